Context: an optimization exercise on an open-source flow, tuned for small area and a short achievable clock period. The choices shown serve that exercise and are no tape-out recipe. At most, simulation tests tie the RTL to the original design; equivalence was not proved. Order is by start time. A run may have started before the one above it ended, and the first run may already hold edits. Not every run is shown, and edits may drop behaviour that the tests do not exercise. Function not checked in runs 2 to 4, 16, 18, 24 and 26: the RTL went through the layout flow alone. Power figures rest on the tool's default switching activity, not on a simulated workload.

### design/flow/config.mk
export PLATFORM = sky130hd
export DESIGN_NAME = mult_top
export DESIGN_NICKNAME = mult_top
export VERILOG_FILES = /design/flow/design.v
export SDC_FILE = /design/flow/constraint.sdc
export NUM_CORES = 4
export LEC_CHECK = 0
export CAP_MARGIN = 20
export CORE_MARGIN = 2
export CORE_UTILIZATION = 40
export SLEW_MARGIN = 20
### design/flow/constraint.sdc
create_clock -name core_clock -period 7.0 [get_ports {clk}]
set_input_delay 1.4000 -clock core_clock [delete_from_list [all_inputs] [get_ports {clk}]]
set_output_delay 1.4000 -clock core_clock [all_outputs]
set_load 0.01 [all_outputs]
### design/flow/design.v
module ELM_Mitchw6(
    input [15:0] x,
    input [15:0] y,
    output [31:0] p
    );
    wire [1:0] sign_factor;
    wire [16:0] PP_2;
    wire [14:0] PP_1;
    wire [27:0] PP_0;
    PP_2_gen High(
        .x1(x[15:13]),
        .y(y),
        .sign_factor(sign_factor[1]),
        .PP(PP_2)
        );
    PP_1_gen Middle(
        .x(x[13:0]),
        .y1(y[15:13]),
        .sign_factor(sign_factor[0]),
        .PP(PP_1)
        );
    PP_0_gen Low(
        .x0(x[13:0]),
        .y0(y[13:0]),
        .PP(PP_0)
        );
    PP_add Final(
        .sign_factor(sign_factor),
        .PP_2(PP_2),
        .PP_1(PP_1),
        .PP_0(PP_0),
        .p(p)
        );
endmodule
module PP_2_gen(
    input [2:0] x1,
    input [15:0] y,
    output sign_factor,
    output [16:0] PP
    );
    wire one, two, sign;
    code encode_block(
        .one(one),
        .two(two),
        .sign(sign),
        .y2(x1[2]),
        .y1(x1[1]),
        .y0(x1[0])
        );
    wire [16:0] tmp1_pp; 
    assign tmp1_pp = {y[15],y};  
    wire [17:0] out1;
    assign out1[0] = sign;
    genvar i;
    generate
        for ( i = 0; i < 17; i = i+1 )
            begin : pp_rad4_first 
            product pp_pr(tmp1_pp[i],out1[i],one,two,sign,PP[i],out1[i+1]);
            end
    endgenerate
    sgn_gen sign_gen(one,two,sign,sign_factor);
endmodule
module PP_1_gen(
    input [13:0] x,
    input [2:0] y1,
    output sign_factor,
    output [14:0] PP
    );
    wire one, two, sign;
    code encode_block(
        .one(one),
        .two(two),
        .sign(sign),
        .y2(y1[2]),
        .y1(y1[1]),
        .y0(y1[0])
        );
    wire [14:0] tmp1_pp; 
    assign tmp1_pp = {x[13],x};  
    wire [15:0] out1;
    assign out1[0] = sign;
    genvar i;
    generate
        for ( i = 0; i < 15; i = i+1 )
            begin : pp_rad4_first 
            product pp_pr(tmp1_pp[i],out1[i],one,two,sign,PP[i],out1[i+1]);
            end
    endgenerate
    sgn_gen sign_gen(one,two,sign,sign_factor);
endmodule   
module code(one,two,sign,y2,y1,y0);  
	input y2,y1,y0;                     
	output one,two,sign;                
	wire [1:0]k;                        
	xor x1(one,y0,y1);                  
	xor x2(k[1],y2,y1);                 
	not n1(k[0],one);                   
	and a1(two,k[0],k[1]);              
	assign sign=y2;                     
endmodule       
module product(x1,x0,one,two,sign,p,i);
	input x1,x0,sign,one,two;
	output p,i;
	wire [1:0] k;
	xor xo1(i,x1,sign);
	and a1(k[1],i,one);
	and a0(k[0],x0,two);
	or o1(p,k[1],k[0]);
endmodule
module sgn_gen(one,two,sign,sign_factor);
    input sign,one,two;
    output sign_factor;
    wire k;
    or o1(k,one,two);
    and a1(sign_factor,sign,k);
endmodule
module PP_0_gen(
    input signed [13:0] x0,
    input signed [13:0] y0,
    output signed [27:0] PP
    );
    wire [13:0] x0_abs;
    assign x0_abs = x0 ^ {14{x0[13]}};
    wire [13:0] k_x0;
    wire zero_x0;
    wire [13:0] x0_abs2;
	assign x0_abs2 = x0_abs;
    LOD14 lod_x0(
        .data_i(x0_abs),
        .zero_o(zero_x0),
        .data_o(k_x0));
    wire [3:0] k_x0_enc;
    PriorityEncoder_14v2 PE_x0(
        .data_i(k_x0),
        .code_o(k_x0_enc));
    wire [4:0] x_shift;
    LBarrel Lshift_x0(
        .data_i(x0_abs2),
        .shift_i(k_x0),
        .data_o(x_shift));
    wire [13:0] y0_abs;
    assign y0_abs = y0 ^ {14{y0[13]}};
    wire [13:0] k_y0;
    wire zero_y0;
    LOD14 lod_y0(
        .data_i(y0_abs),
        .zero_o(zero_y0),
        .data_o(k_y0));
	wire [13:0] y0_abs2;
	assign y0_abs2 = y0_abs;  
    wire [3:0] k_y0_enc;
    PriorityEncoder_14v2 PE_y0(
        .data_i(k_y0),
        .code_o(k_y0_enc));
    wire [4:0] y_shift;
    LBarrel Lshift_y0(
        .data_i(y0_abs2),
        .shift_i(k_y0),
        .data_o(y_shift));
    wire [9:0] x_log;
    wire [9:0] y_log;
    wire [9:0] p_log;
    assign x_log = {1'b0,k_x0_enc,x_shift};
    assign y_log = {1'b0,k_y0_enc,y_shift};
    assign p_log = x_log + y_log;
    wire [21:0] p_l1b;
    wire [5:0] l1_input;
    assign l1_input = {1'b1,p_log[4:0]};
    L1Barrel L1shift_plog(
        .data_i(l1_input),
        .shift_i(p_log[8:5]),
        .data_o(p_l1b));
    wire [10:0] p_low;
    wire not_k_l5 = ~p_log[9];
    assign p_low = p_l1b[15:5] & {11{not_k_l5}};
    wire [5:0] p_med;
    assign p_med = p_log[9] ? p_l1b[5:0] : p_l1b[21:16];
    wire [10:0] p_high;
    assign p_high = p_l1b[16:6] & {11{p_log[9]}};
    wire [27:0] PP_abs;
    assign PP_abs = {p_high,p_med,p_low};
    wire p_sign;
    wire [27:0] PP_temp;
    assign p_sign = x0[13] ^ y0[13];
    assign PP_temp = PP_abs ^ {28{p_sign}};
    wire notZeroA, notZeroB, notZeroD;
    assign notZeroA = ~zero_x0 | x0[13] | x0[0];
    assign notZeroB = ~zero_y0 | y0[13] | y0[0];
    assign notZeroD = notZeroA & notZeroB;
    assign PP = notZeroD? PP_temp : 28'b0;
endmodule
module LOD14(
    input [13:0] data_i,
    output zero_o,
    output [13:0] data_o
    );
	 wire [13:0] z;
	 wire [3:0] zdet;
	 wire [3:0] select;
	 assign zdet[3] = |(data_i[13:12]);
	 assign zdet[2] = |(data_i[11:8]);
	 assign zdet[1] = |(data_i[7:4]);
	 assign zdet[0] = |(data_i[3:0]);
	 assign zero_o = ~( zdet[0]  | zdet[1] );
	 LOD4 lod4_1 (
		.data_i(data_i[3:0]), 
		.data_o(z[3:0])
	 );
	  LOD4 lod4_2 (
            .data_i(data_i[7:4]), 
            .data_o(z[7:4])
         );
      LOD4 lod4_3 (
           .data_i(data_i[11:8]), 
           .data_o(z[11:8])
        );
	 LOD2 lod2_4 (
                .data_i(data_i[13:12]), 
                .data_o(z[13:12])
             );
	 	LOD4 lod4_5 (
                .data_i(zdet), 
                .data_o(select)
             );
	Muxes2in1Array2 Inst_MUX214_3 (
         .data_i(z[13:12]), 
         .select_i(select[3]), 
         .data_o(data_o[13:12])
     );
	Muxes2in1Array4 Inst_MUX214_2 (
        .data_i(z[11:8]), 
        .select_i(select[2]), 
        .data_o(data_o[11:8])
    );
	 Muxes2in1Array4 Inst_MUX214_1 (
        .data_i(z[7:4]), 
        .select_i(select[1]), 
        .data_o(data_o[7:4])
    );
	 Muxes2in1Array4 Inst_MUX214_0 (
		.data_i(z[3:0]), 
		.select_i(select[0]), 
		.data_o(data_o[3:0])
    );
endmodule
module LOD4(
    input [3:0] data_i,
    output [3:0] data_o
    );
	 wire mux0;
	 wire mux1;
	 wire mux2;
	 assign mux2 = (data_i[3]==1) ? 1'b0 : 1'b1;
	 assign mux1 = (data_i[2]==1) ? 1'b0 : mux2;
	 assign mux0 = (data_i[1]==1) ? 1'b0 : mux1;
	 assign data_o[3] = data_i[3];
	 assign data_o[2] =(mux2 & data_i[2]);
	 assign data_o[1] =(mux1 & data_i[1]);
	 assign data_o[0] =(mux0 & data_i[0]);
endmodule
module LOD2(
    input [1:0] data_i,
    output [1:0] data_o
    );
	 assign data_o[1] = data_i[1];
	 assign data_o[0] =(~data_i[1] & data_i[0]);
endmodule
module Muxes2in1Array4(
    input [3:0] data_i,
    input select_i,
    output [3:0] data_o
    );
	assign data_o[3] = select_i ? data_i[3] : 1'b0;
	assign data_o[2] = select_i ? data_i[2] : 1'b0;
	assign data_o[1] = select_i ? data_i[1] : 1'b0;
	assign data_o[0] = select_i ? data_i[0] : 1'b0;
endmodule
module Muxes2in1Array2(
    input [1:0] data_i,
    input select_i,
    output [1:0] data_o
    );
	assign data_o[1] = select_i ? data_i[1] : 1'b0;
	assign data_o[0] = select_i ? data_i[0] : 1'b0;
endmodule
module PriorityEncoder_14v2(
    input [13:0] data_i,
    output [3:0] code_o
    );
	wire tmp10, tmp20,tmp30,tmp40;
	assign tmp10 = ~(~(data_i[1] | data_i[3]) & ~data_i[5]);
	assign tmp20 = ~(~(data_i[7] | data_i[9]) & ~data_i[11]);
	assign code_o[0] = tmp10 | tmp20;
	assign tmp30 = ~(~(data_i[2] | data_i[3]) & ~data_i[6]);
	assign tmp40 = ~(~(data_i[7] | data_i[10]) & ~data_i[11]);
	assign code_o[1] = tmp30 | tmp40;
	wire [1:0] tmp50, tmp60;
	wire tmp70, tmp80;
	assign tmp50 = ~ (data_i[5:4] | data_i[7:6]);
	assign tmp70 = ~&(tmp50);
	assign code_o[2] = tmp70 | data_i[12];
	assign tmp60 = ~ (data_i[9:8] | data_i[11:10]);
	assign tmp80 = ~&(tmp60);
	assign code_o[3] = tmp80 | data_i[12];
endmodule
module LBarrel(
    input [13:0] data_i,
    input [13:0] shift_i,
    output [4:0] data_o);
	wire [11:0] tmp1_l;  
	wire [5:0] tmp2_l;	 
	wire [2:0] tmp3_l;	 
	assign tmp1_l = ~(data_i[11:0] & shift_i[12:1]);
	assign tmp2_l = ~(tmp1_l[11:6] & tmp1_l[5:0]);	
    assign tmp3_l = ~(tmp2_l[5:3] | tmp2_l[2:0]);
	assign data_o[4] = 	~&tmp3_l;
	wire [11:0] tmp1_r;
	wire [5:0] tmp2_r;
	wire [2:0] tmp3_r;
	assign tmp1_r[11] = 1'b1;
	assign tmp1_r[10:0] = ~(data_i[10:0] & shift_i[12:2]);
	assign tmp2_r = ~(tmp1_r[11:6] & tmp1_r[5:0]);	
    assign tmp3_r = ~(tmp2_r[5:3] | tmp2_r[2:0]);
	assign data_o[3] = 	~&tmp3_r;
	wire [11:0] tmp1_u;
	wire [5:0] tmp2_u;
	wire [2:0] tmp3_u;
	assign tmp1_u[11] = 1'b1;
	assign tmp1_u[10] = 1'b1;
	assign tmp1_u[9:0] = ~(data_i[9:0] & shift_i[12:3]);
	assign tmp2_u = ~(tmp1_u[11:6] & tmp1_u[5:0]);	
    assign tmp3_u = ~(tmp2_u[5:3] | tmp2_u[2:0]);
	assign data_o[2] = 	~&tmp3_u;
	wire [11:0] tmp1_d;
	wire [5:0] tmp2_d;
	wire [2:0] tmp3_d;
    assign tmp1_d[11] = 1'b1;
	assign tmp1_d[10] = 1'b1;
	assign tmp1_d[9] = 1'b1;
	assign tmp1_d[8:0] = ~(data_i[8:0] & shift_i[12:4]);
	assign tmp2_d = ~(tmp1_d[11:6] & tmp1_d[5:0]);	
    assign tmp3_d = ~(tmp2_d[5:3] | tmp2_d[2:0]);
	assign data_o[1] = 	~&tmp3_d;
	wire [11:0] tmp1_m;
	wire [5:0] tmp2_m;
	wire [2:0] tmp3_m;
    assign tmp1_m[11] = 1'b1;
	assign tmp1_m[10] = 1'b1;
	assign tmp1_m[9] = 1'b1;
	assign tmp1_m[8] = 1'b1;
	assign tmp1_m[7:0] = ~(data_i[7:0] & shift_i[12:5]);
	assign tmp2_m = ~(tmp1_m[11:6] & tmp1_m[5:0]);	
    assign tmp3_m = ~(tmp2_m[5:3] | tmp2_m[2:0]);
	assign data_o[0] = 	~&tmp3_m;
endmodule
module L1Barrel(
    input [5:0] data_i,
    input [3:0] shift_i,
    output reg [21:0] data_o);
    always @*
        case (shift_i)
           4'b0000: data_o = data_i;
           4'b0001: data_o = data_i << 1;
           4'b0010: data_o = data_i << 2;
           4'b0011: data_o = data_i << 3;
           4'b0100: data_o = data_i << 4;
           4'b0101: data_o = data_i << 5;
           4'b0110: data_o = data_i << 6;
           4'b0111: data_o = data_i << 7;
           4'b1000: data_o = data_i << 8;
           4'b1001: data_o = data_i << 9;
           4'b1010: data_o = data_i << 10;
           4'b1011: data_o = data_i << 11;
           4'b1100: data_o = data_i << 12;
           4'b1101: data_o = data_i << 13;
           4'b1110: data_o = data_i << 14;
           default: data_o = data_i << 15;
        endcase
endmodule
module PP_add(
    input [1:0] sign_factor,
    input [16:0] PP_2,
    input [14:0] PP_1,
    input [27:0] PP_0,
    output [31:0] p
    );
    wire [2:0] E_MSB;
    assign E_MSB[0] = ~ PP_0[27];
    assign E_MSB[1] = ~ PP_1[14];
    assign E_MSB[2] = ~ PP_2[16];
    wire [15:0] sum00_FA;
    wire [15:0] carry00_FA;
    wire [15:0] tmp001_FA;
    wire [15:0] tmp002_FA;
    wire [15:0] tmp003_FA;
    assign tmp001_FA = {E_MSB[0],PP_0[27],PP_0[27:14]};
    assign tmp002_FA = {E_MSB[1],PP_1};
    assign tmp003_FA = {PP_2[15:0]};
    genvar i001;
    generate
        for (i001 = 0; i001 < 16; i001 = i001 + 1)
            begin : pp_fad00
            FAd pp_fad(tmp001_FA[i001],tmp002_FA[i001], tmp003_FA[i001], carry00_FA[i001],sum00_FA[i001]);
            end
    endgenerate
    wire sum00_HA, carry00_HA;
    assign carry00_HA = PP_2[16];  
    assign sum00_HA = E_MSB[2];  
    wire [31:0] tmp1_add;
    wire [31:0] tmp2_add;
    assign tmp1_add = {E_MSB[2],sum00_HA,sum00_FA,PP_0[13:0]};
    assign tmp2_add = {carry00_HA,carry00_FA,sign_factor[1],{14{sign_factor[0]}}};
    assign p = tmp1_add + tmp2_add;
endmodule
module FAd(a,b,c,cy,sm);
	input a,b,c;
	output cy,sm;
	wire x,y,z;
	xor x1(x,a,b);
	xor x2(sm,x,c);
	and a1(y,a,b);
	and a2(z,x,c);
	or o1(cy,y,z);
endmodule 
module mult_top(
    input clk,
    input  [15:0] x,
    input  [15:0] y,
    output reg [31:0] p_out
    );
    wire [31:0] P_vec;
    reg [15:0] X_vec;
    reg [15:0] Y_vec;
    ELM_Mitchw6 mult(X_vec,Y_vec,P_vec); 
    always @(posedge clk) 
    begin
        p_out <= P_vec;
        X_vec <= x;
        Y_vec <= y;
    end
endmodule 
### design/flow/run.sh
#!/bin/bash
# synth_recipe.tcl (not shown) runs the flow's synth.tcl, then flattens the netlist and writes it again
# the make line also repeats each setting of config.mk as NAME=value (left out here)
make -C /OpenROAD-flow-scripts/flow DESIGN_CONFIG=/design/flow/config.mk WORK_HOME=/design/flow/orfs CLKGATE_MAP_FILE= SYNTH_SCRIPT=/design/flow/synth_recipe.tcl finish
==> results of run 1 <==
## routing by layer
| metal | vias up | part of all wire (%) |
|---|---|---|
| li1 | 4490 | - |
| met5 | - | 0 |
| met3 | 55 | 5.1 |
| met4 | 0 | 3.2 |
| met1 | 4260 | 45 |
| met2 | 320 | 46 |
## cell usage in the layout (no fill, tap or decap), types with 7 or more instances in the layout
cell and count:
buf_4 132, nor2_1 128, nand2_1 76, a21oi_1 76
clkdlybuf4s50_1 64, dfxtp_1 58, inv_1 58, xnor2_1 57
o21ai_0 56, a211oi_1 37, ha_1 37, nand3_1 29
nor3_1 29, mux2i_1 21, fa_1 17, nor2b_1 15
o22ai_1 15, a21o_1 15, o221ai_1 14, o21ai_1 13
a21oi_2 12, a31oi_1 12, o21a_1 12, nand2b_1 11
xor2_1 11, a221oi_1 9, o211ai_1 9, clkbuf_16 9
nand4_1 8, a21boi_0 8, o31ai_1 8, nor4_2 8
o2111ai_1 7, nor4_1 7, and2_1 7
## state kept, by name (all words and copies together), names as in the netlist
signal / flops
Y_vec: 16
p_out: 32
X_vec: 16
## through the flow
step | instance area, sq um | power, uW | cells | util, % | hold slack, ns
3_3_place_gp | 9840 | 2730 | 1517 | 48.5 | 1.07
2_1_floorplan | 8290 | 1990 | 1151 | - | 0.900
3_5_place_dp | 9840 | 2730 | 1518 | 48.5 | 1.09
6_report | 10800 | 3500 | 1546 | 53.1 | 1.10
5_1_grt | 10800 | 3780 | 1546 | 53.1 | 1.14
4_1_cts | 10200 | 3270 | 1534 | 50.1 | 1.10
## layout make-up
class / count / area (sq um)
multi-input cells: 933 / 6870
repair buffers: 202 / 1730
clock buffers: 12 / 236
flip-flops and latches: 64 / 1290
inverters: 61 / 229
clock inverters: 4 / 77.6
well taps: 270 / 338
fillers: 1977 / 9530
## power by group through the flow
stage | clock, uW | sequential [uW] | combinational (uW)
after detailed placement | 0 | 521 | 2210
after global placement | 0 | 522 | 2210
after floorplan | 0 | 554 | 1430
after global routing | 540 | 523 | 2720
final | 512 | 515 | 2480
after CTS | 523 | 513 | 2230
## kinds of logic (layout without fill, tap and decap cells)
kind of cell | after synthesis | in the layout | share of synthesized area [%]
AOI/OAI and AO/OA | 394 | 394 | 32.9
xor gates and xnor gates | 70 | 70 | 7.40
adders and majority gates | 58 | 58 | 10.4
buffers and inverters | 154 | 279 | 7.52
DFF | 64 | 64 | 15.5
muxes | 32 | 32 | 3.93
and+or+nand+nor | 379 | 379 | 22.5
## worst reg2reg max path: cells and delay by family (launching register included)
kind | cells | cell delay, ns
and+or+nand+nor | 11 | 2.04
buffers and inverters | 5 | 0.72
adders and majority gates | 3 | 0.56
AOI/OAI and AO/OA | 13 | 2.89
DFF | 1 | 0.37
## worst paths after layout
| check | endpoint | cells after the start |
|---|---|---|
| hold / removal | p_out[0] | 3 |
| setup / recovery | p_out[31] | 32 |
| setup reg to reg | p_out[31] | 32 |
| hold reg to reg | p_out[0] | 3 |
## timing repair
item                       in CTS  in global routing
gates resized for setup         3                119
pin swaps                       0                 31
setup endpoints to repair       5                 22
buffers inserted                0                 12
==> run summary, run 1 <==
std cell rows=52; Yosys reg bits=64; Final Cycle Share=between 90% and 100%; Cell Pwr Density=approximately 330 nW/um^2; Clock power frac=between 10% and 20%; Worst VDD drop=about 0.00014 V; post-synthesis sequential area ratio=~15%; Logic pwr share=70.7%; grt peak-use layer=met2; Vias=around 9000; Sw Share=44.5%; met3 Use GR=slightly below 4%; Layout area overhead=30.0%; Leakage=approximately 0.0042 uW; GPL Wtd Cong=0.937; CTS max path bufs=2; CP max-delay cell=or3b_2; TNS Setup=0 ns; area leader, netlist=dfxtp_1; Clock Latency Late Sink=0.36 ns; CTS sink cnt=64; Synth Cell Area=approximately 8300 sq um; core area=20300 sq um; met2 Track Usage GR=between 30% and 40%; drt first pass iters=5; CP max stage delay=approximately 0.46 ns; cell mode on critical path=buf_4; Net Count, Synth=about 1200; largest net degree at the start of global routing=34; synthesized netlist cell count=approximately 1200; RR Startpoint=X_vec[13]; critical-path maximum fanout=6; top_reg_cell synth=dfxtp_1; CTS hold repair buffers=0; 1st-iter DRT viols=680; Synth area leaders=dfxtp_1, xnor2_1, ha_1; Setup-failing EPs final=0; final hold vios=0; GRT Total Usage=between 20% and 30%; Via density=between 5 and 6; Max H-tree Level=3; Final WS setup=roughly 0.33 ns; CTS tree=yes; final wirelength=26400 um; first-pass GRT wire length=~42000 um; Yosys cell types=just under 90; Warnings, synthesis=2; vias in the first global route=just over 8000; Net Switching=approximately 1600 uW; Slew headroom=approximately 33%; global-route met1 utilization=between 30% and 40%; DIE HEIGHT=148 um; Post-synth EDFFs=0; layout cells sized above 1=between 20% and 30%; Hold Crit Start=Y_vec[14]; Critical Path RT=between 7 and 8 ns; Chip Width=~150 um; Max Transition Viols Final=0; Setup Skew=~0.017 ns; CTS root buf=clkbuf_16; Initial Utilization=40.8%; CP Capture Type=register; # diodes=0; DP HPWL=slightly below 20000 um; I/O Pins=65; startpoint class of the critical path=register; initial antenna violation count=0; Layout Nets=roughly 1400; Critical path buffers and inverters=5; WL per Instance=17.1 um; global route total overflow=0; Int Power=1940 uW; max cap viols=0; top cells by instance count after synthesis=nor2_1, a21oi_1, nand2_1, clkbuf_1, o21ai_0; IO Port Bufs=between 60 and 70; worst slew pin tran=between 0.9 and 1 ns; Async SR Flop Fraction=0%; max frequency=roughly 0.15 GHz; Reg clk slew, reported paths=0.06 ns; DR DRC count=0; Critical path origin=X_vec[13]; Die ar.=21900 sq um; CP delay by family, top=compound AO/OA/AOI/OAI gates; top-count cell post-synth=nor2_1; Final ANT Viol Nets=0; pre-CTS setup slack=-0.0719 ns; R2R setup slack=~0.33 ns; Mean Syn Cell Area=between 7 and 8 sq um; Arrival @ worst endpoint=around 6.9 ns; sequential share of power=roughly 15%; HP Class=reg2reg; Tmin final=approximately 6.7 ns; top-area cell type share of the netlist area=roughly 15%; status=complete, no violations; Crit Path Class=reg2reg; Num CTS Buffers=9
==> run 2, diff against run 1 <==
==> design/flow/design.v (replaced) <==
module ELM_Mitchw6(
    input [15:0] x,
    input [15:0] y,
    output [31:0] p
    );
    wire xone = x[14] ^ x[13];
    wire xtwo = ~xone & (x[15] ^ x[14]);
    wire xneg = x[15] & (xone | xtwo);
    wire [16:0] ys = {y[15], y};
    wire [16:0] pp2 = (({17{xone}} & ys) | ({17{xtwo}} & {ys[15:0], 1'b0})) ^ {17{xneg}};
    wire yone = y[14] ^ y[13];
    wire ytwo = ~yone & (y[15] ^ y[14]);
    wire yneg = y[15] & (yone | ytwo);
    wire [14:0] xs = {x[13], x[13:0]};
    wire [14:0] pp1 = (({15{yone}} & xs) | ({15{ytwo}} & {xs[13:0], 1'b0})) ^ {15{yneg}};
    wire [12:0] ax = x[12:0] ^ {13{x[13]}};
    wire [12:0] ay = y[12:0] ^ {13{y[13]}};
    function [3:0] lod;
        input [12:0] a;
        integer i;
        begin
            lod = 4'd0;
            for (i = 0; i < 13; i = i + 1)
                if (a[i]) lod = i;
        end
    endfunction
    wire [3:0] kx = lod(ax);
    wire [3:0] ky = lod(ay);
    wire [17:0] sx = {ax, 5'b0} >> kx;
    wire [17:0] sy = {ay, 5'b0} >> ky;
    wire [9:0] pl = {1'b0, kx, sx[4:0]} + {1'b0, ky, sy[4:0]};
    wire [36:0] ab = {31'b0, 1'b1, pl[4:0]} << pl[9:5];
    wire [27:0] pa = ab[32:5];
    wire s = x[13] ^ y[13];
    wire nz = (x[13] | (|x[7:0])) & (y[13] | (|y[7:0]));
    wire [27:0] pp0 = {28{nz}} & (pa ^ {28{s}});
    assign p = {{1{pp2[16]}}, pp2, 14'b0} + {{3{pp1[14]}}, pp1, 14'b0}
             + {{4{pp0[27]}}, pp0} + {17'b0, xneg, {14{yneg}}};
endmodule
module mult_top(
    input clk,
    input  [15:0] x,
    input  [15:0] y,
    output reg [31:0] p_out
    );
    wire [31:0] P_vec;
    reg [15:0] X_vec;
    reg [15:0] Y_vec;
    ELM_Mitchw6 mult(X_vec,Y_vec,P_vec); 
    always @(posedge clk) 
    begin
        p_out <= P_vec;
        X_vec <= x;
        Y_vec <= y;
    end
endmodule 
==> run summary, run 2 <==
Final ANT Viol Nets=0; top_reg_cell synth=dfxtp_1; WL per Instance=16.9 um; dpl cells=between 1000 and 1500; critical-path maximum fanout=4; Yosys cell types=81; Reg-to-Reg End=p_out[30]; Clock Latency Late Sink=0.36 ns; post-synthesis sequential area ratio=about 17%; DR DRC count=0; IO Port Bufs=64; top-count cell post-synth=a21oi_1; Worst setup endpoint=p_out[30]; Logic pwr share=77.5%; HP Class=reg2reg; RR Startpoint=Y_vec[1]; hold slack=~1.3 ns; cell mode on critical path=a21o_1; sequential share of power=about an eighth; CTS max path bufs=2; Num CTS Buffers=9; 1st-iter DRT viols=between 500 and 600; Layout Nets=around 1400; most frequent cells in the layout=buf_4, nor2_1, xnor2_1; first-pass GRT wire length=roughly 38000 um; SO Faults=setup timing; CP max-delay cell=a2111o_1; area occupied by multi-input gates=around 7000 sq um; Yosys reg bits=64; DIE HEIGHT=143 um; largest net degree at the start of global routing=25; startpoint class of the critical path=register; CTS sink cnt=64; Arrival @ worst endpoint=roughly 7.7 ns; Mean Syn Cell Area=between 8 and 9 sq um; unrepaired setup endpoints after global routing=yes; Non-Filler Instances=about 1500; top-area cell type share of the netlist area=16.7%; Tmin final=7.47 ns; Worst VDD drop=0.000361 V; vias in the first global route=roughly 7600; Slew headroom=just under 30%; worst slew pin tran=~1.0 ns; Setup Skew=around 0.0080 ns; Int Power=2530 uW; Leakage=0.00525 uW; Max H-tree Level=3; Via density=about 5.5; Hold Crit Start=Y_vec[15]; Core Util, Final=between 60% and 70%; Synth area leaders=dfxtp_1, ha_1, xnor2_1; DR top layer=met4; max frequency=~0.13 GHz; Regs by FF count=p_out x32, X_vec x16, Y_vec x16; Cell Area, Placed=slightly above 10000 sq um; global route total overflow=0; layout cells sized above 1=38.6%; Net Switching=~1800 uW; wire length on met3=1160 um; Vias=~8200; GRT Total Usage=about a quarter; Final Cycle Share=107%; DP HPWL=around 17000 um; drt first pass iters=5; std cell rows=50; Cell Pwr Density=366 nW/um^2; largest reg by FF count=p_out; Setup-failing EPs final=18; initial antenna violation count=0; Reg area=approximately 1300 sq um; Chip Width=about 140 um; fin area=about 12000 sq um; max cap viols=0; final hold vios=0; Die ar.=20300 sq um; Synth Cell Area=between 7000 and 8000 sq um; DR WL met2=about 12000 um; Net Count, Synth=1092; synthesized netlist cell count=~960; FILL cells=approximately 1500; Warnings, synthesis=2; Initial Utilization=between 40% and 50%; Max Transition Viols Final=0; Sw Share=a little over two fifths; Clock power frac=between 10% and 20%; max reg flops=32; CTS tree=yes; top cells by instance count after synthesis=a21oi_1, ha_1, nor2_1, xnor2_1, dfxtp_1; worst r2r path cells=35; CP Capture Type=register; status=finished with violations; R2R setup slack=-0.47 ns; CP max stage delay=between 0.5 and 0.6 ns; CTS root buf=clkbuf_16; Crit Path Class=reg2reg; Reg clk slew, reported paths=approximately 0.06 ns; area leader, netlist=dfxtp_1; met1 wire length=11400 um; Post-synth EDFFs=0; GPL Wtd Cong=a little over 0.9; Layout area overhead=54.7%; core area=between 15000 and 20000 sq um; Critical path origin=Y_vec[1]; final wirelength=between 20000 and 30000 um; I/O Pins=65; commonest non-fill, non-tap cell in the layout=buf_4; Critical Path RT=between 7 and 8 ns; Final WS setup=-0.471 ns; Async SR Flop Fraction=0%; # diodes=0
==> run 2: critical path, delay by kind of cell, from the launching register on <==
kind / cells / cell delay [ns]
multiplexers: 4 / 0.84
AND/OR/NAND/NOR: 5 / 0.79
XOR/XNOR: 1 / 0.11
flip-flops: 1 / 0.39
buffers and inverters: 4 / 0.44
AO/OA/AOI/OAI: 16 / 3.18
adder cells (fa/ha/maj): 5 / 1.61
==> run 2: through the flow <==
| step | total power (uW) | setup WS (ns) | TNS [ns] |
|---|---|---|---|
| floorplan | 2110 | -0.102 | -0.120 |
| global placement | 3210 | -0.671 | -7.90 |
| detailed placement | 3210 | -0.769 | -9.09 |
| CTS | 3920 | -0.286 | -2.45 |
| global route | 4680 | -0.929 | -11.17 |
| finish | 4350 | -0.471 | -4.59 |
==> run 2: what timing repair did <==
item,CTS,global route
gates resized for setup,76,124
buffers inserted,28,28
hold buffers,0,0
endpoints found under the setup margin,21,23
pin swaps,64,78
==> run 2: kinds of logic after synthesis <==
family | count (synthesis) | synth area share, %
muxes | 72 | 9.97
buffers and inverters | 117 | 6.25
and+or+nand+nor | 244 | 15.2
adders and majority gates | 101 | 18.4
xor gates and xnor gates | 79 | 9.01
AOI/OAI and AO/OA | 281 | 24.5
DFF | 64 | 16.7
==> run 2: worst min path at each step <==
stage	endpoint	slack, ns	depth (start not counted)
after floorplan	p_out[15]	1.06	5
after global placement	p_out[31]	1.25	5
after detailed placement	p_out[31]	1.28	5
after CTS	p_out[31]	1.28	5
after global routing	p_out[31]	1.37	5
final	p_out[31]	1.26	5
==> run 2: cell type report <==
| type | count | area share [%] |
|---|---|---|
| multi-input combinational | 777 | 59.1 |
| timing repair buffer | 336 | 23.3 |
| sequential | 64 | 10.9 |
| tap | 234 | 2.46 |
| clock buffer | 10 | 2.01 |
| inverter | 57 | 1.80 |
| clock inverter | 6 | 0.421 |
==> run 2: per-layer routing <==
metal	GRT usage [%]	vias to the layer above
li1	-	4055
met1	32.7	3888
met2	37.0	236
met3	3.26	51
met4	8.34	0
met5	0	-
==> run 2: power groups by stage <==
stage / Combinational, uW / Sequential, uW / Clock (uW)
6_report: 3370 / 526 / 452
4_1_cts: 2920 / 527 / 467
3_3_place_gp: 2680 / 531 / 0
5_1_grt: 3660 / 535 / 479
3_5_place_dp: 2680 / 531 / 0
2_1_floorplan: 1540 / 570 / 0
==> run 3, diff against run 2 <==
==> design/flow/design.v (replaced) <==
module ELM_log(
    input  [12:0] a,
    output [3:0]  k,
    output [4:0]  f
    );
    wire [12:0] above;    
    wire [12:0] lead;     
    assign above[12] = 1'b0;
    genvar i, j;
    generate
        for (i = 11; i >= 0; i = i - 1) begin : g_above
            assign above[i] = |a[12:i+1];
        end
        for (i = 0; i < 13; i = i + 1) begin : g_lead
            assign lead[i] = a[i] & ~above[i];
        end
    endgenerate
    assign k[0] = lead[1] | lead[3] | lead[5] | lead[7] | lead[9] | lead[11];
    assign k[1] = lead[2] | lead[3] | lead[6] | lead[7] | lead[10] | lead[11];
    assign k[2] = lead[4] | lead[5] | lead[6] | lead[7] | lead[12];
    assign k[3] = lead[8] | lead[9] | lead[10] | lead[11] | lead[12];
    generate
        for (j = 0; j < 5; j = j + 1) begin : g_f
            wire [12:0] t;
            for (i = 0; i < 13; i = i + 1) begin : g_t
                if (i - 1 - j >= 0) begin : g_on
                    assign t[i] = lead[i] & a[i-1-j];
                end else begin : g_off
                    assign t[i] = 1'b0;
                end
            end
            assign f[4-j] = |t;
        end
    endgenerate
endmodule
module ELM_add #(parameter W = 18) (
    input  [W-1:0] a,
    input  [W-1:0] b,
    input          ci,
    output [W-1:0] s
    );
    wire [W-1:0] p0 = a ^ b;
    wire [W-1:0] g0 = a & b;
    wire [W-1:0] g [0:5];
    wire [W-1:0] p [0:5];
    assign g[0] = {g0[W-1:1], g0[0] | (p0[0] & ci)};
    assign p[0] = p0;
    genvar l, i;
    generate
        for (l = 0; l < 5; l = l + 1) begin : g_lvl
            for (i = 0; i < W; i = i + 1) begin : g_bit
                if (i >= (1 << l)) begin : g_op
                    assign g[l+1][i] = g[l][i] | (p[l][i] & g[l][i-(1<<l)]);
                    assign p[l+1][i] = p[l][i] & p[l][i-(1<<l)];
                end else begin : g_pass
                    assign g[l+1][i] = g[l][i];
                    assign p[l+1][i] = p[l][i];
                end
            end
        end
    endgenerate
    assign s = p0 ^ {g[5][W-2:0], ci};
endmodule
module ELM_front(
    input  [15:0] x,
    input  [15:0] y,
    output [17:0] h,       
    output        yneg,    
    output [4:0]  ksum,    
    output [4:0]  fx,
    output [4:0]  fy,
    output        sn       
    );
    wire xone = x[14] ^ x[13];
    wire xtwo = ~xone & (x[15] ^ x[14]);
    wire xneg = x[15] & (xone | xtwo);
    wire [17:0] ys = {y[15], y[15], y};
    wire [17:0] pp2 = (({18{xone}} & ys) | ({18{xtwo}} & {ys[16:0], 1'b0})) ^ {18{xneg}};
    wire yone = y[14] ^ y[13];
    wire ytwo = ~yone & (y[15] ^ y[14]);
    assign yneg = y[15] & (yone | ytwo);
    wire [17:0] xs = {{4{x[13]}}, x[13:0]};
    wire [17:0] pp1 = (({18{yone}} & xs) | ({18{ytwo}} & {xs[16:0], 1'b0})) ^ {18{yneg}};
    ELM_add #(18) add_h(.a(pp2), .b(pp1), .ci(xneg), .s(h));
    wire [12:0] ax = x[12:0] ^ {13{x[13]}};
    wire [12:0] ay = y[12:0] ^ {13{y[13]}};
    wire [3:0] kx, ky;
    ELM_log log_x(.a(ax), .k(kx), .f(fx));
    ELM_log log_y(.a(ay), .k(ky), .f(fy));
    wire nz = (x[13] | (|x[7:0])) & (y[13] | (|y[7:0]));
    wire [4:0] kk = kx + ky;
    assign ksum = kk | {5{~nz}};
    assign sn = nz & (x[13] ^ y[13]);
endmodule
module ELM_back(
    input  [17:0] h,
    input         yneg,
    input  [4:0]  ksum,
    input  [4:0]  fx,
    input  [4:0]  fy,
    input         sn,
    output [31:0] p
    );
    wire [5:0] m = fx + fy;
    wire [6:0] w = m[5] ? {1'b1, m[4:0], 1'b0} : {1'b0, 1'b1, m[4:0]};
    wire [24:0] oh;
    genvar i, j;
    generate
        for (i = 0; i < 25; i = i + 1) begin : g_oh
            assign oh[i] = (ksum == i);
        end
    endgenerate
    wire [27:0] a;
    generate
        for (j = 0; j < 28; j = j + 1) begin : g_a
            wire [6:0] t;
            for (i = 0; i < 7; i = i + 1) begin : g_t
                if (j + 5 - i >= 0 && j + 5 - i <= 24) begin : g_on
                    assign t[i] = w[i] & oh[j+5-i];
                end else begin : g_off
                    assign t[i] = 1'b0;
                end
            end
            assign a[j] = |t;
        end
    endgenerate
    wire [27:0] pp0 = a ^ {28{sn}};
    assign p[13:0] = pp0[13:0] - yneg;
    wire c14 = yneg & (|pp0[13:0]);
    ELM_add #(18) add_p(.a(h), .b({{4{sn}}, pp0[27:14]}), .ci(c14), .s(p[31:14]));
endmodule
module ELM_Mitchw6(
    input [15:0] x,
    input [15:0] y,
    output [31:0] p
    );
    wire [17:0] h;
    wire yneg, sn;
    wire [4:0] ksum, fx, fy;
    ELM_front front(.x(x), .y(y), .h(h), .yneg(yneg), .ksum(ksum), .fx(fx), .fy(fy), .sn(sn));
    ELM_back back(.h(h), .yneg(yneg), .ksum(ksum), .fx(fx), .fy(fy), .sn(sn), .p(p));
endmodule
module mult_top(
    input clk,
    input  [15:0] x,
    input  [15:0] y,
    output reg [31:0] p_out
    );
    wire [17:0] h_d;
    wire yneg_d, sn_d;
    wire [4:0] ksum_d, fx_d, fy_d;
    ELM_front front(.x(x), .y(y), .h(h_d), .yneg(yneg_d), .ksum(ksum_d),
                    .fx(fx_d), .fy(fy_d), .sn(sn_d));
    reg [17:0] h_q;
    reg yneg_q, sn_q;
    reg [4:0] ksum_q, fx_q, fy_q;
    wire [31:0] P_vec;
    ELM_back back(.h(h_q), .yneg(yneg_q), .ksum(ksum_q), .fx(fx_q), .fy(fy_q),
                  .sn(sn_q), .p(P_vec));
    always @(posedge clk)
    begin
        h_q <= h_d;
        yneg_q <= yneg_d;
        ksum_q <= ksum_d;
        fx_q <= fx_d;
        fy_q <= fy_d;
        sn_q <= sn_d;
        p_out <= P_vec;
    end
endmodule
--- a/design/flow/config.mk
+++ b/design/flow/config.mk
@@ -6,6 +6,8 @@
 export NUM_CORES = 4
 export LEC_CHECK = 0
+export ABC_AREA = 1
 export CAP_MARGIN = 20
 export CORE_MARGIN = 2
 export CORE_UTILIZATION = 40
+export SETUP_SLACK_MARGIN = 0
 export SLEW_MARGIN = 20
==> run summary, run 3 <==
status=complete, no violations; Post-synth EDFFs=0; Vias=7557; R2R setup slack=roughly 1.4 ns; Tmin final=approximately 5.6 ns; # diodes=0; CP max-delay cell=nor2_4; worst r2r path cells=25; Leakage=~0.0041 uW; Yosys reg bits=67; Synth Cell Area=approximately 7400 sq um; post-synthesis sequential area ratio=roughly 18%; Layout Nets=approximately 1300; largest net degree at the start of global routing=27; Regs by FF count=p_out x32, h_q x18; Hold Crit Start=h_q[0]; Max H-tree Level=3; cell mode on critical path=nand2_1; Reg-to-Reg End=p_out[28]; vias in the first global route=6920; first-pass GRT wire length=33400 um; hold depth=1; post-CTS setup repair buffer count=0; unrepaired setup endpoints after global routing=no; Reg area=1340 sq um; startpoint class of the critical path=register; Cell Pwr Density=roughly 340 nW/um^2; Critical path origin=fy_q[4]; Critical Path RT=~7.3 ns; synthesized netlist cell count=1136; critical-path maximum fanout=24; top_reg_cell synth=dfxtp_1; Warnings, synthesis=2; CTS sink cnt=between 60 and 70; GPL Wtd Cong=~0.96; Setup Skew=approximately 0.006 ns; Num CTS Buffers=9; CTS root buf=clkbuf_16; area leader, netlist=dfxtp_1; Overall Power=between 2000 and 3000 uW; final hold vios=0; DIE HEIGHT=approximately 140 um; core area=approximately 18000 sq um; Die ar.=19500 sq um; Crit Path Class=reg2reg; largest reg by FF count=p_out; Reg clk slew, reported paths=0.06 ns; Net Count, Synth=1217; Via density=roughly 5.3; FILL cells=roughly 1900; layout cells sized above 1=6.30%; CP Capture Type=register; TNS Setup=0 ns; drt first pass iters=6; Yosys cell types=between 50 and 60; max reg flops=32; Initial Utilization=about two fifths; Synth area leaders=dfxtp_1, nand2_1, xor2_1; IO Port Bufs=64; max frequency=0.178 GHz; worst slew pin tran=~0.92 ns; CP max stage delay=~0.52 ns; top cells by instance count after synthesis=nand2_1, inv_1, nor2_1, o22ai_1, nand3_1; Clock Latency Late Sink=roughly 0.34 ns; CTS max path bufs=2; 1st-iter DRT viols=702; Layout area overhead=14.2%; most frequent cells in the layout=nand2_1, inv_1, nor2_1; Final ANT Viol Nets=0; GRT Total Usage=between 20% and 30%; std cell rows=49; Slew headroom=between 30% and 40%; I/O Pins=65; Async SR Flop Fraction=0%; DP HPWL=16200 um; Setup-failing EPs final=0; dpl cells=roughly 1400; DR DRC count=0; final wirelength=approximately 20000 um; Worst VDD drop=~0.00025 V; global route total overflow=0; CTS hold repair buffers=0; commonest non-fill, non-tap cell in the layout=nand2_1; WL per Instance=roughly 14 um; HP Class=reg2reg; top-count cell post-synth=nand2_1; max cap viols=0; area occupied by multi-input gates=~5200 sq um; CTS tree=yes; Chip Width=roughly 140 um; top-area cell type share of the netlist area=between 10% and 20%; Worst setup endpoint=p_out[28]; Post-CTS Resized=0; Max Transition Viols Final=0; RR Startpoint=fy_q[4]; Arrival @ worst endpoint=between 5 and 6 ns; Mean Syn Cell Area=between 6 and 7 sq um; Non-Filler Instances=1420; Final Cycle Share=80.0%; initial antenna violation count=0; hold slack=between 0.5 and 0.6 ns
-- run 3: changes by cell type after synthesis, sizes merged, moves of 19 or more --
cell,delta
a21oi,-19
clkbuf,-28
ha,-38
inv,+110
mux2i,-59
nand2,+193
nand3,+67
nor2,+49
nor3,-19
o22ai,+44
xnor2,-39
xor2,+65
-- run 3: worst min path at each step --
stage                     end  slack [ns]
finish              p_out[14]        0.51
global route        p_out[14]        0.53
CTS                 p_out[14]        0.51
detailed placement  p_out[14]        0.50
global placement    p_out[14]        0.48
floorplan           p_out[14]        0.47
-- run 3: final cells by class --
type	instances	share of cell area, %
Clock buffer	10	2.72
Clock inverter	6	0.773
Inverter	166	7.40
Multi-Input combinational cell	876	62.0
Sequential cell	67	15.9
Tap cell	229	3.40
Timing Repair Buffer	66	7.79
-- run 3: stage by stage --
| step | setup WS, ns | area (sq um) | util (%) |
|---|---|---|---|
| after global placement | 1.41 | 8120 | 45.1 |
| after CTS | 1.44 | 8420 | 46.7 |
| after floorplan | 2.41 | 7370 | - |
| after global routing | 0.819 | 8420 | 46.7 |
| after detailed placement | 1.30 | 8120 | 45.1 |
| final | 1.40 | 8420 | 46.7 |
-- run 3: per-layer routing --
metal  routed length [um]  GRT usage (%)  share of wire [%]
met5                    0              0                  0
met4                  406           6.11                2.0
met3                 1080           2.58                5.4
met2                 8880           31.9                 44
met1                 9790           29.1                 49
-- run 3: where the power goes --
group          internal, uW  total, uW  switching (uW)
registers               546        599            52.9
logic                   694       1820            1120
clock network           276        451             175
-- run 3: cell families after synthesis --
family | count (synthesis) | synth area share, %
DFF | 67 | 18.2
adders and majority gates | 48 | 8.65
buffers and inverters | 193 | 11.1
xor gates and xnor gates | 105 | 12.5
and+or+nand+nor | 497 | 31.0
AOI/OAI and AO/OA | 226 | 18.6
-- run 3: worst max-delay path: cells and delay by family, from the launching register on --
kind	cells	cell delay, ns
xor+xnor	1	0.16
compound gates	7	1.60
flops	1	0.30
fa+ha+maj	3	1.31
simple gates	14	2.15
==> run 4, diff against run 3 <==
--- a/design/flow/config.mk
+++ b/design/flow/config.mk
@@ -10,4 +10,4 @@
 export CORE_MARGIN = 2
 export CORE_UTILIZATION = 40
-export SETUP_SLACK_MARGIN = 0
+export SETUP_SLACK_MARGIN = 3.5
 export SLEW_MARGIN = 20
==> run summary, run 4 <==
Final ANT Viol Nets=0; Warnings, synthesis=2; Reg clk slew, reported paths=0.06 ns; Cell Pwr Density=352 nW/um^2; Layout Nets=approximately 1400; HP Class=reg2reg; CTS hold repair buffers=0; CTS max path bufs=2; I/O Pins=65; top-count cell post-synth=nand2_1; Mean Syn Cell Area=6.49 sq um; worst slew pin tran=between 0.9 and 1 ns; post-synthesis sequential area ratio=a little under a fifth; area leader, netlist=dfxtp_1; Crit Path Class=reg2reg; largest net degree at the start of global routing=27; CP max stage delay=0.38 ns; final wirelength=~24000 um; CTS root buf=clkbuf_16; Async SR Flop Fraction=0%; Reg-to-Reg End=p_out[9]; Overall Power=between 3000 and 4000 uW; largest reg by FF count=p_out; Die ar.=19500 sq um; drt first pass iters=6; unrepaired setup endpoints after global routing=yes; std cell rows=49; max frequency=approximately 0.23 GHz; DIE HEIGHT=140 um; Setup-failing EPs final=0; DR WL met2=around 12000 um; Setup Skew=between 0.008 and 0.009 ns; GRT Total Usage=22.9%; hold depth=1; layout cells sized above 1=a little under a third; Arrival @ worst endpoint=4.53 ns; Post-synth EDFFs=0; Critical Path RT=approximately 7.2 ns; 1st-iter DRT viols=slightly below 800; Max Transition Viols Final=0; Layout area overhead=49.1%; top cells by instance count after synthesis=nand2_1, inv_1, nor2_1, o22ai_1, nand3_1; DP HPWL=around 16000 um; worst r2r path cells=31; Chip Width=around 140 um; CP max-delay cell=fa_2; Regs by FF count=p_out x32, h_q x18; Max H-tree Level=3; Via density=5.46; WL per Instance=around 16 um; TNS Setup=0 ns; status=complete, no violations; Worst VDD drop=~0.00025 V; GPL Wtd Cong=about 0.96; DR top layer=met4; critical-path maximum fanout=7; Tmin final=approximately 4.3 ns; Yosys cell types=a little over 50; Vias=8580; Critical path origin=fx_q[0]; wire length on met3=1340 um; initial antenna violation count=0; core area=approximately 18000 sq um; top-area cell type share of the netlist area=18.2%; CTS sink cnt=67; IO Port Bufs=between 60 and 70; max reg flops=32; Initial Utilization=about two fifths; Synth Cell Area=~7400 sq um; most frequent cells in the layout=nand2_1, inv_1, buf_4; met1 wire length=between 10000 and 15000 um; Worst setup endpoint=p_out[9]; Net Count, Synth=between 1000 and 1500; R2R setup slack=about 2.7 ns; commonest non-fill, non-tap cell in the layout=nand2_1; CTS tree=yes; Clock Latency Late Sink=~0.35 ns; RR Startpoint=fx_q[0]; cell mode on critical path=buf_4; vias in the first global route=~8000; Synth area leaders=dfxtp_1, nand2_1, xor2_1; Final Cycle Share=between 60% and 70%; top_reg_cell synth=dfxtp_1; first-pass GRT wire length=about 37000 um; max cap viols=0; synthesized netlist cell count=roughly 1100; DR DRC count=0; startpoint class of the critical path=register; Yosys reg bits=67; FILL cells=roughly 1600; Leakage=0.00529 uW; final hold vios=0; Core Util, Final=~61%; CP Capture Type=register; Slew headroom=about a third; Num CTS Buffers=9; # diodes=0; global route total overflow=0
run 4: changes by cell type in the layout (fill, tap and decap cells not counted), sizes merged, moves of 2 or more:
cell	change
clkbuf	+2
buf	+152
clkdlybuf4s50	-32
clkdlybuf4s15	+3
dlygate4sd2	+15
dlymetal6s2s	+7
run 4: per-layer routing:
metal | track usage (%) | up-vias
met1 | 29.8 | 3956
met4 | 8.89 | 0
met5 | 0 | -
met2 | 38.5 | 379
li1 | - | 4184
met3 | 2.86 | 61
run 4: stage by stage:
step	setup slack (ns)	hold slack (ns)	cell area (sq um)	cells
after floorplan	3.00	0.493	7710	1136
after global placement	1.80	0.541	8400	1404
after detailed placement	1.71	0.560	8400	1404
after CTS	2.73	0.575	9900	1512
after global routing	2.47	0.606	11000	1571
final	2.71	0.569	11000	1571
run 4: worst min-delay path by stage:
| stage | to | start |
|---|---|---|
| 2_1_floorplan | p_out[0] | yneg_q |
| 3_3_place_gp | p_out[14] | h_q[0] |
| 3_5_place_dp | p_out[14] | h_q[0] |
| 4_1_cts | p_out[14] | h_q[0] |
| 5_1_grt | p_out[14] | h_q[0] |
| 6_report | p_out[14] | h_q[0] |
run 4: layout make-up:
class,count,area [sq um],share of cell area [%]
Clock buffer,9,225,2.05
Timing Repair Buffer,214,1970,17.9
Inverter,166,649,5.91
Clock inverter,7,98.8,0.899
Tap cell,229,287,2.61
Timing Repair inverter,1,6.26,0.0569
Multi-Input combinational cell,878,6410,58.3
Sequential cell,67,1350,12.2
run 4: logic make-up after synthesis:
family	synth area share (%)
AOI/OAI and AO/OA	18.6
adders and majority gates	8.65
buffers and inverters	11.1
and+or+nand+nor	31.0
DFF	18.2
xor gates and xnor gates	12.5
run 4: report_power, final:
part	total (uW)	switching (uW)	leakage (uW)	internal (uW)
logic	2770	1490	0.00457	1280
registers	610	62.4	0.000565	548
clock network	497	183	0.000156	314
run 4: repair_timing:
| item | in CTS | in global routing |
|---|---|---|
| pin swaps | 82 | 99 |
| setup buffers | 88 | 59 |
| endpoints found under the setup margin | 53 | 31 |
| gates cloned | 4 | 0 |
| resized for setup | 137 | 177 |
run 4: critical path, delay by kind of cell, from the launching register on:
family	cells	cell delay, ns
adders and majority gates	2	0.54
DFF	1	0.32
buffers and inverters	19	2.42
and+or+nand+nor	10	0.91
==> run 5, diff against run 4 <==
--- a/design/flow/design.v
+++ b/design/flow/design.v
@@ -68,6 +68,5 @@
     output        yneg,    
     output [4:0]  ksum,    
-    output [4:0]  fx,
-    output [4:0]  fy,
+    output [5:0]  m,       
     output        sn       
     );
@@ -86,4 +85,5 @@
     wire [12:0] ay = y[12:0] ^ {13{y[13]}};
     wire [3:0] kx, ky;
+    wire [4:0] fx, fy;
     ELM_log log_x(.a(ax), .k(kx), .f(fx));
     ELM_log log_y(.a(ay), .k(ky), .f(fy));
@@ -92,4 +92,5 @@
     assign ksum = kk | {5{~nz}};
     assign sn = nz & (x[13] ^ y[13]);
+    assign m = fx + fy;
 endmodule
 module ELM_back(
@@ -97,10 +98,8 @@
     input         yneg,
     input  [4:0]  ksum,
-    input  [4:0]  fx,
-    input  [4:0]  fy,
+    input  [5:0]  m,
     input         sn,
     output [31:0] p
     );
-    wire [5:0] m = fx + fy;
     wire [6:0] w = m[5] ? {1'b1, m[4:0], 1'b0} : {1'b0, 1'b1, m[4:0]};
     wire [24:0] oh;
@@ -137,7 +136,8 @@
     wire [17:0] h;
     wire yneg, sn;
-    wire [4:0] ksum, fx, fy;
-    ELM_front front(.x(x), .y(y), .h(h), .yneg(yneg), .ksum(ksum), .fx(fx), .fy(fy), .sn(sn));
-    ELM_back back(.h(h), .yneg(yneg), .ksum(ksum), .fx(fx), .fy(fy), .sn(sn), .p(p));
+    wire [4:0] ksum;
+    wire [5:0] m;
+    ELM_front front(.x(x), .y(y), .h(h), .yneg(yneg), .ksum(ksum), .m(m), .sn(sn));
+    ELM_back back(.h(h), .yneg(yneg), .ksum(ksum), .m(m), .sn(sn), .p(p));
 endmodule
 module mult_top(
@@ -149,12 +149,14 @@
     wire [17:0] h_d;
     wire yneg_d, sn_d;
-    wire [4:0] ksum_d, fx_d, fy_d;
+    wire [4:0] ksum_d;
+    wire [5:0] m_d;
     ELM_front front(.x(x), .y(y), .h(h_d), .yneg(yneg_d), .ksum(ksum_d),
-                    .fx(fx_d), .fy(fy_d), .sn(sn_d));
+                    .m(m_d), .sn(sn_d));
     reg [17:0] h_q;
     reg yneg_q, sn_q;
-    reg [4:0] ksum_q, fx_q, fy_q;
+    reg [4:0] ksum_q;
+    reg [5:0] m_q;
     wire [31:0] P_vec;
-    ELM_back back(.h(h_q), .yneg(yneg_q), .ksum(ksum_q), .fx(fx_q), .fy(fy_q),
+    ELM_back back(.h(h_q), .yneg(yneg_q), .ksum(ksum_q), .m(m_q),
                   .sn(sn_q), .p(P_vec));
     always @(posedge clk)
@@ -163,6 +165,5 @@
         yneg_q <= yneg_d;
         ksum_q <= ksum_d;
-        fx_q <= fx_d;
-        fy_q <= fy_d;
+        m_q <= m_d;
         sn_q <= sn_d;
         p_out <= P_vec;
--- a/design/flow/config.mk
+++ b/design/flow/config.mk
@@ -10,4 +10,3 @@
 export CORE_MARGIN = 2
 export CORE_UTILIZATION = 40
-export SETUP_SLACK_MARGIN = 3.5
 export SLEW_MARGIN = 20
==> run summary, run 5 <==
status=complete, no violations; Slew headroom=between 30 and 40%; Leakage=0.00403 uW; Hold Crit Start=h_q[17]; std cell rows=slightly below 50; Setup-failing EPs final=0; CTS sink cnt=63; top cells by instance count after synthesis=nand2_1, inv_1, nor2_1, nand3_1, xor2_1; GRT Total Usage=about a fifth; Setup Skew=around 0.0066 ns; Vias=~7500; vias in the first global route=about 6800; Reg clk slew, reported paths=0.06 ns; top_reg_cell synth=dfxtp_1; Critical Path RT=just over 7 ns; Layout area overhead=14.6%; Yosys reg bits=between 60 and 70; CTS root buf=clkbuf_16; HP Class=reg2reg; Layout Nets=roughly 1300; largest reg by FF count=p_out; Crit Path Class=in2reg; TNS Setup=0 ns; 1st-iter DRT viols=690; fin area=roughly 8400 sq um; synthesized netlist cell count=roughly 1100; worst slew pin tran=0.981 ns; max cap viols=0; DR DRC count=0; Max Transition Viols Final=0; Max H-tree Level=3; max frequency=~0.21 GHz; Clock Latency Late Sink=roughly 0.34 ns; DP HPWL=15400 um; Die ar.=between 15000 and 20000 sq um; Async SR Flop Fraction=0%; Final ANT Viol Nets=0; I/O Pins=65; Final Cycle Share=~67%; CP Capture Type=register; global route total overflow=0; largest net degree at the start of global routing=29; unrepaired setup endpoints after global routing=no; CTS hold repair buffers=0; top-count cell post-synth=nand2_1; initial antenna violation count=0; drt first pass iters=5; Cell Area, Placed=approximately 8000 sq um; Mean Syn Cell Area=approximately 6.5 sq um; RR Startpoint=m_q[5]; Post-synth EDFFs=0; Chip Width=140 um; Regs by FF count=p_out x32, h_q x18, m_q x6; DIE HEIGHT=approximately 140 um; post-CTS setup repair buffer count=0; final hold vios=0; worst r2r path cells=21; CTS max path bufs=2; post-synthesis sequential area ratio=roughly 17%; Post-CTS Resized=0; Reg-to-Reg End=p_out[30]; most frequent cells in the layout=nand2_1, inv_1, nor2_1; Net Count, Synth=1221; Warnings, synthesis=2; startpoint class of the critical path=input port; IO Port Bufs=64; Tmin final=around 4.7 ns; Num CTS Buffers=9; Initial Utilization=roughly two fifths; area leader, netlist=dfxtp_1; Arrival @ worst endpoint=4.91 ns; first-pass GRT wire length=about 33000 um; # diodes=0; Cell Pwr Density=342 nW/um^2; Synth area leaders=dfxtp_1, nand2_1, xor2_1; top-area cell type share of the netlist area=approximately 17%; R2R setup slack=approximately 2.4 ns; Yosys cell types=52; Via density=5.31; Synth Cell Area=approximately 7400 sq um; hold depth=2; Worst VDD drop=between 0.0003 and 0.0004 V; max reg flops=32; critical-path maximum fanout=20; core area=approximately 18000 sq um; CTS tree=yes; hold-critical path endpoint=p_out[31]; WL per Instance=approximately 14 um; GPL Wtd Cong=slightly above 0.9; final wirelength=19600 um; layout cells sized above 1=between 7 and 8%; commonest non-fill, non-tap cell in the layout=nand2_1
==> run 5: area by class of cell <==
| type | count | area [sq um] |
|---|---|---|
| inverters | 141 | 537 |
| repair buffers | 68 | 671 |
| well taps | 229 | 287 |
| multi-input cells | 902 | 5330 |
| flip-flops and latches | 63 | 1260 |
| clock inverters | 7 | 120 |
| fillers | 1932 | 9600 |
| clock buffers | 9 | 225 |
==> run 5: routing by layer <==
layer	vias up	track usage, %	part of all wire (%)
li1	3892	-	-
met1	3352	28.4	48
met2	264	31.8	44
met3	30	2.51	5.9
met4	0	6.47	1.7
met5	-	0	0
==> run 5: worst max path at each step <==
stage	start	to	slack [ns]	cells past startpoint
final	y[13]	m_q[4]	2.31	16
after global routing	y[13]	m_q[5]	1.93	17
after CTS	y[13]	h_q[14]	2.29	16
after detailed placement	y[13]	h_q[14]	1.92	16
after global placement	y[13]	h_q[14]	2.03	16
after floorplan	y[13]	h_q[14]	3.13	15
==> run 5: cell families after synthesis <==
kind of cell | share of synthesized area (%)
buffers and inverters | 10.4
AOI/OAI and AO/OA | 16.6
adders and majority gates | 8.68
and+or+nand+nor | 33.6
xor gates and xnor gates | 13.6
DFF | 17.2
==> run 5: report_power, final <==
group	total [uW]	internal (uW)	switching [uW]
clock network	510	348	162
logic	1760	670	1090
registers	613	530	82.5
==> run 5: critical path: stages <==
cell and delay (ns):
clkdlybuf4s50_1 0.92, xnor2_1 0.55, nand2_1 0.11, nor2_2 0.16
nand3_2 0.14, nor2_2 0.19, inv_1 0.07, nor2_2 0.20
nand2_1 0.08, o2111ai_1 0.12, ha_1 0.20, inv_1 0.06
fa_1 0.39, nor2_1 0.12, a211oi_1 0.06, xor2_1 0.14
==> run 5: stage by stage <==
stage | setup slack (ns) | hold WS, ns | util (%) | instances | power [uW]
after floorplan | 3.13 | 0.472 | - | 1140 | 1920
after detailed placement | 1.92 | 0.550 | 44.8 | 1403 | 2370
after global placement | 2.03 | 0.544 | 44.8 | 1403 | 2360
after CTS | 2.29 | 0.559 | 46.8 | 1419 | 2890
final | 2.31 | 0.554 | 46.8 | 1419 | 2880
after global routing | 1.93 | 0.612 | 46.8 | 1419 | 3150
==> run 6, diff against run 5 <==
==> design/flow/flow/run.sh (new file) <==
#!/bin/bash
# Standard layout, with the port buffers made from the smallest buffer cell.
cp standard.sh standard_copy.sh.txt
export BUFFER_PORTS_ARGS="-buffer_cell sky130_fd_sc_hd__buf_1"
bash standard.sh > standard.log 2>&1
==> design/flow/standard.sh (new file) <==
#!/bin/bash
# synth_recipe.tcl (not shown) runs the flow's synth.tcl, then flattens the netlist and writes it again
# the make line also repeats each setting of config.mk as NAME=value (left out here)
make -C /OpenROAD-flow-scripts/flow DESIGN_CONFIG=/design/flow/config.mk WORK_HOME=/design/flow/orfs CLKGATE_MAP_FILE= SYNTH_SCRIPT=/design/flow/synth_recipe.tcl "${@:-finish}"
removed: design/flow/run.sh
==> run summary, run 6 <==
status=complete, no violations; Async SR Flop Fraction=0%; CTS tree=yes; CTS hold repair buffers=0; sequential share of power=~22%; startpoint class of the critical path=register; Clock power frac=a little under a fifth; unrepaired setup endpoints after global routing=no; Layout area overhead=9.17%; GRT Total Usage=19.7%; TNS Setup=0 ns; Chip Width=around 140 um; Crit Path Class=reg2reg; Worst VDD drop=0.000240 V; core area=between 15000 and 20000 sq um; max cap viols=0; worst r2r path cells=21; Die ar.=about 20000 sq um; initial antenna violation count=0; Final Cycle Share=between 60 and 70%; drt first pass iters=5; Clock Latency Late Sink=approximately 0.34 ns; DR DRC count=0; CP Capture Type=register; Slew headroom=between 30% and 40%; Setup Skew=0.00464 ns; hold depth=2; CTS sink cnt=63; synthesized netlist cell count=about 1100; area leader, netlist=dfxtp_1; top-count cell post-synth=nand2_1; top cells by instance count after synthesis=nand2_1, inv_1, nor2_1, nand3_1, xor2_1; commonest non-fill, non-tap cell in the layout=nand2_1; 1st-iter DRT viols=880; Post-synth EDFFs=0; HP Class=reg2reg; Yosys cell types=52; Non-Filler Instances=1419; post-CTS setup repair buffer count=0; Synth Cell Area=7350 sq um; Int Power=about 1400 uW; Setup-failing EPs final=0; most frequent cells in the layout=nand2_1, inv_1, nor2_1; Yosys reg bits=63; CTS root buf=clkbuf_16; final wirelength=a little under 20000 um; layout cells sized above 1=between 7 and 8%; Hold Crit Start=h_q[17]; Sw Share=47.6%; post-synthesis sequential area ratio=17.2%; Synth area leaders=dfxtp_1, nand2_1, xor2_1; Logic pwr share=59.7%; dpl cells=approximately 1400; max frequency=0.219 GHz; critical-path maximum fanout=18; largest net degree at the start of global routing=29; std cell rows=49; Tmin final=4.57 ns; Warnings, synthesis=2; Reg-to-Reg End=p_out[30]; Mean Syn Cell Area=around 6.5 sq um; hold-critical path endpoint=p_out[31]; Cell Pwr Density=345 nW/um^2; Core Util, Final=between 40% and 50%; Leakage=between 0.003 and 0.004 uW; largest reg by FF count=p_out; top_reg_cell synth=dfxtp_1; Arrival @ worst endpoint=approximately 4.8 ns; first-pass GRT wire length=approximately 32000 um; DIE HEIGHT=140 um; DP HPWL=~15000 um; max reg flops=32; RR Startpoint=m_q[5]; Post-CTS Resized=0; # diodes=0; Critical Path RT=7.26 ns; vias in the first global route=6777; GPL Wtd Cong=roughly 0.91; Max H-tree Level=3; global route total overflow=0; top-area cell type share of the netlist area=between 10% and 20%; Net Count, Synth=roughly 1200; Initial Utilization=approximately 41%; I/O Pins=65; Regs by FF count=p_out x32, h_q x18, m_q x6; IO Port Bufs=64; Final ANT Viol Nets=0; final hold vios=0; WL per Instance=around 14 um; Reg clk slew, reported paths=approximately 0.050 ns; R2R setup slack=between 2 and 2.5 ns; FILL cells=1962; Net Switching=between 1000 and 1500 uW; Num CTS Buffers=9; CTS max path bufs=2; Layout Nets=1266; worst slew pin tran=0.910 ns; Max Transition Viols Final=0; Vias=~7500; Via density=~5.3
run 6: cell counts after synthesis:
Identical to the previous run, type by type.
run 6: layout make-up:
class	count	area, sq um	area share [%]
inverters	141	537	6.69
well taps	229	287	3.57
clock inverters	7	121	1.51
clock buffers	9	225	2.81
flip-flops and latches	63	1260	15.7
repair buffers	68	270	3.37
multi-input cells	902	5330	66.3
run 6: worst max-delay path by stage:
stage	end	startpoint	slack [ns]
after CTS	p_out[30]	m_q[5]	2.46
after floorplan	h_q[14]	y[13]	3.13
after global routing	p_out[28]	m_q[5]	2.03
final	p_out[30]	m_q[5]	2.43
after detailed placement	h_q[14]	y[13]	2.29
after global placement	h_q[14]	y[13]	2.38
run 6: metal layers:
metal | up-vias | share of wire (%) | global-route usage [%]
li1 | 3892 | - | -
met1 | 3281 | 49 | 28.1
met2 | 296 | 43 | 30.5
met3 | 43 | 6.5 | 3.13
met4 | 0 | 2.4 | 6.26
met5 | - | 0 | 0
run 6: power by group through the flow:
| stage | sequential, uW | combinational [uW] | clock (uW) |
|---|---|---|---|
| detailed placement | 618 | 1630 | 0 |
| global placement | 616 | 1640 | 0 |
| global route | 628 | 1870 | 533 |
| floorplan | 629 | 1290 | 0 |
| finish | 610 | 1650 | 506 |
| CTS | 612 | 1650 | 517 |
run 6: worst max-delay path: stages, from the launching register on:
cell,delay (ns)
dfxtp_1,0.86
inv_6,0.21
nand2_2,0.11
nand2_2,0.24
inv_1,0.34
o21ai_1,0.12
nor2_1,0.13
nand3_1,0.09
nand2_1,0.19
nand3_1,0.10
nor2_1,0.10
a21boi_1,0.10
fa_1,0.44
fa_1,0.44
nand2_1,0.08
nand2_1,0.05
o21ai_0,0.15
inv_1,0.10
nand3_1,0.08
o2111ai_1,0.19
a21oi_1,0.21
xor2_1,0.15
run 6: stage by stage:
stage	power (uW)	setup slack [ns]	hold WS, ns	instance area [sq um]
2_1_floorplan	1920	3.13	0.472	7350
3_3_place_gp	2260	2.38	0.541	7680
3_5_place_dp	2250	2.29	0.546	7680
4_1_cts	2770	2.46	0.555	8030
5_1_grt	3030	2.03	0.584	8030
6_report	2770	2.43	0.551	8030
run 6: cell families (layout without fill, tap and decap cells):
kind of cell    count (synthesis)  count (layout)  share of synthesized area [%]
xor+xnor                      111             111                           13.6
buf+inv                       175             225                           10.4
fa+ha+maj                      48              48                           8.68
simple gates                  539             539                           33.6
flops                          63              63                           17.2
compound gates                204             204                           16.6
==> run 7, diff against run 6 <==
==> design/flow/flow/run.sh (replaced) <==
#!/bin/bash
# Standard layout, with two changes passed to the ORFS make run:
#  - no full/half adder cell extraction in synthesis (ABC maps the adders),
#  - port buffers made from the smallest buffer cell.
export ADDER_MAP_FILE=
export BUFFER_PORTS_ARGS="-buffer_cell sky130_fd_sc_hd__buf_1"
bash standard.sh > standard.log 2>&1
==> run summary, run 7 <==
status=complete, no violations; met1 wire length=between 10000 and 15000 um; Clock Latency Late Sink=between 0.3 and 0.4 ns; worst slew pin tran=approximately 1.0 ns; I/O Pins=65; DP HPWL=approximately 16000 um; Slew headroom=32.7%; CP max stage delay=slightly below 0.6 ns; TNS Setup=0 ns; unrepaired setup endpoints after global routing=no; CP delay by family, top=simple AND/OR/NAND/NOR gates; hold-critical path endpoint=p_out[14]; Setup-failing EPs final=0; CTS root buf=clkbuf_16; Num CTS Buffers=9; first-pass GRT wire length=between 30000 and 40000 um; IO Port Bufs=64; CP max-delay cell=nand2_1; top-area cell type share of the netlist area=18.0%; startpoint class of the critical path=input port; Vias=a little over 8000; GRT Total Usage=between 20% and 30%; Post-CTS Resized=0; Worst VDD drop=roughly 0.00014 V; most frequent cells in the layout=nand2_1, nor2_1, inv_1; Final Cycle Share=approximately 57%; 1st-iter DRT viols=between 900 and 1000; GPL Wtd Cong=approximately 0.93; Crit Path Class=in2reg; FILL cells=about 2000; Chip Width=between 100 and 150 um; layout cells sized above 1=~7.8%; CTS hold repair buffers=0; wire length on met3=between 1000 and 1500 um; core area=between 15000 and 20000 sq um; cell mode on critical path=nand2_1; area leader, netlist=nand2_1; Reg clk slew, reported paths=about 0.060 ns; max reg flops=32; CTS sink cnt=63; Hold Crit Start=yneg_q; Via density=between 5 and 6; R2R setup slack=a little over 3 ns; top_reg_cell synth=dfxtp_1; CP Capture Type=register; Layout Nets=~1400; Yosys reg bits=between 60 and 70; DR DRC count=0; hold depth=2; critical-path maximum fanout=17; vias in the first global route=between 7000 and 8000; commonest non-fill, non-tap cell in the layout=nand2_1; DIE HEIGHT=~140 um; Synth Cell Area=~7500 sq um; Leakage=between 0.004 and 0.005 uW; Tmin final=4.02 ns; Setup Skew=between 0.006 and 0.007 ns; largest net degree at the start of global routing=37; Synth area leaders=nand2_1, dfxtp_1, xor2_1; area occupied by multi-input gates=between 5000 and 6000 sq um; Arrival @ worst endpoint=4.25 ns; RR Startpoint=m_q[5]; HP Class=reg2reg; synthesized netlist cell count=between 1000 and 1500; Post-synth EDFFs=0; Critical path buffers and inverters=1; Final WS setup=just under 3 ns; Cell Pwr Density=338 nW/um^2; top-count cell post-synth=nand2_1; dpl cells=approximately 1600; Reg-to-Reg End=p_out[30]; post-CTS setup repair buffer count=0; top cells by instance count after synthesis=nand2_1, nor2_1, inv_1, nand3_1, xor2_1; WL per Instance=between 10 and 15 um; Die ar.=a little under 20000 sq um; Critical Path RT=7.23 ns; Max H-tree Level=3; worst r2r path cells=23; Mean Syn Cell Area=5.77 sq um; pre-CTS setup slack=2.16 ns; max frequency=0.249 GHz; Async SR Flop Fraction=0%; Yosys cell types=51; DR WL met2=~9100 um; final hold vios=0; max cap viols=0; Max Transition Viols Final=0; Net Count, Synth=1326; Regs by FF count=p_out x32, h_q x18, m_q x6; Final ANT Viol Nets=0; CTS tree=yes; drt first pass iters=5; DR top layer=met4; # diodes=0; Initial Utilization=between 40% and 50%; largest reg by FF count=p_out; global route total overflow=0; Non-Filler Instances=between 1500 and 2000; Warnings, synthesis=2; final wirelength=approximately 21000 um; post-synthesis sequential area ratio=between 10% and 20%; Layout area overhead=8.40%; initial antenna violation count=0; std cell rows=49; Cell Chain, Critical Path=clkbuf_2, nand2_1, nand2_1, xor2_1, o21ai_0, nand3_1, o21ai_1, nand2_1, nand3_1, nand3_1, nand2_1, a21o_1, nand2_1, nand3_1, nand2_1; CTS max path bufs=2; Reg area=1260 sq um
==> run 7: how the worst max path moves through the flow <==
stage | startpoint | endpoint | depth (start not counted)
2_1_floorplan | y[13] | h_q[11] | 20
3_3_place_gp | y[13] | h_q[16] | 15
3_5_place_dp | y[13] | h_q[16] | 15
4_1_cts | y[13] | h_q[16] | 15
5_1_grt | y[13] | h_q[17] | 15
6_report | y[13] | h_q[16] | 15
==> run 7: worst reg2reg max path, cell delays in order (launching register included) <==
cell and delay, ns:
dfxtp_1 0.85, nand2_1 0.56, inv_1 0.58, nor3_1 0.12, nor2_1 0.16, nand2_1 0.07, nand2_1 0.05, nand2_1 0.14
nor2_2 0.18, nand2_1 0.07, nor2_1 0.10, nand2_1 0.10, nand3_2 0.07, nand2_2 0.10, nand2_2 0.08, nand2_2 0.06
nand2_2 0.06, nand2_2 0.07, nand2_1 0.09, nand2_2 0.08, nand2_1 0.10, nand2_1 0.05, nand2_1 0.05, nand2_1 0.05
==> run 7: cell type report <==
cell class	instances	share of cell area [%]
multi-input cells	1038	66.6
flip-flops and latches	63	15.6
inverters	157	7.35
well taps	229	3.54
repair buffers	66	3.17
clock buffers	9	2.79
clock inverters	7	0.990
==> run 7: logic make-up (layout without fill, tap and decap cells) <==
| logic type | Yosys count | in the layout | share of synthesized area (%) |
|---|---|---|---|
| buffers and inverters | 192 | 239 | 10.9 |
| AND/OR/NAND/NOR | 759 | 759 | 44.6 |
| AO/OA/AOI/OAI | 172 | 172 | 14.3 |
| XOR/XNOR | 107 | 107 | 13.3 |
| flip-flops | 63 | 63 | 16.9 |
==> run 7: power by group <==
group          internal (uW)  total (uW)  leakage [uW]  switching [uW]
Sequential               516         598      0.000531            82.1
Clock                    280         455      0.000148             175
Combinational            529        1680       0.00342            1150
Total                   1330        2730       0.00410            1410
==> run 7: layer usage <==
metal | GRT usage [%] | up-vias
li1 | - | 4264
met1 | 30.2 | 3550
met2 | 32.5 | 337
met3 | 2.74 | 26
met4 | 5.26 | 0
met5 | 0 | -
==> run 7: per-stage QoR <==
stage / util [%] / hold WS, ns / power [uW] / area, sq um
6_report: 44.6 / 0.561 / 2730 / 8090
5_1_grt: 44.6 / 0.595 / 2980 / 8090
4_1_cts: 44.6 / 0.557 / 2730 / 8090
3_5_place_dp: 42.9 / 0.549 / 2270 / 7780
3_3_place_gp: 42.9 / 0.548 / 2260 / 7780
2_1_floorplan: - / 0.483 / 1910 / 7460
==> run 8, diff against run 7 <==
--- a/design/flow/config.mk
+++ b/design/flow/config.mk
@@ -10,3 +10,4 @@
 export CORE_MARGIN = 2
 export CORE_UTILIZATION = 40
+export SETUP_SLACK_MARGIN = 3.8
 export SLEW_MARGIN = 20
==> run summary, run 8 <==
drt first pass iters=6; Arrival @ worst endpoint=between 3 and 4 ns; largest reg by FF count=p_out; Vias=about 8600; Final ANT Viol Nets=0; worst r2r path cells=14; first-pass GRT wire length=around 36000 um; unrepaired setup endpoints after global routing=yes; Num CTS Buffers=9; status=complete, no violations; layout cells sized above 1=approximately 24%; Via density=~5.3; Async SR Flop Fraction=0%; Final Cycle Share=46.7%; Initial Utilization=between 40% and 50%; Yosys reg bits=63; final wirelength=23200 um; Synth Cell Area=7460 sq um; Yosys cell types=slightly above 50; compound-cell area share of the yosys netlist=14.3%; Post-Synth XOR/XNOR Area=between 10% and 20%; 1st-iter DRT viols=about 760; final hold vios=0; Max Transition Viols Final=0; Max H-tree Level=3; post-synthesis sequential area ratio=between 10% and 20%; Die ar.=a little under 20000 sq um; Chip Width=between 100 and 150 um; I/O Pins=65; critical-path maximum fanout=8; synthesized netlist cell count=~1300; CTS sink cnt=63; vias in the first global route=approximately 7500; Net Count, Synth=roughly 1300; largest family of logic cells by synthesized area=simple AND/OR/NAND/NOR gates; Mean Syn Cell Area=5.77 sq um; Synth area leaders=nand2_1, dfxtp_1, xor2_1; Worst VDD drop=approximately 0.00016 V; CTS hold repair buffers=0; Setup Skew=between 0.006 and 0.007 ns; CTS max path bufs=2; fin area=a little under 10000 sq um; Layout Nets=between 1000 and 1500; top_reg_cell synth=dfxtp_1; Tmin final=3.27 ns; WL per Instance=14.3 um; top-count cell post-synth=nand2_1; # diodes=0; DP HPWL=16300 um; Core Util, Final=~54%; Clock Latency Late Sink=about 0.34 ns; max frequency=~0.31 GHz; IO Port Bufs=64; Crit Path Class=in2reg; most frequent cells in the layout=nand2_1, nor2_1, inv_1; Layout area overhead=31.3%; core area=between 15000 and 20000 sq um; max reg flops=32; GRT Total Usage=between 20% and 30%; CTS root buf=clkbuf_16; commonest non-fill, non-tap cell in the layout=nand2_1; HP Class=reg2reg; Post-synth EDFFs=0; std cell rows=between 40 and 50; Cell Pwr Density=around 300 nW/um^2; Reg clk slew, reported paths=0.06 ns; TNS Setup=0 ns; CTS tree=yes; largest net degree at the start of global routing=37; Warnings, synthesis=2; global route total overflow=0; Regs by FF count=p_out x32, h_q x18, m_q x6; pre-CTS setup slack=2.62 ns; startpoint class of the critical path=input port; hold depth=2; CP Capture Type=register; area leader, netlist=nand2_1; worst slew pin tran=0.603 ns; max cap viols=0; adder-cell area share of the yosys netlist=0%; Cell Area, Placed=around 8100 sq um; Setup-failing EPs final=0; mux cell area share after synthesis=0%; Slew headroom=about three fifths; Final WS setup=approximately 3.7 ns; post-synthesis simple-gate area fraction=44.6%; initial antenna violation count=0; DR DRC count=0; top cells by instance count after synthesis=nand2_1, nor2_1, inv_1, nand3_1, xor2_1; Leakage=approximately 0.0047 uW; Critical Path RT=~7.2 ns; GPL Wtd Cong=0.950; top-area cell type share of the netlist area=between 15 and 20%; DIE HEIGHT=around 140 um
-- run 8: per-stage QoR --
step | hold slack, ns | cells | total power, uW
after floorplan | 0.483 | 1293 | 1940
after global placement | 0.552 | 1553 | 2290
after detailed placement | 0.555 | 1553 | 2300
after CTS | 0.564 | 1585 | 2810
after global routing | 0.614 | 1622 | 3270
final | 0.570 | 1622 | 3010
-- run 8: logic make-up (layout without fill, tap and decap cells) --
group | Yosys count | after routing
AND/OR/NAND/NOR | 759 | 761
XOR/XNOR | 107 | 107
flip-flops | 63 | 63
AO/OA/AOI/OAI | 172 | 172
buffers and inverters | 192 | 290
-- run 8: power breakdown --
part	internal, uW	total (uW)	switching [uW]
Clock	280	453	173
Combinational	683	1960	1280
Sequential	519	596	77.2
-- run 8: critical path, stage by stage --
cell       delay [ns]
clkbuf_16        0.18
clkinv_8         0.07
nand2_8          0.08
nand2_4          0.10
nand2_8          0.09
buf_12           0.16
o22ai_4          0.11
xor2_2           0.17
or2_4            0.17
nand2_2          0.09
inv_2            0.07
nand2_1          0.07
nor2_1           0.20
nand3_2          0.11
nand2_2          0.09
a21o_1           0.14
nand2_1          0.07
nand3_2          0.07
nand2_1          0.06
-- run 8: worst paths after layout --
kind                from   endpoint  slack, ns
setup reg to reg  m_q[5]  p_out[31]       4.01
hold / removal    yneg_q  p_out[14]       0.57
hold reg to reg   yneg_q  p_out[14]       0.57
setup / recovery   y[13]    h_q[17]       3.73
-- run 8: metal layers --
metal / up-vias / wire length, um / track usage, %
met3: 54 / 1430 / 2.39
met2: 352 / 10800 / 35.6
met5: - / 0 / 0
li1: 4384 / - / -
met4: 0 / 487 / 7.68
met1: 3838 / 10500 / 30.4
-- run 8: cell type report --
type	instances	area (sq um)
flip-flops and latches	63	1270
multi-input cells	1040	6500
well taps	229	287
inverters	157	638
clock inverters	7	80.1
fillers	1774	8350
clock buffers	9	225
repair buffers	117	793
-- run 8: repair_timing --
action | 4_1_cts | 5_1_grt
buffers inserted | 12 | 36
endpoints found under the hold margin | 0 | 0
pin swaps | 12 | 51
resized for setup | 61 | 155
setup endpoints to repair | 53 | 34
gates cloned | 4 | 1
==> run 9, diff against run 8 <==
--- a/design/flow/config.mk
+++ b/design/flow/config.mk
@@ -10,4 +10,4 @@
 export CORE_MARGIN = 2
 export CORE_UTILIZATION = 40
-export SETUP_SLACK_MARGIN = 3.8
+export SETUP_SLACK_MARGIN = 3.0
 export SLEW_MARGIN = 20
==> run summary, run 9 <==
Synth area leaders=nand2_1, dfxtp_1, xor2_1; Initial Utilization=41.1%; CTS hold repair buffers=0; status=complete, no violations; Hold Crit Start=yneg_q; CTS max path bufs=2; layout cells sized above 1=under 10%; CTS sink cnt=63; Tmin final=around 3.7 ns; commonest non-fill, non-tap cell in the layout=nand2_1; Net Count, Synth=approximately 1300; # diodes=0; Leakage=~0.0041 uW; Yosys cell types=51; DP HPWL=roughly 16000 um; Critical Path RT=~7.2 ns; Reg clk slew, reported paths=around 0.060 ns; Via density=a little over 5; Clock Latency Late Sink=0.33 ns; unrepaired setup endpoints after global routing=no; Worst VDD drop=0.000141 V; startpoint class of the critical path=input port; IO Port Bufs=64; Regs by FF count=p_out x32, h_q x18, m_q x6; global-route met1 utilization=a little under a third; Chip Width=roughly 140 um; FILL cells=1976; max frequency=around 0.27 GHz; CTS tree=yes; CTS root buf=clkbuf_16; Arrival @ worst endpoint=approximately 3.9 ns; TNS Setup=0 ns; Yosys reg bits=63; Slew headroom=between 30% and 40%; final wirelength=21000 um; Max H-tree Level=3; Synth Cell Area=about 7500 sq um; Setup-failing EPs final=0; max cap viols=0; top cells by instance count after synthesis=nand2_1, nor2_1, inv_1, nand3_1, xor2_1; DIE HEIGHT=about 140 um; Post-synth EDFFs=0; Vias=around 8200; DR DRC count=0; area leader, netlist=nand2_1; global route total overflow=0; top-count cell post-synth=nand2_1; post-synthesis sequential area ratio=16.9%; drt first pass iters=6; synthesized netlist cell count=~1300; 1st-iter DRT viols=a little over 900; most frequent cells in the layout=nand2_1, nor2_1, inv_1; Critical path origin=x[13]; std cell rows=49; vias in the first global route=~7200; Cell Pwr Density=337 nW/um^2; met2 Track Usage GR=between 30% and 40%; Mean Syn Cell Area=around 5.8 sq um; grt peak-use layer=met2; Layout Nets=1368; Warnings, synthesis=2; met3 Use GR=under 10%; HP Class=reg2reg; GPL Wtd Cong=between 0.9 and 1; worst slew pin tran=1.01 ns; Overall Power=~2700 uW; Async SR Flop Fraction=0%; initial antenna violation count=0; Setup Skew=roughly 0.0069 ns; Max Transition Viols Final=0; RR Startpoint=m_q[5]; largest net degree at the start of global routing=37; I/O Pins=65; WL per Instance=13.4 um; first-pass GRT wire length=approximately 35000 um; core area=around 18000 sq um; Final Cycle Share=a little over half; largest reg by FF count=p_out; top-area cell type share of the netlist area=18.0%; Crit Path Class=in2reg; top_reg_cell synth=dfxtp_1; Layout area overhead=9.16%; critical-path maximum fanout=20; max reg flops=32; final hold vios=0; GRT Total Usage=20.8%; Final ANT Viol Nets=0; Die ar.=around 20000 sq um; CP Capture Type=register; post-CTS setup repair buffer count=0; Num CTS Buffers=9
[run 9: cell counts after synthesis]
No cell type changed its count.
[run 9: critical path, stage by stage]
cell	delay, ns
buf_1	0.08
buf_6	0.24
inv_1	0.13
nand2_1	0.16
nand2_4	0.14
o22ai_1	0.21
xor2_1	0.25
inv_1	0.07
nand2_1	0.12
nand3_1	0.10
o21ai_1	0.22
nand2_1	0.07
nand3_1	0.14
nand3_1	0.09
nand2_1	0.10
a21o_1	0.14
nand2_1	0.05
nand3_1	0.09
nand2_1	0.06
[run 9: power by group]
group / switching [uW] / total (uW) / internal, uW
Sequential: 81.9 / 599 / 517
Clock: 174 / 454 / 280
Combinational: 1160 / 1690 / 531
Total: 1410 / 2740 / 1330
[run 9: cells by family after synthesis]
logic type / share of synthesized area, %
simple gates: 44.6
flops: 16.9
buf+inv: 10.9
compound gates: 14.3
xor+xnor: 13.3
[run 9: layer usage]
layer,wire length (um),vias up
met1,10000,3522
met5,0,-
met3,1590,23
met2,9090,344
met4,297,0
li1,-,4264
[run 9: repair_timing]
action,CTS,global route
setup endpoints to repair,18,33
gates cloned,0,0
gates resized for setup,3,15
pin swaps,0,0
[run 9: metrics by stage]
stage | cell area (sq um) | utilization (%) | cells | hold WS, ns | setup slack, ns
floorplan | 7460 | - | 1293 | 0.483 | 3.58
global placement | 7780 | 42.9 | 1553 | 0.548 | 2.32
detailed placement | 7780 | 42.9 | 1553 | 0.549 | 2.16
CTS | 8100 | 44.6 | 1569 | 0.557 | 3.03
global route | 8140 | 44.9 | 1569 | 0.595 | 3.01
finish | 8140 | 44.9 | 1569 | 0.567 | 3.34
[run 9: worst paths after layout]
path                             endpoint  slack [ns]  cells after the start
worst max-delay path              h_q[16]        3.34                     19
worst min-delay path            p_out[14]        0.57                      2
worst max register to register  p_out[31]        3.41                     13
worst min register to register  p_out[14]        0.57                      2
[run 9: cell type report]
type                            instances  area [sq um]  share of cell area (%)
Sequential cell                        63          1260                    15.5
Clock inverter                          7          80.1                   0.983
Inverter                              157           594                    7.30
Clock buffer                            9           225                    2.77
Tap cell                              229           287                    3.52
Multi-Input combinational cell       1038          5430                    66.7
Timing Repair Buffer                   66           263                    3.23
==> run 10, diff against run 9 <==
--- a/design/flow/design.v
+++ b/design/flow/design.v
@@ -103,9 +103,10 @@
     );
     wire [6:0] w = m[5] ? {1'b1, m[4:0], 1'b0} : {1'b0, 1'b1, m[4:0]};
-    wire [24:0] oh;
+    wire [9:0] u = {3'b0, w} << ksum[1:0];
+    wire [7:0] oq;
     genvar i, j;
     generate
-        for (i = 0; i < 25; i = i + 1) begin : g_oh
-            assign oh[i] = (ksum == i);
+        for (i = 0; i < 8; i = i + 1) begin : g_oq
+            assign oq[i] = (ksum[4:2] == i) && (i < 7);
         end
     endgenerate
@@ -115,6 +116,6 @@
             wire [6:0] t;
             for (i = 0; i < 7; i = i + 1) begin : g_t
-                if (j + 5 - i >= 0 && j + 5 - i <= 24) begin : g_on
-                    assign t[i] = w[i] & oh[j+5-i];
+                if (j + 5 - 4 * i >= 0 && j + 5 - 4 * i <= 9) begin : g_on
+                    assign t[i] = u[j+5-4*i] & oq[i];
                 end else begin : g_off
                     assign t[i] = 1'b0;
==> run summary, run 10 <==
Num CTS Buffers=9; CTS tree=yes; post-CTS setup repair buffer count=0; R2R setup slack=around 3.5 ns; max frequency=about 0.27 GHz; Clock Latency Late Sink=between 0.3 and 0.4 ns; TNS Setup=0 ns; vias in the first global route=6279; top_reg_cell synth=dfxtp_1; WL per Instance=~12 um; Cell Pwr Density=between 300 and 400 nW/um^2; final wirelength=17300 um; worst r2r path cells=12; FILL cells=roughly 1800; CP max stage delay=0.47 ns; Tmin final=roughly 3.7 ns; Max Transition Viols Final=0; status=complete, no violations; Initial Utilization=approximately two fifths; post-synthesis sequential area ratio=a little under a fifth; drt first pass iters=5; Leakage=approximately 0.0038 uW; max reg flops=32; IO Port Bufs=64; Net Count, Synth=about 1200; CP Capture Type=register; Critical path buffers and inverters=3; top-count cell post-synth=nand2_1; area leader, netlist=dfxtp_1; largest net degree at the start of global routing=27; commonest non-fill, non-tap cell in the layout=nand2_1; HP Class=reg2reg; first-pass GRT wire length=slightly below 30000 um; Hold Crit Start=yneg_q; Crit Path Class=in2reg; Critical Path RT=slightly above 7 ns; I/O Pins=65; hold-critical path endpoint=p_out[14]; max cap viols=0; top-area cell type share of the netlist area=a little under a fifth; top cells by instance count after synthesis=nand2_1, inv_1, nor2_1, nand3_1, xor2_1; global route total overflow=0; Vias=between 7000 and 8000; Async SR Flop Fraction=0%; Mean Syn Cell Area=5.99 sq um; # diodes=0; Yosys cell types=56; Post-synth EDFFs=0; 1st-iter DRT viols=440; Chip Width=between 100 and 150 um; CTS root buf=clkbuf_16; critical-path maximum fanout=19; GRT Total Usage=roughly a fifth; DR DRC count=0; Via density=roughly 5.0; unrepaired setup endpoints after global routing=no; largest reg by FF count=p_out; CTS sink cnt=63; Warnings, synthesis=2; Die ar.=18000 sq um; Layout Nets=roughly 1200; std cell rows=between 40 and 50; most frequent cells in the layout=nand2_1, inv_1, nor2_1; Max H-tree Level=3; Regs by FF count=p_out x32, h_q x18, m_q x6; initial antenna violation count=0; Final Cycle Share=between 50% and 60%; RR Startpoint=sn_q; layout cells sized above 1=between 8 and 9%; GPL Wtd Cong=a little over 0.9; Reg clk slew, reported paths=~0.050 ns; worst slew pin tran=about 1.1 ns; startpoint class of the critical path=input port; CP delay by family, top=simple AND/OR/NAND/NOR gates; Worst VDD drop=0.000159 V; CTS max path bufs=2; DP HPWL=roughly 14000 um; Synth area leaders=dfxtp_1, nand2_1, xor2_1; Setup-failing EPs final=0; Reg-to-Reg End=p_out[30]; hold depth=2; Synth Cell Area=6780 sq um; Final ANT Viol Nets=0; final hold vios=0; CP max-delay cell=nor3_2; Cell Chain, Critical Path=buf_1, buf_4, xor2_2, nor3_2, nand3_2, nor3_2, a31oi_1, nand4_1, nand2_1, o21ai_2, inv_2, a21oi_2, nand3_1, nand3_1; synthesized netlist cell count=between 1000 and 1500; Slew headroom=about a quarter; Setup Skew=slightly below 0.007 ns; CTS hold repair buffers=0; DIE HEIGHT=134 um; Arrival @ worst endpoint=between 3 and 4 ns; core area=16600 sq um; Yosys reg bits=63; Layout area overhead=10.5%; Core Util, Final=between 40% and 50%
-- run 10: logic make-up after synthesis --
family	count (synthesis)	synth area share (%)
and+or+nand+nor	616	40.8
buffers and inverters	192	11.7
DFF	63	18.6
AOI/OAI and AO/OA	151	13.9
xor gates and xnor gates	110	15.0
-- run 10: how the worst max path moves through the flow --
stage	startpoint	to	cells past startpoint
6_report	x[13]	ksum_q[4]	14
5_1_grt	x[13]	h_q[11]	19
3_3_place_gp	y[13]	h_q[11]	16
2_1_floorplan	y[13]	m_q[3]	18
4_1_cts	sn_q	p_out[31]	11
3_5_place_dp	y[13]	h_q[11]	16
-- run 10: area by class of cell --
cell class	instances	area, sq um	area share (%)
inverters	173	656	8.74
repair inverters	1	7.51	0.100
clock inverters	5	56.3	0.751
well taps	220	275	3.67
repair buffers	65	251	3.35
multi-input cells	877	4740	63.2
clock buffers	11	253	3.37
flip-flops and latches	63	1260	16.8
-- run 10: power breakdown --
group	total [uW]	internal (uW)	switching, uW
Clock	446	293	152
Sequential	589	518	71.5
Combinational	1580	539	1040
Total	2610	1350	1260
-- run 10: metal layers --
layer	vias to the layer above	track usage, %	share of wire (%)
met2	254	30.4	43
met5	-	0	0
met3	31	3.25	6.2
li1	3741	-	-
met4	0	6.49	2.1
met1	2981	27.0	49
-- run 10: metrics by stage --
step / power [uW] / hold slack (ns) / cell area [sq um] / worst slack [ns] / cells
floorplan: 1840 / 0.483 / 6780 / 3.61 / 1132
global placement: 2160 / 0.535 / 7160 / 2.46 / 1398
detailed placement: 2170 / 0.540 / 7160 / 2.37 / 1398
CTS: 2620 / 0.550 / 7480 / 3.12 / 1414
global route: 2890 / 0.608 / 7500 / 3.02 / 1415
finish: 2610 / 0.546 / 7500 / 3.28 / 1415
-- run 10: worst min-delay path: stages (launching register included) --
cell	delay (ns)
dfxtp_1	0.35
nand2_1	0.09
xnor2_1	0.05
-- run 10: what timing repair did --
| item | 4_1_cts | 5_1_grt |
|---|---|---|
| pin swaps | 0 | 0 |
| setup endpoints to repair | 12 | 24 |
| resized for setup | 3 | 7 |
| gates cloned | 0 | 1 |
==> run 11, diff against run 10 <==
--- a/design/flow/config.mk
+++ b/design/flow/config.mk
@@ -10,4 +10,4 @@
 export CORE_MARGIN = 2
 export CORE_UTILIZATION = 40
-export SETUP_SLACK_MARGIN = 3.0
+export SETUP_SLACK_MARGIN = 3.3
 export SLEW_MARGIN = 20
==> run summary, run 11 <==
startpoint class of the critical path=input port; Slew headroom=52.2%; Num CTS Buffers=9; Vias=7080; Critical path origin=x[13]; Yosys reg bits=63; final wirelength=~17000 um; Max Transition Viols Final=0; # diodes=0; Cell Area, Placed=about 7000 sq um; Final Cycle Share=51.1%; Worst VDD drop=around 0.00016 V; max cap viols=0; max frequency=0.280 GHz; Chip Width=roughly 130 um; Warnings, synthesis=2; CP Capture Type=register; Reg clk slew, reported paths=around 0.050 ns; GPL Wtd Cong=just over 0.9; HP Class=reg2reg; RR Startpoint=sn_q; CTS root buf=clkbuf_16; GRT Total Usage=between 10% and 20%; initial antenna violation count=0; Net Count, Synth=about 1200; Yosys cell types=56; FILL cells=1796; top cells by instance count after synthesis=nand2_1, inv_1, nor2_1, nand3_1, xor2_1; Critical Path RT=roughly 7.2 ns; top_reg_cell synth=dfxtp_1; fin area=7730 sq um; synthesized netlist cell count=between 1000 and 1500; commonest non-fill, non-tap cell in the layout=nand2_1; Synth area leaders=dfxtp_1, nand2_1, xor2_1; IO Port Bufs=64; Regs by FF count=p_out x32, h_q x18, m_q x6; most frequent cells in the layout=nand2_1, inv_1, nor2_1; DR DRC count=0; CTS sink cnt=63; first-pass GRT wire length=roughly 29000 um; Crit Path Class=in2reg; I/O Pins=between 60 and 70; CTS tree=yes; top-count cell post-synth=nand2_1; Final ANT Viol Nets=0; Initial Utilization=between 40% and 50%; pre-CTS setup slack=~2.4 ns; Cell Pwr Density=341 nW/um^2; Core Util, Final=between 40% and 50%; layout cells sized above 1=between 10 and 15%; Post-synth EDFFs=0; vias in the first global route=around 6300; Clock Latency Late Sink=0.33 ns; largest reg by FF count=p_out; post-synthesis sequential area ratio=18.6%; std cell rows=between 40 and 50; Overall Power=about 2600 uW; 1st-iter DRT viols=roughly 450; max reg flops=32; Worst setup endpoint=m_q[5]; drt first pass iters=8; unrepaired setup endpoints after global routing=yes; WL per Instance=between 10 and 15 um; Mean Syn Cell Area=about 6 sq um; Leakage=between 0.003 and 0.004 uW; TNS Setup=0 ns; R2R setup slack=around 4.1 ns; area leader, netlist=dfxtp_1; Layout Nets=~1200; critical-path maximum fanout=13; worst slew pin tran=roughly 0.71 ns; final hold vios=0; Setup Skew=approximately 0.0067 ns; largest net degree at the start of global routing=27; Arrival @ worst endpoint=3.80 ns; Async SR Flop Fraction=0%; worst r2r path cells=12; global route total overflow=0; Max H-tree Level=3; DP HPWL=14100 um; CTS max path bufs=2; Layout area overhead=13.9%; status=complete, no violations; Reg-to-Reg End=p_out[30]; top-area cell type share of the netlist area=18.6%; Setup-failing EPs final=0; DIE HEIGHT=~130 um; Die ar.=approximately 18000 sq um; Tmin final=about 3.6 ns; Final WS setup=3.42 ns; Via density=around 5; core area=16600 sq um; Synth Cell Area=slightly below 7000 sq um
[run 11: cell counts after synthesis]
Identical to the previous run, type by type.
[run 11: layer usage]
layer / part of all wire (%) / global-route usage [%] / up-vias
met5: 0 / 0 / -
met2: 43 / 30.4 / 282
met1: 48 / 27.0 / 3005
met3: 6.4 / 3.25 / 35
met4: 2.2 / 6.49 / 0
li1: - / - / 3758
[run 11: power breakdown]
part | internal (uW) | switching, uW | leakage [uW]
registers | 518 | 70.8 | 0.000531
logic | 549 | 1050 | 0.00317
clock network | 294 | 153 | 0.000152
total | 1360 | 1270 | 0.00386
[run 11: timing repair]
| action | 4_1_cts | 5_1_grt |
|---|---|---|
| buffers inserted | 0 | 9 |
| resized for setup | 9 | 34 |
| setup endpoints to repair | 31 | 22 |
| hold buffers | 0 | 0 |
| pin swaps | 0 | 5 |
[run 11: layout make-up]
type | instances | area, sq um | share of cell area, %
inverter | 173 | 656 | 8.48
timing repair buffer | 74 | 335 | 4.34
multi-input combinational | 877 | 4890 | 63.3
sequential | 63 | 1260 | 16.3
clock buffer | 11 | 253 | 3.27
tap | 220 | 275 | 3.56
clock inverter | 5 | 56.3 | 0.729
[run 11: kinds of logic after synthesis]
kind of cell | share of synthesized area (%)
xor gates and xnor gates | 15.0
AOI/OAI and AO/OA | 13.9
DFF | 18.6
buffers and inverters | 11.7
and+or+nand+nor | 40.8
[run 11: critical path, stage by stage]
cell	delay (ns)
buf_1	0.10
buf_12	0.15
buf_4	0.15
xnor2_4	0.19
inv_1	0.11
nor3_4	0.24
nand3_4	0.19
nor3_4	0.36
nand2_1	0.09
o21ai_1	0.11
nor3_2	0.07
a21o_1	0.19
nand2_1	0.10
o21ai_2	0.08
nand3_1	0.09
nand2_1	0.07
nand2_1	0.06
nand2_1	0.05
[run 11: worst min path at each step]
stage	start	end	slack, ns	depth (start not counted)
floorplan	yneg_q	p_out[14]	0.48	2
global placement	h_q[17]	p_out[31]	0.53	3
detailed placement	yneg_q	p_out[14]	0.54	2
finish	yneg_q	p_out[14]	0.55	2
global route	yneg_q	p_out[14]	0.61	2
CTS	yneg_q	p_out[14]	0.55	2
[run 11: through the flow]
step	hold WS [ns]	cells
5_1_grt	0.608	1423
2_1_floorplan	0.483	1132
3_5_place_dp	0.540	1398
4_1_cts	0.550	1414
6_report	0.551	1423
3_3_place_gp	0.535	1398
==> run 12, diff against run 11 <==
--- a/design/flow/config.mk
+++ b/design/flow/config.mk
@@ -10,4 +10,5 @@
 export CORE_MARGIN = 2
 export CORE_UTILIZATION = 40
-export SETUP_SLACK_MARGIN = 3.3
+export CTS_BUF_LIST = sky130_fd_sc_hd__clkbuf_4
+export SETUP_SLACK_MARGIN = 3.0
 export SLEW_MARGIN = 20
==> run summary, run 12 <==
Cell Area, Placed=7160 sq um; Tmin final=3.73 ns; Arrival @ worst endpoint=around 4.0 ns; Worst VDD drop=approximately 0.00015 V; max cap viols=0; hold slack=between 0.5 and 0.6 ns; Mean Syn Cell Area=approximately 6 sq um; top-count cell post-synth=nand2_1; RR Startpoint=sn_q; CTS root buf=clkbuf_4; Cell Pwr Density=~330 nW/um^2; layout cells sized above 1=8.70%; Hold Crit Start=yneg_q; dpl cells=about 1400; CTS max path bufs=2; Synth area leaders=dfxtp_1, nand2_1, xor2_1; synthesized netlist cell count=around 1100; top-area cell type share of the netlist area=~19%; Chip Width=around 130 um; CP Capture Type=register; Net Count, Synth=between 1000 and 1500; CTS sink cnt=63; CTS tree=yes; Die ar.=~18000 sq um; startpoint class of the critical path=input port; Async SR Flop Fraction=0%; R2R setup slack=between 3 and 4 ns; TNS Setup=0 ns; Regs by FF count=p_out x32, h_q x18, m_q x6; Layout Nets=1223; worst slew pin tran=approximately 1.1 ns; cell mode on critical path=nand2_1; Non-Filler Instances=roughly 1400; Final ANT Viol Nets=0; I/O Pins=65; final hold vios=0; area occupied by multi-input gates=about 4700 sq um; first-pass GRT wire length=between 20000 and 30000 um; Leakage=around 0.0037 uW; initial antenna violation count=0; Vias=around 7000; area leader, netlist=dfxtp_1; Yosys reg bits=63; Post-synth EDFFs=0; top_reg_cell synth=dfxtp_1; global route total overflow=0; status=complete, no violations; HP Class=reg2reg; 1st-iter DRT viols=slightly above 400; Cell Chain, Critical Path=buf_1, buf_4, xor2_2, nor3_2, nand3_2, inv_2, nand2_1, nand2_1, nor4_1, inv_1, nor2_1, a21oi_2, a21boi_1, o21ai_0; Clock Latency Late Sink=between 0.4 and 0.5 ns; Synth Cell Area=slightly below 7000 sq um; Reg clk slew, reported paths=0.09 ns; DP HPWL=14100 um; top cells by instance count after synthesis=nand2_1, inv_1, nor2_1, nand3_1, xor2_1; most frequent cells in the layout=nand2_1, inv_1, nor2_1; largest net degree at the start of global routing=27; FILL cells=1854; std cell rows=between 40 and 50; WL per Instance=about 12 um; Slew headroom=around 28%; Reg-to-Reg End=p_out[31]; CP max stage delay=roughly 0.6 ns; # diodes=0; IO Port Bufs=64; largest reg by FF count=p_out; post-synthesis sequential area ratio=between 10% and 20%; Reg area=between 1000 and 1500 sq um; unrepaired setup endpoints after global routing=yes; Warnings, synthesis=2; CP max-delay cell=nor4_1; vias in the first global route=roughly 6300; GPL Wtd Cong=0.919; DR DRC count=0; commonest non-fill, non-tap cell in the layout=nand2_1; Initial Utilization=between 40% and 50%; Setup-failing EPs final=0; max reg flops=32; Worst setup endpoint=ksum_q[3]; CTS hold repair buffers=0; Max H-tree Level=3; core area=16600 sq um; worst r2r path cells=11; Final Cycle Share=between 50% and 60%; max frequency=roughly 0.27 GHz; Num CTS Buffers=9; DIE HEIGHT=roughly 130 um; Via density=between 4 and 5; Critical Path RT=~7.3 ns; Yosys cell types=56; Critical path origin=x[13]; fin area=approximately 7300 sq um; drt first pass iters=5; GRT Total Usage=between 10% and 20%; Max Transition Viols Final=0; Layout area overhead=7.75%; critical-path maximum fanout=19; Setup Skew=0.0197 ns; Overall Power=2390 uW; Crit Path Class=in2reg; final wirelength=roughly 17000 um
-- run 12: cell counts after synthesis --
Identical to the previous run, type by type.
-- run 12: repair_timing --
action	CTS	global route
endpoints found under the setup margin	6	16
gates resized for setup	3	4
setup buffers	0	0
gates cloned	0	1
hold endpoints to repair	0	0
-- run 12: worst max-delay path, delay by kind of cell --
family                    cells  cell delay (ns)
and+or+nand+nor               6             1.42
xor gates and xnor gates      1             0.36
AOI/OAI and AO/OA             3             0.26
buffers and inverters         4             0.58
-- run 12: how the worst min path moves through the flow --
stage	to	cells after the start
3_3_place_gp	p_out[31]	3
5_1_grt	p_out[14]	2
6_report	p_out[14]	2
4_1_cts	p_out[14]	2
2_1_floorplan	p_out[14]	2
3_5_place_dp	p_out[14]	2
-- run 12: through the flow --
stage / worst slack (ns) / util, %
after CTS: 3.13 / 44.0
after global placement: 2.46 / 43.2
after floorplan: 3.61 / -
after global routing: 2.97 / 44.1
after detailed placement: 2.37 / 43.2
final: 3.27 / 44.1
-- run 12: cell families (layout without fill, tap and decap cells) --
family / Yosys count / count (layout) / share of synthesized area, %
AO/OA/AOI/OAI: 151 / 151 / 13.9
XOR/XNOR: 110 / 110 / 15.0
buffers and inverters: 192 / 255 / 11.7
flip-flops: 63 / 63 / 18.6
AND/OR/NAND/NOR: 616 / 616 / 40.8
-- run 12: report_power, final --
group	internal [uW]	switching (uW)
combinational	539	1040
sequential	516	71.1
clock	106	128
total	1160	1230
-- run 12: layout make-up --
type                            count  share of cell area [%]
Clock buffer                        9                   0.924
Clock inverter                      7                   0.873
Inverter                          173                    8.97
Multi-Input combinational cell    877                    64.7
Sequential cell                    63                    17.3
Tap cell                          220                    3.77
Timing Repair Buffer               65                    3.41
Timing Repair inverter              1                  0.0685
-- run 12: metal layers --
| metal | vias to the layer above | part of all wire [%] | track usage (%) | routed length, um |
|---|---|---|---|---|
| met5 | - | 0 | 0 | 0 |
| met4 | 0 | 1.7 | 6.08 | 296 |
| met3 | 28 | 5.6 | 2.72 | 965 |
| met2 | 247 | 43 | 30.5 | 7440 |
| met1 | 2973 | 49 | 26.8 | 8490 |
| li1 | 3740 | - | - | - |
==> run 13, diff against run 12 <==
--- a/design/flow/config.mk
+++ b/design/flow/config.mk
@@ -10,5 +10,5 @@
 export CORE_MARGIN = 2
 export CORE_UTILIZATION = 40
-export CTS_BUF_LIST = sky130_fd_sc_hd__clkbuf_4
-export SETUP_SLACK_MARGIN = 3.0
+export CTS_BUF_LIST = sky130_fd_sc_hd__clkbuf_8
+export SETUP_SLACK_MARGIN = 3.3
 export SLEW_MARGIN = 20
==> run summary, run 13 <==
CTS sink cnt=63; CTS tree=yes; Layout area overhead=10.2%; Vias=7024; Crit Path Class=in2reg; Initial Utilization=between 40% and 50%; Regs by FF count=p_out x32, h_q x18, m_q x6; std cell rows=47; Chip Width=134 um; cell mode on critical path=nand2_1; GRT Total Usage=between 10% and 20%; # diodes=0; I/O Pins=between 60 and 70; top_reg_cell synth=dfxtp_1; Max Transition Viols Final=0; met3 Use GR=around 2.8%; CP max stage delay=about 0.27 ns; Worst VDD drop=0.000154 V; Final Cycle Share=about half; Layout Nets=between 1000 and 1500; startpoint class of the critical path=input port; GPL Wtd Cong=0.919; Critical path buffers and inverters=5; largest reg by FF count=p_out; top-count cell post-synth=nand2_1; CTS root buf=clkbuf_8; CTS hold repair buffers=0; DIE HEIGHT=134 um; drt first pass iters=5; Leakage=0.00376 uW; vias in the first global route=6292; Reg-to-Reg End=p_out[30]; worst slew pin tran=0.697 ns; FILL cells=between 1500 and 2000; max frequency=approximately 0.28 GHz; top cells by instance count after synthesis=nand2_1, inv_1, nor2_1, nand3_1, xor2_1; Warnings, synthesis=2; Via density=4.97; Max H-tree Level=3; Synth Cell Area=6780 sq um; worst r2r path cells=12; layout cells sized above 1=about a tenth; Hold Crit Start=yneg_q; final hold vios=0; Slew headroom=53.2%; HP Class=reg2reg; DR DRC count=0; 1st-iter DRT viols=447; global route total overflow=0; CTS max path bufs=2; Arrival @ worst endpoint=between 3 and 4 ns; met2 Track Usage GR=~30%; grt peak-use layer=met2; Critical Path RT=between 7 and 8 ns; Tmin final=about 3.5 ns; Reg clk slew, reported paths=around 0.07 ns; Crit path depth=16; max cap viols=0; Async SR Flop Fraction=0%; CP max-delay cell=xnor2_1; initial antenna violation count=0; CP Capture Type=register; global-route met1 utilization=a little over a quarter; post-CTS setup repair buffer count=0; post-synthesis sequential area ratio=a little under a fifth; IO Port Bufs=64; largest net degree at the start of global routing=27; final wirelength=roughly 17000 um; Net Count, Synth=~1200; Cell Pwr Density=approximately 330 nW/um^2; Cell Chain, Critical Path=buf_1, buf_12, xor2_1, inv_1, nand3_4, inv_2, nand2_1, nand2_1, nor3_1, nand2_1, xnor2_1, o21ai_2, inv_2, a21oi_2, a21boi_1, o21ai_0; Setup-failing EPs final=0; Clock Latency Late Sink=0.35 ns; status=complete, no violations; DP HPWL=~14000 um; Die ar.=18000 sq um; TNS Setup=0 ns; R2R setup slack=4.05 ns; commonest non-fill, non-tap cell in the layout=nand2_1; Final ANT Viol Nets=0; first-pass GRT wire length=about 29000 um; CP delay by family, top=simple AND/OR/NAND/NOR gates; Mean Syn Cell Area=around 6 sq um; RR Startpoint=sn_q; Yosys reg bits=63; WL per Instance=about 12 um; Overall Power=2490 uW; critical-path maximum fanout=19; most frequent cells in the layout=nand2_1, inv_1, nor2_1; Yosys cell types=56; hold depth=2; Synth area leaders=dfxtp_1, nand2_1, xor2_1; Num CTS Buffers=9; Post-synth EDFFs=0; Setup Skew=0.0108 ns; synthesized netlist cell count=between 1000 and 1500; max reg flops=32; unrepaired setup endpoints after global routing=yes; top-area cell type share of the netlist area=between 10% and 20%; area leader, netlist=dfxtp_1; core area=about 17000 sq um; hold-critical path endpoint=p_out[14]
==> run 13: logic make-up (layout without fill, tap and decap cells) <==
logic type             after synthesis  count (layout)  share of synthesized area, %
AO/OA/AOI/OAI                      151             151                          13.9
flip-flops                          63              63                          18.6
XOR/XNOR                           110             110                          15.0
buffers and inverters              192             254                          11.7
AND/OR/NAND/NOR                    616             616                          40.8
==> run 13: power breakdown <==
group	switching, uW	leakage [uW]	total [uW]	internal (uW)
logic	1040	0.00313	1580	542
registers	70.6	0.000531	587	517
clock network	139	0.000105	322	183
==> run 13: timing repair <==
| item | in CTS | in global routing |
|---|---|---|
| setup endpoints to repair | 28 | 22 |
| pin swaps | 0 | 0 |
| endpoints found under the hold margin | 0 | 0 |
| gates resized for setup | 8 | 18 |
==> run 13: cell type report <==
type	count	area, sq um	area share, %
Timing Repair Buffer	65	264	3.53
Inverter	173	653	8.74
Clock buffer	11	151	2.03
Multi-Input combinational cell	877	4810	64.4
Tap cell	220	275	3.68
Clock inverter	5	56.3	0.753
Sequential cell	63	1260	16.9
==> run 13: metal layers <==
layer,vias to the layer above,share of wire (%)
met5,-,0
met4,0,1.8
met3,26,5.8
met2,249,43
met1,3000,49
li1,3749,-
==> run 13: worst max-delay path by stage <==
stage / end / start
after global routing: h_q[11] / y[13]
after CTS: m_q[5] / x[13]
after floorplan: m_q[3] / y[13]
after global placement: h_q[11] / y[13]
after detailed placement: h_q[11] / y[13]
final: ksum_q[3] / x[13]
==> run 13: worst register-to-register path: cells and delay by family (launching register included) <==
kind / cells / cell delay (ns)
XOR/XNOR: 1 / 0.33
AND/OR/NAND/NOR: 6 / 0.71
flip-flops: 1 / 0.67
buffers and inverters: 2 / 0.60
AO/OA/AOI/OAI: 3 / 0.56
==> run 13: per-stage QoR <==
step / instance area (sq um) / setup slack (ns) / hold slack [ns] / instances / util (%)
6_report: 7470 / 3.46 / 0.552 / 1414 / 45.1
4_1_cts: 7380 / 3.31 / 0.553 / 1414 / 44.5
2_1_floorplan: 6780 / 3.61 / 0.483 / 1132 / -
3_3_place_gp: 7160 / 2.46 / 0.535 / 1398 / 43.2
5_1_grt: 7470 / 3.21 / 0.610 / 1414 / 45.1
3_5_place_dp: 7160 / 2.37 / 0.540 / 1398 / 43.2
==> run 14, diff against run 13 <==
--- a/design/flow/config.mk
+++ b/design/flow/config.mk
@@ -10,5 +10,5 @@
 export CORE_MARGIN = 2
 export CORE_UTILIZATION = 40
-export CTS_BUF_LIST = sky130_fd_sc_hd__clkbuf_8
+export CTS_BUF_LIST = sky130_fd_sc_hd__clkbuf_4
 export SETUP_SLACK_MARGIN = 3.3
 export SLEW_MARGIN = 20
==> run summary, run 14 <==
1st-iter DRT viols=486; max reg flops=32; Setup Skew=roughly 0.02 ns; Int Power=~1200 uW; DP HPWL=~14000 um; Mean Syn Cell Area=approximately 6.0 sq um; Synth Cell Area=6780 sq um; GPL Wtd Cong=between 0.9 and 1; post-synthesis sequential area ratio=18.6%; top-count cell post-synth=nand2_1; Post-synth EDFFs=0; I/O Pins=between 60 and 70; Core Util, Final=44.4%; Initial Utilization=40.9%; HP Class=reg2reg; Clock Latency Late Sink=0.42 ns; met1 wire length=about 8500 um; unrepaired setup endpoints after global routing=yes; RR Startpoint=sn_q; CTS root buf=clkbuf_4; Sw Share=51.6%; pre-CTS setup slack=between 2 and 2.5 ns; DR DRC count=0; Net Count, Synth=about 1200; worst slew pin tran=approximately 0.73 ns; first-pass GRT wire length=between 20000 and 30000 um; max cap viols=0; # diodes=0; Reg-to-Reg End=p_out[30]; Arrival @ worst endpoint=~3.9 ns; max frequency=around 0.28 GHz; Max Transition Viols Final=0; CTS tree=yes; Yosys reg bits=63; initial antenna violation count=0; Max H-tree Level=3; Cell Pwr Density=between 300 and 400 nW/um^2; Chip Width=134 um; post-CTS setup repair buffer count=0; GRT Total Usage=19.2%; vias in the first global route=6273; TNS Setup=0 ns; hold-critical path endpoint=p_out[14]; final hold vios=0; global route total overflow=0; std cell rows=47; Layout area overhead=8.52%; Setup-failing EPs final=0; Vias=around 7000; drt first pass iters=6; Slew headroom=around half; Async SR Flop Fraction=0%; layout cells sized above 1=a little under a tenth; Regs by FF count=p_out x32, h_q x18, m_q x6; Final ANT Viol Nets=0; top_reg_cell synth=dfxtp_1; Worst VDD drop=0.000153 V; status=complete, no violations; DR top layer=met4; synthesized netlist cell count=1132; CTS max path bufs=2; worst r2r path cells=12; Reg clk slew, reported paths=approximately 0.09 ns; Clock power frac=9.8%; largest reg by FF count=p_out; Tmin final=roughly 3.5 ns; Yosys cell types=56; Synth area leaders=dfxtp_1, nand2_1, xor2_1; CP Capture Type=register; core area=~17000 sq um; critical-path maximum fanout=19; Hold Crit Start=yneg_q; startpoint class of the critical path=input port; Final WS setup=3.46 ns; Layout Nets=around 1200; top-area cell type share of the netlist area=between 10% and 20%; top cells by instance count after synthesis=nand2_1, inv_1, nor2_1, nand3_1, xor2_1; Leakage=~0.0037 uW; Logic pwr share=65.8%; Die ar.=~18000 sq um; final wirelength=approximately 17000 um; wire length on met3=917 um; Crit Path Class=in2reg; WL per Instance=12.2 um; IO Port Bufs=64; Warnings, synthesis=2; largest net degree at the start of global routing=27; Net Switching=1240 uW; DIE HEIGHT=around 130 um; hold depth=2; Final Cycle Share=50.6%; fin area=7360 sq um; sequential share of power=around 24%; area leader, netlist=dfxtp_1; Critical Path RT=around 7.4 ns; Cell Area, Placed=between 7000 and 8000 sq um; R2R setup slack=4.07 ns; most frequent cells in the layout=nand2_1, inv_1, nor2_1; DR WL met2=7490 um; commonest non-fill, non-tap cell in the layout=nand2_1; CTS sink cnt=between 60 and 70; Num CTS Buffers=9; Via density=4.96
==> run 14: cell families after synthesis <==
kind of cell | count (synthesis) | synth area share [%]
AOI/OAI and AO/OA | 151 | 13.9
and+or+nand+nor | 616 | 40.8
xor gates and xnor gates | 110 | 15.0
DFF | 63 | 18.6
buffers and inverters | 192 | 11.7
==> run 14: critical path, stage by stage <==
cell and delay (ns):
buf_1 0.08, buf_6 0.26, xor2_1 0.28, inv_1 0.16
nand3_4 0.19, inv_2 0.10, nand2_1 0.19, o22ai_1 0.11
nor3_1 0.33, a21o_1 0.20, nand2_1 0.09, o21ai_2 0.17
nand3_1 0.11, nand2_1 0.09, nand2_1 0.05, nand2_1 0.06
==> run 14: repair_timing <==
| item | CTS | global route |
|---|---|---|
| hold buffers | 0 | 0 |
| pin swaps | 0 | 0 |
| setup endpoints to repair | 27 | 20 |
| hold endpoints to repair | 0 | 0 |
| gates cloned | 0 | 0 |
| gates resized for setup | 7 | 11 |
==> run 14: per-stage QoR <==
step	power (uW)	cells	hold slack [ns]
after global placement	2160	1398	0.535
after CTS	2410	1414	0.553
after detailed placement	2170	1398	0.540
final	2400	1414	0.550
after global routing	2680	1414	0.613
after floorplan	1840	1132	0.483
==> run 14: power groups by stage <==
stage | combinational, uW | clock (uW) | sequential (uW)
global placement | 1560 | 0 | 593
detailed placement | 1570 | 0 | 596
CTS | 1580 | 245 | 587
finish | 1580 | 234 | 586
floorplan | 1240 | 0 | 607
global route | 1810 | 262 | 604
==> run 14: area by class of cell <==
type                       count  area [sq um]
clock inverter                 7          63.8
inverter                     173           653
clock buffer                   9          67.6
fill                        1839          9220
sequential                    63          1260
multi-input combinational    877          4780
tap                          220           275
timing repair buffer          65           255
==> run 14: worst max path at each step <==
stage	start	depth (start not counted)	to
finish	x[13]	16	m_q[5]
global route	x[13]	18	h_q[11]
CTS	x[13]	14	ksum_q[3]
detailed placement	y[13]	16	h_q[11]
global placement	y[13]	16	h_q[11]
floorplan	y[13]	18	m_q[3]
==> run 14: per-layer routing <==
metal	vias to the layer above	GRT usage, %
met3	26	2.72
met2	227	30.5
met1	3017	26.8
li1	3742	-
met5	-	0
met4	0	6.08
==> run 15, diff against run 14 <==
--- a/design/flow/config.mk
+++ b/design/flow/config.mk
@@ -9,5 +9,5 @@
 export CAP_MARGIN = 20
 export CORE_MARGIN = 2
-export CORE_UTILIZATION = 40
+export CORE_UTILIZATION = 60
 export CTS_BUF_LIST = sky130_fd_sc_hd__clkbuf_4
 export SETUP_SLACK_MARGIN = 3.3
==> run summary, run 15 <==
dpl cells=~1300; Leakage=0.00375 uW; Max Transition Viols Final=0; DR DRC count=0; sequential share of power=between 20% and 30%; CP max stage delay=around 0.62 ns; Layout Nets=~1200; worst slew pin tran=0.859 ns; Reg-to-Reg End=p_out[31]; CP max-delay cell=a2111oi_0; layout cells sized above 1=9.04%; Tmin final=~3.5 ns; post-CTS setup repair buffer count=0; final hold vios=0; top_reg_cell synth=dfxtp_1; Slew headroom=about 42%; hold-critical path endpoint=p_out[31]; Net Switching=between 1000 and 1500 uW; Final Cycle Share=~50%; RR Startpoint=sn_q; Synth area leaders=dfxtp_1, nand2_1, xor2_1; HP Class=reg2reg; startpoint class of the critical path=input port; Worst VDD drop=0.000311 V; commonest non-fill, non-tap cell in the layout=nand2_1; Hold Crit Start=h_q[17]; final wirelength=~16000 um; Final ANT Viol Nets=0; max reg flops=32; status=complete, no violations; synthesized netlist cell count=approximately 1100; Via density=roughly 5.3; Cell Chain, Critical Path=clkbuf_4, xnor2_1, inv_1, nand4_1, o22ai_1, a2111oi_0, nand4_1, nand2_1, inv_1, nor2_1, inv_1, nand2_1, nand2_1; Crit Path Class=in2reg; Yosys reg bits=63; Setup Skew=~0.011 ns; Clock Latency Late Sink=roughly 0.42 ns; post-synthesis sequential area ratio=a little under a fifth; CTS root buf=clkbuf_4; Vias=a little over 7000; std cell rows=38; vias in the first global route=about 6100; Critical Path RT=roughly 7.3 ns; Regs by FF count=p_out x32, h_q x18, m_q x6; Logic pwr share=a little over three fifths; largest net degree at the start of global routing=27; CTS sink cnt=63; max frequency=between 0.2 and 0.3 GHz; core area=about 11000 sq um; unrepaired setup endpoints after global routing=yes; hold slack=0.547 ns; TNS Setup=0 ns; area leader, netlist=dfxtp_1; Die ar.=between 10000 and 15000 sq um; max cap viols=0; Warnings, synthesis=2; worst r2r path cells=13; Cell Pwr Density=between 300 and 400 nW/um^2; Chip Width=about 110 um; top cells by instance count after synthesis=nand2_1, inv_1, nor2_1, nand3_1, xor2_1; DP HPWL=between 10000 and 15000 um; Num CTS Buffers=9; hold depth=3; 1st-iter DRT viols=between 500 and 600; Yosys cell types=between 50 and 60; Net Count, Synth=about 1200; CTS tree=yes; most frequent cells in the layout=nand2_1, inv_1, nor2_1; Synth Cell Area=between 6000 and 7000 sq um; CP Capture Type=register; Non-Filler Instances=between 1000 and 1500; GRT Total Usage=a little over a quarter; Initial Utilization=62.0%; Async SR Flop Fraction=0%; GPL Wtd Cong=approximately 0.97; Sw Share=around half; I/O Pins=65; CTS max path bufs=2; IO Port Bufs=between 60 and 70; fin area=around 7300 sq um; Overall Power=2510 uW; Arrival @ worst endpoint=3.86 ns; global route total overflow=0; critical-path maximum fanout=16; Cell Area, Placed=about 7000 sq um; Clock power frac=a little over an eighth; largest reg by FF count=p_out; top-area cell type share of the netlist area=18.6%; Layout area overhead=7.93%; Mean Syn Cell Area=5.99 sq um; Int Power=about 1300 uW; drt first pass iters=6; Max H-tree Level=3; Reg clk slew, reported paths=approximately 0.10 ns; initial antenna violation count=1; WL per Instance=12.1 um; R2R setup slack=approximately 3.8 ns; top-count cell post-synth=nand2_1; DIE HEIGHT=approximately 110 um; Setup-failing EPs final=0; Post-synth EDFFs=0; first-pass GRT wire length=27000 um
-- run 15: cell counts after synthesis --
Identical to the previous run, type by type.
-- run 15: layout make-up --
cell class              count  area, sq um
clock buffers              10         75.1
multi-input cells         877         4760
inverters                 173          652
flip-flops and latches     63         1260
well taps                 140          175
clock inverters             6          133
repair buffers             66          263
fillers                  1045         3610
diodes                      1         2.50
-- run 15: kinds of logic (layout without fill, tap and decap cells) --
family,after synthesis,after routing,share of synthesized area [%]
xor gates and xnor gates,110,110,15.0
buffers and inverters,192,255,11.7
and+or+nand+nor,616,616,40.8
AOI/OAI and AO/OA,151,151,13.9
DFF,63,63,18.6
other,0,1,0
-- run 15: power groups by stage --
stage	clock [uW]	combinational, uW	sequential (uW)
2_1_floorplan	0	1240	607
3_3_place_gp	0	1540	589
3_5_place_dp	0	1550	591
4_1_cts	354	1560	583
5_1_grt	368	1810	607
6_report	345	1580	582
-- run 15: repair_timing --
action	4_1_cts	5_1_grt
setup endpoints to repair	20	13
hold buffers	0	0
hold endpoints to repair	0	0
gates resized for setup	5	8
-- run 15: per-stage QoR --
stage / util, % / setup slack [ns]
finish: 67.0 / 3.46
global route: 67.0 / 3.25
CTS: 66.6 / 3.37
detailed placement: 64.7 / 2.32
global placement: 64.7 / 2.45
floorplan: - / 3.61
-- run 15: critical path, delay by kind of cell --
family                    cells  cell delay (ns)
and+or+nand+nor               6             0.92
AOI/OAI and AO/OA             2             0.73
buffers and inverters         4             0.49
xor gates and xnor gates      1             0.30
-- run 15: how the worst max path moves through the flow --
stage,startpoint,end,slack [ns],cells past startpoint
finish,y[13],m_q[4],3.46,13
global route,y[13],ksum_q[3],3.25,16
CTS,y[13],h_q[11],3.37,18
detailed placement,y[13],h_q[11],2.32,16
global placement,y[13],h_q[11],2.45,16
floorplan,y[13],m_q[3],3.61,18
-- run 15: per-layer routing --
layer  share of wire [%]  global-route usage [%]
met1                  47                    36.7
met2                  44                    44.7
met3                 6.4                    3.12
met4                 2.2                    11.3
met5                   0                       0
==> run 16, diff against run 15 <==
--- a/design/flow/design.v
+++ b/design/flow/design.v
@@ -50,7 +50,8 @@
         for (l = 0; l < 5; l = l + 1) begin : g_lvl
             for (i = 0; i < W; i = i + 1) begin : g_bit
-                if (i >= (1 << l)) begin : g_op
-                    assign g[l+1][i] = g[l][i] | (p[l][i] & g[l][i-(1<<l)]);
-                    assign p[l+1][i] = p[l][i] & p[l][i-(1<<l)];
+                if ((i >> l) & 1) begin : g_op
+                    localparam integer J = ((i >> l) << l) - 1;
+                    assign g[l+1][i] = g[l][i] | (p[l][i] & g[l][J]);
+                    assign p[l+1][i] = p[l][i] & p[l][J];
                 end else begin : g_pass
                     assign g[l+1][i] = g[l][i];
--- a/design/flow/config.mk
+++ b/design/flow/config.mk
@@ -9,5 +9,5 @@
 export CAP_MARGIN = 20
 export CORE_MARGIN = 2
-export CORE_UTILIZATION = 60
+export CORE_UTILIZATION = 40
 export CTS_BUF_LIST = sky130_fd_sc_hd__clkbuf_4
 export SETUP_SLACK_MARGIN = 3.3
==> run summary, run 16 <==
Warnings, synthesis=2; critical-path maximum fanout=16; max cap viols=0; top-area cell type share of the netlist area=about a fifth; Synth Cell Area=~6400 sq um; CTS sink cnt=63; synthesized netlist cell count=approximately 1000; CTS root buf=clkbuf_4; Layout area overhead=11.3%; Slew headroom=a little under half; CTS max path bufs=2; final wirelength=roughly 16000 um; global route total overflow=0; Via density=4.87; Leakage=~0.0035 uW; DIE HEIGHT=131 um; status=complete, no violations; Critical Path RT=approximately 7.4 ns; Initial Utilization=40.6%; Chip Width=~130 um; Yosys cell types=53; Max H-tree Level=3; Setup Skew=0.0245 ns; post-synthesis sequential area ratio=19.7%; core area=around 16000 sq um; Die ar.=between 15000 and 20000 sq um; WL per Instance=between 10 and 15 um; Cell Pwr Density=between 300 and 400 nW/um^2; std cell rows=46; area leader, netlist=dfxtp_1; most frequent cells in the layout=nand2_1, inv_1, xor2_1; Reg clk slew, reported paths=roughly 0.12 ns; Final Cycle Share=50.5%; Yosys reg bits=63; commonest non-fill, non-tap cell in the layout=nand2_1; largest net degree at the start of global routing=28; Mean Syn Cell Area=between 6 and 7 sq um; max frequency=0.283 GHz; DP HPWL=around 13000 um; Net Count, Synth=~1100; DR DRC count=0; CP Capture Type=register; layout cells sized above 1=13.3%; Final ANT Viol Nets=0; initial antenna violation count=0; Overall Power=~2200 uW; final hold vios=0; unrepaired setup endpoints after global routing=no; HP Class=reg2reg; largest reg by FF count=p_out; Tmin final=around 3.5 ns; Async SR Flop Fraction=0%; TNS Setup=0 ns; Clock Latency Late Sink=~0.43 ns; grt peak-use layer=met2; max reg flops=32; startpoint class of the critical path=input port; global-route met1 utilization=around 26%; 1st-iter DRT viols=461; hold slack=about 0.55 ns; met3 Use GR=under 10%; top cells by instance count after synthesis=nand2_1, inv_1, xor2_1, nor2_1, dfxtp_1; vias in the first global route=about 5500; Vias=about 6400; GPL Wtd Cong=roughly 0.94; Post-synth EDFFs=0; Synth area leaders=dfxtp_1, nand2_1, xor2_1; Max Transition Viols Final=0; Setup-failing EPs final=0; first-pass GRT wire length=~26000 um; I/O Pins=65; met2 Track Usage GR=29.6%; Num CTS Buffers=9; worst slew pin tran=0.818 ns; top_reg_cell synth=dfxtp_1; Core Util, Final=45.2%; # diodes=0; CTS tree=yes; Worst VDD drop=between 0.0001 and 0.00015 V; Layout Nets=1120; GRT Total Usage=roughly 19%; Crit Path Class=in2reg; Regs by FF count=p_out x32, h_q x18, m_q x6; top-count cell post-synth=nand2_1; Arrival @ worst endpoint=3.91 ns; IO Port Bufs=64; drt first pass iters=7
run 16: cell count changes in the layout (fill, tap and decap cells not counted), moves of 7 or more:
cell | before | now
inv_1 | 153 | 130
nand2_1 | 321 | 267
nand2_4 | 2 | 13
o21ai_0 | 31 | 22
nor2_1 | 100 | 84
buf_4 | 1 | 11
a21oi_1 | 32 | 25
nand3_1 | 83 | 61
run 16: cell families (layout without fill, tap and decap cells):
| group | after synthesis | count (layout) | synth area share, % |
|---|---|---|---|
| AOI/OAI and AO/OA | 143 | 143 | 14.4 |
| xor gates and xnor gates | 114 | 114 | 16.6 |
| DFF | 63 | 63 | 19.7 |
| and+or+nand+nor | 527 | 527 | 38.4 |
| buffers and inverters | 170 | 245 | 10.9 |
run 16: where the power goes:
| part | internal, uW | switching [uW] |
|---|---|---|
| sequential | 514 | 65.2 |
| clock | 72.5 | 140 |
| combinational | 507 | 897 |
run 16: critical path: stages:
cell      delay, ns
buf_1          0.12
buf_12         0.19
buf_4          0.16
xor2_1         0.49
inv_1          0.21
o22ai_1        0.18
a21oi_1        0.06
o221ai_1       0.10
a21oi_1        0.06
o221ai_1       0.15
nand2_1        0.16
o21ai_2        0.20
nand2_1        0.07
nand2_1        0.09
nand2_1        0.08
nand2_1        0.08
nand2_1        0.05
nand2_1        0.06
run 16: worst paths after layout:
kind / from / end / slack, ns / depth (start not counted)
max: x[13] / m_q[5] / 3.46 / 18
min: h_q[17] / p_out[31] / 0.55 / 3
max reg2reg: sn_q / p_out[31] / 3.81 / 22
min reg2reg: h_q[17] / p_out[31] / 0.55 / 3
run 16: what timing repair did:
action | 4_1_cts | 5_1_grt
pin swaps | 0 | 2
hold buffers | 0 | 0
buffers inserted | 0 | 10
gates resized for setup | 2 | 20
endpoints found under the setup margin | 3 | 18
run 16: final cells by class:
class | instances | area, sq um
Fill cell | 1718 | 8640
Inverter | 152 | 573
Tap cell | 216 | 270
Multi-Input combinational cell | 784 | 4540
Sequential cell | 63 | 1260
Clock buffer | 9 | 67.6
Clock inverter | 7 | 47.5
Timing Repair Buffer | 77 | 363
run 16: layer usage:
metal	wire length [um]	part of all wire, %	vias up
li1	-	-	3420
met1	7590	49	2729
met2	6750	44	195
met3	909	5.9	23
met4	271	1.7	0
met5	0	0	-
run 16: per-stage QoR:
| stage | instances | setup WS (ns) | instance area (sq um) |
|---|---|---|---|
| global route | 1308 | 3.29 | 7130 |
| finish | 1308 | 3.46 | 7130 |
| CTS | 1298 | 3.33 | 6930 |
| floorplan | 1017 | 3.54 | 6400 |
| detailed placement | 1282 | 2.78 | 6810 |
| global placement | 1282 | 2.86 | 6810 |
==> run 17, diff against run 16 <==
--- a/design/flow/design.v
+++ b/design/flow/design.v
@@ -50,8 +50,7 @@
         for (l = 0; l < 5; l = l + 1) begin : g_lvl
             for (i = 0; i < W; i = i + 1) begin : g_bit
-                if ((i >> l) & 1) begin : g_op
-                    localparam integer J = ((i >> l) << l) - 1;
-                    assign g[l+1][i] = g[l][i] | (p[l][i] & g[l][J]);
-                    assign p[l+1][i] = p[l][i] & p[l][J];
+                if (i >= (1 << l)) begin : g_op
+                    assign g[l+1][i] = g[l][i] | (p[l][i] & g[l][i-(1<<l)]);
+                    assign p[l+1][i] = p[l][i] & p[l][i-(1<<l)];
                 end else begin : g_pass
                     assign g[l+1][i] = g[l][i];
--- a/design/flow/config.mk
+++ b/design/flow/config.mk
@@ -11,4 +11,4 @@
 export CORE_UTILIZATION = 40
 export CTS_BUF_LIST = sky130_fd_sc_hd__clkbuf_4
-export SETUP_SLACK_MARGIN = 3.3
+export SETUP_SLACK_MARGIN = 3.6
 export SLEW_MARGIN = 20
==> run summary, run 17 <==
max reg flops=32; Net Switching=roughly 1300 uW; vias in the first global route=between 6000 and 7000; max cap viols=0; DIE HEIGHT=134 um; unrepaired setup endpoints after global routing=yes; Die ar.=roughly 18000 sq um; 1st-iter DRT viols=460; core area=approximately 17000 sq um; RR Startpoint=sn_q; synthesized netlist cell count=roughly 1100; Async SR Flop Fraction=0%; Layout Nets=approximately 1200; Final ANT Viol Nets=0; Initial Utilization=roughly two fifths; Reg area=around 1300 sq um; Warnings, synthesis=2; top-area cell type share of the netlist area=around 19%; Net Count, Synth=1165; Non-Filler Instances=1430; GRT Total Usage=19.2%; startpoint class of the critical path=input port; CTS hold repair buffers=0; Critical path origin=x[13]; GPL Wtd Cong=about 0.92; IO Port Bufs=64; HP Class=reg2reg; Mean Syn Cell Area=between 5 and 6 sq um; sequential share of power=between 20% and 30%; std cell rows=between 40 and 50; final wirelength=17800 um; Max H-tree Level=3; first-pass GRT wire length=slightly below 30000 um; top cells by instance count after synthesis=nand2_1, inv_1, nor2_1, nand3_1, xor2_1; TNS Setup=0 ns; FILL cells=approximately 1800; CTS sink cnt=63; critical-path maximum fanout=7; final hold vios=0; Chip Width=roughly 130 um; drt first pass iters=7; worst slew pin tran=0.732 ns; initial antenna violation count=0; Leakage=between 0.003 and 0.004 uW; Arrival @ worst endpoint=between 3 and 4 ns; Clock Latency Late Sink=0.42 ns; Synth Cell Area=around 6800 sq um; Layout area overhead=15.7%; Int Power=between 1000 and 1500 uW; DR DRC count=0; top-count cell post-synth=nand2_1; Yosys cell types=56; Regs by FF count=p_out x32, h_q x18, m_q x6; WL per Instance=between 10 and 15 um; Worst VDD drop=roughly 0.00015 V; Post-synth EDFFs=0; Slew headroom=50.8%; area leader, netlist=dfxtp_1; I/O Pins=65; top_reg_cell synth=dfxtp_1; most frequent cells in the layout=nand2_1, inv_1, nor2_1; Setup-failing EPs final=0; DP HPWL=about 14000 um; layout cells sized above 1=14.0%; largest net degree at the start of global routing=27; Vias=slightly above 7000; Cell Pwr Density=313 nW/um^2; Logic pwr share=around two thirds; Synth area leaders=dfxtp_1, nand2_1, xor2_1; # diodes=0; largest reg by FF count=p_out; Setup Skew=between 0.02 and 0.025 ns; CTS max path bufs=2; Clock power frac=9.5%; Sw Share=51.4%; post-synthesis sequential area ratio=a little under a fifth; Yosys reg bits=between 60 and 70; Via density=about 5.0; CTS root buf=clkbuf_4; Reg clk slew, reported paths=approximately 0.09 ns; Final Cycle Share=47.7%; CTS tree=yes; Num CTS Buffers=9; area occupied by multi-input gates=between 5000 and 6000 sq um; Crit Path Class=in2reg; global route total overflow=0; status=complete, no violations; max frequency=around 0.3 GHz; Critical Path RT=between 7 and 8 ns; CP Capture Type=register; Hold Crit Start=yneg_q; dpl cells=roughly 1400; Tmin final=about 3.3 ns; Max Transition Viols Final=0; commonest non-fill, non-tap cell in the layout=nand2_1
run 17: changes by cell type in the layout (fill, tap and decap cells not counted), sizes merged, moves of 3 or more:
cell / delta
o21ai: +10
nand3: +16
o22ai: -4
nand2: +42
and2: +3
nor2: +13
a221oi: -3
nor3: +11
inv: +21
clkbuf: +3
a21oi: +4
run 17: cell type report:
class,count,share of cell area (%)
sequential,63,16.1
multi-input combinational,878,64.9
tap,220,3.51
clock buffer,9,0.861
inverter,173,8.39
clock inverter,7,0.813
timing repair buffer,80,5.45
run 17: kinds of logic after synthesis:
group           count (synthesis)  synth area share (%)
compound gates                151                  13.9
xor+xnor                      110                  15.0
buf+inv                       192                  11.7
flops                          63                  18.6
simple gates                  616                  40.8
run 17: worst paths after layout:
path         slack, ns  cells past startpoint        end
max               3.66                     16  ksum_q[3]
min               0.55                      2  p_out[14]
max reg2reg       4.09                     12  p_out[30]
min reg2reg       0.55                      2  p_out[14]
run 17: power by group through the flow:
stage	sequential [uW]	clock, uW	combinational [uW]
floorplan	607	0	1240
global placement	593	0	1560
detailed placement	596	0	1570
CTS	587	245	1580
global route	604	262	1870
finish	586	234	1640
run 17: metal layers:
layer  part of all wire (%)  routed length (um)  track usage, %  vias up
li1                       -                   -               -     3771
met1                     48                8560            26.7     3064
met2                     44                7910            30.5      247
met3                    5.7                1010            2.80       27
met4                    1.7                 306            6.32        0
met5                      0                   0               0        -
run 17: critical path: stages:
cell and delay [ns]:
buf_4 0.15, buf_12 0.15, xor2_1 0.29, inv_1 0.17
nand3_4 0.18, inv_4 0.08, nand2_2 0.13, nand2_1 0.11
nor3_1 0.15, nand2_1 0.14, xnor2_1 0.26, o21ai_2 0.09
inv_2 0.08, a21oi_4 0.05, a21boi_1 0.11, o21ai_0 0.08
run 17: stage by stage:
stage          worst slack [ns]  hold slack (ns)  total power [uW]  area [sq um]  util (%)
6_report                   3.66            0.548              2460          7850      47.3
5_1_grt                    3.48            0.613              2740          7850      47.3
4_1_cts                    3.59            0.553              2410          7370      44.4
3_5_place_dp               2.37            0.540              2170          7160      43.2
3_3_place_gp               2.46            0.535              2160          7160      43.2
2_1_floorplan              3.61            0.483              1840          6780         -
run 17: timing repair:
action | in CTS | in global routing
cloned | 0 | 3
setup endpoints to repair | 47 | 35
gates resized for setup | 19 | 77
pin swaps | 0 | 23
setup buffers | 0 | 13
==> run 18, diff against run 17 <==
--- a/design/flow/design.v
+++ b/design/flow/design.v
@@ -50,7 +50,8 @@
         for (l = 0; l < 5; l = l + 1) begin : g_lvl
             for (i = 0; i < W; i = i + 1) begin : g_bit
-                if (i >= (1 << l)) begin : g_op
-                    assign g[l+1][i] = g[l][i] | (p[l][i] & g[l][i-(1<<l)]);
-                    assign p[l+1][i] = p[l][i] & p[l][i-(1<<l)];
+                if ((i >> l) & 1) begin : g_op
+                    localparam integer J = ((i >> l) << l) - 1;
+                    assign g[l+1][i] = g[l][i] | (p[l][i] & g[l][J]);
+                    assign p[l+1][i] = p[l][i] & p[l][J];
                 end else begin : g_pass
                     assign g[l+1][i] = g[l][i];
--- a/design/flow/config.mk
+++ b/design/flow/config.mk
@@ -10,5 +10,5 @@
 export CORE_MARGIN = 2
 export CORE_UTILIZATION = 40
-export CTS_BUF_LIST = sky130_fd_sc_hd__clkbuf_4
-export SETUP_SLACK_MARGIN = 3.6
+export CTS_BUF_LIST = sky130_fd_sc_hd__clkbuf_8
+export SETUP_SLACK_MARGIN = 3.3
 export SLEW_MARGIN = 20
==> run summary, run 18 <==
1st-iter DRT viols=~470; drt first pass iters=5; FILL cells=approximately 1700; Slew headroom=between 40% and 50%; Num CTS Buffers=9; commonest non-fill, non-tap cell in the layout=nand2_1; initial antenna violation count=0; CP Capture Type=register; Regs by FF count=p_out x32, h_q x18, m_q x6; startpoint class of the critical path=input port; Net Count, Synth=~1100; Max H-tree Level=3; core area=between 15000 and 20000 sq um; final wirelength=15900 um; std cell rows=between 40 and 50; Final ANT Viol Nets=0; GPL Wtd Cong=0.937; Synth area leaders=dfxtp_1, nand2_1, xor2_1; GRT Total Usage=roughly a fifth; unrepaired setup endpoints after global routing=no; CTS max path bufs=2; vias in the first global route=approximately 5500; Core Util, Final=a little under half; I/O Pins=65; top-count cell post-synth=nand2_1; top_reg_cell synth=dfxtp_1; # diodes=0; largest net degree at the start of global routing=28; Crit Path Class=in2reg; adder-cell area share of the yosys netlist=0%; most frequent cells in the layout=nand2_1, inv_1, nor2_1; Critical Path RT=between 7 and 8 ns; max frequency=between 0.2 and 0.3 GHz; Clock Latency Late Sink=0.35 ns; first-pass GRT wire length=about 26000 um; final hold vios=0; max reg flops=32; pre-CTS setup slack=between 2 and 3 ns; mux cell area share after synthesis=0%; Cell Pwr Density=slightly above 300 nW/um^2; R2R setup slack=around 3.8 ns; Post-synth EDFFs=0; Final WS setup=3.46 ns; compound-cell area share of the yosys netlist=roughly 14%; critical-path maximum fanout=8; synthesized netlist cell count=roughly 1000; met2 Track Usage GR=29.7%; met3 Use GR=about 3.1%; Warnings, synthesis=2; CTS tree=yes; IO Port Bufs=between 60 and 70; TNS Setup=0 ns; post-synthesis sequential area ratio=between 10% and 20%; Chip Width=131 um; CTS root buf=clkbuf_8; Final Cycle Share=between 50 and 60%; Setup Skew=between 0.01 and 0.015 ns; max cap viols=0; Setup-failing EPs final=0; Worst VDD drop=0.000127 V; Tmin final=between 3 and 4 ns; Post-Synth XOR/XNOR Area=between 10% and 20%; global-route met1 utilization=between 20 and 30%; Layout area overhead=15.1%; Vias=around 6400; status=complete, no violations; largest reg by FF count=p_out; Yosys reg bits=63; Layout Nets=roughly 1100; worst slew pin tran=about 0.83 ns; top-area cell type share of the netlist area=19.7%; Via density=approximately 4.9; area leader, netlist=dfxtp_1; Leakage=between 0.003 and 0.004 uW; DR DRC count=0; Die ar.=around 17000 sq um; DIE HEIGHT=roughly 130 um; Async SR Flop Fraction=0%; global route total overflow=0; CTS sink cnt=63; WL per Instance=12.1 um; Max Transition Viols Final=0; grt peak-use layer=met2; Reg clk slew, reported paths=approximately 0.07 ns; DP HPWL=roughly 13000 um; largest family of logic cells by synthesized area=simple AND/OR/NAND/NOR gates; Arrival @ worst endpoint=between 3 and 4 ns; Initial Utilization=around two fifths; Synth Cell Area=approximately 6400 sq um; HP Class=reg2reg; layout cells sized above 1=around 15%; Mean Syn Cell Area=around 6.3 sq um; post-synthesis simple-gate area fraction=between 30% and 40%; Yosys cell types=53; top cells by instance count after synthesis=nand2_1, inv_1, xor2_1, nor2_1, dfxtp_1
-- run 18: stage by stage --
| step | hold slack, ns | cells | cell area (sq um) | total power [uW] |
|---|---|---|---|---|
| after floorplan | 0.483 | 1017 | 6400 | 1710 |
| after global placement | 0.531 | 1282 | 6810 | 1970 |
| after detailed placement | 0.535 | 1282 | 6810 | 1980 |
| after CTS | 0.549 | 1298 | 6990 | 2260 |
| after global routing | 0.580 | 1317 | 7370 | 2520 |
| final | 0.540 | 1317 | 7370 | 2280 |
-- run 18: layout make-up --
type                            instances  area [sq um]  area share [%]
Multi-Input combinational cell        784          4620            62.7
Sequential cell                        63          1260            17.1
Inverter                              152           573            7.78
Timing Repair Buffer                   86           469            6.37
Tap cell                              216           270            3.67
Clock buffer                            9           124            1.68
Clock inverter                          7          47.5           0.645
-- run 18: power by group --
group	internal (uW)	leakage, uW	switching (uW)
Clock	128	0.0000854	148
Sequential	515	0.000531	65.2
Combinational	523	0.00300	905
Total	1170	0.00362	1120
-- run 18: repair_timing --
| action | CTS | global route |
|---|---|---|
| pin swaps | 0 | 9 |
| buffers inserted | 0 | 17 |
| hold buffers | 0 | 0 |
| gates cloned | 0 | 2 |
| endpoints found under the setup margin | 6 | 19 |
| gates resized for setup | 3 | 35 |
-- run 18: worst paths after layout --
check / start / to / cells past startpoint
worst max-delay path: x[13] / m_q[5] / 18
worst min-delay path: yneg_q / p_out[14] / 2
worst max register to register: sn_q / p_out[31] / 22
worst min register to register: yneg_q / p_out[14] / 2
-- run 18: logic make-up after synthesis --
family,Yosys count
xor+xnor,114
flops,63
buf+inv,170
compound gates,143
simple gates,527
-- run 18: critical path: stages --
cell      delay [ns]
clkbuf_2        0.13
buf_12          0.17
buf_4           0.16
xor2_2          0.34
inv_1           0.11
nor2_1          0.31
a21oi_1         0.12
o221ai_1        0.11
a21oi_1         0.07
o221ai_1        0.15
nand2_1         0.16
o21ai_2         0.20
nand2_1         0.07
nand2_1         0.09
nand2_1         0.08
nand2_1         0.08
nand2_1         0.05
nand2_1         0.06
-- run 18: per-layer routing --
layer  vias to the layer above  part of all wire, %
met1                      2746                   49
met2                       208                   44
met5                         -                    0
met3                        28                  5.4
li1                       3430                    -
met4                         0                  1.9
==> run 19, diff against run 18 <==
--- a/design/flow/design.v
+++ b/design/flow/design.v
@@ -4,33 +4,21 @@
     output [4:0]  f
     );
-    wire [12:0] above;    
-    wire [12:0] lead;     
-    assign above[12] = 1'b0;
-    genvar i, j;
-    generate
-        for (i = 11; i >= 0; i = i - 1) begin : g_above
-            assign above[i] = |a[12:i+1];
-        end
-        for (i = 0; i < 13; i = i + 1) begin : g_lead
-            assign lead[i] = a[i] & ~above[i];
-        end
-    endgenerate
-    assign k[0] = lead[1] | lead[3] | lead[5] | lead[7] | lead[9] | lead[11];
-    assign k[1] = lead[2] | lead[3] | lead[6] | lead[7] | lead[10] | lead[11];
-    assign k[2] = lead[4] | lead[5] | lead[6] | lead[7] | lead[12];
-    assign k[3] = lead[8] | lead[9] | lead[10] | lead[11] | lead[12];
-    generate
-        for (j = 0; j < 5; j = j + 1) begin : g_f
-            wire [12:0] t;
-            for (i = 0; i < 13; i = i + 1) begin : g_t
-                if (i - 1 - j >= 0) begin : g_on
-                    assign t[i] = lead[i] & a[i-1-j];
-                end else begin : g_off
-                    assign t[i] = 1'b0;
-                end
-            end
-            assign f[4-j] = |t;
-        end
-    endgenerate
+    wire n3 = a[12];
+    wire n2 = ~n3 & (|a[11:8]);
+    wire n1 = ~n3 & ~(|a[11:8]) & (|a[7:4]);
+    wire n0 = ~n3 & ~(|a[11:4]);
+    assign k[3] = n3 | n2;
+    assign k[2] = n3 | n1;
+    wire [20:0] e = {3'b0, a, 5'b0};
+    wire [8:0] g = ({9{n0}} & e[8:0]) | ({9{n1}} & e[12:4])
+                 | ({9{n2}} & e[16:8]) | ({9{n3}} & e[20:12]);
+    wire l3 = g[8];
+    wire l2 = ~g[8] & g[7];
+    wire l1 = ~g[8] & ~g[7] & g[6];
+    wire l0 = ~g[8] & ~g[7] & ~g[6];
+    assign k[1] = l3 | l2;
+    assign k[0] = l3 | l1;
+    assign f = ({5{l0}} & g[4:0]) | ({5{l1}} & g[5:1])
+             | ({5{l2}} & g[6:2]) | ({5{l3}} & g[7:3]);
 endmodule
 module ELM_add #(parameter W = 18) (
--- a/design/flow/config.mk
+++ b/design/flow/config.mk
@@ -10,5 +10,5 @@
 export CORE_MARGIN = 2
 export CORE_UTILIZATION = 40
-export CTS_BUF_LIST = sky130_fd_sc_hd__clkbuf_8
+export CTS_BUF_LIST = sky130_fd_sc_hd__clkbuf_4 sky130_fd_sc_hd__clkbuf_8
 export SETUP_SLACK_MARGIN = 3.3
 export SLEW_MARGIN = 20
==> run summary, run 19 <==
top cells by instance count after synthesis=nand2_1, inv_1, nor2_1, xor2_1, nand3_1; Mean Syn Cell Area=6.15 sq um; Async SR Flop Fraction=0%; CTS root buf=clkbuf_8; DIE HEIGHT=~130 um; Die ar.=around 17000 sq um; Vias=approximately 6000; CP Capture Type=register; CTS sink cnt=63; Final WS setup=about 3.4 ns; Layout area overhead=20.1%; Overall Power=between 2000 and 2500 uW; Worst VDD drop=~0.00014 V; Leakage=approximately 0.0038 uW; Post-synth EDFFs=0; CTS hold repair buffers=0; Max Transition Viols Final=0; first-pass GRT wire length=about 24000 um; Num CTS Buffers=9; Via density=approximately 4.7; Core Util, Final=49.2%; Layout Nets=1128; synthesized netlist cell count=1012; status=complete, no violations; GRT Total Usage=about 18%; Arrival @ worst endpoint=between 3 and 4 ns; CTS tree=yes; top-area cell type share of the netlist area=just over 20%; critical-path maximum fanout=6; Critical Path RT=around 7.3 ns; GPL Wtd Cong=roughly 0.9; max cap viols=0; Regs by FF count=p_out x32, h_q x18, m_q x6; Chip Width=129 um; final wirelength=between 10000 and 15000 um; Setup Skew=between 0.009 and 0.01 ns; Synth Cell Area=6230 sq um; DP HPWL=11700 um; commonest non-fill, non-tap cell in the layout=nand2_1; pre-CTS setup slack=about 2.7 ns; Reg clk slew, reported paths=approximately 0.07 ns; # diodes=0; unrepaired setup endpoints after global routing=yes; Warnings, synthesis=2; worst slew pin tran=~0.57 ns; Initial Utilization=between 40% and 50%; CTS max path bufs=2; Tmin final=roughly 3.6 ns; Slew headroom=about three fifths; top_reg_cell synth=dfxtp_1; layout cells sized above 1=15.6%; top-count cell post-synth=nand2_1; startpoint class of the critical path=input port; area leader, netlist=dfxtp_1; Yosys reg bits=63; vias in the first global route=5394; Setup-failing EPs final=0; Final ANT Viol Nets=0; most frequent cells in the layout=nand2_1, inv_1, nor2_1; 1st-iter DRT viols=roughly 340; Cell Area, Placed=6590 sq um; largest net degree at the start of global routing=28; core area=15200 sq um; Yosys cell types=56; fin area=7480 sq um; initial antenna violation count=0; I/O Pins=65; DR DRC count=0; max frequency=roughly 0.28 GHz; max reg flops=32; Max H-tree Level=3; std cell rows=45; Crit Path Class=in2reg; largest reg by FF count=p_out; WL per Instance=between 10 and 15 um; HP Class=reg2reg; Net Count, Synth=roughly 1000; final hold vios=0; drt first pass iters=4; Synth area leaders=dfxtp_1, nand2_1, xor2_1; IO Port Bufs=64; Cell Pwr Density=roughly 330 nW/um^2; post-synthesis sequential area ratio=20.3%; Final Cycle Share=51.2%; global route total overflow=0; TNS Setup=0 ns; Clock Latency Late Sink=0.35 ns
-- run 19: changes by cell type after synthesis, sizes merged, moves of 4 or more --
cell | previous run | this run
nand2 | 300 | 321
nor2 | 97 | 111
o22ai | 46 | 36
or2 | 21 | 11
xnor2 | 26 | 35
a21oi | 30 | 24
xor2 | 88 | 82
o21ai | 31 | 26
nor4 | 6 | 2
-- run 19: critical path, cell delays in order --
cell,delay (ns)
buf_6,0.11
buf_12,0.14
buf_12,0.15
xnor2_4,0.15
nand2_1,0.09
nor2_2,0.12
nand2_2,0.12
inv_2,0.09
nor2_4,0.04
nand2_2,0.06
nand2_2,0.06
nor2_4,0.24
nand2_4,0.10
nor2_4,0.19
nand2_1,0.08
nand4_1,0.15
xnor2_2,0.17
nor2_1,0.08
a21oi_1,0.15
xor2_1,0.16
-- run 19: logic make-up after synthesis --
logic type | count (synthesis) | synth area share [%]
AOI/OAI and AO/OA | 112 | 11.7
xor gates and xnor gates | 117 | 17.7
buffers and inverters | 171 | 11.2
DFF | 63 | 20.3
muxes | 1 | 0.181
and+or+nand+nor | 548 | 39.0
-- run 19: path summary, 6_finish.rpt --
path,startpoint,endpoint,slack (ns),cells past startpoint
max,y[13],m_q[3],3.42,20
min,yneg_q,p_out[14],0.54,2
max reg2reg,sn_q,p_out[31],3.97,21
min reg2reg,yneg_q,p_out[14],0.54,2
-- run 19: where the power goes --
group          internal [uW]  switching (uW)
clock network            170             142
logic                    588             997
registers                524            74.6
total                   1280            1210
-- run 19: area by class of cell --
cell class	count	area, sq um
clock inverters	6	71.3
multi-input cells	780	4680
flip-flops and latches	63	1260
well taps	188	235
inverters	153	578
repair buffers	88	519
clock buffers	10	131
fillers	1602	7720
-- run 19: stage by stage --
step                hold WS [ns]  std cells
finish                     0.541       1288
global route               0.547       1288
CTS                        0.546       1264
detailed placement         0.531       1248
global placement           0.524       1248
floorplan                  0.471       1012
-- run 19: routing by layer --
metal	global-route usage (%)	share of wire, %
met4	5.43	1.7
met5	0	0
met1	24.4	51
met3	2.37	3.9
met2	28.1	43
-- run 19: timing repair --
action	in CTS	in global routing
gates resized for setup	9	73
gates cloned	0	5
pin swaps	0	21
setup endpoints to repair	28	32
buffers inserted	0	19
==> run 20, diff against run 19 <==
--- a/design/flow/config.mk
+++ b/design/flow/config.mk
@@ -10,5 +10,6 @@
 export CORE_MARGIN = 2
 export CORE_UTILIZATION = 40
-export CTS_BUF_LIST = sky130_fd_sc_hd__clkbuf_4 sky130_fd_sc_hd__clkbuf_8
+export CTS_BUF_LIST = sky130_fd_sc_hd__clkbuf_4
+export CTS_CLUSTER_SIZE = 6
 export SETUP_SLACK_MARGIN = 3.3
 export SLEW_MARGIN = 20
==> run summary, run 20 <==
FILL cells=roughly 1600; Via density=roughly 4.7; max frequency=about 0.29 GHz; core area=between 15000 and 20000 sq um; largest net degree at the start of global routing=28; CTS tree=yes; final wirelength=14300 um; initial antenna violation count=1; Vias=between 5000 and 6000; vias in the first global route=5363; Cell Area, Placed=roughly 6600 sq um; DR DRC count=0; 1st-iter DRT viols=slightly below 400; Warnings, synthesis=2; Max H-tree Level=3; WL per Instance=11.2 um; GRT Total Usage=between 10% and 20%; Critical Path RT=about 7.4 ns; layout cells sized above 1=13.1%; status=complete, no violations; most frequent cells in the layout=nand2_1, inv_1, nor2_1; Die ar.=16600 sq um; HP Class=reg2reg; Num CTS Buffers=9; Layout Nets=between 1000 and 1500; CTS root buf=clkbuf_4; Tmin final=roughly 3.5 ns; top-area cell type share of the netlist area=20.3%; Synth area leaders=dfxtp_1, nand2_1, xor2_1; fin area=about 7000 sq um; Setup Skew=0.0126 ns; Final ANT Viol Nets=0; max cap viols=0; Final Cycle Share=49.8%; global route total overflow=0; Mean Syn Cell Area=about 6 sq um; Regs by FF count=p_out x32, h_q x18, m_q x6; synthesized netlist cell count=approximately 1000; TNS Setup=0 ns; Arrival @ worst endpoint=3.83 ns; CTS sink cnt=63; worst slew pin tran=0.573 ns; CTS max path bufs=2; Chip Width=around 130 um; commonest non-fill, non-tap cell in the layout=nand2_1; Yosys reg bits=63; max reg flops=32; Initial Utilization=41.0%; final hold vios=0; Cell Pwr Density=336 nW/um^2; DP HPWL=approximately 12000 um; unrepaired setup endpoints after global routing=yes; post-synthesis sequential area ratio=just over 20%; top-count cell post-synth=nand2_1; Yosys cell types=between 50 and 60; Synth Cell Area=roughly 6200 sq um; area leader, netlist=dfxtp_1; first-pass GRT wire length=roughly 24000 um; Setup-failing EPs final=0; Slew headroom=approximately three fifths; Async SR Flop Fraction=0%; drt first pass iters=4; Crit Path Class=in2reg; CTS hold repair buffers=0; DIE HEIGHT=approximately 130 um; Clock Latency Late Sink=between 0.4 and 0.5 ns; Max Transition Viols Final=0; critical-path maximum fanout=13; largest reg by FF count=p_out; Post-synth EDFFs=0; CP Capture Type=register; I/O Pins=65; Reg clk slew, reported paths=0.11 ns; startpoint class of the critical path=input port; top cells by instance count after synthesis=nand2_1, inv_1, nor2_1, xor2_1, nand3_1; IO Port Bufs=64; Worst VDD drop=0.000130 V; top_reg_cell synth=dfxtp_1; hold slack=around 0.55 ns; Layout area overhead=13.5%; Leakage=approximately 0.0036 uW; std cell rows=between 40 and 50; Net Count, Synth=1045; GPL Wtd Cong=between 0.9 and 1
-- run 20: per-stage QoR --
| stage | worst slack (ns) | total power (uW) | utilization [%] | std cells |
|---|---|---|---|---|
| after floorplan | 3.51 | 1820 | - | 1012 |
| after detailed placement | 2.72 | 2110 | 43.4 | 1248 |
| after global placement | 2.72 | 2100 | 43.4 | 1248 |
| final | 3.52 | 2380 | 46.5 | 1273 |
| after CTS | 3.35 | 2370 | 44.4 | 1264 |
| after global routing | 3.27 | 2650 | 46.5 | 1273 |
-- run 20: per-layer routing --
metal	GRT usage [%]	up-vias	part of all wire [%]
met5	0	-	0
met4	5.24	0	1.6
met3	2.12	18	4.7
met2	27.9	142	42
met1	24.3	2458	52
li1	-	3311	-
-- run 20: worst paths after layout --
kind               start   endpoint  slack [ns]  cells after the start
setup / recovery   y[13]    h_q[14]        3.52                     21
hold / removal    yneg_q  p_out[14]        0.55                      2
setup reg to reg    sn_q  p_out[31]        3.97                     21
hold reg to reg   yneg_q  p_out[14]        0.55                      2
-- run 20: repair_timing --
| item | 4_1_cts | 5_1_grt |
|---|---|---|
| buffers inserted | 0 | 8 |
| setup endpoints to repair | 23 | 32 |
| resized for setup | 4 | 38 |
| pin swaps | 0 | 3 |
| endpoints found under the hold margin | 0 | 0 |
-- run 20: cell type report --
type                       count  area (sq um)  area share (%)
tap                          188           235            3.33
multi-input combinational    778          4480            63.4
timing repair buffer          74           365            5.17
clock buffer                  10          75.1            1.06
sequential                    63          1260            17.9
inverter                     153           576            8.15
antenna                        1          2.50          0.0354
clock inverter                 6          71.3            1.01
-- run 20: critical path, cell delays in order --
cell and delay, ns:
buf_1 0.13, buf_12 0.19, inv_2 0.07, nand2_2 0.08, nand2_2 0.15, inv_1 0.12
nand2_1 0.10, xor2_1 0.18, mux2_2 0.30, o21bai_2 0.17, nand2_1 0.06, nand2_1 0.09
nand2_1 0.07, nand2_2 0.08, nand2_1 0.06, nand2_2 0.09, nand2_2 0.07, nand2_4 0.10
nand3_1 0.08, nand2_1 0.07, xor2_1 0.16
-- run 20: cells by family after synthesis --
kind of cell    after synthesis  share of synthesized area (%)
compound gates              112                           11.7
flops                        63                           20.3
simple gates                548                           39.0
xor+xnor                    117                           17.7
mux                           1                          0.181
buf+inv                     171                           11.2
-- run 20: report_power, final --
group	internal (uW)	switching [uW]
Clock	114	134
Sequential	523	74.8
Combinational	557	974
Total	1190	1180
==> run 21, diff against run 20 <==
--- a/design/flow/config.mk
+++ b/design/flow/config.mk
@@ -14,2 +14,3 @@
 export SETUP_SLACK_MARGIN = 3.3
 export SLEW_MARGIN = 20
+export TNS_END_PERCENT = 0
==> run summary, run 21 <==
CP max stage delay=between 0.3 and 0.4 ns; RR Startpoint=sn_q; final wirelength=14000 um; unrepaired setup endpoints after global routing=yes; Mean Syn Cell Area=a little over 6 sq um; CTS max path bufs=2; fin area=roughly 6800 sq um; CP Capture Type=register; CP delay by family, top=simple AND/OR/NAND/NOR gates; vias in the first global route=~5400; 1st-iter DRT viols=353; max reg flops=32; post-synthesis simple-gate area fraction=39.0%; TNS Setup=0 ns; largest reg by FF count=p_out; critical-path maximum fanout=16; DIE HEIGHT=129 um; area leader, netlist=dfxtp_1; Setup-failing EPs final=0; WL per Instance=about 11 um; Core Util, Final=44.7%; Worst VDD drop=approximately 0.00013 V; core area=15200 sq um; Synth area leaders=dfxtp_1, nand2_1, xor2_1; pre-CTS setup slack=roughly 2.7 ns; Chip Width=129 um; Cell Chain, Critical Path=buf_1, buf_6, xor2_2, nor2_1, nand2_1, inv_2, nand2_2, nor2_1, nor3_1, inv_1, nand2_1, nand2_1, a221oi_2, inv_2, nand2_1, inv_1, a21oi_1, xor2_1; top-area cell type share of the netlist area=around a fifth; Initial Utilization=between 40 and 50%; Max Transition Viols Final=0; top-count cell post-synth=nand2_1; std cell rows=45; layout cells sized above 1=10.8%; HP Class=reg2reg; Layout Nets=1104; Cell Pwr Density=346 nW/um^2; Num CTS Buffers=9; global route total overflow=0; FILL cells=1697; Warnings, synthesis=2; mux cell area share after synthesis=less than 1%; top_reg_cell synth=dfxtp_1; Hold Crit Start=h_q[17]; Layout area overhead=9.20%; Final Cycle Share=approximately half; Net Count, Synth=roughly 1000; max cap viols=0; commonest non-fill, non-tap cell in the layout=nand2_1; startpoint class of the critical path=input port; worst slew pin tran=about 0.59 ns; Yosys cell types=56; post-synthesis sequential area ratio=between 20% and 30%; GRT Total Usage=between 10% and 20%; Overall Power=about 2400 uW; CTS root buf=clkbuf_4; DR DRC count=0; compound-cell area share of the yosys netlist=between 10% and 20%; Crit Path Class=in2reg; CP max-delay cell=nor3_1; Final ANT Viol Nets=0; Via density=approximately 4.6; final hold vios=0; Vias=just under 6000; largest net degree at the start of global routing=28; first-pass GRT wire length=23800 um; top cells by instance count after synthesis=nand2_1, inv_1, nor2_1, xor2_1, nand3_1; Final WS setup=3.37 ns; I/O Pins=65; largest family of logic cells by synthesized area=simple AND/OR/NAND/NOR gates; IO Port Bufs=64; Synth Cell Area=between 6000 and 7000 sq um; Critical path origin=y[13]; Leakage=approximately 0.0035 uW; Async SR Flop Fraction=0%; Reg clk slew, reported paths=between 0.1 and 0.15 ns; DP HPWL=11700 um; adder-cell area share of the yosys netlist=0%; Die ar.=roughly 17000 sq um; status=complete, no violations; CTS tree=yes; Setup Skew=~0.013 ns; drt first pass iters=4; Tmin final=~3.6 ns; cell mode on critical path=nand2_1; most frequent cells in the layout=nand2_1, inv_1, nor2_1; Post-synth EDFFs=0; Yosys reg bits=63; Clock Latency Late Sink=around 0.4 ns; max frequency=roughly 0.28 GHz; Regs by FF count=p_out x32, h_q x18, m_q x6; Max H-tree Level=3; GPL Wtd Cong=0.900; Post-Synth XOR/XNOR Area=between 15 and 20%; post-CTS setup repair buffer count=0; Cell Area, Placed=about 6600 sq um; initial antenna violation count=1; CTS sink cnt=63; synthesized netlist cell count=1012; Slew headroom=between 60% and 70%; Critical path buffers and inverters=6; Critical Path RT=roughly 7.3 ns; Arrival @ worst endpoint=about 4.0 ns
-- run 21: cell counts after synthesis --
No cell type changed its count.
-- run 21: metrics by stage --
| step | hold WS (ns) | cells |
|---|---|---|
| after global routing | 0.547 | 1265 |
| final | 0.548 | 1265 |
| after detailed placement | 0.531 | 1248 |
| after CTS | 0.554 | 1264 |
| after global placement | 0.524 | 1248 |
| after floorplan | 0.471 | 1012 |
-- run 21: power by group --
group / internal, uW / total (uW) / switching (uW) / leakage [uW]
clock network: 114 / 249 / 134 / 0.0000728
logic: 543 / 1510 / 964 / 0.00288
registers: 523 / 598 / 74.8 / 0.000531
-- run 21: layer usage --
metal / GRT usage [%] / part of all wire, % / up-vias
li1: - / - / 3291
met1: 24.3 / 53 / 2420
met2: 27.9 / 41 / 131
met3: 2.12 / 4.1 / 20
met4: 5.24 / 1.7 / 0
met5: 0 / 0 / -
-- run 21: final timing paths --
kind | endpoint | slack [ns] | cells after the start
worst max-delay path | m_q[3] | 3.37 | 18
worst min-delay path | p_out[31] | 0.55 | 3
worst max register to register | p_out[31] | 3.98 | 21
worst min register to register | p_out[31] | 0.55 | 3
-- run 21: timing repair --
action,CTS,global route
cloned,0,0
setup endpoints to repair,23,34
resized for setup,1,10
hold buffers,0,0
-- run 21: cell families (layout without fill, tap and decap cells) --
logic type,count (synthesis),count (layout)
AO/OA/AOI/OAI,112,112
multiplexers,1,1
AND/OR/NAND/NOR,548,548
buffers and inverters,171,235
XOR/XNOR,117,117
flip-flops,63,63
other,0,1
-- run 21: worst min-delay path, cell delays in order (launching register included) --
cell and delay [ns]:
dfxtp_1 0.34, xnor2_1 0.08, nand2_1 0.06, nand2_1 0.04
-- run 21: layout make-up --
type / count / area [sq um] / share of cell area (%)
repair buffers: 66 / 259 / 3.81
clock inverters: 6 / 71.3 / 1.05
inverters: 153 / 576 / 8.46
flip-flops and latches: 63 / 1260 / 18.6
clock buffers: 10 / 75.1 / 1.10
diodes: 1 / 2.50 / 0.0368
well taps: 188 / 235 / 3.46
multi-input cells: 778 / 4320 / 63.5
==> run 22, diff against run 21 <==
--- a/design/flow/config.mk
+++ b/design/flow/config.mk
@@ -12,5 +12,5 @@
 export CTS_BUF_LIST = sky130_fd_sc_hd__clkbuf_4
 export CTS_CLUSTER_SIZE = 6
-export SETUP_SLACK_MARGIN = 3.3
+export SETUP_SLACK_MARGIN = 3.9
 export SLEW_MARGIN = 20
 export TNS_END_PERCENT = 0
==> run summary, run 22 <==
post-synthesis sequential area ratio=about a fifth; final hold vios=0; DR DRC count=0; I/O Pins=65; Layout Nets=1112; TNS Setup=0 ns; Final ANT Viol Nets=0; Crit Path Class=in2reg; largest reg by FF count=p_out; CTS hold repair buffers=0; most frequent cells in the layout=nand2_1, inv_1, nor2_1; fin area=a little over 7000 sq um; Clock Latency Late Sink=approximately 0.42 ns; synthesized netlist cell count=~1000; global route total overflow=0; Max Transition Viols Final=0; FILL cells=~1600; largest net degree at the start of global routing=28; Yosys reg bits=63; top cells by instance count after synthesis=nand2_1, inv_1, nor2_1, xor2_1, nand3_1; DIE HEIGHT=roughly 130 um; initial antenna violation count=1; Arrival @ worst endpoint=between 3 and 4 ns; hold depth=2; Setup Skew=between 0.02 and 0.025 ns; Regs by FF count=p_out x32, h_q x18, m_q x6; Synth area leaders=dfxtp_1, nand2_1, xor2_1; R2R setup slack=between 3 and 4 ns; Worst VDD drop=0.000155 V; Leakage=between 0.003 and 0.004 uW; std cell rows=45; top-count cell post-synth=nand2_1; Initial Utilization=between 40% and 50%; Die ar.=16600 sq um; Chip Width=129 um; RR Startpoint=sn_q; CP Capture Type=register; IO Port Bufs=between 60 and 70; Layout area overhead=15.5%; max frequency=about 0.29 GHz; max cap viols=0; area leader, netlist=dfxtp_1; status=complete, no violations; CTS sink cnt=63; Vias=a little over 6000; drt first pass iters=6; Final Cycle Share=around half; CTS root buf=clkbuf_4; Hold Crit Start=yneg_q; Num CTS Buffers=9; startpoint class of the critical path=input port; unrepaired setup endpoints after global routing=yes; Synth Cell Area=~6200 sq um; Async SR Flop Fraction=0%; Reg clk slew, reported paths=about 0.1 ns; Cell Chain, Critical Path=buf_6, buf_12, buf_12, xnor2_4, nand2_1, nor2_2, nand2_4, nand2_4, nor2_4, nor3_4, nand2_2, nor2_4, nand2_1, nand4_1, xnor2_2, o21ai_1, a21oi_1, xor2_1; critical-path maximum fanout=7; Via density=about 4.8; Slew headroom=between 60% and 70%; CP max-delay cell=nor3_4; Setup-failing EPs final=0; CP max stage delay=roughly 0.28 ns; DP HPWL=11800 um; Tmin final=about 3.4 ns; GPL Wtd Cong=~0.91; Mean Syn Cell Area=6.15 sq um; Reg-to-Reg End=p_out[31]; Post-synth EDFFs=0; max reg flops=32; worst slew pin tran=approximately 0.56 ns; worst r2r path cells=21; Net Count, Synth=about 1000; top_reg_cell synth=dfxtp_1; layout cells sized above 1=between 10% and 20%; Yosys cell types=56; GRT Total Usage=about 18%; top-area cell type share of the netlist area=20.3%; hold-critical path endpoint=p_out[14]; Critical Path RT=approximately 7.3 ns; 1st-iter DRT viols=between 400 and 500; Critical path buffers and inverters=3; CTS tree=yes; WL per Instance=11.5 um; commonest non-fill, non-tap cell in the layout=nand2_1; vias in the first global route=roughly 5200; HP Class=reg2reg; Warnings, synthesis=2; CTS max path bufs=2; core area=15200 sq um; first-pass GRT wire length=between 20000 and 25000 um; Cell Area, Placed=around 6600 sq um; CP delay by family, top=simple AND/OR/NAND/NOR gates; final wirelength=around 15000 um; Max H-tree Level=3; Cell Pwr Density=~340 nW/um^2
==> run 22: repair_timing <==
action	CTS	global route
setup endpoints to repair	55	40
gates cloned	0	1
pin swaps	0	13
gates resized for setup	17	35
buffers inserted	0	7
==> run 22: cell type report <==
type / count / area, sq um / area share, %
antenna: 1 / 2.50 / 0.0348
clock buffer: 9 / 67.6 / 0.940
clock inverter: 7 / 97.6 / 1.36
inverter: 153 / 576 / 8.00
multi-input combinational: 778 / 4560 / 63.4
sequential: 63 / 1260 / 17.6
tap: 188 / 235 / 3.27
timing repair buffer: 74 / 390 / 5.43
==> run 22: worst max-delay path by stage <==
| stage | startpoint | endpoint | slack, ns | cells after the start |
|---|---|---|---|---|
| 2_1_floorplan | x[13] | m_q[3] | 3.55 | 17 |
| 3_3_place_gp | x[13] | h_q[15] | 2.81 | 20 |
| 3_5_place_dp | x[13] | h_q[12] | 2.75 | 19 |
| 4_1_cts | x[13] | h_q[12] | 3.46 | 19 |
| 5_1_grt | x[13] | m_q[3] | 3.38 | 18 |
| 6_report | y[13] | m_q[3] | 3.57 | 18 |
==> run 22: cells by family after synthesis <==
family	share of synthesized area, %
AOI/OAI and AO/OA	11.7
xor gates and xnor gates	17.7
buffers and inverters	11.2
DFF	20.3
muxes	0.181
and+or+nand+nor	39.0
==> run 22: report_power, final <==
group	internal, uW	switching (uW)
clock network	145	137
logic	564	980
registers	523	76.3
==> run 22: routing by layer <==
| layer | up-vias | global-route usage, % | wire [um] | part of all wire [%] |
|---|---|---|---|---|
| met1 | 2566 | 25.3 | 7530 | 51 |
| met4 | 0 | 4.99 | 167 | 1.1 |
| met3 | 12 | 2.33 | 707 | 4.8 |
| met5 | - | 0 | 0 | 0 |
| li1 | 3330 | - | - | - |
| met2 | 152 | 27.3 | 6290 | 43 |
==> run 22: worst register-to-register path, cell delays in order (launching register included) <==
cell and delay (ns):
dfxtp_2 0.69, clkinv_2 0.52, nand2_1 0.19, nand2_1 0.13, nor2_2 0.16, nand2_1 0.09, nor2_1 0.10, nand2_1 0.08
nand3_1 0.07, nand2_1 0.07, nand2_1 0.07, nand2_2 0.06, nand2_1 0.07, nand2_2 0.07, nand2_2 0.08, nand2_4 0.08
nand2_1 0.08, nand2_1 0.08, nand2_1 0.09, nand2_1 0.06, nand2_1 0.05, nand2_1 0.04
==> run 22: metrics by stage <==
stage                     setup WS (ns)  total power (uW)  utilization [%]  hold WS (ns)  std cells
after global placement             2.81              2110             43.6         0.528       1248
final                              3.57              2430             47.3         0.536       1273
after detailed placement           2.75              2120             43.6         0.522       1248
after floorplan                    3.55              1830                -         0.471       1012
after global routing               3.38              2690             47.3         0.550       1273
after CTS                          3.46              2410             45.3         0.541       1264
==> run 23, diff against run 22 <==
--- a/design/flow/config.mk
+++ b/design/flow/config.mk
@@ -12,5 +12,5 @@
 export CTS_BUF_LIST = sky130_fd_sc_hd__clkbuf_4
 export CTS_CLUSTER_SIZE = 6
-export SETUP_SLACK_MARGIN = 3.9
+export SETUP_SLACK_MARGIN = 3.6
 export SLEW_MARGIN = 20
 export TNS_END_PERCENT = 0
==> run summary, run 23 <==
Clock Latency Late Sink=around 0.42 ns; CTS sink cnt=63; CTS tree=yes; global-route met1 utilization=about a quarter; Cell Pwr Density=about 340 nW/um^2; Final WS setup=between 3 and 4 ns; Synth Cell Area=just over 6000 sq um; dpl cells=approximately 1200; Max H-tree Level=3; top-area cell type share of the netlist area=20.3%; hold slack=between 0.5 and 0.6 ns; compound-cell area share of the yosys netlist=roughly an eighth; core area=between 15000 and 20000 sq um; max frequency=between 0.2 and 0.3 GHz; CP max-delay cell=nor3_4; top_reg_cell synth=dfxtp_1; adder-cell area share of the yosys netlist=0%; Worst VDD drop=between 0.00015 and 0.0002 V; Yosys reg bits=63; CTS max path bufs=2; Leakage=about 0.0036 uW; CTS root buf=clkbuf_4; max cap viols=0; Net Switching=around 1200 uW; initial antenna violation count=1; Cell Chain, Critical Path=buf_6, buf_12, buf_12, xnor2_4, nand2_1, nor2_2, nand2_4, nand2_4, nor2_4, nor3_4, nand2_2, nor2_4, nand2_1, nand4_1, xnor2_2, o21ai_1, a21oi_1, xor2_1; CTS hold repair buffers=0; post-synthesis sequential area ratio=between 20% and 30%; worst slew pin tran=roughly 0.56 ns; startpoint class of the critical path=input port; Logic pwr share=63.7%; DIE HEIGHT=~130 um; drt first pass iters=6; std cell rows=45; met2 Track Usage GR=a little over a quarter; WL per Instance=11.5 um; unrepaired setup endpoints after global routing=yes; final hold vios=0; TNS Setup=0 ns; 1st-iter DRT viols=about 430; global route total overflow=0; DP HPWL=11800 um; Mean Syn Cell Area=6.15 sq um; GPL Wtd Cong=around 0.9; Final Cycle Share=between 40% and 50%; layout cells sized above 1=13.7%; Slew headroom=62.4%; DR DRC count=0; Reg clk slew, reported paths=0.10 ns; Non-Filler Instances=between 1000 and 1500; HP Class=reg2reg; Final ANT Viol Nets=0; GRT Total Usage=about 18%; final wirelength=around 15000 um; top-count cell post-synth=nand2_1; Via density=roughly 4.8; IO Port Bufs=64; Clock power frac=between 10 and 15%; Initial Utilization=41.0%; Chip Width=between 100 and 150 um; largest reg by FF count=p_out; grt peak-use layer=met2; area leader, netlist=dfxtp_1; largest net degree at the start of global routing=28; Crit Path Class=in2reg; max reg flops=32; Synth area leaders=dfxtp_1, nand2_1, xor2_1; Critical Path RT=~7.3 ns; Post-synth EDFFs=0; pre-CTS setup slack=2.75 ns; Async SR Flop Fraction=0%; FILL cells=around 1600; Layout Nets=between 1000 and 1500; largest family of logic cells by synthesized area=simple AND/OR/NAND/NOR gates; critical-path maximum fanout=7; commonest non-fill, non-tap cell in the layout=nand2_1; Max Transition Viols Final=0; Int Power=1230 uW; Warnings, synthesis=2; Vias=around 6000; Regs by FF count=p_out x32, h_q x18, m_q x6; Tmin final=roughly 3.4 ns; CP Capture Type=register; Yosys cell types=56; Post-Synth XOR/XNOR Area=between 15 and 20%; I/O Pins=65; Setup-failing EPs final=0; first-pass GRT wire length=about 24000 um; Setup Skew=roughly 0.023 ns; most frequent cells in the layout=nand2_1, inv_1, nor2_1; met3 Use GR=around 2.3%; Net Count, Synth=between 1000 and 1500; mux cell area share after synthesis=less than 1%; post-synthesis simple-gate area fraction=between 30 and 40%; Sw Share=roughly 49%; vias in the first global route=about 5200; Die ar.=between 15000 and 20000 sq um; CP max stage delay=0.28 ns; Layout area overhead=15.5%; top cells by instance count after synthesis=nand2_1, inv_1, nor2_1, xor2_1, nand3_1; synthesized netlist cell count=~1000; status=complete, no violations; sequential share of power=24.7%; Arrival @ worst endpoint=between 3 and 4 ns; Num CTS Buffers=9
run 23: kinds of logic (layout without fill, tap and decap cells):
group                  Yosys count  count (layout)
AND/OR/NAND/NOR                548             548
other                            0               1
multiplexers                     1               1
XOR/XNOR                       117             117
AO/OA/AOI/OAI                  112             112
flip-flops                      63              63
buffers and inverters          171             243
run 23: worst max-delay path: cells and delay by family:
family                    cells  cell delay (ns)
and+or+nand+nor              10             1.24
xor gates and xnor gates      3             0.49
AOI/OAI and AO/OA             2             0.25
buffers and inverters         3             0.38
run 23: through the flow:
| step | util, % | cell area (sq um) | total power, uW |
|---|---|---|---|
| 4_1_cts | 45.3 | 6890 | 2410 |
| 3_3_place_gp | 43.6 | 6630 | 2110 |
| 3_5_place_dp | 43.6 | 6630 | 2120 |
| 2_1_floorplan | - | 6270 | 1830 |
| 5_1_grt | 47.3 | 7190 | 2690 |
| 6_report | 47.3 | 7190 | 2430 |
run 23: path summary, 6_finish.rpt:
| path | startpoint | end | slack, ns | cells after the start |
|---|---|---|---|---|
| worst max-delay path | y[13] | m_q[3] | 3.57 | 18 |
| worst min-delay path | yneg_q | p_out[14] | 0.54 | 2 |
| worst max register to register | sn_q | p_out[31] | 3.99 | 21 |
| worst min register to register | yneg_q | p_out[14] | 0.54 | 2 |
run 23: what timing repair did:
action | 4_1_cts | 5_1_grt
setup endpoints to repair | 45 | 23
gates resized for setup | 17 | 35
buffers inserted | 0 | 7
pin swaps | 0 | 13
cloned | 0 | 1
run 23: final cells by class:
class / instances / area (sq um) / area share [%]
multi-input combinational: 778 / 4560 / 63.4
inverter: 153 / 576 / 8.00
antenna: 1 / 2.50 / 0.0348
sequential: 63 / 1260 / 17.6
clock inverter: 7 / 97.6 / 1.36
clock buffer: 9 / 67.6 / 0.940
timing repair buffer: 74 / 390 / 5.43
tap: 188 / 235 / 3.27
run 23: power groups by stage:
stage	logic, uW	registers, uW	clock network, uW
5_1_grt	1770	619	305
3_5_place_dp	1500	611	0
3_3_place_gp	1500	610	0
6_report	1540	600	282
4_1_cts	1520	601	292
2_1_floorplan	1210	621	0
run 23: layer usage:
layer  wire length [um]  share of wire, %
met3                707               4.8
met5                  0                 0
met2               6290                43
met4                167               1.1
met1               7530                51
==> run 24, diff against run 23 <==
--- a/design/flow/design.v
+++ b/design/flow/design.v
@@ -91,6 +91,7 @@
     output [31:0] p
     );
-    wire [6:0] w = m[5] ? {1'b1, m[4:0], 1'b0} : {1'b0, 1'b1, m[4:0]};
-    wire [9:0] u = {3'b0, w} << ksum[1:0];
+    wire [5:0] v = {1'b1, m[4:0]};
+    wire [2:0] tf = ksum[1:0] + m[5];
+    wire [9:0] u = {4'b0, v} << tf;
     wire [7:0] oq;
     genvar i, j;
--- a/design/flow/config.mk
+++ b/design/flow/config.mk
@@ -12,5 +12,4 @@
 export CTS_BUF_LIST = sky130_fd_sc_hd__clkbuf_4
 export CTS_CLUSTER_SIZE = 6
-export SETUP_SLACK_MARGIN = 3.6
+export SETUP_SLACK_MARGIN = 3.3
 export SLEW_MARGIN = 20
-export TNS_END_PERCENT = 0
==> run summary, run 24 <==
status=complete, no violations; Final Cycle Share=~51%; sequential share of power=24.5%; WL per Instance=about 12 um; Sw Share=approximately half; Vias=about 6000; max reg flops=32; first-pass GRT wire length=between 20000 and 25000 um; Cell Area, Placed=~6600 sq um; Chip Width=roughly 130 um; adder-cell area share of the yosys netlist=0%; std cell rows=45; Via density=between 4 and 5; Tmin final=3.56 ns; top cells by instance count after synthesis=nand2_1, inv_1, nor2_1, xor2_1, nand3_1; top_reg_cell synth=dfxtp_1; Synth area leaders=dfxtp_1, nand2_1, xor2_1; Yosys reg bits=63; max cap viols=0; Max Transition Viols Final=0; Hold Crit Start=h_q[17]; CTS sink cnt=63; GRT Total Usage=~18%; CTS tree=yes; synthesized netlist cell count=roughly 1000; Critical Path RT=7.31 ns; DIE HEIGHT=roughly 130 um; Reg clk slew, reported paths=~0.1 ns; Cell Chain, Critical Path=buf_2, buf_12, inv_1, nand2_2, nand2_1, nand2_4, buf_4, buf_4, o22ai_1, xor2_1, or2_2, nand2_1, o21ai_0, a21oi_1, a31o_2; CTS hold repair buffers=0; Async SR Flop Fraction=0%; Setup-failing EPs final=0; Mean Syn Cell Area=slightly above 6 sq um; GPL Wtd Cong=0.970; IO Port Bufs=64; largest reg by FF count=p_out; initial antenna violation count=1; DR DRC count=0; final wirelength=15300 um; drt first pass iters=5; unrepaired setup endpoints after global routing=yes; Crit Path Class=in2reg; Final ANT Viol Nets=0; post-synthesis sequential area ratio=a little over 20%; post-synthesis simple-gate area fraction=roughly 39%; 1st-iter DRT viols=437; Net Count, Synth=about 1000; Logic pwr share=67.1%; Yosys cell types=47; CP max stage delay=between 0.3 and 0.4 ns; commonest non-fill, non-tap cell in the layout=nand2_1; most frequent cells in the layout=nand2_1, inv_1, nor2_1; critical-path maximum fanout=6; startpoint class of the critical path=input port; global route total overflow=0; Die ar.=16500 sq um; Max H-tree Level=3; R2R setup slack=between 4 and 5 ns; Cell Pwr Density=roughly 340 nW/um^2; worst slew pin tran=just over 0.8 ns; Layout area overhead=15.2%; max frequency=roughly 0.28 GHz; top-area cell type share of the netlist area=just over 20%; mux cell area share after synthesis=0%; top-count cell post-synth=nand2_1; CTS max path bufs=2; HP Class=reg2reg; Net Switching=roughly 1200 uW; Slew headroom=45.6%; Num CTS Buffers=9; Leakage=between 0.003 and 0.004 uW; vias in the first global route=5242; Arrival @ worst endpoint=between 3 and 4 ns; DP HPWL=about 12000 um; Worst VDD drop=between 0.0001 and 0.00015 V; largest net degree at the start of global routing=28; area leader, netlist=dfxtp_1; TNS Setup=0 ns; Synth Cell Area=between 6000 and 7000 sq um; CP max-delay cell=o21ai_0; compound-cell area share of the yosys netlist=between 10% and 20%; Clock Latency Late Sink=a little over 0.4 ns; I/O Pins=65; fin area=between 7000 and 8000 sq um; CP Capture Type=register; final hold vios=0; Layout Nets=between 1000 and 1500; worst r2r path cells=27; Initial Utilization=40.8%; Post-synth EDFFs=0; core area=~15000 sq um; RR Startpoint=ksum_q[0]; Critical path origin=x[13]; Post-Synth XOR/XNOR Area=between 10% and 20%; Clock power frac=~8.5%; Int Power=about 1200 uW; Regs by FF count=p_out x32, h_q x18, m_q x6; hold depth=3; Overall Power=around 2400 uW; largest family of logic cells by synthesized area=simple AND/OR/NAND/NOR gates; layout cells sized above 1=about 16%; hold slack=around 0.54 ns; Setup Skew=just under 0.02 ns; Warnings, synthesis=2; CTS root buf=clkbuf_4
-- run 24: cell types whose count changed after synthesis, moves of 4 or more --
| cell | previous run | this run |
|---|---|---|
| xnor2_2 | 5 | 1 |
| o21ai_0 | 15 | 11 |
| xnor2_1 | 29 | 34 |
| inv_2 | 15 | 20 |
| or2_2 | 7 | 11 |
| nor2_2 | 10 | 6 |
-- run 24: power by group through the flow --
stage	clock, uW	combinational (uW)	sequential [uW]
2_1_floorplan	0	1220	623
3_3_place_gp	0	1550	594
3_5_place_dp	0	1550	597
4_1_cts	215	1550	588
5_1_grt	229	1810	601
6_report	203	1610	586
-- run 24: per-layer routing --
layer  vias up  wire [um]  track usage (%)
met5         -          0                0
met1      2628       7630             25.4
met2       173       6590             27.9
met3        27        737             2.91
met4         0        311             5.82
li1       3316          -                -
-- run 24: what timing repair did --
action                                  4_1_cts  5_1_grt
resized for setup                             9       50
endpoints found under the setup margin       22       19
pin swaps                                     0       14
setup buffers                                 0       16
cloned                                        0        2
-- run 24: worst paths after layout --
| kind | endpoint |
|---|---|
| min reg2reg | p_out[31] |
| min | p_out[31] |
| max reg2reg | p_out[31] |
| max | h_q[16] |
-- run 24: critical path: cells and delay by family --
kind                   cells  cell delay (ns)
AO/OA/AOI/OAI              4             0.97
AND/OR/NAND/NOR            5             0.53
buffers and inverters      5             0.76
XOR/XNOR                   1             0.20
-- run 24: kinds of logic after synthesis --
family	count (synthesis)
flops	63
buf+inv	171
compound gates	105
simple gates	544
xor+xnor	122
-- run 24: layout make-up --
class / instances / area, sq um
flip-flops and latches: 63 / 1260
well taps: 188 / 235
diodes: 1 / 2.50
repair buffers: 84 / 450
clock inverters: 5 / 25.0
inverters: 156 / 586
multi-input cells: 771 / 4480
fillers: 1602 / 8020
clock buffers: 11 / 82.6
-- run 24: per-stage QoR --
| stage | std cells | setup slack [ns] | util [%] |
|---|---|---|---|
| 3_3_place_gp | 1244 | 2.34 | 43.4 |
| 6_report | 1279 | 3.44 | 47.0 |
| 4_1_cts | 1260 | 3.35 | 44.2 |
| 5_1_grt | 1279 | 3.26 | 47.0 |
| 3_5_place_dp | 1244 | 2.27 | 43.4 |
| 2_1_floorplan | 1005 | 3.42 | - |
==> run 25, diff against run 24 <==
--- a/design/flow/design.v
+++ b/design/flow/design.v
@@ -91,7 +91,6 @@
     output [31:0] p
     );
-    wire [5:0] v = {1'b1, m[4:0]};
-    wire [2:0] tf = ksum[1:0] + m[5];
-    wire [9:0] u = {4'b0, v} << tf;
+    wire [6:0] w = m[5] ? {1'b1, m[4:0], 1'b0} : {1'b0, 1'b1, m[4:0]};
+    wire [9:0] u = {3'b0, w} << ksum[1:0];
     wire [7:0] oq;
     genvar i, j;
--- a/design/flow/config.mk
+++ b/design/flow/config.mk
@@ -12,4 +12,5 @@
 export CTS_BUF_LIST = sky130_fd_sc_hd__clkbuf_4
 export CTS_CLUSTER_SIZE = 6
+export PLACE_DENSITY = 0.75
 export SETUP_SLACK_MARGIN = 3.3
 export SLEW_MARGIN = 20
==> run summary, run 25 <==
Regs by FF count=p_out x32, h_q x18, m_q x6; critical-path maximum fanout=20; Vias=between 6000 and 7000; CTS hold repair buffers=0; I/O Pins=between 60 and 70; top cells by instance count after synthesis=nand2_1, inv_1, nor2_1, xor2_1, nand3_1; Reg clk slew, reported paths=around 0.12 ns; Async SR Flop Fraction=0%; Via density=between 4 and 5; Max Transition Viols Final=0; Yosys reg bits=63; top-count cell post-synth=nand2_1; CTS max path bufs=2; fin area=7010 sq um; Warnings, synthesis=2; DP HPWL=around 12000 um; CP delay by family, top=simple AND/OR/NAND/NOR gates; Crit Path Class=in2reg; Cell Chain, Critical Path=buf_1, buf_12, or2_2, nand2_8, nand2_4, o22ai_4, xor2_2, xnor2_1, o21bai_2, nand2_1, nand2_1, nand2_1, nand2_2, nand2_1, nand2_2, nand2_2, nand2_4, a21oi_1, xor2_1; Critical path origin=x[13]; Arrival @ worst endpoint=between 3 and 4 ns; IO Port Bufs=64; CP Capture Type=register; Synth area leaders=dfxtp_1, nand2_1, xor2_1; synthesized netlist cell count=between 1000 and 1500; # diodes=0; CP max stage delay=approximately 0.36 ns; Layout Nets=about 1100; unrepaired setup endpoints after global routing=no; CTS tree=yes; DR DRC count=0; Overall Power=approximately 2500 uW; std cell rows=45; Tmin final=~3.5 ns; commonest non-fill, non-tap cell in the layout=nand2_1; most frequent cells in the layout=nand2_1, inv_1, nor2_1; Cell Pwr Density=350 nW/um^2; Critical Path RT=about 7.4 ns; Post-synth EDFFs=0; largest reg by FF count=p_out; Layout area overhead=12.6%; Clock Latency Late Sink=~0.44 ns; Cell Area, Placed=6590 sq um; Max H-tree Level=3; Mean Syn Cell Area=just over 6 sq um; Num CTS Buffers=9; Leakage=~0.0036 uW; startpoint class of the critical path=input port; worst slew pin tran=approximately 0.60 ns; Initial Utilization=~41%; Hold Crit Start=yneg_q; RR Startpoint=sn_q; layout cells sized above 1=between 10% and 20%; Final Cycle Share=around half; final wirelength=approximately 14000 um; max cap viols=0; CP max-delay cell=or2_2; Setup-failing EPs final=0; hold slack=between 0.5 and 0.6 ns; top_reg_cell synth=dfxtp_1; Slew headroom=59.7%; Worst VDD drop=roughly 0.00013 V; global route total overflow=0; GPL Wtd Cong=0.961; Yosys cell types=56; area leader, netlist=dfxtp_1; Setup Skew=approximately 0.018 ns; GRT Total Usage=~17%; drt first pass iters=5; initial antenna violation count=0; largest net degree at the start of global routing=28; DIE HEIGHT=around 130 um; post-synthesis sequential area ratio=20.3%; R2R setup slack=3.99 ns; Critical path buffers and inverters=2; Chip Width=roughly 130 um; 1st-iter DRT viols=397; max frequency=~0.29 GHz; status=complete, no violations; Die ar.=between 15000 and 20000 sq um; Final ANT Viol Nets=0; cell mode on critical path=nand2_1; CTS sink cnt=63; max reg flops=32; CTS root buf=clkbuf_4; Net Count, Synth=approximately 1000; vias in the first global route=roughly 5300; TNS Setup=0 ns; top-area cell type share of the netlist area=between 20% and 30%; HP Class=reg2reg; WL per Instance=11.3 um; first-pass GRT wire length=between 20000 and 25000 um; Synth Cell Area=about 6200 sq um; final hold vios=0; core area=between 15000 and 20000 sq um
## run 25: changes by cell type in the layout (fill, tap and decap cells not counted), moves of 4 or more
| cell | change |
|---|---|
| nand2_1 | +9 |
| xnor2_2 | +9 |
| nand2_2 | -5 |
| inv_2 | -7 |
| o21ai_0 | +4 |
| nand2_4 | -8 |
| nand3_1 | +5 |
| xnor2_1 | -6 |
| nor2_2 | +4 |
| buf_4 | -14 |
| or2_2 | -4 |
| xor2_2 | -4 |
## run 25: power by group
group	switching [uW]	internal [uW]	leakage (uW)
Sequential	77.2	523	0.000531
Clock	138	182	0.0000946
Combinational	979	554	0.00295
## run 25: final cells by class
type / count / area [sq um]
clock inverters: 7 / 119
inverters: 153 / 576
clock buffers: 9 / 67.6
fillers: 1599 / 8190
well taps: 188 / 235
flip-flops and latches: 63 / 1260
multi-input cells: 778 / 4430
repair buffers: 70 / 323
## run 25: worst paths after layout
check / endpoint / cells past startpoint
worst min register to register: p_out[14] / 2
worst min-delay path: p_out[14] / 2
worst max-delay path: h_q[12] / 19
worst max register to register: p_out[31] / 21
## run 25: metal layers
metal,vias up,wire [um],share of wire (%),track usage [%]
li1,3318,-,-,-
met2,155,6210,43,27.1
met1,2662,7130,50,24.1
met5,-,0,0,0
met3,11,789,5.5,3.08
met4,0,157,1.1,4.86
## run 25: logic make-up after synthesis
logic type / synth area share, %
flops: 20.3
buf+inv: 11.2
compound gates: 11.7
simple gates: 39.0
mux: 0.181
xor+xnor: 17.7
## run 25: metrics by stage
stage                     util [%]  setup WS [ns]  instances
after floorplan                  -           3.51       1012
after global placement        43.4           2.84       1248
after detailed placement      43.4           2.72       1248
after CTS                     44.7           3.30       1264
after global routing          46.1           3.29       1268
final                         46.1           3.50       1268
## run 25: tightest hold or removal path: cells and delay by family (launching register included)
kind / cells / cell delay, ns
xor gates and xnor gates: 1 / 0.06
DFF: 1 / 0.35
and+or+nand+nor: 1 / 0.09
## run 25: what timing repair did
action,in CTS,in global routing
pin swaps,0,2
endpoints found under the setup margin,23,31
setup buffers,0,4
hold endpoints to repair,0,0
resized for setup,3,32
gates cloned,0,0
==> run 26, diff against run 25 <==
--- a/design/flow/design.v
+++ b/design/flow/design.v
@@ -21,4 +21,32 @@
     assign f = ({5{l0}} & g[4:0]) | ({5{l1}} & g[5:1])
              | ({5{l2}} & g[6:2]) | ({5{l3}} & g[7:3]);
+endmodule
+module ELM_add_ks #(parameter W = 18) (
+    input  [W-1:0] a,
+    input  [W-1:0] b,
+    input          ci,
+    output [W-1:0] s
+    );
+    wire [W-1:0] p0 = a ^ b;
+    wire [W-1:0] g0 = a & b;
+    wire [W-1:0] g [0:5];
+    wire [W-1:0] p [0:5];
+    assign g[0] = {g0[W-1:1], g0[0] | (p0[0] & ci)};
+    assign p[0] = p0;
+    genvar l, i;
+    generate
+        for (l = 0; l < 5; l = l + 1) begin : g_lvl
+            for (i = 0; i < W; i = i + 1) begin : g_bit
+                if (i >= (1 << l)) begin : g_op
+                    assign g[l+1][i] = g[l][i] | (p[l][i] & g[l][i-(1<<l)]);
+                    assign p[l+1][i] = p[l][i] & p[l][i-(1<<l)];
+                end else begin : g_pass
+                    assign g[l+1][i] = g[l][i];
+                    assign p[l+1][i] = p[l][i];
+                end
+            end
+        end
+    endgenerate
+    assign s = p0 ^ {g[5][W-2:0], ci};
 endmodule
 module ELM_add #(parameter W = 18) (
@@ -70,5 +98,5 @@
     wire [17:0] xs = {{4{x[13]}}, x[13:0]};
     wire [17:0] pp1 = (({18{yone}} & xs) | ({18{ytwo}} & {xs[16:0], 1'b0})) ^ {18{yneg}};
-    ELM_add #(18) add_h(.a(pp2), .b(pp1), .ci(xneg), .s(h));
+    ELM_add_ks #(18) add_h(.a(pp2), .b(pp1), .ci(xneg), .s(h));
     wire [12:0] ax = x[12:0] ^ {13{x[13]}};
     wire [12:0] ay = y[12:0] ^ {13{y[13]}};
--- a/design/flow/config.mk
+++ b/design/flow/config.mk
@@ -12,5 +12,4 @@
 export CTS_BUF_LIST = sky130_fd_sc_hd__clkbuf_4
 export CTS_CLUSTER_SIZE = 6
-export PLACE_DENSITY = 0.75
 export SETUP_SLACK_MARGIN = 3.3
 export SLEW_MARGIN = 20
==> run summary, run 26 <==
CTS hold repair buffers=0; 1st-iter DRT viols=approximately 390; Via density=between 4 and 5; Die ar.=approximately 17000 sq um; Synth Cell Area=6250 sq um; global route total overflow=0; initial antenna violation count=1; max frequency=approximately 0.28 GHz; unrepaired setup endpoints after global routing=yes; max reg flops=32; Cell Chain, Critical Path=buf_1, buf_12, inv_2, nand2_1, nand2_1, nand2_2, o22ai_1, xor2_1, or2_2, nand2_1, o21a_1, o21ai_1, nand2_1, nand2_1, a21oi_2, o21bai_2, nand2_1, nand2_1, xnor2_1; top-count cell post-synth=nand2_1; Worst VDD drop=0.000140 V; first-pass GRT wire length=around 25000 um; final hold vios=0; Worst setup endpoint=h_q[13]; largest reg by FF count=p_out; Layout area overhead=17.8%; Cell Area, Placed=6640 sq um; HP Class=reg2reg; final wirelength=roughly 15000 um; Yosys cell types=59; GPL Wtd Cong=approximately 0.9; Leakage=roughly 0.0036 uW; worst r2r path cells=21; Cell Pwr Density=approximately 320 nW/um^2; Clock power frac=9.0%; Mean Syn Cell Area=between 6 and 7 sq um; Setup Skew=0.0237 ns; top cells by instance count after synthesis=nand2_1, inv_1, nor2_1, xor2_1, nand3_1; status=complete, no violations; Chip Width=around 130 um; R2R setup slack=3.94 ns; Regs by FF count=p_out x32, h_q x18, m_q x6; Hold Crit Start=h_q[17]; Setup-failing EPs final=0; Sw Share=around half; largest net degree at the start of global routing=28; IO Port Bufs=64; DP HPWL=12200 um; fin area=7360 sq um; Post-synth EDFFs=0; sequential share of power=25.2%; CP max stage delay=0.34 ns; CTS sink cnt=63; hold slack=0.546 ns; CTS max path bufs=2; vias in the first global route=5509; Int Power=about 1200 uW; top_reg_cell synth=dfxtp_1; CP Capture Type=register; Critical Path RT=approximately 7.3 ns; area leader, netlist=dfxtp_1; Warnings, synthesis=3; Yosys reg bits=63; Vias=about 6300; layout cells sized above 1=14.4%; WL per Instance=roughly 12 um; critical-path maximum fanout=12; max cap viols=0; Net Count, Synth=1041; Layout Nets=roughly 1100; Initial Utilization=about 41%; synthesized netlist cell count=between 1000 and 1500; top-area cell type share of the netlist area=between 20% and 30%; drt first pass iters=7; Reg-to-Reg End=p_out[28]; CP max-delay cell=or2_2; Slew headroom=roughly 58%; core area=between 15000 and 20000 sq um; Max Transition Viols Final=0; std cell rows=45; DIE HEIGHT=approximately 130 um; commonest non-fill, non-tap cell in the layout=nand2_1; CTS root buf=clkbuf_4; Final ANT Viol Nets=0; CTS tree=yes; Num CTS Buffers=9; post-synthesis sequential area ratio=20.2%; Critical path origin=y[13]; Synth area leaders=dfxtp_1, nand2_1, xor2_1; Reg clk slew, reported paths=0.11 ns; Max H-tree Level=3; DR DRC count=0; most frequent cells in the layout=nand2_1, inv_1, nor2_1; I/O Pins=between 60 and 70; Overall Power=~2300 uW; TNS Setup=0 ns; Logic pwr share=about two thirds; GRT Total Usage=between 10% and 20%; Clock Latency Late Sink=0.42 ns; Arrival @ worst endpoint=roughly 4 ns; RR Startpoint=sn_q; Final Cycle Share=slightly above 50%; startpoint class of the critical path=input port; worst slew pin tran=roughly 0.63 ns; cell mode on critical path=nand2_1; Async SR Flop Fraction=0%; Tmin final=3.59 ns; Net Switching=1180 uW; Crit Path Class=in2reg
run 26: timing repair:
item	CTS	global route
gates resized for setup	7	59
pin swaps	0	18
endpoints found under the setup margin	23	30
setup buffers	0	23
run 26: layout make-up:
cell class	count	area, sq um
repair buffers	89	532
multi-input cells	783	4640
clock buffers	9	67.6
fillers	1617	7900
diodes	1	2.50
flip-flops and latches	63	1260
inverters	144	546
well taps	211	264
clock inverters	7	48.8
run 26: cell families after synthesis:
group	count (synthesis)	share of synthesized area [%]
flip-flops	63	20.2
AND/OR/NAND/NOR	543	38.7
XOR/XNOR	115	17.3
buffers and inverters	162	10.7
AO/OA/AOI/OAI	125	13.2
run 26: per-stage QoR:
| step | util (%) | instances | worst slack (ns) |
|---|---|---|---|
| 2_1_floorplan | - | 1008 | 3.48 |
| 3_3_place_gp | 43.5 | 1267 | 2.74 |
| 3_5_place_dp | 43.5 | 1267 | 2.65 |
| 4_1_cts | 44.4 | 1283 | 3.30 |
| 5_1_grt | 48.2 | 1307 | 3.19 |
| 6_report | 48.2 | 1307 | 3.41 |
run 26: worst min path at each step:
stage	endpoint	slack, ns	cells past startpoint
finish	p_out[31]	0.55	3
global route	p_out[31]	0.57	3
detailed placement	p_out[31]	0.53	3
floorplan	p_out[14]	0.47	2
CTS	p_out[31]	0.55	3
global placement	p_out[31]	0.53	3
run 26: power groups by stage:
| stage | logic (uW) | registers, uW | clock network [uW] |
|---|---|---|---|
| CTS | 1480 | 591 | 221 |
| detailed placement | 1470 | 600 | 0 |
| floorplan | 1170 | 615 | 0 |
| global route | 1770 | 609 | 235 |
| global placement | 1460 | 600 | 0 |
| finish | 1540 | 590 | 210 |
run 26: per-layer routing:
metal / GRT usage, % / vias up / wire, um
met5: 0 / - / 0
met4: 6.01 / 0 / 344
met3: 2.39 / 27 / 734
met2: 27.9 / 187 / 6460
met1: 25.6 / 2674 / 7600
li1: - / 3389 / -
run 26: worst max-delay path, delay by kind of cell:
| kind | cells | cell delay, ns |
|---|---|---|
| xor gates and xnor gates | 2 | 0.28 |
| AOI/OAI and AO/OA | 5 | 0.62 |
| and+or+nand+nor | 9 | 1.24 |
| buffers and inverters | 3 | 0.35 |
==> run 27, diff against run 26 <==
--- a/design/flow/design.v
+++ b/design/flow/design.v
@@ -21,32 +21,4 @@
     assign f = ({5{l0}} & g[4:0]) | ({5{l1}} & g[5:1])
              | ({5{l2}} & g[6:2]) | ({5{l3}} & g[7:3]);
-endmodule
-module ELM_add_ks #(parameter W = 18) (
-    input  [W-1:0] a,
-    input  [W-1:0] b,
-    input          ci,
-    output [W-1:0] s
-    );
-    wire [W-1:0] p0 = a ^ b;
-    wire [W-1:0] g0 = a & b;
-    wire [W-1:0] g [0:5];
-    wire [W-1:0] p [0:5];
-    assign g[0] = {g0[W-1:1], g0[0] | (p0[0] & ci)};
-    assign p[0] = p0;
-    genvar l, i;
-    generate
-        for (l = 0; l < 5; l = l + 1) begin : g_lvl
-            for (i = 0; i < W; i = i + 1) begin : g_bit
-                if (i >= (1 << l)) begin : g_op
-                    assign g[l+1][i] = g[l][i] | (p[l][i] & g[l][i-(1<<l)]);
-                    assign p[l+1][i] = p[l][i] & p[l][i-(1<<l)];
-                end else begin : g_pass
-                    assign g[l+1][i] = g[l][i];
-                    assign p[l+1][i] = p[l][i];
-                end
-            end
-        end
-    endgenerate
-    assign s = p0 ^ {g[5][W-2:0], ci};
 endmodule
 module ELM_add #(parameter W = 18) (
@@ -98,5 +70,5 @@
     wire [17:0] xs = {{4{x[13]}}, x[13:0]};
     wire [17:0] pp1 = (({18{yone}} & xs) | ({18{ytwo}} & {xs[16:0], 1'b0})) ^ {18{yneg}};
-    ELM_add_ks #(18) add_h(.a(pp2), .b(pp1), .ci(xneg), .s(h));
+    ELM_add #(18) add_h(.a(pp2), .b(pp1), .ci(xneg), .s(h));
     wire [12:0] ax = x[12:0] ^ {13{x[13]}};
     wire [12:0] ay = y[12:0] ^ {13{y[13]}};
--- a/design/flow/config.mk
+++ b/design/flow/config.mk
@@ -12,4 +12,4 @@
 export CTS_BUF_LIST = sky130_fd_sc_hd__clkbuf_4
 export CTS_CLUSTER_SIZE = 6
-export SETUP_SLACK_MARGIN = 3.3
+export SETUP_SLACK_MARGIN = 3.1
 export SLEW_MARGIN = 20
==> run summary, run 27 <==
status=complete, no violations; Slew headroom=roughly 61%; FILL cells=1697; Cell Pwr Density=~350 nW/um^2; global route total overflow=0; HP Class=reg2reg; Worst VDD drop=0.000130 V; Yosys cell types=56; CP Capture Type=register; Core Util, Final=between 40% and 50%; post-synthesis sequential area ratio=between 20 and 25%; Synth area leaders=dfxtp_1, nand2_1, xor2_1; 1st-iter DRT viols=approximately 310; Chip Width=approximately 130 um; DR DRC count=0; Layout area overhead=9.28%; CTS sink cnt=between 60 and 70; final hold vios=0; most frequent cells in the layout=nand2_1, inv_1, nor2_1; unrepaired setup endpoints after global routing=no; top-count cell post-synth=nand2_1; GRT Total Usage=roughly 17%; worst slew pin tran=0.585 ns; Cell Area, Placed=~6600 sq um; CTS hold repair buffers=0; IO Port Bufs=64; Max H-tree Level=3; critical-path maximum fanout=16; Reg clk slew, reported paths=approximately 0.11 ns; dpl cells=around 1200; CTS root buf=clkbuf_4; CTS max path bufs=2; Post-CTS Resized=1; Clock Latency Late Sink=approximately 0.4 ns; Async SR Flop Fraction=0%; largest reg by FF count=p_out; Die ar.=between 15000 and 20000 sq um; Leakage=about 0.0035 uW; Num CTS Buffers=9; Net Count, Synth=1045; drt first pass iters=4; Crit Path Class=in2reg; Regs by FF count=p_out x32, h_q x18, m_q x6; Arrival @ worst endpoint=3.97 ns; fin area=about 6800 sq um; max cap viols=0; top_reg_cell synth=dfxtp_1; Yosys reg bits=63; final wirelength=14000 um; core area=approximately 15000 sq um; GPL Wtd Cong=between 0.9 and 1; Reg area=1260 sq um; startpoint class of the critical path=input port; Layout Nets=1104; post-CTS setup repair buffer count=0; Non-Filler Instances=about 1300; Initial Utilization=41.0%; max frequency=approximately 0.28 GHz; WL per Instance=around 11 um; Overall Power=~2400 uW; DIE HEIGHT=about 130 um; area leader, netlist=dfxtp_1; area occupied by multi-input gates=roughly 4300 sq um; Synth Cell Area=6230 sq um; first-pass GRT wire length=23800 um; Final Cycle Share=between 50% and 60%; initial antenna violation count=1; top cells by instance count after synthesis=nand2_1, inv_1, nor2_1, xor2_1, nand3_1; Mean Syn Cell Area=approximately 6 sq um; Post-synth EDFFs=0; Max Transition Viols Final=0; top-area cell type share of the netlist area=between 20% and 30%; synthesized netlist cell count=just over 1000; Critical Path RT=approximately 7.3 ns; Vias=about 5900; Tmin final=between 3 and 4 ns; largest net degree at the start of global routing=28; Final ANT Viol Nets=0; R2R setup slack=between 3 and 4 ns; Via density=around 4.6; TNS Setup=0 ns; Setup-failing EPs final=0; CTS tree=yes; layout cells sized above 1=a little over a tenth; max reg flops=32; std cell rows=45; Warnings, synthesis=2; commonest non-fill, non-tap cell in the layout=nand2_1; Setup Skew=approximately 0.013 ns; vias in the first global route=around 5400; DP HPWL=approximately 12000 um; I/O Pins=65
## run 27: cell count changes in the layout (fill, tap and decap cells not counted), sizes merged, moves of 4 or more
| cell | change |
|---|---|
| o22ai | -5 |
| nor3 | +4 |
| o221ai | -4 |
| nand3 | +6 |
| inv | +9 |
| o211ai | -4 |
| buf | -23 |
| o21ai | -5 |
| nor2 | +4 |
| a21oi | +7 |
## run 27: logic make-up after synthesis
family	after synthesis	share of synthesized area (%)
flip-flops	63	20.3
XOR/XNOR	117	17.7
buffers and inverters	171	11.2
multiplexers	1	0.181
AO/OA/AOI/OAI	112	11.7
AND/OR/NAND/NOR	548	39.0
## run 27: worst paths after layout
kind,endpoint,depth (start not counted),startpoint
worst max-delay path,m_q[3],18,y[13]
worst min-delay path,p_out[31],3,h_q[17]
worst max register to register,p_out[31],21,sn_q
worst min register to register,p_out[31],3,h_q[17]
## run 27: power by group
part	total [uW]	switching, uW	internal [uW]	leakage (uW)
Sequential	598	74.8	523	0.000531
Clock	249	134	114	0.0000728
Combinational	1510	964	544	0.00288
Total	2350	1170	1180	0.00348
## run 27: through the flow
step | hold slack [ns] | worst slack (ns)
2_1_floorplan | 0.471 | 3.51
3_3_place_gp | 0.524 | 2.72
3_5_place_dp | 0.531 | 2.72
4_1_cts | 0.554 | 3.18
5_1_grt | 0.547 | 3.11
6_report | 0.548 | 3.36
## run 27: layout make-up
class / count / area share [%]
Antenna cell: 1 / 0.0368
Clock buffer: 10 / 1.10
Clock inverter: 6 / 1.05
Inverter: 153 / 8.46
Multi-Input combinational cell: 778 / 63.5
Sequential cell: 63 / 18.6
Tap cell: 188 / 3.46
Timing Repair Buffer: 66 / 3.81
## run 27: routing by layer
metal  part of all wire, %  vias to the layer above  GRT usage, %
met4                   1.7                        0          5.24
met3                   4.1                       20          2.12
met2                    42                      131          27.9
li1                      -                     3291             -
met1                    53                     2430          24.3
met5                     0                        -             0
## run 27: critical path, stage by stage
cell,delay [ns]
buf_1,0.08
buf_6,0.25
xor2_2,0.29
nor2_1,0.10
nand2_1,0.18
inv_2,0.08
nand2_2,0.11
nor2_1,0.06
nor3_1,0.33
inv_1,0.12
nand2_1,0.08
nand2_1,0.06
a221oi_2,0.23
inv_2,0.07
nand2_1,0.13
inv_1,0.07
a21oi_1,0.17
xor2_1,0.16

-- separate check: timing with driven ports --
In the flow no input, the clock included, has a driving cell. The finished layouts below were timed again as built, in two steps.
Step 1: set_driving_cell puts a clkbuf_16 on clk and a buf_2 on each other input, an assumption about the parent block.
Step 2 moves the port delays by t, midway between the first and last clock arrival at a register: inputs arrive t later, outputs are due t later. That takes back most of the time a late clock gives input paths.
a / b / c = ideal ports / drivers / drivers and shift; a / b = the first two.
| run | t, ns | slack for setup (ns) | pins driven straight from the clock port |
|---|---|---|---|
| run 1 | 0.396 | 0.326 / 0.326 / 0.326 | 1 |
| run 2 | 0.400 | -0.471 / -0.471 / -0.471 | 1 |
| run 3 | 0.376 | 1.397 / 1.397 / 1.235 | 1 |
| run 4 | 0.386 | 2.710 / 2.710 / 2.710 | 1 |
| run 5 | 0.372 | 2.305 / 2.322 / 1.949 | 1 |
| run 6 | 0.374 | 2.434 / 2.434 / 2.382 | 1 |
| run 7 | 0.372 | 2.976 / 2.994 / 2.622 | 1 |
| run 8 | 0.379 | 3.732 / 3.677 / 3.298 | 1 |
| run 9 | 0.372 | 3.344 / 3.364 / 2.991 | 1 |
| run 10 | 0.365 | 3.282 / 3.298 / 2.933 | 1 |
| run 11 | 0.368 | 3.423 / 3.443 / 3.075 | 1 |
| run 12 | 0.433 | 3.269 / 3.276 / 2.843 | 1 |
| run 13 | 0.380 | 3.461 / 3.474 / 3.094 | 1 |
| run 14 | 0.435 | 3.461 / 3.468 / 3.033 | 1 |
| run 15 | 0.450 | 3.456 / 3.471 / 3.021 | 1 |
| run 16 | 0.447 | 3.464 / 3.473 / 3.026 | 1 |
| run 17 | 0.435 | 3.659 / 3.666 / 3.231 | 1 |
| run 18 | 0.378 | 3.458 / 3.471 / 3.093 | 1 |
| run 19 | 0.374 | 3.416 / 3.417 / 3.042 | 1 |
| run 20 | 0.435 | 3.517 / 3.525 / 3.089 | 1 |
| run 21 | 0.435 | 3.366 / 3.375 / 2.940 | 1 |
| run 22 | 0.444 | 3.568 / 3.562 / 3.118 | 1 |
| run 23 | 0.444 | 3.568 / 3.562 / 3.118 | 1 |
| run 24 | 0.430 | 3.440 / 3.451 / 3.021 | 1 |
| run 25 | 0.457 | 3.500 / 3.510 / 3.053 | 1 |
| run 26 | 0.442 | 3.408 / 3.416 / 2.974 | 1 |
| run 27 | 0.435 | 3.365 / 3.373 / 2.938 | 1 |
